From an optimization exercise on the open Yosys and OpenROAD flow, aimed at small area and a short achievable clock period; shortcuts taken in it are not production practice.
The RTL was checked by simulation tests, not by an equivalence proof against the original design.
Order is by start time. A run may have started before the one above it ended, and the first run may already hold edits.
Not every run is shown, and edits may drop behaviour that the tests do not exercise.
No activity file was given, so power comes from the tool's default toggle rates.

### flow/run.sh
#!/bin/bash
# synth_recipe.tcl (not shown) runs the flow's synth.tcl, then flattens the netlist and writes it again
# the make line also repeats each setting of config.mk as NAME=value (left out here)
make -C /OpenROAD-flow-scripts/flow DESIGN_CONFIG=/design/flow/config.mk WORK_HOME=/design/flow/orfs CLKGATE_MAP_FILE= SYNTH_SCRIPT=/design/flow/synth_recipe.tcl finish
### flow/config.mk
export PLATFORM = sky130hd
export DESIGN_NAME = tomasulo_backend
export DESIGN_NICKNAME = tomasulo_backend
export VERILOG_FILES = /design/flow/design.v
export SDC_FILE = /design/flow/constraint.sdc
export NUM_CORES = 4
export LEC_CHECK = 0
export CAP_MARGIN = 20
export CORE_MARGIN = 2
export CORE_UTILIZATION = 35
export SLEW_MARGIN = 20
### flow/constraint.sdc
create_clock -name core_clock -period 28.0 [get_ports {Clk}]
set_input_delay 5.6000 -clock core_clock [delete_from_list [all_inputs] [get_ports {Clk}]]
set_output_delay 5.6000 -clock core_clock [all_outputs]
set_load 0.01 [all_outputs]
### flow/design.v
module Xor(Z,A,B);
  input  A, B;
  output Z;
  not  xor_not0 (A_neg,  A);
  not  xor_not1 (B_neg,  B);
  and  xor_and0 (S0, A,  B_neg);
  and  xor_and1 (S1, B,  A_neg);
  or   xor_or0  (Z , S0, S1);
endmodule
module Full_Adder(A, B, Cin, S, Cout);
  input  A, B, Cin;
  output S, Cout;
  Xor  fa_xor0 (X0, A,  B);
  Xor  fa_xor1 (S , X0, Cin);
  and  fa_and0 (S0, A,    B);
  and  fa_and1 (S1, Cin,  X0);
  or   fa_or0  (Cout, S0, S1);
endmodule
module Full_Adder32(A,B,Cin,Mod,S,Cout,Overflow);
  input  [31:0] A, B;
  input         Cin, Mod;
  output [31:0] S;
  output        Cout;
  output        Overflow;
  wire [30:0] Cp;
  generate
  genvar i;
    for(i=0; i<32; i=i+1) begin: Adder_gen
      if(i == 0)
        Full_Adder Full_Adder_inst ( .A(A[i]), .B(B[i]^Mod), .Cin(Cin),     .S(S[i]), .Cout(Cp[i])   );
      else if(i<31)
        Full_Adder Full_Adder_inst ( .A(A[i]), .B(B[i]^Mod), .Cin(Cp[i-1]), .S(S[i]), .Cout(Cp[i])   );
      else  
        Full_Adder Full_Adder_inst ( .A(A[i]), .B(B[i]^Mod), .Cin(Cp[i-1]), .S(S[i]), .Cout(Cout)   );
    end
  endgenerate
  assign Overflow = Cout ^ Cp[30];
endmodule
module ALU( 
   input       [31:0]   Operand1, 
   input       [31:0]   Operand2,
   input       [ 4:0]   Shfamt,
   input       [ 4:0]   Tag_In,
   input       [ 3:0]   ALU_Opcode,   
   output reg  [31:0]   Result,
   output      [ 4:0]   Tag_Out,
   output reg           ALU_Branch,
   output reg           ALU_Branch_Taken,
   output reg           Carry_Out,
   output reg           Overflow   
   );
   parameter OP_AND  = 4'b0000;   
   parameter OP_OR   = 4'b0001;   
   parameter OP_ADD  = 4'b0010;   
   parameter OP_ADDU = 4'b0011;   
   parameter OP_SUB  = 4'b0110;   
   parameter OP_SLT  = 4'b0111;   
   parameter OP_SLTU = 4'b1010;   
   parameter OP_NOR  = 4'b1100;   
   parameter OP_SLL  = 4'b1000;   
   parameter OP_SRL  = 4'b1001;   
   parameter OP_BEQ  = 4'b0100;   
   parameter OP_BNQ  = 4'b0101;   
   wire [31:0] FA_Result;
   wire        FA_Cout;
   wire        FA_Overflow;
   wire        FA_Mod;
   assign FA_Mod = (ALU_Opcode == OP_SUB);
   Full_Adder32 Full_Adder32_inst0(
      .A        (Operand1),
      .B        (Operand2),
      .Cin      (FA_Mod),
      .Mod      (FA_Mod),
      .S        (FA_Result),   
      .Cout     (FA_Cout),
      .Overflow (FA_Overflow)
    );
   always@(*) begin
      ALU_Branch       = 1'b0;
      ALU_Branch_Taken = 1'b0;
      Carry_Out        = 1'b0;
      Overflow         = 1'b0;
      Result           = 32'h00000000;
      case(ALU_Opcode)
         OP_AND:  Result =   Operand1 & Operand2;
         OP_OR:   Result =   Operand1 | Operand2;        
         OP_ADDU: {Carry_Out,Result} =  {FA_Cout,FA_Result};          
         OP_SLTU: Result =  (Operand1 < Operand2) ? 32'h00000001:32'b00000000;
         OP_NOR:  Result = ~(Operand1 | Operand2);
         OP_SLL:  Result =   Operand1 << Shfamt;
         OP_SRL:  Result =   Operand1 >> Shfamt;
         OP_BEQ:  {ALU_Branch, ALU_Branch_Taken} = {1'b1, (Operand1 == Operand2)} ;
         OP_BNQ:  {ALU_Branch, ALU_Branch_Taken} = {1'b1, (Operand1 != Operand2)} ;
         OP_ADD:  {Overflow, Carry_Out, Result} =  {FA_Overflow, FA_Cout, FA_Result};
         OP_SUB:  {Overflow, Carry_Out, Result} =  {FA_Overflow, FA_Cout, FA_Result};             
         OP_SLT: begin
            Result =  ($signed(Operand1) < $signed(Operand2)) ? 32'h00000001:32'b00000000;
         end
         default: Result = 32'h00000000;
       endcase
   end 
   assign Tag_Out = Tag_In;  
endmodule
module Mult(
   input                Clk,
   input                Rst,
   input       [15:0]   OpA,
   input       [15:0]   OpB,
   output      [31:0]   Result
   );
   reg [31:0] result_reg [0:2];
   always@(posedge Clk, posedge Rst) begin
      if(Rst) begin
         result_reg[0] <= 32'h00000000;
         result_reg[1] <= 32'h00000000;
         result_reg[2] <= 32'h00000000;
      end
      else begin
         result_reg[0] <= OpA*OpB;
         result_reg[1] <= result_reg[0];
         result_reg[2] <= result_reg[1];
      end    
   end
   assign Result = result_reg[2];
endmodule
module DCache( 
   input                Clk,
   input                Rst,
   input       [31:0]   IssueQue_Data_In,
   input       [31:0]   IssueQue_Address,
   input       [ 4:0]   IssueQue_Tag_In,
   input                IssueQue_Opcode,
   input                IssueQue_Ready_In,
   output               IssueQue_Issue_Out,                        
   input                IssueUnit_Issue_In,
   output      [31:0]   IssueUnit_Data_Out,
   output      [ 4:0]   IssueUnit_Tag_Out, 
   output               IssueUnit_Ready_Out
   );
   integer i;
   reg [7:0] bank0 [0:31];
   reg [7:0] bank1 [0:31];
   reg [7:0] bank2 [0:31];
   reg [7:0] bank3 [0:31];
   wire [1:0] off  = IssueQue_Address[1:0];
   wire [4:0] row  = IssueQue_Address[6:2];
   wire [4:0] rown = IssueQue_Address[6:2] + 5'd1;
   wire [4:0] row0 = (off > 2'd0) ? rown : row;
   wire [4:0] row1 = (off > 2'd1) ? rown : row;
   wire [4:0] row2 = (off > 2'd2) ? rown : row;
   wire [4:0] row3 = row;
   wire [7:0] b0 = bank0[row0];
   wire [7:0] b1 = bank1[row1];
   wire [7:0] b2 = bank2[row2];
   wire [7:0] b3 = bank3[row3];
   assign IssueUnit_Tag_Out    = IssueQue_Tag_In;  
   assign IssueUnit_Ready_Out  = IssueQue_Ready_In & IssueQue_Opcode;  
   assign IssueQue_Issue_Out   = ((~IssueQue_Opcode) & IssueQue_Ready_In) | IssueUnit_Issue_In;
   assign IssueUnit_Data_Out = (off == 2'd0) ? {b3, b2, b1, b0} :
                               (off == 2'd1) ? {b0, b3, b2, b1} :
                               (off == 2'd2) ? {b1, b0, b3, b2} :
                                               {b2, b1, b0, b3};
   wire [7:0] d0 = IssueQue_Data_In[ 7: 0];
   wire [7:0] d1 = IssueQue_Data_In[15: 8];
   wire [7:0] d2 = IssueQue_Data_In[23:16];
   wire [7:0] d3 = IssueQue_Data_In[31:24];
   wire [7:0] w0 = (off == 2'd0) ? d0 : (off == 2'd1) ? d3 : (off == 2'd2) ? d2 : d1;
   wire [7:0] w1 = (off == 2'd0) ? d1 : (off == 2'd1) ? d0 : (off == 2'd2) ? d3 : d2;
   wire [7:0] w2 = (off == 2'd0) ? d2 : (off == 2'd1) ? d1 : (off == 2'd2) ? d0 : d3;
   wire [7:0] w3 = (off == 2'd0) ? d3 : (off == 2'd1) ? d2 : (off == 2'd2) ? d1 : d0;
   wire store = IssueQue_Ready_In & (~IssueQue_Opcode);
   function [31:0] init_word(input integer r);
      case (r)
         0: init_word = 4;
         1: init_word = 5;
         2: init_word = 3;
         3: init_word = 9;
         4: init_word = 15;
         5: init_word = 1;
         6: init_word = 2;
         7: init_word = 2;
         8: init_word = 20;
         9: init_word = 7;
         default: init_word = 0;
      endcase
   endfunction
   always@(posedge Clk, posedge Rst) begin
      if(Rst) begin
         for(i = 0; i < 32; i = i+1) begin
            {bank3[i], bank2[i], bank1[i], bank0[i]} <= init_word(i);
         end
      end
      else if(store) begin
         bank0[row0] <= w0;
         bank1[row1] <= w1;
         bank2[row2] <= w2;
         bank3[row3] <= w3;
      end
   end
endmodule
module IssueQueueInt (
   input                Clk,
   input                Rst,
   input       [ 4:0]   Dispatch_Rd_Tag,
   input       [31:0]   Dispatch_Rs_Data,
   input       [ 4:0]   Dispatch_Rs_Tag,
   input                Dispatch_Rs_Data_Val,    
   input       [31:0]   Dispatch_Rt_Data,
   input       [ 4:0]   Dispatch_Rt_Tag,
   input                Dispatch_Rt_Data_Val,    
   input       [ 3:0]   Dispatch_Opcode,
   input       [ 4:0]   Dispatch_Shfamt,
   input                Dispatch_Enable,
   output reg           IssueQue_Full,
   input       [ 4:0]   CDB_Tag,
   input       [31:0]   CDB_Data,
   input                CDB_Valid,   
   output reg           IssueQue_Ready,
   output reg  [31:0]   IssueQue_Rs_Data,
   output reg  [31:0]   IssueQue_Rt_Data,
   output reg  [ 4:0]   IssueQue_Rd_Tag,
   output reg  [ 3:0]   IssueQue_Opcode,
   output reg  [ 4:0]   IssueQue_Shfamt,
   input                Issueblk_Issue,   
   input                RB_Flush_Valid    
);
   parameter N_QUEUE = 4;
   integer i;
   reg [ 3:0] opcode_reg  [0:N_QUEUE-1];
   reg [ 4:0] shfamt_reg  [0:N_QUEUE-1];
   reg [ 4:0] rd_tag_reg  [0:N_QUEUE-1];
   reg [ 4:0] rs_tag_reg  [0:N_QUEUE-1];
   reg [31:0] rs_data_reg [0:N_QUEUE-1];
   reg        rs_val_reg  [0:N_QUEUE-1];
   reg [ 4:0] rt_tag_reg  [0:N_QUEUE-1];
   reg [31:0] rt_data_reg [0:N_QUEUE-1];
   reg        rt_val_reg  [0:N_QUEUE-1];
   reg        valid_reg   [0:N_QUEUE-1];
   reg valid_logic     [0:N_QUEUE-1];
   reg queue_add;
   reg queue_shift     [1:N_QUEUE-1];
   reg queue_rs_match  [0:N_QUEUE-1];
   reg queue_rt_match  [0:N_QUEUE-1];
   reg queue_ready     [0:N_QUEUE-1];
   reg queue_issue     [0:N_QUEUE-1];
   reg [ 4:0] src_rs_tag  [0:N_QUEUE-1];
   reg [31:0] src_rs_data [0:N_QUEUE-1];
   reg        src_rs_val  [0:N_QUEUE-1];
   reg [ 4:0] src_rt_tag  [0:N_QUEUE-1];
   reg [31:0] src_rt_data [0:N_QUEUE-1];
   reg        src_rt_val  [0:N_QUEUE-1];
   always@(*) begin : Src_Match_Logic
      for(i = 0; i<N_QUEUE; i = i+1) begin
         if(i == (N_QUEUE-1)) begin
            src_rs_tag [i] = (queue_add) ? Dispatch_Rs_Tag      : rs_tag_reg [i];
            src_rs_data[i] = (queue_add) ? Dispatch_Rs_Data     : rs_data_reg[i];
            src_rs_val [i] = (queue_add) ? Dispatch_Rs_Data_Val : rs_val_reg [i];
            src_rt_tag [i] = (queue_add) ? Dispatch_Rt_Tag      : rt_tag_reg [i];
            src_rt_data[i] = (queue_add) ? Dispatch_Rt_Data     : rt_data_reg[i];
            src_rt_val [i] = (queue_add) ? Dispatch_Rt_Data_Val : rt_val_reg [i];
         end
         else begin
            src_rs_tag [i] = (queue_shift[i+1]) ? rs_tag_reg [i+1] : rs_tag_reg [i];
            src_rs_data[i] = (queue_shift[i+1]) ? rs_data_reg[i+1] : rs_data_reg[i];
            src_rs_val [i] = (queue_shift[i+1]) ? rs_val_reg [i+1] : rs_val_reg [i];
            src_rt_tag [i] = (queue_shift[i+1]) ? rt_tag_reg [i+1] : rt_tag_reg [i];
            src_rt_data[i] = (queue_shift[i+1]) ? rt_data_reg[i+1] : rt_data_reg[i];
            src_rt_val [i] = (queue_shift[i+1]) ? rt_val_reg [i+1] : rt_val_reg [i];
         end
         queue_rt_match[i] = CDB_Valid & (~src_rt_val[i]) & (CDB_Tag == src_rt_tag[i]);
         queue_rs_match[i] = CDB_Valid & (~src_rs_val[i]) & (CDB_Tag == src_rs_tag[i]);
      end
   end
   always@(*) begin : Match_Rdy_Logic
      for(i = 0; i<N_QUEUE; i = i+1) begin
         queue_ready[i] = rs_val_reg[i] & rt_val_reg[i] & valid_reg[i]; 
      end
   end
   always@(*) begin
      queue_add      = (Dispatch_Enable) & ( ~(valid_reg[0]&valid_reg[1]&valid_reg[2]&valid_reg[3]) | (Issueblk_Issue & (queue_issue[0]|queue_issue[1]|queue_issue[2]|queue_issue[3]))  );
      queue_shift[1] = (valid_reg[1]) & (~(Issueblk_Issue & queue_issue[1])) & ( ~(valid_reg[0]                          ) | (Issueblk_Issue &  queue_issue[0]                               ) );
      queue_shift[2] = (valid_reg[2]) & (~(Issueblk_Issue & queue_issue[2])) & ( ~(valid_reg[0]&valid_reg[1]             ) | (Issueblk_Issue & (queue_issue[0]|queue_issue[1]               )) );
      queue_shift[3] = (valid_reg[3]) & (~(Issueblk_Issue & queue_issue[3])) & ( ~(valid_reg[0]&valid_reg[1]&valid_reg[2]) | (Issueblk_Issue & (queue_issue[0]|queue_issue[1]|queue_issue[2])) );   
      valid_logic[0] = (RB_Flush_Valid) ? 1'b0 : ( queue_shift[1] | (valid_reg[0] & (~(Issueblk_Issue & queue_issue[0]))      ) );
      valid_logic[1] = (RB_Flush_Valid) ? 1'b0 : ( queue_shift[2] | (valid_reg[1] & (~(Issueblk_Issue & queue_issue[1])) & (~queue_shift[1])) );
      valid_logic[2] = (RB_Flush_Valid) ? 1'b0 : ( queue_shift[3] | (valid_reg[2] & (~(Issueblk_Issue & queue_issue[2])) & (~queue_shift[2])) );
      valid_logic[3] = (RB_Flush_Valid) ? 1'b0 : ( queue_add      | (valid_reg[3] & (~(Issueblk_Issue & queue_issue[3])) & (~queue_shift[3])) );
   end
   always@(*) begin
      for(i = 0; i<N_QUEUE; i = i+1) begin
         queue_issue[i] = 1'b0;
      end
      casex({queue_ready[3],queue_ready[2],queue_ready[1],queue_ready[0]})
         {1'bX, 1'bX, 1'bX, 1'b1}: begin
            queue_issue[0]   = 1'b1; 
            IssueQue_Ready   = 1'b1;
            IssueQue_Opcode  = opcode_reg [0];
            IssueQue_Shfamt  = shfamt_reg [0];
            IssueQue_Rs_Data = rs_data_reg[0];
            IssueQue_Rt_Data = rt_data_reg[0];
            IssueQue_Rd_Tag  = rd_tag_reg [0];   
         end
         {1'bX, 1'bX, 1'b1, 1'b0}: begin
            queue_issue[1]   = 1'b1; 
            IssueQue_Ready   = 1'b1;
            IssueQue_Opcode  = opcode_reg [1];
            IssueQue_Shfamt  = shfamt_reg [1];
            IssueQue_Rs_Data = rs_data_reg[1];
            IssueQue_Rt_Data = rt_data_reg[1];
            IssueQue_Rd_Tag  = rd_tag_reg [1]; 
         end
         {1'bX, 1'b1, 1'b0, 1'b0}: begin
            queue_issue[2]   = 1'b1;
            IssueQue_Ready   = 1'b1;
            IssueQue_Opcode  = opcode_reg [2];
            IssueQue_Shfamt  = shfamt_reg [2];
            IssueQue_Rs_Data = rs_data_reg[2];
            IssueQue_Rt_Data = rt_data_reg[2];
            IssueQue_Rd_Tag  = rd_tag_reg [2]; 
         end
         {1'b1, 1'b0, 1'b0, 1'b0}: begin
            queue_issue[3]   = 1'b1;
            IssueQue_Ready   = 1'b1;
            IssueQue_Opcode  = opcode_reg [3];
            IssueQue_Shfamt  = shfamt_reg [3];
            IssueQue_Rs_Data = rs_data_reg[3];
            IssueQue_Rt_Data = rt_data_reg[3];
            IssueQue_Rd_Tag  = rd_tag_reg [3];  
         end
         default: begin   
            IssueQue_Ready   = 1'b0;
            IssueQue_Opcode  = opcode_reg [0];
            IssueQue_Shfamt  = shfamt_reg [0];
            IssueQue_Rs_Data = rs_data_reg[0];
            IssueQue_Rt_Data = rt_data_reg[0];
            IssueQue_Rd_Tag  = rd_tag_reg [0];        
         end  
      endcase
      IssueQue_Full = valid_reg[3] & valid_reg[2] & valid_reg[1] & valid_reg[0] & (~Issueblk_Issue);  
   end
   always@(posedge Clk, posedge Rst) begin
      if(Rst) begin
         for(i = 0; i < N_QUEUE; i = i + 1) begin
            opcode_reg  [i] <= 4'b0;
            shfamt_reg  [i] <= 5'b0;
            rd_tag_reg  [i] <= 5'b0;
            rs_tag_reg  [i] <= 5'b0;
            rs_data_reg [i] <= 32'h0;
            rs_val_reg  [i] <= 1'b0;
            rt_tag_reg  [i] <= 5'b0;
            rt_data_reg [i] <= 32'h0;
            rt_val_reg  [i] <= 1'b0;
            valid_reg   [i] <= 1'b0;
         end
      end
      else begin
         for(i = 0; i < N_QUEUE; i = i + 1) begin
            if(i == (N_QUEUE-1)) begin
               opcode_reg[i] <= (queue_add) ? Dispatch_Opcode : opcode_reg[i];
               shfamt_reg[i] <= (queue_add) ? Dispatch_Shfamt : shfamt_reg[i];
               rd_tag_reg[i] <= (queue_add) ? Dispatch_Rd_Tag : rd_tag_reg[i];
               rs_tag_reg[i] <= (queue_add) ? Dispatch_Rs_Tag : rs_tag_reg[i];
               rt_tag_reg[i] <= (queue_add) ? Dispatch_Rt_Tag : rt_tag_reg[i];
               rs_data_reg[i] <= (queue_rs_match[i]) ? CDB_Data : src_rs_data[i];
               rs_val_reg [i] <= (queue_rs_match[i]) | src_rs_val[i];
               rt_data_reg[i] <= (queue_rt_match[i]) ? CDB_Data : src_rt_data[i];
               rt_val_reg [i] <= (queue_rt_match[i]) | src_rt_val[i];
               valid_reg [i] <=  valid_logic[i];
            end
            else begin
               opcode_reg[i] <= (queue_shift[i+1]) ? opcode_reg[i+1] : opcode_reg[i];
               shfamt_reg[i] <= (queue_shift[i+1]) ? shfamt_reg[i+1] : shfamt_reg[i];
               rd_tag_reg[i] <= (queue_shift[i+1]) ? rd_tag_reg[i+1] : rd_tag_reg[i];
               rs_tag_reg[i] <= (queue_shift[i+1]) ? rs_tag_reg[i+1] : rs_tag_reg[i];
               rt_tag_reg[i] <= (queue_shift[i+1]) ? rt_tag_reg[i+1] : rt_tag_reg[i];
               rs_data_reg[i] <= (queue_rs_match[i]) ? CDB_Data : src_rs_data[i];
               rs_val_reg [i] <= (queue_rs_match[i]) | src_rs_val[i];
               rt_data_reg[i] <= (queue_rt_match[i]) ? CDB_Data : src_rt_data[i];
               rt_val_reg [i] <= (queue_rt_match[i]) | src_rt_val[i];
               valid_reg [i] <=  valid_logic[i];
            end
         end
      end
  end
endmodule
module IssueQueueMult (
   input                Clk,
   input                Rst,
   input       [ 4:0]   Dispatch_Rd_Tag,
   input       [15:0]   Dispatch_Rs_Data,
   input       [ 4:0]   Dispatch_Rs_Tag,
   input                Dispatch_Rs_Data_Val,    
   input       [15:0]   Dispatch_Rt_Data,
   input       [ 4:0]   Dispatch_Rt_Tag,
   input                Dispatch_Rt_Data_Val,    
   input                Dispatch_Enable,
   output reg           IssueQue_Full,
   input       [ 4:0]   CDB_Tag,
   input       [15:0]   CDB_Data,
   input                CDB_Valid,   
   output reg           IssueQue_Ready,
   output reg  [15:0]   IssueQue_Rs_Data,
   output reg  [15:0]   IssueQue_Rt_Data,
   output reg  [ 4:0]   IssueQue_Rd_Tag,
   input                Issueblk_Issue,   
   input                RB_Flush_Valid    
);
   parameter N_QUEUE = 4;
   integer i;
   reg [ 4:0] rd_tag_reg  [0:N_QUEUE-1];
   reg [ 4:0] rs_tag_reg  [0:N_QUEUE-1];
   reg [15:0] rs_data_reg [0:N_QUEUE-1];
   reg        rs_val_reg  [0:N_QUEUE-1];
   reg [ 4:0] rt_tag_reg  [0:N_QUEUE-1];
   reg [15:0] rt_data_reg [0:N_QUEUE-1];
   reg        rt_val_reg  [0:N_QUEUE-1];
   reg        valid_reg   [0:N_QUEUE-1];
   reg valid_logic     [0:N_QUEUE-1];
   reg queue_add;
   reg queue_shift     [1:N_QUEUE-1];
   reg queue_rs_match  [0:N_QUEUE-1];
   reg queue_rt_match  [0:N_QUEUE-1];
   reg queue_ready     [0:N_QUEUE-1];
   reg queue_issue     [0:N_QUEUE-1];
   reg [ 4:0] src_rs_tag  [0:N_QUEUE-1];
   reg [15:0] src_rs_data [0:N_QUEUE-1];
   reg        src_rs_val  [0:N_QUEUE-1];
   reg [ 4:0] src_rt_tag  [0:N_QUEUE-1];
   reg [15:0] src_rt_data [0:N_QUEUE-1];
   reg        src_rt_val  [0:N_QUEUE-1];
   always@(*) begin : Src_Match_Logic
      for(i = 0; i<N_QUEUE; i = i+1) begin
         if(i == (N_QUEUE-1)) begin
            src_rs_tag [i] = (queue_add) ? Dispatch_Rs_Tag      : rs_tag_reg [i];
            src_rs_data[i] = (queue_add) ? Dispatch_Rs_Data     : rs_data_reg[i];
            src_rs_val [i] = (queue_add) ? Dispatch_Rs_Data_Val : rs_val_reg [i];
            src_rt_tag [i] = (queue_add) ? Dispatch_Rt_Tag      : rt_tag_reg [i];
            src_rt_data[i] = (queue_add) ? Dispatch_Rt_Data     : rt_data_reg[i];
            src_rt_val [i] = (queue_add) ? Dispatch_Rt_Data_Val : rt_val_reg [i];
         end
         else begin
            src_rs_tag [i] = (queue_shift[i+1]) ? rs_tag_reg [i+1] : rs_tag_reg [i];
            src_rs_data[i] = (queue_shift[i+1]) ? rs_data_reg[i+1] : rs_data_reg[i];
            src_rs_val [i] = (queue_shift[i+1]) ? rs_val_reg [i+1] : rs_val_reg [i];
            src_rt_tag [i] = (queue_shift[i+1]) ? rt_tag_reg [i+1] : rt_tag_reg [i];
            src_rt_data[i] = (queue_shift[i+1]) ? rt_data_reg[i+1] : rt_data_reg[i];
            src_rt_val [i] = (queue_shift[i+1]) ? rt_val_reg [i+1] : rt_val_reg [i];
         end
         queue_rt_match[i] = CDB_Valid & (~src_rt_val[i]) & (CDB_Tag == src_rt_tag[i]);
         queue_rs_match[i] = CDB_Valid & (~src_rs_val[i]) & (CDB_Tag == src_rs_tag[i]);
      end
   end
   always@(*) begin : Match_Rdy_Logic
      for(i = 0; i<N_QUEUE; i = i+1) begin
         queue_ready[i] = rs_val_reg[i] & rt_val_reg[i] & valid_reg[i]; 
      end
   end
   always@(*) begin
      queue_add      = (Dispatch_Enable) & ( ~(valid_reg[0]&valid_reg[1]&valid_reg[2]&valid_reg[3]) | (Issueblk_Issue & (queue_issue[0]|queue_issue[1]|queue_issue[2]|queue_issue[3]))  );
      queue_shift[1] = (valid_reg[1]) & (~(Issueblk_Issue & queue_issue[1])) & ( ~(valid_reg[0]                          ) | (Issueblk_Issue &  queue_issue[0]                               ) );
      queue_shift[2] = (valid_reg[2]) & (~(Issueblk_Issue & queue_issue[2])) & ( ~(valid_reg[0]&valid_reg[1]             ) | (Issueblk_Issue & (queue_issue[0]|queue_issue[1]               )) );
      queue_shift[3] = (valid_reg[3]) & (~(Issueblk_Issue & queue_issue[3])) & ( ~(valid_reg[0]&valid_reg[1]&valid_reg[2]) | (Issueblk_Issue & (queue_issue[0]|queue_issue[1]|queue_issue[2])) );   
      valid_logic[0] = (RB_Flush_Valid) ? 1'b0 : ( queue_shift[1] | (valid_reg[0] & (~(Issueblk_Issue & queue_issue[0]))      ) );
      valid_logic[1] = (RB_Flush_Valid) ? 1'b0 : ( queue_shift[2] | (valid_reg[1] & (~(Issueblk_Issue & queue_issue[1])) & (~queue_shift[1])) );
      valid_logic[2] = (RB_Flush_Valid) ? 1'b0 : ( queue_shift[3] | (valid_reg[2] & (~(Issueblk_Issue & queue_issue[2])) & (~queue_shift[2])) );
      valid_logic[3] = (RB_Flush_Valid) ? 1'b0 : ( queue_add      | (valid_reg[3] & (~(Issueblk_Issue & queue_issue[3])) & (~queue_shift[3])) );
   end
   always@(*) begin
      for(i = 0; i<N_QUEUE; i = i+1) begin
         queue_issue[i] = 1'b0;
      end
      casex({queue_ready[3],queue_ready[2],queue_ready[1],queue_ready[0]})
         {1'bX, 1'bX, 1'bX, 1'b1}: begin
            queue_issue[0]   = 1'b1; 
            IssueQue_Ready   = 1'b1;
            IssueQue_Rs_Data = rs_data_reg[0];
            IssueQue_Rt_Data = rt_data_reg[0];
            IssueQue_Rd_Tag  = rd_tag_reg [0];   
         end
         {1'bX, 1'bX, 1'b1, 1'b0}: begin
            queue_issue[1]   = 1'b1; 
            IssueQue_Ready   = 1'b1;
            IssueQue_Rs_Data = rs_data_reg[1];
            IssueQue_Rt_Data = rt_data_reg[1];
            IssueQue_Rd_Tag  = rd_tag_reg [1]; 
         end
         {1'bX, 1'b1, 1'b0, 1'b0}: begin
            queue_issue[2]   = 1'b1;
            IssueQue_Ready   = 1'b1;
            IssueQue_Rs_Data = rs_data_reg[2];
            IssueQue_Rt_Data = rt_data_reg[2];
            IssueQue_Rd_Tag  = rd_tag_reg [2]; 
         end
         {1'b1, 1'b0, 1'b0, 1'b0}: begin
            queue_issue[3]   = 1'b1;
            IssueQue_Ready   = 1'b1;
            IssueQue_Rs_Data = rs_data_reg[3];
            IssueQue_Rt_Data = rt_data_reg[3];
            IssueQue_Rd_Tag  = rd_tag_reg [3];  
         end
         default: begin   
            IssueQue_Ready   = 1'b0;
            IssueQue_Rs_Data = rs_data_reg[0];
            IssueQue_Rt_Data = rt_data_reg[0];
            IssueQue_Rd_Tag  = rd_tag_reg [0];        
         end  
      endcase
      IssueQue_Full = valid_reg[3] & valid_reg[2] & valid_reg[1] & valid_reg[0] & (~Issueblk_Issue);  
   end
   always@(posedge Clk, posedge Rst) begin
      if(Rst) begin
         for(i = 0; i < N_QUEUE; i = i + 1) begin
            rd_tag_reg  [i] <= 5'b0;
            rs_tag_reg  [i] <= 5'b0;
            rs_data_reg [i] <= 16'h0;
            rs_val_reg  [i] <= 1'b0;
            rt_tag_reg  [i] <= 5'b0;
            rt_data_reg [i] <= 16'h0;
            rt_val_reg  [i] <= 1'b0;
            valid_reg   [i] <= 1'b0;
         end
      end
      else begin
         for(i = 0; i < N_QUEUE; i = i + 1) begin
            if(i == (N_QUEUE-1)) begin
               rd_tag_reg[i] <= (queue_add) ? Dispatch_Rd_Tag : rd_tag_reg[i];
               rs_tag_reg[i] <= (queue_add) ? Dispatch_Rs_Tag : rs_tag_reg[i];
               rt_tag_reg[i] <= (queue_add) ? Dispatch_Rt_Tag : rt_tag_reg[i];
               rs_data_reg[i] <= (queue_rs_match[i]) ? CDB_Data : src_rs_data[i];
               rs_val_reg [i] <= (queue_rs_match[i]) | src_rs_val[i];
               rt_data_reg[i] <= (queue_rt_match[i]) ? CDB_Data : src_rt_data[i];
               rt_val_reg [i] <= (queue_rt_match[i]) | src_rt_val[i];
               valid_reg [i] <=  valid_logic[i];
            end
            else begin
               rd_tag_reg[i] <= (queue_shift[i+1]) ? rd_tag_reg[i+1] : rd_tag_reg[i];
               rs_tag_reg[i] <= (queue_shift[i+1]) ? rs_tag_reg[i+1] : rs_tag_reg[i];
               rt_tag_reg[i] <= (queue_shift[i+1]) ? rt_tag_reg[i+1] : rt_tag_reg[i];
               rs_data_reg[i] <= (queue_rs_match[i]) ? CDB_Data : src_rs_data[i];
               rs_val_reg [i] <= (queue_rs_match[i]) | src_rs_val[i];
               rt_data_reg[i] <= (queue_rt_match[i]) ? CDB_Data : src_rt_data[i];
               rt_val_reg [i] <= (queue_rt_match[i]) | src_rt_val[i];
               valid_reg [i] <=  valid_logic[i];
            end
         end
      end
  end
endmodule
module IssueQueueLS (
   input                Clk,
   input                Rst,
   input       [ 4:0]   Dispatch_Rd_Tag,
   input       [31:0]   Dispatch_Rs_Data,
   input       [ 4:0]   Dispatch_Rs_Tag,
   input                Dispatch_Rs_Data_Val,    
   input       [31:0]   Dispatch_Rt_Data,
   input       [ 4:0]   Dispatch_Rt_Tag,
   input                Dispatch_Rt_Data_Val,    
   input                Dispatch_Opcode,
   input       [15:0]   Dispatch_Imm,  
   input                Dispatch_Enable,
   output reg           IssueQue_Full,
   input       [ 4:0]   CDB_Tag,
   input       [31:0]   CDB_Data,
   input                CDB_Valid,   
   output reg           IssueQue_Ready,
   output reg  [31:0]   IssueQue_Data,
   output reg  [31:0]   IssueQue_Address,
   output reg  [ 4:0]   IssueQue_Rd_Tag,
   output reg           IssueQue_Opcode,
   input                Issueblk_Issue,   
   input                RB_Store_Ready,
   input                RB_Flush_Valid    
);
   parameter N_QUEUE = 4;
   integer i;
   reg        opcode_reg  [0:N_QUEUE-1];
   reg [15:0] imm_reg     [0:N_QUEUE-1];
   reg [31:0] address_reg [0:N_QUEUE-1];
   reg [ 4:0] rd_tag_reg  [0:N_QUEUE-1];
   reg [ 4:0] rs_tag_reg  [0:N_QUEUE-1];
   reg [31:0] rs_data_reg [0:N_QUEUE-1];
   reg        rs_val_reg  [0:N_QUEUE-1];
   reg [ 4:0] rt_tag_reg  [0:N_QUEUE-1];
   reg [31:0] rt_data_reg [0:N_QUEUE-1];
   reg        rt_val_reg  [0:N_QUEUE-1];
   reg        valid_reg   [0:N_QUEUE-1];
   reg valid_logic     [0:N_QUEUE-1];
   reg queue_add;
   reg queue_shift     [1:N_QUEUE-1];
   reg queue_rs_match  [0:N_QUEUE-1];
   reg queue_rt_match  [0:N_QUEUE-1];
   reg queue_ready     [0:N_QUEUE-1];
   reg queue_issue     [0:N_QUEUE-1];
   reg [ 4:0] src_rs_tag  [0:N_QUEUE-1];
   reg [31:0] src_rs_data [0:N_QUEUE-1];
   reg        src_rs_val  [0:N_QUEUE-1];
   reg [ 4:0] src_rt_tag  [0:N_QUEUE-1];
   reg [31:0] src_rt_data [0:N_QUEUE-1];
   reg        src_rt_val  [0:N_QUEUE-1];
   reg [15:0] src_imm     [0:N_QUEUE-1];
   always@(*) begin : Src_Match_Logic
      for(i = 0; i<N_QUEUE; i = i+1) begin
         if(i == (N_QUEUE-1)) begin
            src_rs_tag [i] = (queue_add) ? Dispatch_Rs_Tag      : rs_tag_reg [i];
            src_imm    [i] = (queue_add) ? Dispatch_Imm         : imm_reg    [i];
            src_rs_data[i] = (queue_add) ? Dispatch_Rs_Data     : rs_data_reg[i];
            src_rs_val [i] = (queue_add) ? Dispatch_Rs_Data_Val : rs_val_reg [i];
            src_rt_tag [i] = (queue_add) ? Dispatch_Rt_Tag      : rt_tag_reg [i];
            src_rt_data[i] = (queue_add) ? Dispatch_Rt_Data     : rt_data_reg[i];
            src_rt_val [i] = (queue_add) ? Dispatch_Rt_Data_Val : rt_val_reg [i];
         end
         else begin
            src_rs_tag [i] = (queue_shift[i+1]) ? rs_tag_reg [i+1] : rs_tag_reg [i];
            src_imm    [i] = (queue_shift[i+1]) ? imm_reg    [i+1] : imm_reg    [i];
            src_rs_data[i] = (queue_shift[i+1]) ? rs_data_reg[i+1] : rs_data_reg[i];
            src_rs_val [i] = (queue_shift[i+1]) ? rs_val_reg [i+1] : rs_val_reg [i];
            src_rt_tag [i] = (queue_shift[i+1]) ? rt_tag_reg [i+1] : rt_tag_reg [i];
            src_rt_data[i] = (queue_shift[i+1]) ? rt_data_reg[i+1] : rt_data_reg[i];
            src_rt_val [i] = (queue_shift[i+1]) ? rt_val_reg [i+1] : rt_val_reg [i];
         end
         queue_rt_match[i] = CDB_Valid & (~src_rt_val[i]) & (CDB_Tag == src_rt_tag[i]);
         queue_rs_match[i] = CDB_Valid & (~src_rs_val[i]) & (CDB_Tag == src_rs_tag[i]);
      end
   end
   always@(*) begin : Match_Rdy_Logic
      for(i = 0; i<N_QUEUE; i = i+1) begin
         queue_ready[i] =(RB_Store_Ready | opcode_reg[i]) & rs_val_reg[i] & (rt_val_reg[i] | opcode_reg[i]);  
      end
   end
   always@(*) begin
      queue_add      = (Dispatch_Enable) & ( ~(valid_reg[0]&valid_reg[1]&valid_reg[2]&valid_reg[3]) | (Issueblk_Issue & (queue_issue[0]|queue_issue[1]|queue_issue[2]|queue_issue[3]))  );
      queue_shift[1] = (valid_reg[1]) & (~(Issueblk_Issue & queue_issue[1])) & ( ~(valid_reg[0]                          ) | (Issueblk_Issue &  queue_issue[0]                               ) );
      queue_shift[2] = (valid_reg[2]) & (~(Issueblk_Issue & queue_issue[2])) & ( ~(valid_reg[0]&valid_reg[1]             ) | (Issueblk_Issue & (queue_issue[0]|queue_issue[1]               )) );
      queue_shift[3] = (valid_reg[3]) & (~(Issueblk_Issue & queue_issue[3])) & ( ~(valid_reg[0]&valid_reg[1]&valid_reg[2]) | (Issueblk_Issue & (queue_issue[0]|queue_issue[1]|queue_issue[2])) );   
      valid_logic[0] = (RB_Flush_Valid) ? 1'b0 : ( queue_shift[1] | (valid_reg[0] & (~(Issueblk_Issue & queue_issue[0]))      ) );
      valid_logic[1] = (RB_Flush_Valid) ? 1'b0 : ( queue_shift[2] | (valid_reg[1] & (~(Issueblk_Issue & queue_issue[1])) & (~queue_shift[1])) );
      valid_logic[2] = (RB_Flush_Valid) ? 1'b0 : ( queue_shift[3] | (valid_reg[2] & (~(Issueblk_Issue & queue_issue[2])) & (~queue_shift[2])) );
      valid_logic[3] = (RB_Flush_Valid) ? 1'b0 : ( queue_add      | (valid_reg[3] & (~(Issueblk_Issue & queue_issue[3])) & (~queue_shift[3])) );
   end
   always@(*) begin
      for(i = 0; i<N_QUEUE; i = i+1) begin
         queue_issue[i] = 1'b0;
      end
      casex({queue_ready[3], valid_reg[3], queue_ready[2], valid_reg[2], queue_ready[1], valid_reg[1], queue_ready[0], valid_reg[0]})
         {2'bXX, 2'bXX, 2'bXX, 2'b11}: begin
            queue_issue[0]   = 1'b1; 
            IssueQue_Ready   = 1'b1;
            IssueQue_Opcode  = opcode_reg [0];           
            IssueQue_Data    = rt_data_reg[0];
            IssueQue_Address = address_reg[0];
            IssueQue_Rd_Tag  = rd_tag_reg [0];   
         end
         {2'bXX, 2'bXX, 2'b11, 2'b00}: begin
            queue_issue[1]   = 1'b1; 
            IssueQue_Ready   = 1'b1;
            IssueQue_Opcode  = opcode_reg [1];         
            IssueQue_Data    = rt_data_reg[1];
            IssueQue_Address = address_reg[1];
            IssueQue_Rd_Tag  = rd_tag_reg [1]; 
         end
         {2'bXX, 2'b11, 2'b00, 2'b00}: begin
            queue_issue[2]   = 1'b1;
            IssueQue_Ready   = 1'b1;
            IssueQue_Opcode  = opcode_reg [2];           
            IssueQue_Data    = rt_data_reg[2];
            IssueQue_Address = address_reg[2];
            IssueQue_Rd_Tag  = rd_tag_reg [2]; 
         end
         {2'b11, 2'b00, 2'b00, 2'b00}: begin
            queue_issue[3]   = 1'b1;
            IssueQue_Ready   = 1'b1;
            IssueQue_Opcode  = opcode_reg [3];           
            IssueQue_Data    = rt_data_reg[3];
            IssueQue_Address = address_reg[3];
            IssueQue_Rd_Tag  = rd_tag_reg [3];  
         end
         default: begin   
            IssueQue_Ready   = 1'b0;
            IssueQue_Opcode  = opcode_reg [0];            
            IssueQue_Data    = rt_data_reg[0];
            IssueQue_Address = address_reg[0];
            IssueQue_Rd_Tag  = rd_tag_reg [0];        
         end  
      endcase
      IssueQue_Full = valid_reg[3] & valid_reg[2] & valid_reg[1] & valid_reg[0] & (~Issueblk_Issue);  
   end
   always@(posedge Clk, posedge Rst) begin
      if(Rst) begin
         for(i = 0; i < N_QUEUE; i = i + 1) begin
            opcode_reg  [i] <= 1'b0;
            imm_reg     [i] <= 16'b0;
            address_reg [i] <= 32'h0;
            rd_tag_reg  [i] <= 5'b0;
            rs_tag_reg  [i] <= 5'b0;
            rs_data_reg [i] <= 32'h0;
            rs_val_reg  [i] <= 1'b0;
            rt_tag_reg  [i] <= 5'b0;
            rt_data_reg [i] <= 32'h0;
            rt_val_reg  [i] <= 1'b0;
            valid_reg   [i] <= 1'b0;
         end
      end
      else begin
         for(i = 0; i < N_QUEUE; i = i + 1) begin
            if(i == (N_QUEUE-1)) begin
               opcode_reg[i] <= (queue_add) ? Dispatch_Opcode : opcode_reg[i];
               imm_reg[i]    <= (queue_add) ? Dispatch_Imm    :    imm_reg[i];
               rd_tag_reg[i] <= (queue_add) ? Dispatch_Rd_Tag : rd_tag_reg[i];
               rs_tag_reg[i] <= (queue_add) ? Dispatch_Rs_Tag : rs_tag_reg[i];
               rt_tag_reg[i] <= (queue_add) ? Dispatch_Rt_Tag : rt_tag_reg[i];
               address_reg[i] <= (queue_rs_match[i]) ? (CDB_Data + {{16{src_imm[i][15]}},src_imm[i]}) : 
                                 (queue_add)  ?  (Dispatch_Rs_Data + {{16{Dispatch_Imm[15]}},Dispatch_Imm}) : address_reg[i]; 
               rs_data_reg[i] <= (queue_rs_match[i]) ? CDB_Data : src_rs_data[i];
               rs_val_reg [i] <= (queue_rs_match[i]) | src_rs_val[i];
               rt_data_reg[i] <= (queue_rt_match[i]) ? CDB_Data : src_rt_data[i];
               rt_val_reg [i] <= (queue_rt_match[i]) | src_rt_val[i];
               valid_reg [i] <=  valid_logic[i];
            end
            else begin
               opcode_reg[i] <= (queue_shift[i+1]) ? opcode_reg[i+1] : opcode_reg[i];
               imm_reg[i]    <= (queue_shift[i+1]) ? imm_reg[i+1]    :    imm_reg[i];
               rd_tag_reg[i] <= (queue_shift[i+1]) ? rd_tag_reg[i+1] : rd_tag_reg[i];
               rs_tag_reg[i] <= (queue_shift[i+1]) ? rs_tag_reg[i+1] : rs_tag_reg[i];
               rt_tag_reg[i] <= (queue_shift[i+1]) ? rt_tag_reg[i+1] : rt_tag_reg[i];
               address_reg[i] <= (queue_rs_match[i]) ? (CDB_Data + {{16{src_imm[i][15]}},src_imm[i]}) : (queue_shift[i+1])  ? address_reg[i+1] : address_reg[i];
               rs_data_reg[i] <= (queue_rs_match[i]) ? CDB_Data : src_rs_data[i];
               rs_val_reg [i] <= (queue_rs_match[i]) | src_rs_val[i];
               rt_data_reg[i] <= (queue_rt_match[i]) ? CDB_Data : src_rt_data[i];
               rt_val_reg [i] <= (queue_rt_match[i]) | src_rt_val[i];
               valid_reg [i] <=  valid_logic[i];
            end
         end
      end
  end
endmodule
module IssueUnit(
   input                Clk,
   input                Rst,
   input                Ready_Int0,
   input                Ready_Int1,
   input                Ready_Mult,
   input                Ready_LS,
   output reg           Issue_Int0,
   output reg           Issue_Int1,
   output reg           Issue_Mult,
   output reg           Issue_LS,
   output      [ 4:0]   CDB_Tag,
   output      [31:0]   CDB_Data,
   output               CDB_Valid,
   output               CDB_Branch,
   output               CDB_Branch_Taken,
   input       [ 4:0]   IntIssue0_Tag,
   input       [31:0]   IntIssue0_Result,
   input                IntIssue0_ALU_Branch,
   input                IntIssue0_ALU_Branch_Taken,
   input       [ 4:0]   IntIssue1_Tag,
   input       [31:0]   IntIssue1_Result,
   input                IntIssue1_ALU_Branch,
   input                IntIssue1_ALU_Branch_Taken,
   input       [ 4:0]   LSIssue_Tag,
   input       [31:0]   LSIssue_Result,
   input       [ 4:0]   MultIssue_Tag,
   input       [31:0]   MultIssue_Result   
);
   reg  [ 4:0]   CDB_Tag_reg;
   reg  [31:0]   CDB_Data_reg;
   reg           CDB_Valid_reg;
   reg           CDB_Branch_reg;
   reg           CDB_Branch_Taken_reg;
   wire       mult_done;
   reg [ 1:0] LRU_logic;
   reg [ 1:0] LRU_reg;
   reg [ 3:0] CDB_Slot_reg;
   always@(posedge Clk, posedge Rst) begin
      if(Rst) begin
         CDB_Slot_reg <= 4'b0000;
      end
      else begin      
         CDB_Slot_reg[3] <= Ready_Mult;  
         CDB_Slot_reg[2] <= CDB_Slot_reg[3];
         CDB_Slot_reg[1] <= CDB_Slot_reg[2];
         CDB_Slot_reg[0] <= CDB_Slot_reg[1] | Ready_Int0 | Ready_Int1 | Ready_LS;  
      end
   end
   always@(posedge Clk, posedge Rst) begin
      if(Rst) begin
         LRU_reg <= 2'b10;
      end    
      else begin
         LRU_reg <= LRU_logic;        
      end         
   end
   assign mult_done = CDB_Slot_reg[1];
   always@(*) begin 
      Issue_Int0 = 1'b0;
      Issue_Int1 = 1'b0;
      Issue_LS   = 1'b0;      
      Issue_Mult = Ready_Mult;
      LRU_logic  = LRU_reg;
      casex ({mult_done,LRU_reg})
         {1'b0, 2'b00}: begin
            casex({Ready_LS, Ready_Int1, Ready_Int0})
               {1'b1,1'bX,1'bX}: begin
                  Issue_LS   = 1'b1;
                  LRU_logic  = 2'b10;   
               end
               {1'b0,1'b1,1'bX}: begin
                  Issue_Int1 = 1'b1;
                  LRU_logic  = 2'b01;   
               end 
               {1'b0,1'b0,1'b1}: begin
                  Issue_Int0 = 1'b1;
                  LRU_logic  = 2'b00;   
               end   
            endcase           
         end 
         {1'b0, 2'b01}: begin       
            casex({Ready_LS, Ready_Int0, Ready_Int1})
               {1'b1,1'bX,1'bX}: begin
                  Issue_LS   = 1'b1;
                  LRU_logic  = 2'b11;   
               end
               {1'b0,1'b1,1'bX}: begin
                  Issue_Int0 = 1'b1;
                  LRU_logic  = 2'b00;   
               end 
               {1'b0,1'b0,1'b1}: begin
                  Issue_Int1 = 1'b1;
                  LRU_logic  = 2'b01;   
               end   
            endcase       
         end
         {1'b0, 2'b10}: begin       
            casex({Ready_Int1, Ready_Int0, Ready_LS})
               {1'b1,1'bX,1'bX}: begin
                  Issue_Int1 = 1'b1;
                  LRU_logic  = 2'b01;   
               end
               {1'b0,1'b1,1'bX}: begin
                  Issue_Int0 = 1'b1;
                  LRU_logic  = 2'b00;   
               end 
               {1'b0,1'b0,1'b1}: begin
                  Issue_LS   = 1'b1;
                  LRU_logic  = 2'b10;   
               end   
            endcase
         end
         {1'b0, 2'b11}: begin       
            casex({Ready_Int0, Ready_Int1, Ready_LS})
               {1'b1,1'bX,1'bX}: begin
                  Issue_Int0   = 1'b1;
                  LRU_logic  = 2'b00;   
               end
               {1'b0,1'b1,1'bX}: begin
                  Issue_Int1 = 1'b1;
                  LRU_logic  = 2'b01;   
               end 
               {1'b0,1'b0,1'b1}: begin
                  Issue_LS   = 1'b1;
                  LRU_logic  = 2'b11;   
               end   
            endcase    
         end
         default begin       
            LRU_logic  = LRU_reg;        
         end
      endcase
   end
   assign CDB_Tag          = CDB_Tag_reg;
   assign CDB_Data         = CDB_Data_reg;
   assign CDB_Valid        = CDB_Valid_reg;
   assign CDB_Branch       = CDB_Branch_reg;
   assign CDB_Branch_Taken = CDB_Branch_Taken_reg;
   always@(posedge Clk, posedge Rst) begin
      if (Rst) begin
         CDB_Tag_reg          <= 5'b00000;
         CDB_Data_reg         <= 32'h00000000;
         CDB_Valid_reg        <= 1'b0;
         CDB_Branch_reg       <= 1'b0;
         CDB_Branch_Taken_reg <= 1'b0;   
      end
      else begin
        case({mult_done,Issue_LS,Issue_Int1,Issue_Int0})
         4'b0100: begin
            CDB_Tag_reg          <= LSIssue_Tag;
            CDB_Data_reg         <= LSIssue_Result;
            CDB_Valid_reg        <= 1'b1;
            CDB_Branch_reg       <= 1'b0;
            CDB_Branch_Taken_reg <= 1'b0;
         end
         4'b0001: begin
            CDB_Tag_reg          <= IntIssue0_Tag;
            CDB_Data_reg         <= IntIssue0_Result;
            CDB_Valid_reg        <= 1'b1;
            CDB_Branch_reg       <= IntIssue0_ALU_Branch;
            CDB_Branch_Taken_reg <= IntIssue0_ALU_Branch_Taken;     
         end
         4'b0010: begin
            CDB_Tag_reg          <= IntIssue1_Tag;
            CDB_Data_reg         <= IntIssue1_Result;
            CDB_Valid_reg        <= 1'b1;
            CDB_Branch_reg       <= IntIssue1_ALU_Branch;
            CDB_Branch_Taken_reg <= IntIssue1_ALU_Branch_Taken;
         end
         4'b1000: begin
            CDB_Tag_reg          <= MultIssue_Tag;
            CDB_Data_reg         <= MultIssue_Result;
            CDB_Valid_reg        <= 1'b1;
            CDB_Branch_reg       <= 1'b0;
            CDB_Branch_Taken_reg <= 1'b0;   
         end
         default: begin
            CDB_Tag_reg          <= 5'b00000;
            CDB_Data_reg         <= 32'h00000000;
            CDB_Valid_reg        <= 1'b0;
            CDB_Branch_reg       <= 1'b0;
            CDB_Branch_Taken_reg <= 1'b0;  
         end  
        endcase
      end
   end
endmodule
module BackEnd(
   input                Clk,
   input                Rst,  
   input       [ 4:0]   Dispatch_Rd_Tag,
   input       [31:0]   Dispatch_Rs_Data,
   input       [ 4:0]   Dispatch_Rs_Tag,
   input                Dispatch_Rs_Data_Val,
   input       [31:0]   Dispatch_Rt_Data,
   input       [ 4:0]   Dispatch_Rt_Tag,
   input                Dispatch_Rt_Data_Val,     
   input       [ 3:0]   Dispatch_Opcode_Int,
   input       [ 4:0]   Dispatch_Shfamt_Int,   
   input                Dispatch_Opcode_LS,
   input       [15:0]   Dispatch_Imm_LS,   
   input                Dispatch_Enable_Int0,
   input                Dispatch_Enable_Int1,
   input                Dispatch_Enable_Mult,
   input                Dispatch_Enable_LS,   
   output               IssueQueInt0_Full,
   output               IssueQueInt1_Full,
   output               IssueQueMult_Full,
   output               IssueQueLS_Full,
   input       [ 4:0]   CDB_Tag_In,
   input       [31:0]   CDB_Data_In,
   input                CDB_Valid_In,
   output      [ 4:0]   CDB_Tag_Out,
   output      [31:0]   CDB_Data_Out,
   output               CDB_Valid_Out,
   output               CDB_Branch_Out,
   output               CDB_Branch_Taken_Out,
   input                RB_Store_Ready,
   input                RB_Flush_Valid,
   output               ALU0_Overflow,
   output               ALU0_Carry_Out,
   output               ALU1_Overflow,
   output               ALU1_Carry_Out   
  );
   wire        IssueQueInt0_Ready;
   wire [31:0] IssueQueInt0_Rs_Data;
   wire [31:0] IssueQueInt0_Rt_Data;
   wire [ 4:0] IssueQueInt0_Rd_Tag;
   wire [ 3:0] IssueQueInt0_Opcode;
   wire [ 4:0] IssueQueInt0_Shfamt;
   wire        IssueblkInt0_Issue;
   wire [31:0] ALU0_Result;
   wire [ 4:0] ALU0_Tag_Out;
   wire        ALU0_Branch;
   wire        ALU0_Branch_Taken;  
   wire        IssueQueInt1_Ready;
   wire [31:0] IssueQueInt1_Rs_Data;
   wire [31:0] IssueQueInt1_Rt_Data;
   wire [ 4:0] IssueQueInt1_Rd_Tag;
   wire [ 3:0] IssueQueInt1_Opcode;
   wire [ 4:0] IssueQueInt1_Shfamt;
   wire        IssueblkInt1_Issue;
   wire [31:0] ALU1_Result;
   wire [ 4:0] ALU1_Tag_Out;
   wire        ALU1_Branch;
   wire        ALU1_Branch_Taken;
   wire        IssueQueMult_Ready;
   wire [15:0] IssueQueMult_Rs_Data;
   wire [15:0] IssueQueMult_Rt_Data;
   wire [ 4:0] IssueQueMult_Rd_Tag;
   wire        IssueblkMult_Issue;
   wire [31:0] Multiplier_Result; 
   wire        IssueQueLS_Ready;
   wire [31:0] IssueQueLS_Data;
   wire [31:0] IssueQueLS_Address;
   wire [ 4:0] IssueQueLS_Rd_Tag;
   wire        IssueQueLS_Opcode;
   wire        IssueblkLS_Issue;
   wire [31:0] DCache_Data;
   wire [ 4:0] DCache_Tag_Out;
   wire        DCache_Ready_Out;
   wire        DCache_Issue_In;
   IssueQueueInt IssueQueueInt_inst0(
   .Clk                   (Clk),
   .Rst                   (Rst),
   .Dispatch_Rd_Tag       (Dispatch_Rd_Tag),
   .Dispatch_Rs_Data      (Dispatch_Rs_Data),
   .Dispatch_Rs_Tag       (Dispatch_Rs_Tag),
   .Dispatch_Rs_Data_Val  (Dispatch_Rs_Data_Val), 
   .Dispatch_Rt_Data      (Dispatch_Rt_Data),
   .Dispatch_Rt_Tag       (Dispatch_Rt_Tag),
   .Dispatch_Rt_Data_Val  (Dispatch_Rt_Data_Val), 
   .Dispatch_Opcode       (Dispatch_Opcode_Int),
   .Dispatch_Shfamt       (Dispatch_Shfamt_Int),
   .Dispatch_Enable       (Dispatch_Enable_Int0),
   .IssueQue_Full         (IssueQueInt0_Full),
   .CDB_Tag               (CDB_Tag_In),
   .CDB_Data              (CDB_Data_In),
   .CDB_Valid             (CDB_Valid_In),
   .IssueQue_Ready        (IssueQueInt0_Ready),
   .IssueQue_Rs_Data      (IssueQueInt0_Rs_Data),
   .IssueQue_Rt_Data      (IssueQueInt0_Rt_Data),
   .IssueQue_Rd_Tag       (IssueQueInt0_Rd_Tag),
   .IssueQue_Opcode       (IssueQueInt0_Opcode),
   .IssueQue_Shfamt       (IssueQueInt0_Shfamt),
   .Issueblk_Issue        (IssueblkInt0_Issue),  
   .RB_Flush_Valid        (RB_Flush_Valid)
);
   ALU ALU_inst0( 
   .Operand1          (IssueQueInt0_Rs_Data), 
   .Operand2          (IssueQueInt0_Rt_Data),
   .Shfamt            (IssueQueInt0_Shfamt),
   .Tag_In            (IssueQueInt0_Rd_Tag),
   .ALU_Opcode        (IssueQueInt0_Opcode),
   .Result            (ALU0_Result),
   .Tag_Out           (ALU0_Tag_Out),
   .ALU_Branch        (ALU0_Branch),
   .ALU_Branch_Taken  (ALU0_Branch_Taken),
   .Carry_Out         (ALU0_Carry_Out),
   .Overflow          (ALU0_Overflow)
   );
   IssueQueueInt IssueQueueInt_inst1(
   .Clk                   (Clk),
   .Rst                   (Rst),
   .Dispatch_Rd_Tag       (Dispatch_Rd_Tag),
   .Dispatch_Rs_Data      (Dispatch_Rs_Data),
   .Dispatch_Rs_Tag       (Dispatch_Rs_Tag),
   .Dispatch_Rs_Data_Val  (Dispatch_Rs_Data_Val), 
   .Dispatch_Rt_Data      (Dispatch_Rt_Data),
   .Dispatch_Rt_Tag       (Dispatch_Rt_Tag),
   .Dispatch_Rt_Data_Val  (Dispatch_Rt_Data_Val), 
   .Dispatch_Opcode       (Dispatch_Opcode_Int),
   .Dispatch_Shfamt       (Dispatch_Shfamt_Int),
   .Dispatch_Enable       (Dispatch_Enable_Int1),
   .IssueQue_Full         (IssueQueInt1_Full),
   .CDB_Tag               (CDB_Tag_In),
   .CDB_Data              (CDB_Data_In),
   .CDB_Valid             (CDB_Valid_In),
   .IssueQue_Ready        (IssueQueInt1_Ready),
   .IssueQue_Rs_Data      (IssueQueInt1_Rs_Data),
   .IssueQue_Rt_Data      (IssueQueInt1_Rt_Data),
   .IssueQue_Rd_Tag       (IssueQueInt1_Rd_Tag),
   .IssueQue_Opcode       (IssueQueInt1_Opcode),
   .IssueQue_Shfamt       (IssueQueInt1_Shfamt),
   .Issueblk_Issue        (IssueblkInt1_Issue),  
   .RB_Flush_Valid        (RB_Flush_Valid)
);
   ALU ALU_inst1( 
   .Operand1          (IssueQueInt1_Rs_Data), 
   .Operand2          (IssueQueInt1_Rt_Data),
   .Shfamt            (IssueQueInt1_Shfamt),
   .Tag_In            (IssueQueInt1_Rd_Tag),
   .ALU_Opcode        (IssueQueInt1_Opcode),
   .Result            (ALU1_Result),
   .Tag_Out           (ALU1_Tag_Out),
   .ALU_Branch        (ALU1_Branch),
   .ALU_Branch_Taken  (ALU1_Branch_Taken),
   .Carry_Out         (ALU1_Carry_Out),
   .Overflow          (ALU1_Overflow)
   );
   IssueQueueMult IssueQueueMult_inst0 (
   .Clk                   (Clk),
   .Rst                   (Rst),
   .Dispatch_Rd_Tag       (Dispatch_Rd_Tag),
   .Dispatch_Rs_Data      (Dispatch_Rs_Data[15:0]),
   .Dispatch_Rs_Tag       (Dispatch_Rs_Tag),
   .Dispatch_Rs_Data_Val  (Dispatch_Rs_Data_Val), 
   .Dispatch_Rt_Data      (Dispatch_Rt_Data[15:0]),
   .Dispatch_Rt_Tag       (Dispatch_Rt_Tag),
   .Dispatch_Rt_Data_Val  (Dispatch_Rt_Data_Val), 
   .Dispatch_Enable       (Dispatch_Enable_Mult),
   .IssueQue_Full         (IssueQueMult_Full),
   .CDB_Tag               (CDB_Tag_In),
   .CDB_Data              (CDB_Data_In[15:0]),
   .CDB_Valid             (CDB_Valid_In),  
   .IssueQue_Ready        (IssueQueMult_Ready),
   .IssueQue_Rs_Data      (IssueQueMult_Rs_Data),
   .IssueQue_Rt_Data      (IssueQueMult_Rt_Data),
   .IssueQue_Rd_Tag       (IssueQueMult_Rd_Tag),
   .Issueblk_Issue        (IssueblkMult_Issue),  
   .RB_Flush_Valid        (RB_Flush_Valid)
); 
   reg [ 4:0] Mult_Tag_Pipe [0:2];
   wire [4:0] Mult_Tag_Out = Mult_Tag_Pipe[2];
   always@(posedge Clk, posedge Rst) begin
      if(Rst) begin
         Mult_Tag_Pipe[0] <= 5'b0;
         Mult_Tag_Pipe[1] <= 5'b0;
         Mult_Tag_Pipe[2] <= 5'b0;
      end
      else begin
         Mult_Tag_Pipe[0] <= IssueQueMult_Rd_Tag;
         Mult_Tag_Pipe[1] <= Mult_Tag_Pipe[0];
         Mult_Tag_Pipe[2] <= Mult_Tag_Pipe[1];
      end
   end
   Mult Mult_inst0(
   .Clk     (Clk),
   .Rst     (Rst),
   .OpA     (IssueQueMult_Rs_Data),
   .OpB     (IssueQueMult_Rt_Data),
   .Result  (Multiplier_Result)
   );
   IssueQueueLS IssueQueueLS_inst0 (
   .Clk                    (Clk),
   .Rst                    (Rst),
   .Dispatch_Rd_Tag        (Dispatch_Rd_Tag),
   .Dispatch_Rs_Data       (Dispatch_Rs_Data),
   .Dispatch_Rs_Tag        (Dispatch_Rs_Tag),
   .Dispatch_Rs_Data_Val   (Dispatch_Rs_Data_Val),
   .Dispatch_Rt_Data       (Dispatch_Rt_Data),
   .Dispatch_Rt_Tag        (Dispatch_Rt_Tag),
   .Dispatch_Rt_Data_Val   (Dispatch_Rt_Data_Val),
   .Dispatch_Opcode        (Dispatch_Opcode_LS),
   .Dispatch_Imm           (Dispatch_Imm_LS),
   .Dispatch_Enable        (Dispatch_Enable_LS),
   .IssueQue_Full          (IssueQueLS_Full),
   .CDB_Tag                (CDB_Tag_In),
   .CDB_Data               (CDB_Data_In),
   .CDB_Valid              (CDB_Valid_In), 
   .IssueQue_Ready         (IssueQueLS_Ready),
   .IssueQue_Data          (IssueQueLS_Data),
   .IssueQue_Address       (IssueQueLS_Address),
   .IssueQue_Rd_Tag        (IssueQueLS_Rd_Tag),
   .IssueQue_Opcode        (IssueQueLS_Opcode),
   .Issueblk_Issue         (IssueblkLS_Issue), 
   .RB_Store_Ready         (RB_Store_Ready),
   .RB_Flush_Valid         (RB_Flush_Valid)  
);
   DCache DCache_inst0 ( 
   .Clk                  (Clk),
   .Rst                  (Rst),
   .IssueQue_Data_In     (IssueQueLS_Data),
   .IssueQue_Address     (IssueQueLS_Address),
   .IssueQue_Tag_In      (IssueQueLS_Rd_Tag),
   .IssueQue_Opcode      (IssueQueLS_Opcode),
   .IssueQue_Ready_In    (IssueQueLS_Ready),
   .IssueQue_Issue_Out   (IssueblkLS_Issue),                        
   .IssueUnit_Issue_In   (DCache_Issue_In),
   .IssueUnit_Data_Out   (DCache_Data),
   .IssueUnit_Tag_Out    (DCache_Tag_Out), 
   .IssueUnit_Ready_Out  (DCache_Ready_Out)
   );
   IssueUnit IssueUnit_inst0(
   .Clk                         (Clk),
   .Rst                         (Rst),
   .Ready_Int0                  (IssueQueInt0_Ready),
   .Ready_Int1                  (IssueQueInt1_Ready),
   .Ready_Mult                  (IssueQueMult_Ready),
   .Ready_LS                    (DCache_Ready_Out),
   .Issue_Int0                  (IssueblkInt0_Issue),
   .Issue_Int1                  (IssueblkInt1_Issue),
   .Issue_Mult                  (IssueblkMult_Issue),
   .Issue_LS                    (DCache_Issue_In),
   .CDB_Tag                     (CDB_Tag_Out),
   .CDB_Data                    (CDB_Data_Out),
   .CDB_Valid                   (CDB_Valid_Out),
   .CDB_Branch                  (CDB_Branch_Out),
   .CDB_Branch_Taken            (CDB_Branch_Taken_Out),
   .IntIssue0_Tag               (ALU0_Tag_Out),
   .IntIssue0_Result            (ALU0_Result),
   .IntIssue0_ALU_Branch        (ALU0_Branch),
   .IntIssue0_ALU_Branch_Taken  (ALU0_Branch_Taken),
   .IntIssue1_Tag               (ALU1_Tag_Out),
   .IntIssue1_Result            (ALU1_Result),
   .IntIssue1_ALU_Branch        (ALU1_Branch),
   .IntIssue1_ALU_Branch_Taken  (ALU1_Branch_Taken),
   .LSIssue_Tag                 (DCache_Tag_Out),
   .LSIssue_Result              (DCache_Data),
   .MultIssue_Tag               (Mult_Tag_Out),
   .MultIssue_Result            (Multiplier_Result)
);
endmodule
module tomasulo_backend (
   input                Clk,
   input                Rst,
   input       [ 4:0]   Dispatch_Rd_Tag,
   input       [31:0]   Dispatch_Rs_Data,
   input       [ 4:0]   Dispatch_Rs_Tag,
   input                Dispatch_Rs_Data_Val,
   input       [31:0]   Dispatch_Rt_Data,
   input       [ 4:0]   Dispatch_Rt_Tag,
   input                Dispatch_Rt_Data_Val,
   input       [ 3:0]   Dispatch_Opcode_Int,
   input       [ 4:0]   Dispatch_Shfamt_Int,
   input                Dispatch_Opcode_LS,
   input       [15:0]   Dispatch_Imm_LS,
   input                Dispatch_Enable_Int0,
   input                Dispatch_Enable_Int1,
   input                Dispatch_Enable_Mult,
   input                Dispatch_Enable_LS,
   output               IssueQueInt0_Full,
   output               IssueQueInt1_Full,
   output               IssueQueMult_Full,
   output               IssueQueLS_Full,
   output      [ 4:0]   CDB_Tag,
   output      [31:0]   CDB_Data,
   output               CDB_Valid,
   output               CDB_Branch,
   output               CDB_Branch_Taken,
   input                RB_Store_Ready,
   input                RB_Flush_Valid,
   output               ALU0_Overflow,
   output               ALU0_Carry_Out,
   output               ALU1_Overflow,
   output               ALU1_Carry_Out
);
   BackEnd BackEnd_inst0 (
   .Clk                   (Clk),
   .Rst                   (Rst),
   .Dispatch_Rd_Tag       (Dispatch_Rd_Tag),
   .Dispatch_Rs_Data      (Dispatch_Rs_Data),
   .Dispatch_Rs_Tag       (Dispatch_Rs_Tag),
   .Dispatch_Rs_Data_Val  (Dispatch_Rs_Data_Val),
   .Dispatch_Rt_Data      (Dispatch_Rt_Data),
   .Dispatch_Rt_Tag       (Dispatch_Rt_Tag),
   .Dispatch_Rt_Data_Val  (Dispatch_Rt_Data_Val),
   .Dispatch_Opcode_Int   (Dispatch_Opcode_Int),
   .Dispatch_Shfamt_Int   (Dispatch_Shfamt_Int),
   .Dispatch_Opcode_LS    (Dispatch_Opcode_LS),
   .Dispatch_Imm_LS       (Dispatch_Imm_LS),
   .Dispatch_Enable_Int0  (Dispatch_Enable_Int0),
   .Dispatch_Enable_Int1  (Dispatch_Enable_Int1),
   .Dispatch_Enable_Mult  (Dispatch_Enable_Mult),
   .Dispatch_Enable_LS    (Dispatch_Enable_LS),
   .IssueQueInt0_Full     (IssueQueInt0_Full),
   .IssueQueInt1_Full     (IssueQueInt1_Full),
   .IssueQueMult_Full     (IssueQueMult_Full),
   .IssueQueLS_Full       (IssueQueLS_Full),
   .CDB_Tag_In            (CDB_Tag),
   .CDB_Data_In           (CDB_Data),
   .CDB_Valid_In          (CDB_Valid),
   .CDB_Tag_Out           (CDB_Tag),
   .CDB_Data_Out          (CDB_Data),
   .CDB_Valid_Out         (CDB_Valid),
   .CDB_Branch_Out        (CDB_Branch),
   .CDB_Branch_Taken_Out  (CDB_Branch_Taken),
   .RB_Store_Ready        (RB_Store_Ready),
   .RB_Flush_Valid        (RB_Flush_Valid),
   .ALU0_Overflow         (ALU0_Overflow),
   .ALU0_Carry_Out        (ALU0_Carry_Out),
   .ALU1_Overflow         (ALU1_Overflow),
   .ALU1_Carry_Out        (ALU1_Carry_Out)
   );
endmodule
==> results of run 1 <==
[synthesized netlist by cell type (all sizes together) (21+ instances only)]
| cell type | instances |
|---|---|
| nand2 | 2397 |
| or2 | 24 |
| mux2i | 696 |
| o21ai | 1419 |
| mux2 | 1066 |
| mux4 | 41 |
| o21a | 32 |
| and3 | 72 |
| nor2 | 685 |
| and2 | 67 |
| dfrtp | 2348 |
| clkbuf | 853 |
| xor2 | 57 |
| a22oi | 178 |
| inv | 511 |
| a222oi | 240 |
| o31ai | 26 |
| a2111oi | 35 |
| a31oi | 89 |
| a21o | 31 |
| a211oi | 87 |
| o21bai | 31 |
| buf | 180 |
| o2111ai | 41 |
| a221oi | 90 |
| a22o | 73 |
| fa | 261 |
| nand2b | 29 |
| nand3 | 207 |
| nor2b | 29 |
| o211ai | 87 |
| o221ai | 42 |
| a221o | 31 |
| ha | 332 |
| o22ai | 36 |
| nand4 | 86 |
| a21oi | 513 |
| a32oi | 45 |
| xnor2 | 215 |
| nor3 | 150 |
| nor4 | 50 |
| a32o | 21 |
| a21boi | 77 |
[area by class of cell]
class	count	share of cell area (%)
clock buffers	386	5.22
flip-flops and latches	2368	39.0
diodes	28	0.0460
multi-input cells	9891	46.4
repair buffers	562	3.15
well taps	5038	4.14
inverters	515	1.27
clock inverters	98	0.861
[metrics by stage]
step	util (%)	area (um^2)	setup slack [ns]	hold WS [ns]	instances
after floorplan	-	135000	-10.50	0.331	13807
after global placement	37.3	143000	3.31	0.331	18368
after detailed placement	37.3	143000	3.29	0.335	18370
after CTS	39.7	152000	2.29	0.328	18854
after global routing	39.8	152000	1.70	0.350	18871
final	39.8	152000	2.44	0.328	18886
[metal layers]
| layer | vias to the layer above | wire length [um] |
|---|---|---|
| li1 | 48632 | - |
| met1 | 55056 | 209000 |
| met2 | 4557 | 234000 |
| met3 | 1129 | 38300 |
| met4 | 8 | 27600 |
| met5 | - | 38 |
[logic make-up (layout without fill, tap and decap cells)]
| group | count (synthesis) | in the layout |
|---|---|---|
| flops | 2368 | 2368 |
| compound gates | 3353 | 3353 |
| simple gates | 3870 | 3870 |
| fa+ha+maj | 593 | 593 |
| other cells | 0 | 28 |
| xor+xnor | 272 | 272 |
| buf+inv | 1548 | 1561 |
| mux | 1803 | 1803 |
[worst max path at each step]
stage,startpoint,to,slack [ns],cells after the start
6_report,BackEnd_inst0.IssueQueueInt_inst1.valid_reg[0],ALU1_Overflow,2.44,47
5_1_grt,BackEnd_inst0.IssueQueueInt_inst1.valid_reg[0],ALU1_Overflow,1.70,47
4_1_cts,BackEnd_inst0.IssueQueueInt_inst1.valid_reg[0],ALU1_Overflow,2.29,47
3_5_place_dp,BackEnd_inst0.IssueQueueInt_inst1.valid_reg[0],ALU1_Overflow,3.29,47
3_3_place_gp,BackEnd_inst0.IssueQueueInt_inst1.valid_reg[0],ALU1_Overflow,3.31,47
2_1_floorplan,Rst,BackEnd_inst0.DCache_inst0.bank0[0][0],-10.50,1
[worst reg2reg max path: cells and delay by family (launching register included)]
family | cells | cell delay [ns]
and+or+nand+nor | 4 | 1.18
DFF | 1 | 0.53
xor gates and xnor gates | 1 | 0.30
buffers and inverters | 6 | 1.04
AOI/OAI and AO/OA | 8 | 2.52
adders and majority gates | 31 | 13.98
==> impl_results.md, run 1 <==
* Adder-cell share of the synthesized area at 6.96%
* Number of global-route vias before repair at around 110k
* Core Region at 383000 um^2
* Period utilization at between 90 and 100%
* Yosys top cell area share at 43.6%
* Crit path DAT at 19.96 ns
* Antenna violations before repair at 43
* CP Buf/Inv Count at 7
* Nets at between 10000 and 15000
* CTS buffer count at between 200 and 300
* Synth area leader: dfrtp_1
* Vias per inst at 5.79
* Buffers on Ports at approximately 150
* Tot GR Track Use at 25.5%
* M2 GR Usage at 40.9%
* RSZ-0062 raised after global routing: no
* Proportion of layout cells with a drive suffix above 1 at approximately 16%
* Die W at 624 um
* Filler cell count at 37564
* Register area share after synthesis at 44.0%
* Post-route ant nets at 0
* Met1 Use GR at ~34%
* Seq cells post-synth at 2368
* DRT iter0 DRCs at ~12000
* Mux contribution to synthesized area at 14.8%
* H-tree depth at 5
* Setup violation total in the final timing report at 0
* Top_reg_cell synth: dfrtp_1
* Synth Area in Compound Gates at 16.1%
* Avg Inst Size Synth at 9.75 um^2
* Sink Count at 2368
* Starting density of the core at a little over a third
* Pin count of the biggest net entering global routing at roughly 170
* Dominant cells by area after synthesis: dfrtp_1, mux2_2, nand2_1
* Post-Synthesis Cell Area at between 100000 and 150000 um^2
* Setup Fix Bufs, Post-CTS at 0
* Root Driver: clkbuf_16
* Warnings from Yosys at 87
* Layout Area Growth over Synthesis at 13.0%
* Cell row count at between 200 and 250
* Synthesized net count at 14515
* Setup_tns at 0 ns
* CTS resizes at 0
* Worst hold path class: flop to flop
* Total wire length at around 500000 um
* Die height at 624 um
* DR WL/cell at 26.9 um
* Reg2reg end: BackEnd_inst0.IssueUnit_inst0.CDB_Data_reg[31]
* CTS clk-pin slew, worst paths at 0.06 ns
* Slew @ Worst Pin at 1.28 ns
* Multi-input gate area at 70600 um^2
* Worst flop-to-flop path startpoint: BackEnd_inst0.IssueQueueInt_inst1.valid_reg[0]
* Most frequent cells in the layout: nand2_1, dfrtp_1, o21ai_0
* Largest family of logic cells by synthesized area: compound AO/OA/AOI/OAI gates
* Synth Area in Simple Gates at between 10% and 20%
* Final hold vios at 0
* First-pass GRT wire length at 746000 um
* Worst Setup End Kind: output pin
* Clock skew at 0.123 ns
* Detailed Routing Iterations Pass 1 at 8
* Met3 Track Usage GR at just over 4%
* Residual DRC at 0
* Gate Count Post-Synth at 13807
* Slowest-stage cell, CP: clkdlybuf4s50_1
* Critical path's most frequent cell: fa_1
* Register area at 59300 um^2
* Vias at 109382
* Cell family with most CP delay: adder cells
* Grt total ovfl at 0
* Maximum fanout along the worst path at 32
* Maxcap violations at 0
* GP Congestion at 1.03
* Die area at ~390000 um^2
* Status: finished clean
* Grt peak-use layer: met2
* Clk latency of the worst-skew pair at 0.97 ns
* Reg2Reg Depth at 50
* Worst setup SP type: flop
* Netlist cell types at between 100 and 150
* Fmax at between 0.03 and 0.04 GHz
* Hold wc startpoint: BackEnd_inst0.Mult_inst0.result_reg[1][7]
* Slew headroom at roughly 15%
* Xor/xnor cell area share of the yosys netlist at 1.77%
* Fraction of registers with async set/reset at 100%
* Slowest stage delay, CP at 0.69 ns
* CP required at between 20 and 25 ns
* Worst R2R Setup Slack at 8.38 ns
* Post-synth EDFFs at 0
* Period minus WS final at 25.56 ns
* Hold Path Cell Cnt at 0
* Type of the worst setup path: flop to output pin
* Hpwl dp at around 360000 um
* Slew Viols, Final at 0
* Post-CTS Hold Fix Bufs at 0
* Commonest non-fill, non-tap cell in the layout: nand2_1
* Ports at 163
* CTS tree: done
* Clock tree buffer depth at 4
* WHS Endpoint: BackEnd_inst0.Mult_inst0.result_reg[2][7]
Power of run 1 is not shown: the default activity estimate is doubtful for this run.
==> run 2, diff against run 1 <==
==> flow/design.v (replaced) <==
module Xor(Z,A,B);
  input  A, B;
  output Z;
  not  xor_not0 (A_neg,  A);
  not  xor_not1 (B_neg,  B);
  and  xor_and0 (S0, A,  B_neg);
  and  xor_and1 (S1, B,  A_neg);
  or   xor_or0  (Z , S0, S1);
endmodule
module Full_Adder(A, B, Cin, S, Cout);
  input  A, B, Cin;
  output S, Cout;
  Xor  fa_xor0 (X0, A,  B);
  Xor  fa_xor1 (S , X0, Cin);
  and  fa_and0 (S0, A,    B);
  and  fa_and1 (S1, Cin,  X0);
  or   fa_or0  (Cout, S0, S1);
endmodule
module Full_Adder32(A,B,Cin,Mod,S,Cout,Overflow);
  input  [31:0] A, B;
  input         Cin, Mod;
  output [31:0] S;
  output        Cout;
  output        Overflow;
  wire [30:0] Cp;
  generate
  genvar i;
    for(i=0; i<32; i=i+1) begin: Adder_gen
      if(i == 0)
        Full_Adder Full_Adder_inst ( .A(A[i]), .B(B[i]^Mod), .Cin(Cin),     .S(S[i]), .Cout(Cp[i])   );
      else if(i<31)
        Full_Adder Full_Adder_inst ( .A(A[i]), .B(B[i]^Mod), .Cin(Cp[i-1]), .S(S[i]), .Cout(Cp[i])   );
      else  
        Full_Adder Full_Adder_inst ( .A(A[i]), .B(B[i]^Mod), .Cin(Cp[i-1]), .S(S[i]), .Cout(Cout)   );
    end
  endgenerate
  assign Overflow = Cout ^ Cp[30];
endmodule
module ALU_Adder (
   input       [31:0]   Operand1,
   input       [31:0]   Operand2,
   input       [ 3:0]   ALU_Opcode,
   output      [31:0]   Sum,
   output               Cout,
   output               Ovf,
   output               Carry_Out,
   output               Overflow
);
   wire        sub = ALU_Opcode[3] | ALU_Opcode[2];
   wire [31:0] b   = Operand2 ^ {32{sub}};
   wire [33:0] t   = {1'b0, Operand1, 1'b1} + {1'b0, b, sub};
   assign Sum  = t[32:1];
   assign Cout = t[33];
   assign Ovf  = (Operand1[31] ~^ b[31]) & (Sum[31] ^ Operand1[31]);
   assign Carry_Out = Cout & ~ALU_Opcode[3] & ALU_Opcode[1] & ~(ALU_Opcode[2] & ALU_Opcode[0]);
   assign Overflow  = Ovf  & ~ALU_Opcode[3] & ALU_Opcode[1] & ~ALU_Opcode[0];
endmodule
module ALU (
   input       [31:0]   Operand1,
   input       [31:0]   Operand2,    
   input       [ 3:0]   ALU_Opcode,
   input       [31:0]   Sum,         
   input                Cout,
   input                Ovf,
   output reg  [31:0]   Result,
   output               ALU_Branch,
   output               ALU_Branch_Taken
);
   parameter OP_AND  = 4'b0000;
   parameter OP_OR   = 4'b0001;
   parameter OP_ADD  = 4'b0010;
   parameter OP_ADDU = 4'b0011;
   parameter OP_SUB  = 4'b0110;
   parameter OP_SLT  = 4'b0111;
   parameter OP_SLTU = 4'b1010;
   parameter OP_NOR  = 4'b1100;
   parameter OP_SLL  = 4'b1000;
   parameter OP_SRL  = 4'b1001;
   parameter OP_BEQ  = 4'b0100;
   parameter OP_BNQ  = 4'b0101;
   integer k;
   wire        right = ALU_Opcode[0];
   reg  [31:0] rev_in, rev_out;
   wire [31:0] sh_in  = right ? rev_in : Operand1;
   wire [31:0] sh_out = sh_in << Operand2[4:0];
   always @(*) begin
      for (k = 0; k < 32; k = k + 1) begin
         rev_in[k]  = Operand1[31-k];
         rev_out[k] = sh_out[31-k];
      end
   end
   wire [31:0] shifted = right ? rev_out : sh_out;
   wire eq = (Sum == 32'b0);
   always @(*) begin
      case (ALU_Opcode)
         OP_AND:  Result = Operand1 & Operand2;
         OP_OR:   Result = Operand1 | Operand2;
         OP_NOR:  Result = ~(Operand1 | Operand2);
         OP_ADD, OP_ADDU, OP_SUB:
                  Result = Sum;
         OP_SLT:  Result = {31'b0, Sum[31] ^ Ovf};
         OP_SLTU: Result = {31'b0, ~Cout};
         OP_SLL, OP_SRL:
                  Result = shifted;
         default: Result = 32'b0;
      endcase
   end
   assign ALU_Branch       = (ALU_Opcode[3:1] == 3'b010);
   assign ALU_Branch_Taken = ALU_Branch & (eq ^ ALU_Opcode[0]);
endmodule
module Mult (
   input                Clk,
   input       [15:0]   OpA,
   input       [15:0]   OpB,
   input       [ 4:0]   Tag_In,
   output      [31:0]   Result,
   output      [ 4:0]   Tag_Out
);
   reg [15:0] a_reg, b_reg;
   reg [31:0] p1_reg, p2_reg;
   reg [ 4:0] t0_reg, t1_reg, t2_reg;
   always @(posedge Clk) begin
      a_reg  <= OpA;
      b_reg  <= OpB;
      p1_reg <= a_reg * b_reg;
      p2_reg <= p1_reg;
      t0_reg <= Tag_In;
      t1_reg <= t0_reg;
      t2_reg <= t1_reg;
   end
   assign Result  = p2_reg;
   assign Tag_Out = t2_reg;
endmodule
module DCache (
   input                Clk,
   input                Rst,
   input       [31:0]   Store_Data,
   input       [ 6:0]   Address,
   input                Store,
   output      [31:0]   Load_Data
);
   integer i;
   reg [7:0] bank0 [0:31];
   reg [7:0] bank1 [0:31];
   reg [7:0] bank2 [0:31];
   reg [7:0] bank3 [0:31];
   wire [1:0] off  = Address[1:0];
   wire [4:0] row  = Address[6:2];
   wire [4:0] rown = Address[6:2] + 5'd1;
   wire [4:0] row0 = (off > 2'd0) ? rown : row;
   wire [4:0] row1 = (off > 2'd1) ? rown : row;
   wire [4:0] row2 = (off > 2'd2) ? rown : row;
   wire [4:0] row3 = row;
   wire [7:0] b0 = bank0[row0];
   wire [7:0] b1 = bank1[row1];
   wire [7:0] b2 = bank2[row2];
   wire [7:0] b3 = bank3[row3];
   assign Load_Data = (off == 2'd0) ? {b3, b2, b1, b0} :
                      (off == 2'd1) ? {b0, b3, b2, b1} :
                      (off == 2'd2) ? {b1, b0, b3, b2} :
                                      {b2, b1, b0, b3};
   wire [7:0] d0 = Store_Data[ 7: 0];
   wire [7:0] d1 = Store_Data[15: 8];
   wire [7:0] d2 = Store_Data[23:16];
   wire [7:0] d3 = Store_Data[31:24];
   wire [7:0] w0 = (off == 2'd0) ? d0 : (off == 2'd1) ? d3 : (off == 2'd2) ? d2 : d1;
   wire [7:0] w1 = (off == 2'd0) ? d1 : (off == 2'd1) ? d0 : (off == 2'd2) ? d3 : d2;
   wire [7:0] w2 = (off == 2'd0) ? d2 : (off == 2'd1) ? d1 : (off == 2'd2) ? d0 : d3;
   wire [7:0] w3 = (off == 2'd0) ? d3 : (off == 2'd1) ? d2 : (off == 2'd2) ? d1 : d0;
   function [31:0] init_word(input integer r);
      case (r)
         0: init_word = 4;
         1: init_word = 5;
         2: init_word = 3;
         3: init_word = 9;
         4: init_word = 15;
         5: init_word = 1;
         6: init_word = 2;
         7: init_word = 2;
         8: init_word = 20;
         9: init_word = 7;
         default: init_word = 0;
      endcase
   endfunction
   always @(posedge Clk, posedge Rst) begin
      if (Rst) begin
         for (i = 0; i < 32; i = i + 1) begin
            {bank3[i], bank2[i], bank1[i], bank0[i]} <= init_word(i);
         end
      end
      else if (Store) begin
         bank0[row0] <= w0;
         bank1[row1] <= w1;
         bank2[row2] <= w2;
         bank3[row3] <= w3;
      end
   end
endmodule
module IssueQueueInt (
   input                Clk,
   input                Rst,
   input       [ 4:0]   Dispatch_Rd_Tag,
   input       [31:0]   Dispatch_Rs_Data,
   input       [ 4:0]   Dispatch_Rs_Tag,
   input                Dispatch_Rs_Data_Val,
   input       [31:0]   Dispatch_Rt_Data,
   input       [ 4:0]   Dispatch_Rt_Tag,
   input                Dispatch_Rt_Data_Val,
   input       [ 3:0]   Dispatch_Opcode,
   input       [ 4:0]   Dispatch_Shfamt,
   input                Dispatch_Enable,
   output               IssueQue_AllValid,
   input       [ 4:0]   CDB_Tag,
   input       [31:0]   CDB_Data,
   input                CDB_Valid,
   output               IssueQue_Ready,
   output      [31:0]   IssueQue_Rs_Data,
   output      [31:0]   IssueQue_Rt_Data,    
   output      [ 4:0]   IssueQue_Rd_Tag,
   output      [ 3:0]   IssueQue_Opcode,
   input                Issueblk_Issue,
   input                RB_Flush_Valid
);
   integer i;
   reg [ 3:0] op   [0:3];
   reg [ 4:0] rd   [0:3];
   reg [ 4:0] rst  [0:3];
   reg [31:0] rsd  [0:3];
   reg        rsv  [0:3];
   reg [ 4:0] rtt  [0:3];
   reg [31:0] rtd  [0:3];
   reg        rtv  [0:3];
   reg        v    [0:3];
   wire r0 = rsv[0] & rtv[0] & v[0];
   wire r1 = rsv[1] & rtv[1] & v[1];
   wire r2 = rsv[2] & rtv[2] & v[2];
   wire r3 = rsv[3] & rtv[3] & v[3];
   wire s1 = ~r0 & r1;
   wire s2 = ~r0 & ~r1 & r2;
   wire s3 = ~r0 & ~r1 & ~r2 & r3;
   wire s0 = ~(s1 | s2 | s3);
   assign IssueQue_Ready = r0 | r1 | r2 | r3;
   assign IssueQue_Rs_Data = ({32{s0}} & rsd[0]) | ({32{s1}} & rsd[1]) | ({32{s2}} & rsd[2]) | ({32{s3}} & rsd[3]);
   assign IssueQue_Rt_Data = ({32{s0}} & rtd[0]) | ({32{s1}} & rtd[1]) | ({32{s2}} & rtd[2]) | ({32{s3}} & rtd[3]);
   assign IssueQue_Rd_Tag  = ({ 5{s0}} & rd [0]) | ({ 5{s1}} & rd [1]) | ({ 5{s2}} & rd [2]) | ({ 5{s3}} & rd [3]);
   assign IssueQue_Opcode  = ({ 4{s0}} & op [0]) | ({ 4{s1}} & op [1]) | ({ 4{s2}} & op [2]) | ({ 4{s3}} & op [3]);
   wire i0 = Issueblk_Issue & r0;
   wire i1 = Issueblk_Issue & s1;
   wire i2 = Issueblk_Issue & s2;
   wire i3 = Issueblk_Issue & s3;
   wire allv = v[0] & v[1] & v[2] & v[3];
   wire add  = Dispatch_Enable & (~allv | Issueblk_Issue);
   wire sh1  = v[1] & ~i1 & (~v[0] | i0);
   wire sh2  = v[2] & ~i2 & (~(v[0] & v[1]) | i0 | i1);
   wire sh3  = v[3] & ~i3 & (~(v[0] & v[1] & v[2]) | i0 | i1 | i2);
   wire vn0 = ~RB_Flush_Valid & (sh1 | (v[0] & ~i0));
   wire vn1 = ~RB_Flush_Valid & (sh2 | (v[1] & ~i1 & ~sh1));
   wire vn2 = ~RB_Flush_Valid & (sh3 | (v[2] & ~i2 & ~sh2));
   wire vn3 = ~RB_Flush_Valid & (add | (v[3] & ~i3 & ~sh3));
   assign IssueQue_AllValid = allv;
   wire d_shift = (Dispatch_Opcode[3:1] == 3'b100);
   wire [31:0] d_rtd = {Dispatch_Rt_Data[31:5], d_shift ? Dispatch_Shfamt : Dispatch_Rt_Data[4:0]};
   reg        mv  [0:3];
   reg [ 3:0] nop [0:3];
   reg [ 4:0] nrd [0:3];
   reg [ 4:0] nrst[0:3];
   reg [31:0] nrsd[0:3];
   reg        nrsv[0:3];
   reg [ 4:0] nrtt[0:3];
   reg [31:0] nrtd[0:3];
   reg        nrtv[0:3];
   reg        mrs [0:3];
   reg        mrt [0:3];
   always @(*) begin
      mv[0] = sh1; mv[1] = sh2; mv[2] = sh3; mv[3] = add;
      for (i = 0; i < 3; i = i + 1) begin
         nop [i] = mv[i] ? op [i+1] : op [i];
         nrd [i] = mv[i] ? rd [i+1] : rd [i];
         nrst[i] = mv[i] ? rst[i+1] : rst[i];
         nrsd[i] = mv[i] ? rsd[i+1] : rsd[i];
         nrsv[i] = mv[i] ? rsv[i+1] : rsv[i];
         nrtt[i] = mv[i] ? rtt[i+1] : rtt[i];
         nrtd[i] = mv[i] ? rtd[i+1] : rtd[i];
         nrtv[i] = mv[i] ? rtv[i+1] : rtv[i];
      end
      nop [3] = add ? Dispatch_Opcode      : op [3];
      nrd [3] = add ? Dispatch_Rd_Tag      : rd [3];
      nrst[3] = add ? Dispatch_Rs_Tag      : rst[3];
      nrsd[3] = add ? Dispatch_Rs_Data     : rsd[3];
      nrsv[3] = add ? Dispatch_Rs_Data_Val : rsv[3];
      nrtt[3] = add ? Dispatch_Rt_Tag      : rtt[3];
      nrtd[3] = add ? d_rtd                : rtd[3];
      nrtv[3] = add ? Dispatch_Rt_Data_Val : rtv[3];
      for (i = 0; i < 4; i = i + 1) begin
         mrs[i] = CDB_Valid & ~nrsv[i] & (CDB_Tag == nrst[i]);
         mrt[i] = CDB_Valid & ~nrtv[i] & (CDB_Tag == nrtt[i]);
      end
   end
   always @(posedge Clk, posedge Rst) begin
      if (Rst) begin
         for (i = 0; i < 4; i = i + 1) begin
            op[i] <= 4'b0;
            v [i] <= 1'b0;
         end
      end
      else begin
         v[0] <= vn0; v[1] <= vn1; v[2] <= vn2; v[3] <= vn3;
         for (i = 0; i < 4; i = i + 1)
            op[i] <= nop[i];
      end
   end
   always @(posedge Clk) begin
      for (i = 0; i < 4; i = i + 1) begin
         rd [i] <= nrd [i];
         rst[i] <= nrst[i];
         rtt[i] <= nrtt[i];
         rsd[i] <= mrs[i] ? CDB_Data : nrsd[i];
         rsv[i] <= mrs[i] | nrsv[i];
         rtd[i] <= (mrt[i] & (nop[i][3:1] != 3'b100)) ? CDB_Data : nrtd[i];
         rtv[i] <= mrt[i] | nrtv[i];
      end
   end
endmodule
module IssueQueueMult (
   input                Clk,
   input                Rst,
   input       [ 4:0]   Dispatch_Rd_Tag,
   input       [15:0]   Dispatch_Rs_Data,
   input       [ 4:0]   Dispatch_Rs_Tag,
   input                Dispatch_Rs_Data_Val,
   input       [15:0]   Dispatch_Rt_Data,
   input       [ 4:0]   Dispatch_Rt_Tag,
   input                Dispatch_Rt_Data_Val,
   input                Dispatch_Enable,
   output               IssueQue_Full,
   input       [ 4:0]   CDB_Tag,
   input       [15:0]   CDB_Data,
   input                CDB_Valid,
   output               IssueQue_Ready,
   output      [15:0]   IssueQue_Rs_Data,
   output      [15:0]   IssueQue_Rt_Data,
   output      [ 4:0]   IssueQue_Rd_Tag,
   input                Issueblk_Issue,
   input                RB_Flush_Valid
);
   integer i;
   reg [ 4:0] rd   [0:3];
   reg [15:0] rsd  [0:3];
   reg        rsv  [0:3];
   reg [15:0] rtd  [0:3];
   reg        rtv  [0:3];
   reg        v    [0:3];
   wire r0 = rsv[0] & rtv[0] & v[0];
   wire r1 = rsv[1] & rtv[1] & v[1];
   wire r2 = rsv[2] & rtv[2] & v[2];
   wire r3 = rsv[3] & rtv[3] & v[3];
   wire s1 = ~r0 & r1;
   wire s2 = ~r0 & ~r1 & r2;
   wire s3 = ~r0 & ~r1 & ~r2 & r3;
   wire s0 = ~(s1 | s2 | s3);
   assign IssueQue_Ready = r0 | r1 | r2 | r3;
   assign IssueQue_Rs_Data = ({16{s0}} & rsd[0]) | ({16{s1}} & rsd[1]) | ({16{s2}} & rsd[2]) | ({16{s3}} & rsd[3]);
   assign IssueQue_Rt_Data = ({16{s0}} & rtd[0]) | ({16{s1}} & rtd[1]) | ({16{s2}} & rtd[2]) | ({16{s3}} & rtd[3]);
   assign IssueQue_Rd_Tag  = ({ 5{s0}} & rd [0]) | ({ 5{s1}} & rd [1]) | ({ 5{s2}} & rd [2]) | ({ 5{s3}} & rd [3]);
   wire i0 = Issueblk_Issue & r0;
   wire i1 = Issueblk_Issue & s1;
   wire i2 = Issueblk_Issue & s2;
   wire i3 = Issueblk_Issue & s3;
   wire allv = v[0] & v[1] & v[2] & v[3];
   wire add  = Dispatch_Enable & (~allv | Issueblk_Issue);
   wire sh1  = v[1] & ~i1 & (~v[0] | i0);
   wire sh2  = v[2] & ~i2 & (~(v[0] & v[1]) | i0 | i1);
   wire sh3  = v[3] & ~i3 & (~(v[0] & v[1] & v[2]) | i0 | i1 | i2);
   wire vn0 = ~RB_Flush_Valid & (sh1 | (v[0] & ~i0));
   wire vn1 = ~RB_Flush_Valid & (sh2 | (v[1] & ~i1 & ~sh1));
   wire vn2 = ~RB_Flush_Valid & (sh3 | (v[2] & ~i2 & ~sh2));
   wire vn3 = ~RB_Flush_Valid & (add | (v[3] & ~i3 & ~sh3));
   assign IssueQue_Full = allv & ~Issueblk_Issue;
   wire [15:0] d_rsd = {Dispatch_Rs_Data[15:5], Dispatch_Rs_Data_Val ? Dispatch_Rs_Data[4:0] : Dispatch_Rs_Tag};
   wire [15:0] d_rtd = {Dispatch_Rt_Data[15:5], Dispatch_Rt_Data_Val ? Dispatch_Rt_Data[4:0] : Dispatch_Rt_Tag};
   reg        mv  [0:3];
   reg [ 4:0] nrd [0:3];
   reg [15:0] nrsd[0:3];
   reg        nrsv[0:3];
   reg [15:0] nrtd[0:3];
   reg        nrtv[0:3];
   reg        mrs [0:3];
   reg        mrt [0:3];
   always @(*) begin
      mv[0] = sh1; mv[1] = sh2; mv[2] = sh3; mv[3] = add;
      for (i = 0; i < 3; i = i + 1) begin
         nrd [i] = mv[i] ? rd [i+1] : rd [i];
         nrsd[i] = mv[i] ? rsd[i+1] : rsd[i];
         nrsv[i] = mv[i] ? rsv[i+1] : rsv[i];
         nrtd[i] = mv[i] ? rtd[i+1] : rtd[i];
         nrtv[i] = mv[i] ? rtv[i+1] : rtv[i];
      end
      nrd [3] = add ? Dispatch_Rd_Tag      : rd [3];
      nrsd[3] = add ? d_rsd                : rsd[3];
      nrsv[3] = add ? Dispatch_Rs_Data_Val : rsv[3];
      nrtd[3] = add ? d_rtd                : rtd[3];
      nrtv[3] = add ? Dispatch_Rt_Data_Val : rtv[3];
      for (i = 0; i < 4; i = i + 1) begin
         mrs[i] = CDB_Valid & ~nrsv[i] & (CDB_Tag == nrsd[i][4:0]);
         mrt[i] = CDB_Valid & ~nrtv[i] & (CDB_Tag == nrtd[i][4:0]);
      end
   end
   always @(posedge Clk, posedge Rst) begin
      if (Rst) begin
         for (i = 0; i < 4; i = i + 1)
            v[i] <= 1'b0;
      end
      else begin
         v[0] <= vn0; v[1] <= vn1; v[2] <= vn2; v[3] <= vn3;
      end
   end
   always @(posedge Clk) begin
      for (i = 0; i < 4; i = i + 1) begin
         rd [i] <= nrd[i];
         rsd[i] <= mrs[i] ? CDB_Data : nrsd[i];
         rsv[i] <= mrs[i] | nrsv[i];
         rtd[i] <= mrt[i] ? CDB_Data : nrtd[i];
         rtv[i] <= mrt[i] | nrtv[i];
      end
   end
endmodule
module IssueQueueLS (
   input                Clk,
   input                Rst,
   input       [ 4:0]   Dispatch_Rd_Tag,
   input       [31:0]   Dispatch_Rs_Data,
   input       [ 4:0]   Dispatch_Rs_Tag,
   input                Dispatch_Rs_Data_Val,
   input       [31:0]   Dispatch_Rt_Data,
   input       [ 4:0]   Dispatch_Rt_Tag,
   input                Dispatch_Rt_Data_Val,
   input                Dispatch_Opcode,
   input       [15:0]   Dispatch_Imm,
   input                Dispatch_Enable,
   output               IssueQue_AllValid,
   input       [ 4:0]   CDB_Tag,
   input       [31:0]   CDB_Data,
   input                CDB_Valid,
   output               Ready_1,            
   output               Load_1,             
   output               Store_1,            
   output               Load_0,             
   output      [31:0]   IssueQue_Data,
   output      [ 6:0]   IssueQue_Address,
   output      [ 4:0]   IssueQue_Rd_Tag,
   input                IssueUnit_Issue,    
   output               IssueQue_Store,     
   input                RB_Store_Ready,
   input                RB_Flush_Valid
);
   integer i;
   reg        op   [0:3];
   reg [ 6:0] af   [0:3];
   reg [ 4:0] rd   [0:3];
   reg [ 4:0] rst  [0:3];
   reg        rsv  [0:3];
   reg [ 4:0] rtl  [0:3];    
   reg [31:5] rth  [0:3];    
   reg        rtv  [0:3];
   reg        v    [0:3];
   wire a0 = rsv[0] & (rtv[0] | op[0]);
   wire a1 = rsv[1] & (rtv[1] | op[1]);
   wire a2 = rsv[2] & (rtv[2] | op[2]);
   wire a3 = rsv[3] & (rtv[3] | op[3]);
   wire nb0_1 = ~a0 & ~v[0];
   wire nb1_1 = ~a1 & ~v[1];
   wire nb2_1 = ~a2 & ~v[2];
   wire nb0_0 = ~(a0 & op[0]) & ~v[0];
   wire nb1_0 = ~(a1 & op[1]) & ~v[1];
   wire nb2_0 = ~(a2 & op[2]) & ~v[2];
   wire c0_1 = a0 & v[0];
   wire s1_1 = nb0_1 & a1 & v[1];
   wire s2_1 = nb0_1 & nb1_1 & a2 & v[2];
   wire s3_1 = nb0_1 & nb1_1 & nb2_1 & a3 & v[3];
   wire c0_0 = a0 & op[0] & v[0];
   wire s1_0 = nb0_0 & a1 & op[1] & v[1];
   wire s2_0 = nb0_0 & nb1_0 & a2 & op[2] & v[2];
   wire s3_0 = nb0_0 & nb1_0 & nb2_0 & a3 & op[3] & v[3];
   assign Ready_1  = c0_1 | s1_1 | s2_1 | s3_1;
   assign Load_1   = (c0_1 & op[0]) | (s1_1 & op[1]) | (s2_1 & op[2]) | (s3_1 & op[3]);
   assign Store_1  = Ready_1 & ~Load_1;
   assign Load_0   = c0_0 | s1_0 | s2_0 | s3_0;
   wire c0 = RB_Store_Ready ? c0_1 : c0_0;
   wire s1 = RB_Store_Ready ? s1_1 : s1_0;
   wire s2 = RB_Store_Ready ? s2_1 : s2_0;
   wire s3 = RB_Store_Ready ? s3_1 : s3_0;
   wire s0 = ~(s1 | s2 | s3);
   assign IssueQue_Address = ({ 7{s0}} & af[0]) | ({ 7{s1}} & af[1]) | ({ 7{s2}} & af[2]) | ({ 7{s3}} & af[3]);
   assign IssueQue_Rd_Tag  = ({ 5{s0}} & rd[0]) | ({ 5{s1}} & rd[1]) | ({ 5{s2}} & rd[2]) | ({ 5{s3}} & rd[3]);
   assign IssueQue_Data    = ({32{s0}} & {rth[0], rtl[0]}) | ({32{s1}} & {rth[1], rtl[1]}) |
                             ({32{s2}} & {rth[2], rtl[2]}) | ({32{s3}} & {rth[3], rtl[3]});
   wire store = RB_Store_Ready & Store_1;
   assign IssueQue_Store = store;
   wire issue = store | IssueUnit_Issue;
   wire i0 = issue & c0;
   wire i1 = issue & s1;
   wire i2 = issue & s2;
   wire i3 = issue & s3;
   wire allv = v[0] & v[1] & v[2] & v[3];
   wire add  = Dispatch_Enable & (~allv | issue);
   wire sh1  = v[1] & ~i1 & (~v[0] | i0);
   wire sh2  = v[2] & ~i2 & (~(v[0] & v[1]) | i0 | i1);
   wire sh3  = v[3] & ~i3 & (~(v[0] & v[1] & v[2]) | i0 | i1 | i2);
   wire vn0 = ~RB_Flush_Valid & (sh1 | (v[0] & ~i0));
   wire vn1 = ~RB_Flush_Valid & (sh2 | (v[1] & ~i1 & ~sh1));
   wire vn2 = ~RB_Flush_Valid & (sh3 | (v[2] & ~i2 & ~sh2));
   wire vn3 = ~RB_Flush_Valid & (add | (v[3] & ~i3 & ~sh3));
   assign IssueQue_AllValid = allv;
   wire [6:0] d_af  = Dispatch_Rs_Data_Val ? (Dispatch_Rs_Data[6:0] + Dispatch_Imm[6:0]) : Dispatch_Imm[6:0];
   wire [4:0] d_rtl = Dispatch_Rt_Data_Val ? Dispatch_Rt_Data[4:0] : Dispatch_Rt_Tag;
   reg        mv  [0:3];
   reg        nop [0:3];
   reg [ 6:0] naf [0:3];
   reg [ 4:0] nrd [0:3];
   reg [ 4:0] nrst[0:3];
   reg        nrsv[0:3];
   reg [ 4:0] nrtl[0:3];
   reg [31:5] nrth[0:3];
   reg        nrtv[0:3];
   reg        mrs [0:3];
   reg        mrt [0:3];
   always @(*) begin
      mv[0] = sh1; mv[1] = sh2; mv[2] = sh3; mv[3] = add;
      for (i = 0; i < 3; i = i + 1) begin
         nop [i] = mv[i] ? op [i+1] : op [i];
         naf [i] = mv[i] ? af [i+1] : af [i];
         nrd [i] = mv[i] ? rd [i+1] : rd [i];
         nrst[i] = mv[i] ? rst[i+1] : rst[i];
         nrsv[i] = mv[i] ? rsv[i+1] : rsv[i];
         nrtl[i] = mv[i] ? rtl[i+1] : rtl[i];
         nrth[i] = mv[i] ? rth[i+1] : rth[i];
         nrtv[i] = mv[i] ? rtv[i+1] : rtv[i];
      end
      nop [3] = add ? Dispatch_Opcode        : op [3];
      naf [3] = add ? d_af                   : af [3];
      nrd [3] = add ? Dispatch_Rd_Tag        : rd [3];
      nrst[3] = add ? Dispatch_Rs_Tag        : rst[3];
      nrsv[3] = add ? Dispatch_Rs_Data_Val   : rsv[3];
      nrtl[3] = add ? d_rtl                  : rtl[3];
      nrth[3] = add ? Dispatch_Rt_Data[31:5] : rth[3];
      nrtv[3] = add ? Dispatch_Rt_Data_Val   : rtv[3];
      for (i = 0; i < 4; i = i + 1) begin
         mrs[i] = CDB_Valid & ~nrsv[i] & (CDB_Tag == nrst[i]);
         mrt[i] = CDB_Valid & ~nrtv[i] & (CDB_Tag == nrtl[i]);
      end
   end
   always @(posedge Clk, posedge Rst) begin
      if (Rst) begin
         for (i = 0; i < 4; i = i + 1) begin
            op [i] <= 1'b0;
            rst[i] <= 5'b0;
            rsv[i] <= 1'b0;
            rtl[i] <= 5'b0;
            rtv[i] <= 1'b0;
            v  [i] <= 1'b0;
         end
      end
      else begin
         v[0] <= vn0; v[1] <= vn1; v[2] <= vn2; v[3] <= vn3;
         for (i = 0; i < 4; i = i + 1) begin
            op [i] <= nop[i];
            rst[i] <= nrst[i];
            rsv[i] <= mrs[i] | nrsv[i];
            rtl[i] <= mrt[i] ? CDB_Data[4:0] : nrtl[i];
            rtv[i] <= mrt[i] | nrtv[i];
         end
      end
   end
   always @(posedge Clk) begin
      for (i = 0; i < 4; i = i + 1) begin
         af [i] <= mrs[i] ? (CDB_Data[6:0] + naf[i]) : naf[i];
         rd [i] <= nrd[i];
         rth[i] <= mrt[i] ? CDB_Data[31:5] : nrth[i];
      end
   end
endmodule
module IssueUnit (
   input                Clk,
   input                Rst,
   input                RB_Store_Ready,
   input                Ready_Int0,
   input                Ready_Int1,
   input                Ready_Mult,
   input                Load_1,         
   input                Load_0,         
   input                Store_1,        
   input                AllValid_Int0,
   input                AllValid_Int1,
   input                AllValid_LS,
   output               Issue_Int0,
   output               Issue_Int1,
   output               Issue_LS,
   output               Int_Sel1,       
   output               IssueQueInt0_Full,
   output               IssueQueInt1_Full,
   output               IssueQueLS_Full,
   input       [ 4:0]   Int_Tag,
   input       [31:0]   Int_Result,
   input                Int_Branch,
   input                Int_Branch_Taken,
   input       [ 4:0]   LS_Tag,
   input       [31:0]   LS_Result,
   input       [ 4:0]   Mult_Tag,
   input       [31:0]   Mult_Result,
   output reg  [ 4:0]   CDB_Tag,
   output reg  [31:0]   CDB_Data,
   output reg           CDB_Valid,
   output reg           CDB_Branch,
   output reg           CDB_Branch_Taken
);
   reg [2:0] slot;       
   reg [1:0] LRU_reg;
   wire mult_done = slot[2];
   wire int_first = LRU_reg[1];
   wire i0_first  = LRU_reg[0];
   wire pick1 = ~mult_done & (i0_first ? (~Ready_Int0 & Ready_Int1) : Ready_Int1);
   wire pick0 = ~mult_done & (i0_first ? Ready_Int0 : (~Ready_Int1 & Ready_Int0));
   wire ls_ok = ~mult_done & ~(int_first & (Ready_Int0 | Ready_Int1));
   wire Issue_LS_1   = ls_ok & Load_1;
   wire Issue_LS_0   = ls_ok & Load_0;
   wire Issue_Int1_1 = pick1 & ~(~int_first & Load_1);
   wire Issue_Int1_0 = pick1 & ~(~int_first & Load_0);
   wire Issue_Int0_1 = pick0 & ~(~int_first & Load_1);
   wire Issue_Int0_0 = pick0 & ~(~int_first & Load_0);
   assign Issue_LS   = RB_Store_Ready ? Issue_LS_1   : Issue_LS_0;
   assign Issue_Int1 = RB_Store_Ready ? Issue_Int1_1 : Issue_Int1_0;
   assign Issue_Int0 = RB_Store_Ready ? Issue_Int0_1 : Issue_Int0_0;
   FullFlags FullFlags_inst0 (
      .RB_Store_Ready (RB_Store_Ready),
      .Int0_Full_1    (AllValid_Int0 & ~Issue_Int0_1),
      .Int0_Full_0    (AllValid_Int0 & ~Issue_Int0_0),
      .Int1_Full_1    (AllValid_Int1 & ~Issue_Int1_1),
      .Int1_Full_0    (AllValid_Int1 & ~Issue_Int1_0),
      .LS_Full_1      (AllValid_LS & ~(Store_1 | Issue_LS_1)),
      .LS_Full_0      (AllValid_LS & ~Issue_LS_0),
      .Int0_Full      (IssueQueInt0_Full),
      .Int1_Full      (IssueQueInt1_Full),
      .LS_Full        (IssueQueLS_Full)
   );
   assign Int_Sel1 = i0_first ? ~Ready_Int0 : Ready_Int1;
   wire [1:0] LRU_next = Issue_LS   ? {1'b1, LRU_reg[0]} :
                         Issue_Int1 ? 2'b01 :
                         Issue_Int0 ? 2'b00 : LRU_reg;
   wire int_issue = Issue_Int0 | Issue_Int1;
   always @(posedge Clk, posedge Rst) begin
      if (Rst) begin
         slot             <= 3'b000;
         LRU_reg          <= 2'b10;
         CDB_Tag          <= 5'b0;
         CDB_Data         <= 32'b0;
         CDB_Valid        <= 1'b0;
         CDB_Branch       <= 1'b0;
         CDB_Branch_Taken <= 1'b0;
      end
      else begin
         slot    <= {slot[1:0], Ready_Mult};
         LRU_reg <= LRU_next;
         CDB_Valid        <= mult_done | Issue_LS | int_issue;
         CDB_Tag          <= mult_done ? Mult_Tag    : Issue_LS ? LS_Tag    : int_issue ? Int_Tag    : 5'b0;
         CDB_Data         <= mult_done ? Mult_Result : Issue_LS ? LS_Result : int_issue ? Int_Result : 32'b0;
         CDB_Branch       <= int_issue & Int_Branch;
         CDB_Branch_Taken <= int_issue & Int_Branch_Taken;
      end
   end
endmodule
module FullFlags (
   input                RB_Store_Ready,
   input                Int0_Full_1,
   input                Int0_Full_0,
   input                Int1_Full_1,
   input                Int1_Full_0,
   input                LS_Full_1,
   input                LS_Full_0,
   output               Int0_Full,
   output               Int1_Full,
   output               LS_Full
);
   assign Int0_Full = RB_Store_Ready ? Int0_Full_1 : Int0_Full_0;
   assign Int1_Full = RB_Store_Ready ? Int1_Full_1 : Int1_Full_0;
   assign LS_Full   = RB_Store_Ready ? LS_Full_1   : LS_Full_0;
endmodule
module BackEnd (
   input                Clk,
   input                Rst,
   input       [ 4:0]   Dispatch_Rd_Tag,
   input       [31:0]   Dispatch_Rs_Data,
   input       [ 4:0]   Dispatch_Rs_Tag,
   input                Dispatch_Rs_Data_Val,
   input       [31:0]   Dispatch_Rt_Data,
   input       [ 4:0]   Dispatch_Rt_Tag,
   input                Dispatch_Rt_Data_Val,
   input       [ 3:0]   Dispatch_Opcode_Int,
   input       [ 4:0]   Dispatch_Shfamt_Int,
   input                Dispatch_Opcode_LS,
   input       [15:0]   Dispatch_Imm_LS,
   input                Dispatch_Enable_Int0,
   input                Dispatch_Enable_Int1,
   input                Dispatch_Enable_Mult,
   input                Dispatch_Enable_LS,
   output               IssueQueInt0_Full,
   output               IssueQueInt1_Full,
   output               IssueQueMult_Full,
   output               IssueQueLS_Full,
   input       [ 4:0]   CDB_Tag_In,
   input       [31:0]   CDB_Data_In,
   input                CDB_Valid_In,
   output      [ 4:0]   CDB_Tag_Out,
   output      [31:0]   CDB_Data_Out,
   output               CDB_Valid_Out,
   output               CDB_Branch_Out,
   output               CDB_Branch_Taken_Out,
   input                RB_Store_Ready,
   input                RB_Flush_Valid,
   output               ALU0_Overflow,
   output               ALU0_Carry_Out,
   output               ALU1_Overflow,
   output               ALU1_Carry_Out
);
   wire        Int0_Ready, Int1_Ready;
   wire [31:0] Int0_Rs, Int0_Rt, Int1_Rs, Int1_Rt;
   wire [ 4:0] Int0_Tag, Int1_Tag;
   wire [ 3:0] Int0_Op, Int1_Op;
   wire        Issue_Int0, Issue_Int1, Issue_LS, Int_Sel1;
   wire        Mult_Ready;
   wire [15:0] Mult_Rs, Mult_Rt;
   wire [ 4:0] Mult_Tag;
   wire [31:0] Mult_Result;
   wire [ 4:0] Mult_Tag_Out;
   wire        LS_Load_1, LS_Load_0, LS_Store_1, LS_Ready_1, LS_Store;
   wire        Int0_AllValid, Int1_AllValid, LS_AllValid;
   wire [31:0] LS_Data, Load_Data;
   wire [ 6:0] LS_Address;
   wire [ 4:0] LS_Tag;
   IssueQueueInt IssueQueueInt_inst0 (
      .Clk(Clk), .Rst(Rst),
      .Dispatch_Rd_Tag(Dispatch_Rd_Tag),
      .Dispatch_Rs_Data(Dispatch_Rs_Data), .Dispatch_Rs_Tag(Dispatch_Rs_Tag), .Dispatch_Rs_Data_Val(Dispatch_Rs_Data_Val),
      .Dispatch_Rt_Data(Dispatch_Rt_Data), .Dispatch_Rt_Tag(Dispatch_Rt_Tag), .Dispatch_Rt_Data_Val(Dispatch_Rt_Data_Val),
      .Dispatch_Opcode(Dispatch_Opcode_Int), .Dispatch_Shfamt(Dispatch_Shfamt_Int),
      .Dispatch_Enable(Dispatch_Enable_Int0), .IssueQue_AllValid(Int0_AllValid),
      .CDB_Tag(CDB_Tag_In), .CDB_Data(CDB_Data_In), .CDB_Valid(CDB_Valid_In),
      .IssueQue_Ready(Int0_Ready), .IssueQue_Rs_Data(Int0_Rs), .IssueQue_Rt_Data(Int0_Rt),
      .IssueQue_Rd_Tag(Int0_Tag), .IssueQue_Opcode(Int0_Op),
      .Issueblk_Issue(Issue_Int0), .RB_Flush_Valid(RB_Flush_Valid)
   );
   IssueQueueInt IssueQueueInt_inst1 (
      .Clk(Clk), .Rst(Rst),
      .Dispatch_Rd_Tag(Dispatch_Rd_Tag),
      .Dispatch_Rs_Data(Dispatch_Rs_Data), .Dispatch_Rs_Tag(Dispatch_Rs_Tag), .Dispatch_Rs_Data_Val(Dispatch_Rs_Data_Val),
      .Dispatch_Rt_Data(Dispatch_Rt_Data), .Dispatch_Rt_Tag(Dispatch_Rt_Tag), .Dispatch_Rt_Data_Val(Dispatch_Rt_Data_Val),
      .Dispatch_Opcode(Dispatch_Opcode_Int), .Dispatch_Shfamt(Dispatch_Shfamt_Int),
      .Dispatch_Enable(Dispatch_Enable_Int1), .IssueQue_AllValid(Int1_AllValid),
      .CDB_Tag(CDB_Tag_In), .CDB_Data(CDB_Data_In), .CDB_Valid(CDB_Valid_In),
      .IssueQue_Ready(Int1_Ready), .IssueQue_Rs_Data(Int1_Rs), .IssueQue_Rt_Data(Int1_Rt),
      .IssueQue_Rd_Tag(Int1_Tag), .IssueQue_Opcode(Int1_Op),
      .Issueblk_Issue(Issue_Int1), .RB_Flush_Valid(RB_Flush_Valid)
   );
   wire [31:0] Sum0, Sum1;
   wire        Cout0, Cout1, Ovf0, Ovf1;
   ALU_Adder ALU_Adder_inst0 (
      .Operand1(Int0_Rs), .Operand2(Int0_Rt), .ALU_Opcode(Int0_Op),
      .Sum(Sum0), .Cout(Cout0), .Ovf(Ovf0),
      .Carry_Out(ALU0_Carry_Out), .Overflow(ALU0_Overflow)
   );
   ALU_Adder ALU_Adder_inst1 (
      .Operand1(Int1_Rs), .Operand2(Int1_Rt), .ALU_Opcode(Int1_Op),
      .Sum(Sum1), .Cout(Cout1), .Ovf(Ovf1),
      .Carry_Out(ALU1_Carry_Out), .Overflow(ALU1_Overflow)
   );
   wire [31:0] Alu_Rs  = Int_Sel1 ? Int1_Rs  : Int0_Rs;
   wire [31:0] Alu_Rt  = Int_Sel1 ? Int1_Rt  : Int0_Rt;
   wire [ 3:0] Alu_Op  = Int_Sel1 ? Int1_Op  : Int0_Op;
   wire [ 4:0] Alu_Tag = Int_Sel1 ? Int1_Tag : Int0_Tag;
   wire [31:0] Alu_Sum = Int_Sel1 ? Sum1     : Sum0;
   wire        Alu_Cout = Int_Sel1 ? Cout1   : Cout0;
   wire        Alu_Ovf  = Int_Sel1 ? Ovf1    : Ovf0;
   wire [31:0] Alu_Result;
   wire        Alu_Branch, Alu_Branch_Taken;
   ALU ALU_inst0 (
      .Operand1(Alu_Rs), .Operand2(Alu_Rt), .ALU_Opcode(Alu_Op),
      .Sum(Alu_Sum), .Cout(Alu_Cout), .Ovf(Alu_Ovf),
      .Result(Alu_Result), .ALU_Branch(Alu_Branch), .ALU_Branch_Taken(Alu_Branch_Taken)
   );
   IssueQueueMult IssueQueueMult_inst0 (
      .Clk(Clk), .Rst(Rst),
      .Dispatch_Rd_Tag(Dispatch_Rd_Tag),
      .Dispatch_Rs_Data(Dispatch_Rs_Data[15:0]), .Dispatch_Rs_Tag(Dispatch_Rs_Tag), .Dispatch_Rs_Data_Val(Dispatch_Rs_Data_Val),
      .Dispatch_Rt_Data(Dispatch_Rt_Data[15:0]), .Dispatch_Rt_Tag(Dispatch_Rt_Tag), .Dispatch_Rt_Data_Val(Dispatch_Rt_Data_Val),
      .Dispatch_Enable(Dispatch_Enable_Mult), .IssueQue_Full(IssueQueMult_Full),
      .CDB_Tag(CDB_Tag_In), .CDB_Data(CDB_Data_In[15:0]), .CDB_Valid(CDB_Valid_In),
      .IssueQue_Ready(Mult_Ready), .IssueQue_Rs_Data(Mult_Rs), .IssueQue_Rt_Data(Mult_Rt),
      .IssueQue_Rd_Tag(Mult_Tag),
      .Issueblk_Issue(Mult_Ready), .RB_Flush_Valid(RB_Flush_Valid)
   );
   Mult Mult_inst0 (
      .Clk(Clk), .OpA(Mult_Rs), .OpB(Mult_Rt), .Tag_In(Mult_Tag),
      .Result(Mult_Result), .Tag_Out(Mult_Tag_Out)
   );
   IssueQueueLS IssueQueueLS_inst0 (
      .Clk(Clk), .Rst(Rst),
      .Dispatch_Rd_Tag(Dispatch_Rd_Tag),
      .Dispatch_Rs_Data(Dispatch_Rs_Data), .Dispatch_Rs_Tag(Dispatch_Rs_Tag), .Dispatch_Rs_Data_Val(Dispatch_Rs_Data_Val),
      .Dispatch_Rt_Data(Dispatch_Rt_Data), .Dispatch_Rt_Tag(Dispatch_Rt_Tag), .Dispatch_Rt_Data_Val(Dispatch_Rt_Data_Val),
      .Dispatch_Opcode(Dispatch_Opcode_LS), .Dispatch_Imm(Dispatch_Imm_LS),
      .Dispatch_Enable(Dispatch_Enable_LS), .IssueQue_AllValid(LS_AllValid),
      .CDB_Tag(CDB_Tag_In), .CDB_Data(CDB_Data_In), .CDB_Valid(CDB_Valid_In),
      .Ready_1(LS_Ready_1), .Load_1(LS_Load_1), .Store_1(LS_Store_1), .Load_0(LS_Load_0),
      .IssueQue_Data(LS_Data), .IssueQue_Address(LS_Address), .IssueQue_Rd_Tag(LS_Tag),
      .IssueUnit_Issue(Issue_LS), .IssueQue_Store(LS_Store),
      .RB_Store_Ready(RB_Store_Ready), .RB_Flush_Valid(RB_Flush_Valid)
   );
   DCache DCache_inst0 (
      .Clk(Clk), .Rst(Rst),
      .Store_Data(LS_Data), .Address(LS_Address), .Store(LS_Store),
      .Load_Data(Load_Data)
   );
   IssueUnit IssueUnit_inst0 (
      .Clk(Clk), .Rst(Rst),
      .RB_Store_Ready(RB_Store_Ready),
      .Ready_Int0(Int0_Ready), .Ready_Int1(Int1_Ready), .Ready_Mult(Mult_Ready),
      .Load_1(LS_Load_1), .Load_0(LS_Load_0), .Store_1(LS_Store_1),
      .AllValid_Int0(Int0_AllValid), .AllValid_Int1(Int1_AllValid), .AllValid_LS(LS_AllValid),
      .Issue_Int0(Issue_Int0), .Issue_Int1(Issue_Int1), .Issue_LS(Issue_LS), .Int_Sel1(Int_Sel1),
      .IssueQueInt0_Full(IssueQueInt0_Full), .IssueQueInt1_Full(IssueQueInt1_Full), .IssueQueLS_Full(IssueQueLS_Full),
      .Int_Tag(Alu_Tag), .Int_Result(Alu_Result),
      .Int_Branch(Alu_Branch), .Int_Branch_Taken(Alu_Branch_Taken),
      .LS_Tag(LS_Tag), .LS_Result(Load_Data),
      .Mult_Tag(Mult_Tag_Out), .Mult_Result(Mult_Result),
      .CDB_Tag(CDB_Tag_Out), .CDB_Data(CDB_Data_Out), .CDB_Valid(CDB_Valid_Out),
      .CDB_Branch(CDB_Branch_Out), .CDB_Branch_Taken(CDB_Branch_Taken_Out)
   );
endmodule
module tomasulo_backend (
   input                Clk,
   input                Rst,
   input       [ 4:0]   Dispatch_Rd_Tag,
   input       [31:0]   Dispatch_Rs_Data,
   input       [ 4:0]   Dispatch_Rs_Tag,
   input                Dispatch_Rs_Data_Val,
   input       [31:0]   Dispatch_Rt_Data,
   input       [ 4:0]   Dispatch_Rt_Tag,
   input                Dispatch_Rt_Data_Val,
   input       [ 3:0]   Dispatch_Opcode_Int,
   input       [ 4:0]   Dispatch_Shfamt_Int,
   input                Dispatch_Opcode_LS,
   input       [15:0]   Dispatch_Imm_LS,
   input                Dispatch_Enable_Int0,
   input                Dispatch_Enable_Int1,
   input                Dispatch_Enable_Mult,
   input                Dispatch_Enable_LS,
   output               IssueQueInt0_Full,
   output               IssueQueInt1_Full,
   output               IssueQueMult_Full,
   output               IssueQueLS_Full,
   output      [ 4:0]   CDB_Tag,
   output      [31:0]   CDB_Data,
   output               CDB_Valid,
   output               CDB_Branch,
   output               CDB_Branch_Taken,
   input                RB_Store_Ready,
   input                RB_Flush_Valid,
   output               ALU0_Overflow,
   output               ALU0_Carry_Out,
   output               ALU1_Overflow,
   output               ALU1_Carry_Out
);
   BackEnd BackEnd_inst0 (
   .Clk                   (Clk),
   .Rst                   (Rst),
   .Dispatch_Rd_Tag       (Dispatch_Rd_Tag),
   .Dispatch_Rs_Data      (Dispatch_Rs_Data),
   .Dispatch_Rs_Tag       (Dispatch_Rs_Tag),
   .Dispatch_Rs_Data_Val  (Dispatch_Rs_Data_Val),
   .Dispatch_Rt_Data      (Dispatch_Rt_Data),
   .Dispatch_Rt_Tag       (Dispatch_Rt_Tag),
   .Dispatch_Rt_Data_Val  (Dispatch_Rt_Data_Val),
   .Dispatch_Opcode_Int   (Dispatch_Opcode_Int),
   .Dispatch_Shfamt_Int   (Dispatch_Shfamt_Int),
   .Dispatch_Opcode_LS    (Dispatch_Opcode_LS),
   .Dispatch_Imm_LS       (Dispatch_Imm_LS),
   .Dispatch_Enable_Int0  (Dispatch_Enable_Int0),
   .Dispatch_Enable_Int1  (Dispatch_Enable_Int1),
   .Dispatch_Enable_Mult  (Dispatch_Enable_Mult),
   .Dispatch_Enable_LS    (Dispatch_Enable_LS),
   .IssueQueInt0_Full     (IssueQueInt0_Full),
   .IssueQueInt1_Full     (IssueQueInt1_Full),
   .IssueQueMult_Full     (IssueQueMult_Full),
   .IssueQueLS_Full       (IssueQueLS_Full),
   .CDB_Tag_In            (CDB_Tag),
   .CDB_Data_In           (CDB_Data),
   .CDB_Valid_In          (CDB_Valid),
   .CDB_Tag_Out           (CDB_Tag),
   .CDB_Data_Out          (CDB_Data),
   .CDB_Valid_Out         (CDB_Valid),
   .CDB_Branch_Out        (CDB_Branch),
   .CDB_Branch_Taken_Out  (CDB_Branch_Taken),
   .RB_Store_Ready        (RB_Store_Ready),
   .RB_Flush_Valid        (RB_Flush_Valid),
   .ALU0_Overflow         (ALU0_Overflow),
   .ALU0_Carry_Out        (ALU0_Carry_Out),
   .ALU1_Overflow         (ALU1_Overflow),
   .ALU1_Carry_Out        (ALU1_Carry_Out)
   );
endmodule
==> run 2 against run 1 <==
- still clean
- hold slack got worse by 0.021 ns
- design area shrank 13%
- critical path depth is 40 lower
- largest cell class is now sequential cells
- highest routed layer unchanged
==> impl_results.md, run 2 <==
* Total wire length at 426000 um (was 509000 um)
* Worst setup SP type: primary input (was flop)
* Pin count of the biggest net entering global routing at 150 (was 168)
* Nets at 12080 (was 14316)
* Setup Fix Bufs, Post-CTS at 0 (unchanged)
* Hold WS at 0.307 ns (was 0.328 ns)
* Crit path DAT at 8.79 ns (was 19.96 ns)
* Die height at 583 um (was 624 um)
* Synthesized net count at 12218 (was 14515)
* Synth area leader: dfrtp_1 (unchanged)
* Filler cell count at 32489 (was 37564)
* Top_reg_cell synth: dfrtp_1 (unchanged)
* Clock skew at 0.0719 ns (was 0.123 ns)
* Seq cells post-synth at 2240 (was 2368)
* CTS buffer count at 243 (was 270)
* Worst flop-to-flop path startpoint: BackEnd_inst0.IssueQueueLS_inst0.v[0] (was BackEnd_inst0.IssueQueueInt_inst1.valid_reg[0])
* Buffers on Ports at 153 (unchanged)
* Reg2Reg Depth at 23 (was 50)
* Detailed Routing Iterations Pass 1 at 11 (was 8)
* Commonest cells in the netlist: nand2_1, dfrtp_1, nor2_1 (was nand2_1, dfrtp_1, o21ai_0)
* Fraction of registers with async set/reset at 52.2% (was 100%)
* Worst hold path class: flop to flop (unchanged)
* Die area at 339000 um^2 (was 390000 um^2)
* Post-Synthesis Cell Area at 117000 um^2 (was 135000 um^2)
* Vias per inst at 5.78 (was 5.79)
* Cell row count at 212 (was 227)
* Antenna violations before repair at 26 (was 43)
* Register area share after synthesis at 50.0% (was 44.0%)
* Status: finished clean (unchanged)
* Count leader, synth: nand2_1 (unchanged)
* CP required at 22.40 ns (about the same)
* Proportion of layout cells with a drive suffix above 1 at 13.2% (was 15.8%)
* Period minus WS final at 14.39 ns (was 25.56 ns)
* Layout Area Growth over Synthesis at 12.9% (was 13.0%)
* GP Congestion at 0.982 (was 1.03)
* Residual DRC at 0 (unchanged)
* Slew headroom at 12.7% (was 14.5%)
* Core Region at 333000 um^2 (was 383000 um^2)
* Clk latency of the worst-skew pair at 0.95 ns (was 0.97 ns)
* Crit path launch: RB_Store_Ready (was BackEnd_inst0.IssueQueueInt_inst1.valid_reg[0])
* Setup_tns at 0 ns (unchanged)
* Commonest non-fill, non-tap cell in the layout: nand2_1 (unchanged)
* Final hold vios at 0 (unchanged)
* Netlist cell types at 123 (was 106)
* CTS clk-pin slew, worst paths at 0.06 ns (about the same)
* Die W at 583 um (was 624 um)
* RSZ-0062 raised after global routing: no (unchanged)
* CTS resizes at 0 (unchanged)
* Period utilization at 51.4% (was 91.3%)
* Starting density of the core at 35.1% (was 35.2%)
* Gate Count Post-Synth at 11700 (was 13807)
* Maxcap violations at 0 (unchanged)
* Clock tree buffer depth at 4 (unchanged)
* Number of global-route vias before repair at 89016 (was 106783)
* Yosys top cell area share at 24.5% (was 43.6%)
* Setup violation total in the final timing report at 0 (unchanged)
* Maximum fanout along the worst path at 14 (was 32)
* Ports at 163 (unchanged)
* Tot GR Track Use at 24.4% (was 25.5%)
* DR WL/cell at 26.4 um (was 26.9 um)
* First-pass GRT wire length at 622000 um (was 746000 um)
* Avg Inst Size Synth at 10.0 um^2 (was 9.75 um^2)
* DRT iter0 DRCs at 12221 (was 11685)
* Slew @ Worst Pin at 1.27 ns (was 1.28 ns)
* Vias at 93460 (was 109382)
* Hold Path Cell Cnt at 0 (unchanged)
* Grt total ovfl at 0 (unchanged)
* Hold wc startpoint: BackEnd_inst0.Mult_inst0.p1_reg[18] (was BackEnd_inst0.Mult_inst0.result_reg[1][7])
* Post-synth EDFFs at 788 (was 0)
* Warnings from Yosys at 65 (was 87)
* Hpwl dp at 291000 um (was 360000 um)
* Slew Viols, Final at 0 (unchanged)
* Most frequent cells in the layout: nand2_1, dfrtp_1, nor2_1 (was nand2_1, dfrtp_1, o21ai_0)
* Post-CTS Hold Fix Bufs at 0 (unchanged)
* Post-route ant nets at 0 (unchanged)
* Worst Setup End Kind: output pin (unchanged)
* Sink Count at 2240 (was 2368)
* Root Driver: clkbuf_16 (unchanged)
* Dominant cells by area after synthesis: dfrtp_1, edfxtp_1, mux2_2 (was dfrtp_1, mux2_2, nand2_1)
* Type of the worst setup path: primary input to output pin (was flop to output pin)
* Fmax at 0.0695 GHz (was 0.0391 GHz)
* CTS tree: done (unchanged)
* H-tree depth at 4 (was 5)
-- run 2: changes by cell type after synthesis, sizes merged, moves of 339 or more --
cell,delta
nand2,-781
a21oi,+381
mux2i,-492
dfrtp,-1199
edfxtp,+788
nor2,+415
mux2,-467
o21ai,-339
-- run 2: area by class of cell --
cell class              instances  area (um^2)  area share [%]
clock buffers                 327         6800            5.14
well taps                    4387         5490            4.15
repair buffers                482         4040            3.05
multi-input cells            8273        54400            41.2
inverters                     322         1210           0.918
diodes                          8         20.0          0.0151
flip-flops and latches       2240        58600            44.3
clock inverters               123         1640            1.24
-- run 2: final timing paths --
check / end / slack [ns]
setup / recovery: IssueQueLS_Full / 13.61
setup reg to reg: BackEnd_inst0.IssueUnit_inst0.CDB_Data[10] / 19.23
max in group asynchronous: BackEnd_inst0.DCache_inst0.bank1[27][7] / 18.32
hold / removal: BackEnd_inst0.Mult_inst0.p2_reg[18] / 0.31
hold reg to reg: BackEnd_inst0.Mult_inst0.p2_reg[18] / 0.31
min in group asynchronous: BackEnd_inst0.DCache_inst0.bank2[7][2] / 5.17
-- run 2: logic make-up (layout without fill, tap and decap cells) --
| family | count (synthesis) | in the layout | synth area share (%) |
|---|---|---|---|
| buffers and inverters | 1187 | 1254 | 4.07 |
| flip-flops | 2240 | 2240 | 50.0 |
| multiplexers | 803 | 803 | 7.50 |
| XOR/XNOR | 338 | 338 | 2.53 |
| adder cells (fa/ha/maj) | 410 | 410 | 5.64 |
| AND/OR/NAND/NOR | 3562 | 3562 | 13.0 |
| AO/OA/AOI/OAI | 3160 | 3160 | 17.2 |
| other | 0 | 8 | 0 |
-- run 2: stage by stage --
stage          area (um^2)  instances  utilization [%]  setup WS, ns
4_1_cts             132000      16154             39.6         13.69
3_3_place_gp        124000      15703             37.1         13.70
6_report            132000      16162             39.7         13.61
2_1_floorplan       117000      11700                -          6.27
3_5_place_dp        124000      15704             37.1         13.71
5_1_grt             132000      16157             39.7         13.57
-- run 2: metal layers --
layer / vias up / track usage, % / wire, um
met2: 4438 / 37.2 / 188000
li1: 41807 / - / -
met1: 46373 / 33.9 / 179000
met4: 20 / 11.5 / 22500
met5: - / 0 / 128
met3: 822 / 3.86 / 37100
-- run 2: worst max-delay path, stage by stage --
cell and delay (ns):
clkdlybuf4s50_1 0.64, o2111ai_1 0.28, o31a_1 0.28, and3b_1 0.21, buf_4 0.21, nor3_1 0.85, clkdlybuf4s50_1 0.70
Power of run 2 is not shown: the default activity estimate is doubtful for this run.
==> run 3, diff against run 2 <==
==> flow/flow/run.sh (new file) <==
#!/bin/bash
set -euo pipefail
bash standard.sh \
  SETUP_SLACK_MARGIN=16 \
  "BUFFER_PORTS_ARGS=-buffer_cell sky130_fd_sc_hd__buf_4" \
  finish > make_finish.log 2>&1
==> flow/standard.sh (new file) <==
#!/bin/bash
# synth_recipe.tcl (not shown) runs the flow's synth.tcl, then flattens the netlist and writes it again
# the make line also repeats each setting of config.mk as NAME=value (left out here)
make -C /OpenROAD-flow-scripts/flow DESIGN_CONFIG=/design/flow/config.mk WORK_HOME=/design/flow/orfs CLKGATE_MAP_FILE= SYNTH_SCRIPT=/design/flow/synth_recipe.tcl "${@:-finish}"
--- a/flow/config.mk
+++ b/flow/config.mk
@@ -8,4 +8,4 @@
 export CAP_MARGIN = 20
 export CORE_MARGIN = 2
-export CORE_UTILIZATION = 35
+export CORE_UTILIZATION = 50
 export SLEW_MARGIN = 20
removed: flow/run.sh
==> run 3 against run 2 <==
- critical path depth grew 1
- core utilization grew 17 points
- clock-buffer cell count increased by 9
- synthesized area did not move
- cell count decreased by 7.1%
- routed wire length grew 6.0%
- non-clock buffer count increased by 90
- still clean on timing, DRC and antenna
==> impl_results.md, run 3 <==
* Status: finished clean (unchanged)
* Buffers on Ports at 153 (unchanged)
* RSZ-0062 raised after global routing: yes (was no)
* Non-Filler Instances at 15009 (was 16162)
* Post-CTS Hold Fix Bufs at 0 (unchanged)
* Post-route ant nets at 0 (unchanged)
* Tot GR Track Use at 37.2% (was 24.4%)
* Clock tree buffer depth at 3 (was 4)
* Slew Viols, Final at 0 (unchanged)
* CP Buf/Inv Count at 4 (was 3)
* Slowest-stage cell, CP: o31a_1 (was nor3_1)
* Maxcap violations at 0 (unchanged)
* Seq cells post-synth at 2240 (unchanged)
* Worst setup SP type: primary input (unchanged)
* Slew @ Worst Pin at 1.21 ns (was 1.27 ns)
* Worst hold path class: flop to flop (unchanged)
* Ports at 163 (unchanged)
* Setup violation total in the final timing report at 0 (unchanged)
* Most frequent cells in the layout: nand2_1, dfrtp_1, nor2_1 (unchanged)
* Critical path's most frequent cell: buf_6 (was clkdlybuf4s50_1)
* Synth area leader: dfrtp_1 (unchanged)
* Vias at 96279 (was 93460)
* Sink Count at 2240 (unchanged)
* Antenna violations before repair at 55 (was 26)
* Period minus WS final at 12.58 ns (was 14.39 ns)
* Die height at 488 um (was 583 um)
* Hpwl dp at 313000 um (was 291000 um)
* Clk latency of the worst-skew pair at 0.95 ns (about the same)
* Core Region at 233000 um^2 (was 333000 um^2)
* Die area at 238000 um^2 (was 339000 um^2)
* Gate Count Post-Synth at 11700 (unchanged)
* Commonest cells in the netlist: nand2_1, dfrtp_1, nor2_1 (unchanged)
* Top_reg_cell synth: dfrtp_1 (unchanged)
* Slowest stage delay, CP at 0.25 ns (was 0.85 ns)
* Grt total ovfl at 0 (unchanged)
* DRT iter0 DRCs at 13661 (was 12221)
* Crit path DAT at 6.98 ns (was 8.79 ns)
* Worst Slack Setup Final at 15.42 ns (was 13.61 ns)
* Die W at 488 um (was 583 um)
* Slew headroom at 17.1% (was 12.7%)
* Total wire length at 452000 um (was 426000 um)
* Setup_tns at 0 ns (unchanged)
* Yosys top cell area share at 24.5% (unchanged)
* Proportion of layout cells with a drive suffix above 1 at 15.7% (was 13.2%)
* Starting density of the core at 50.3% (was 35.1%)
* Residual DRC at 0 (unchanged)
* Vias per inst at 6.41 (was 5.78)
* Netlist cell types at 123 (unchanged)
* Number of global-route vias before repair at 91668 (was 89016)
* Root Driver: clkbuf_16 (unchanged)
* Placed insts at 14448 (was 15704)
* Register area share after synthesis at 50.0% (unchanged)
* Dominant cells by area after synthesis: dfrtp_1, edfxtp_1, mux2_2 (unchanged)
* Fmax at 0.0795 GHz (was 0.0695 GHz)
* Fraction of registers with async set/reset at 52.2% (unchanged)
* Layout Area Growth over Synthesis at 12.8% (was 12.9%)
* Detailed Routing Iterations Pass 1 at 12 (was 11)
* CP required at 22.40 ns (about the same)
* Crit path cell chain: buf_12 > nand2b_4 > o31a_1 > buf_6 > a21oi_4 > buf_6 > a31oi_4 > buf_6 (was clkdlybuf4s50_1 > o2111ai_1 > o31a_1 > and3b_1 > buf_4 > nor3_1 > clkdlybuf4s50_1)
* First-pass GRT wire length at 647000 um (was 622000 um)
* Maximum fanout along the worst path at 5 (was 14)
* Post-Synthesis Cell Area at 117000 um^2 (unchanged)
* CTS clk-pin slew, worst paths at 0.06 ns (about the same)
* Type of the worst setup path: primary input to output pin (unchanged)
* Worst Setup End Kind: output pin (unchanged)
* H-tree depth at 4 (unchanged)
* Clock skew at 0.161 ns (was 0.0719 ns)
* Warnings from Yosys at 65 (unchanged)
* Nets at 12164 (was 12080)
* Synthesized net count at 12218 (unchanged)
* Cell row count at 177 (was 212)
* Final core occ at 56.8% (was 39.7%)
* Period utilization at 44.9% (was 51.4%)
* Count leader, synth: nand2_1 (unchanged)
* CTS tree: done (unchanged)
* DR WL/cell at 30.1 um (was 26.4 um)
* Cell family with most CP delay: compound AO/OA/AOI/OAI gates (was buffers and inverters)
* Avg Inst Size Synth at 10.0 um^2 (unchanged)
* Final hold vios at 0 (unchanged)
* GP Congestion at 0.980 (was 0.982)
* Post-synth EDFFs at 788 (unchanged)
* CTS buffer count at 235 (was 243)
* Pin count of the biggest net entering global routing at 187 (was 150)
* Place WS at 14.69 ns (was 13.71 ns)
* Commonest non-fill, non-tap cell in the layout: nand2_1 (unchanged)
-- run 3: cell counts after synthesis --
Identical to the previous run, type by type.
-- run 3: final cells by class --
| class | count | area (um^2) |
|---|---|---|
| Fill cell | 20150 | 101000 |
| Inverter | 322 | 1220 |
| Tap cell | 3132 | 3920 |
| Antenna cell | 27 | 67.6 |
| Sequential cell | 2240 | 58600 |
| Clock buffer | 336 | 6870 |
| Clock inverter | 105 | 1500 |
| Timing Repair Buffer | 572 | 4880 |
| Multi-Input combinational cell | 8275 | 55100 |
-- run 3: through the flow --
stage	cell area (um^2)	hold WS, ns
5_1_grt	132000	0.324
3_5_place_dp	122000	0.313
3_3_place_gp	122000	0.311
4_1_cts	131000	0.320
6_report	132000	0.315
2_1_floorplan	117000	0.310
-- run 3: worst paths after layout --
| path | start | endpoint | slack, ns | depth (start not counted) |
|---|---|---|---|---|
| min in group asynchronous | Rst | BackEnd_inst0.DCache_inst0.bank2[16][0] | 4.87 | 2 |
| max reg2reg | BackEnd_inst0.Mult_inst0.a_reg[12] | BackEnd_inst0.Mult_inst0.p1_reg[29] | 19.98 | 26 |
| max | RB_Store_Ready | IssueQueInt1_Full | 15.42 | 8 |
| min | BackEnd_inst0.Mult_inst0.p1_reg[23] | BackEnd_inst0.Mult_inst0.p2_reg[23] | 0.31 | 0 |
| max in group asynchronous | Rst | BackEnd_inst0.IssueUnit_inst0.CDB_Tag[4] | 18.57 | 8 |
| min reg2reg | BackEnd_inst0.Mult_inst0.p1_reg[23] | BackEnd_inst0.Mult_inst0.p2_reg[23] | 0.31 | 0 |
-- run 3: kinds of logic after synthesis --
family	Yosys count	synth area share, %
simple gates	3562	13.0
compound gates	3160	17.2
flops	2240	50.0
buf+inv	1187	4.07
mux	803	7.50
fa+ha+maj	410	5.64
xor+xnor	338	2.53
-- run 3: what timing repair did --
action	in CTS	in global routing
gates resized for setup	108	83
endpoints found under the setup margin	27	28
pin swaps	23	31
buffers inserted	26	52
cloned	6	6
-- run 3: worst reg2reg max path: stages (launching register included) --
cell and delay (ns):
dfxtp_1 0.87, nand2_1 0.19, fa_1 0.56, inv_1 0.06, fa_1 0.54, inv_1 0.05, fa_1 0.49, inv_1 0.05
fa_1 0.52, inv_1 0.06, fa_1 0.49, inv_1 0.05, fa_1 0.44, ha_1 0.36, nand3_1 0.11, nand2_1 0.05
a41oi_1 0.30, a221oi_1 0.17, a41o_1 0.30, o41ai_1 0.55, o21ai_0 0.30, or4_1 0.46, a31oi_1 0.28, nor2b_1 0.08
o21ai_0 0.24, nor2b_1 0.19, xnor2_1 0.13
-- run 3: layer usage --
layer	global-route usage (%)	vias to the layer above	share of wire [%]
met4	18.7	49	5.9
met2	54.2	5467	43
met3	11.0	1103	12
met5	0.388	-	0.10
li1	-	41962	-
met1	50.4	47698	39
Power of run 3 is not shown: the default activity estimate is doubtful for this run.
==> run 4, diff against run 3 <==
--- a/flow/design.v
+++ b/flow/design.v
@@ -120,8 +120,439 @@
    reg [31:0] p1_reg, p2_reg;
    reg [ 4:0] t0_reg, t1_reg, t2_reg;
+   reg [420:1] n;
+   reg [255:0] pp;
+   reg [31:0] ra, rb;
+   integer gi, gj;
+   always @(*) begin
+      for (gi = 0; gi < 16; gi = gi + 1)
+         for (gj = 0; gj < 16; gj = gj + 1)
+            pp[gi*16+gj] = a_reg[gi] & b_reg[gj];
+      n[1] = pp[13] ^ pp[28];
+      n[2] = pp[13] & pp[28];
+      n[3] = pp[14] ^ pp[29] ^ pp[44];
+      n[4] = (pp[14] & pp[29]) | (pp[14] & pp[44]) | (pp[29] & pp[44]);
+      n[5] = pp[59] ^ pp[74];
+      n[6] = pp[59] & pp[74];
+      n[7] = pp[15] ^ pp[30] ^ pp[45];
+      n[8] = (pp[15] & pp[30]) | (pp[15] & pp[45]) | (pp[30] & pp[45]);
+      n[9] = pp[60] ^ pp[75] ^ pp[90];
+      n[10] = (pp[60] & pp[75]) | (pp[60] & pp[90]) | (pp[75] & pp[90]);
+      n[11] = pp[105] ^ pp[120];
+      n[12] = pp[105] & pp[120];
+      n[13] = pp[31] ^ pp[46] ^ pp[61];
+      n[14] = (pp[31] & pp[46]) | (pp[31] & pp[61]) | (pp[46] & pp[61]);
+      n[15] = pp[76] ^ pp[91] ^ pp[106];
+      n[16] = (pp[76] & pp[91]) | (pp[76] & pp[106]) | (pp[91] & pp[106]);
+      n[17] = pp[121] ^ pp[136];
+      n[18] = pp[121] & pp[136];
+      n[19] = pp[47] ^ pp[62] ^ pp[77];
+      n[20] = (pp[47] & pp[62]) | (pp[47] & pp[77]) | (pp[62] & pp[77]);
+      n[21] = pp[92] ^ pp[107] ^ pp[122];
+      n[22] = (pp[92] & pp[107]) | (pp[92] & pp[122]) | (pp[107] & pp[122]);
+      n[23] = pp[63] ^ pp[78] ^ pp[93];
+      n[24] = (pp[63] & pp[78]) | (pp[63] & pp[93]) | (pp[78] & pp[93]);
+      n[25] = pp[9] ^ pp[24];
+      n[26] = pp[9] & pp[24];
+      n[27] = pp[10] ^ pp[25] ^ pp[40];
+      n[28] = (pp[10] & pp[25]) | (pp[10] & pp[40]) | (pp[25] & pp[40]);
+      n[29] = pp[55] ^ pp[70];
+      n[30] = pp[55] & pp[70];
+      n[31] = pp[11] ^ pp[26] ^ pp[41];
+      n[32] = (pp[11] & pp[26]) | (pp[11] & pp[41]) | (pp[26] & pp[41]);
+      n[33] = pp[56] ^ pp[71] ^ pp[86];
+      n[34] = (pp[56] & pp[71]) | (pp[56] & pp[86]) | (pp[71] & pp[86]);
+      n[35] = pp[101] ^ pp[116];
+      n[36] = pp[101] & pp[116];
+      n[37] = pp[12] ^ pp[27] ^ pp[42];
+      n[38] = (pp[12] & pp[27]) | (pp[12] & pp[42]) | (pp[27] & pp[42]);
+      n[39] = pp[57] ^ pp[72] ^ pp[87];
+      n[40] = (pp[57] & pp[72]) | (pp[57] & pp[87]) | (pp[72] & pp[87]);
+      n[41] = pp[102] ^ pp[117] ^ pp[132];
+      n[42] = (pp[102] & pp[117]) | (pp[102] & pp[132]) | (pp[117] & pp[132]);
+      n[43] = pp[147] ^ pp[162];
+      n[44] = pp[147] & pp[162];
+      n[45] = n[1] ^ pp[43] ^ pp[58];
+      n[46] = (n[1] & pp[43]) | (n[1] & pp[58]) | (pp[43] & pp[58]);
+      n[47] = pp[73] ^ pp[88] ^ pp[103];
+      n[48] = (pp[73] & pp[88]) | (pp[73] & pp[103]) | (pp[88] & pp[103]);
+      n[49] = pp[118] ^ pp[133] ^ pp[148];
+      n[50] = (pp[118] & pp[133]) | (pp[118] & pp[148]) | (pp[133] & pp[148]);
+      n[51] = pp[163] ^ pp[178] ^ pp[193];
+      n[52] = (pp[163] & pp[178]) | (pp[163] & pp[193]) | (pp[178] & pp[193]);
+      n[53] = n[2] ^ n[3] ^ n[5];
+      n[54] = (n[2] & n[3]) | (n[2] & n[5]) | (n[3] & n[5]);
+      n[55] = pp[89] ^ pp[104] ^ pp[119];
+      n[56] = (pp[89] & pp[104]) | (pp[89] & pp[119]) | (pp[104] & pp[119]);
+      n[57] = pp[134] ^ pp[149] ^ pp[164];
+      n[58] = (pp[134] & pp[149]) | (pp[134] & pp[164]) | (pp[149] & pp[164]);
+      n[59] = pp[179] ^ pp[194] ^ pp[209];
+      n[60] = (pp[179] & pp[194]) | (pp[179] & pp[209]) | (pp[194] & pp[209]);
+      n[61] = n[4] ^ n[6] ^ n[7];
+      n[62] = (n[4] & n[6]) | (n[4] & n[7]) | (n[6] & n[7]);
+      n[63] = n[9] ^ n[11] ^ pp[135];
+      n[64] = (n[9] & n[11]) | (n[9] & pp[135]) | (n[11] & pp[135]);
+      n[65] = pp[150] ^ pp[165] ^ pp[180];
+      n[66] = (pp[150] & pp[165]) | (pp[150] & pp[180]) | (pp[165] & pp[180]);
+      n[67] = pp[195] ^ pp[210] ^ pp[225];
+      n[68] = (pp[195] & pp[210]) | (pp[195] & pp[225]) | (pp[210] & pp[225]);
+      n[69] = n[8] ^ n[10] ^ n[12];
+      n[70] = (n[8] & n[10]) | (n[8] & n[12]) | (n[10] & n[12]);
+      n[71] = n[13] ^ n[15] ^ n[17];
+      n[72] = (n[13] & n[15]) | (n[13] & n[17]) | (n[15] & n[17]);
+      n[73] = pp[151] ^ pp[166] ^ pp[181];
+      n[74] = (pp[151] & pp[166]) | (pp[151] & pp[181]) | (pp[166] & pp[181]);
+      n[75] = pp[196] ^ pp[211] ^ pp[226];
+      n[76] = (pp[196] & pp[211]) | (pp[196] & pp[226]) | (pp[211] & pp[226]);
+      n[77] = n[14] ^ n[16] ^ n[18];
+      n[78] = (n[14] & n[16]) | (n[14] & n[18]) | (n[16] & n[18]);
+      n[79] = n[19] ^ n[21] ^ pp[137];
+      n[80] = (n[19] & n[21]) | (n[19] & pp[137]) | (n[21] & pp[137]);
+      n[81] = pp[152] ^ pp[167] ^ pp[182];
+      n[82] = (pp[152] & pp[167]) | (pp[152] & pp[182]) | (pp[167] & pp[182]);
+      n[83] = pp[197] ^ pp[212] ^ pp[227];
+      n[84] = (pp[197] & pp[212]) | (pp[197] & pp[227]) | (pp[212] & pp[227]);
+      n[85] = n[20] ^ n[22] ^ n[23];
+      n[86] = (n[20] & n[22]) | (n[20] & n[23]) | (n[22] & n[23]);
+      n[87] = pp[108] ^ pp[123] ^ pp[138];
+      n[88] = (pp[108] & pp[123]) | (pp[108] & pp[138]) | (pp[123] & pp[138]);
+      n[89] = pp[153] ^ pp[168] ^ pp[183];
+      n[90] = (pp[153] & pp[168]) | (pp[153] & pp[183]) | (pp[168] & pp[183]);
+      n[91] = pp[198] ^ pp[213] ^ pp[228];
+      n[92] = (pp[198] & pp[213]) | (pp[198] & pp[228]) | (pp[213] & pp[228]);
+      n[93] = n[24] ^ pp[79] ^ pp[94];
+      n[94] = (n[24] & pp[79]) | (n[24] & pp[94]) | (pp[79] & pp[94]);
+      n[95] = pp[109] ^ pp[124] ^ pp[139];
+      n[96] = (pp[109] & pp[124]) | (pp[109] & pp[139]) | (pp[124] & pp[139]);
+      n[97] = pp[154] ^ pp[169] ^ pp[184];
+      n[98] = (pp[154] & pp[169]) | (pp[154] & pp[184]) | (pp[169] & pp[184]);
+      n[99] = pp[199] ^ pp[214] ^ pp[229];
+      n[100] = (pp[199] & pp[214]) | (pp[199] & pp[229]) | (pp[214] & pp[229]);
+      n[101] = pp[95] ^ pp[110] ^ pp[125];
+      n[102] = (pp[95] & pp[110]) | (pp[95] & pp[125]) | (pp[110] & pp[125]);
+      n[103] = pp[140] ^ pp[155] ^ pp[170];
+      n[104] = (pp[140] & pp[155]) | (pp[140] & pp[170]) | (pp[155] & pp[170]);
+      n[105] = pp[185] ^ pp[200] ^ pp[215];
+      n[106] = (pp[185] & pp[200]) | (pp[185] & pp[215]) | (pp[200] & pp[215]);
+      n[107] = pp[111] ^ pp[126] ^ pp[141];
+      n[108] = (pp[111] & pp[126]) | (pp[111] & pp[141]) | (pp[126] & pp[141]);
+      n[109] = pp[156] ^ pp[171] ^ pp[186];
+      n[110] = (pp[156] & pp[171]) | (pp[156] & pp[186]) | (pp[171] & pp[186]);
+      n[111] = pp[127] ^ pp[142] ^ pp[157];
+      n[112] = (pp[127] & pp[142]) | (pp[127] & pp[157]) | (pp[142] & pp[157]);
+      n[113] = pp[6] ^ pp[21];
+      n[114] = pp[6] & pp[21];
+      n[115] = pp[7] ^ pp[22] ^ pp[37];
+      n[116] = (pp[7] & pp[22]) | (pp[7] & pp[37]) | (pp[22] & pp[37]);
+      n[117] = pp[52] ^ pp[67];
+      n[118] = pp[52] & pp[67];
+      n[119] = pp[8] ^ pp[23] ^ pp[38];
+      n[120] = (pp[8] & pp[23]) | (pp[8] & pp[38]) | (pp[23] & pp[38]);
+      n[121] = pp[53] ^ pp[68] ^ pp[83];
+      n[122] = (pp[53] & pp[68]) | (pp[53] & pp[83]) | (pp[68] & pp[83]);
+      n[123] = pp[98] ^ pp[113];
+      n[124] = pp[98] & pp[113];
+      n[125] = n[25] ^ pp[39] ^ pp[54];
+      n[126] = (n[25] & pp[39]) | (n[25] & pp[54]) | (pp[39] & pp[54]);
+      n[127] = pp[69] ^ pp[84] ^ pp[99];
+      n[128] = (pp[69] & pp[84]) | (pp[69] & pp[99]) | (pp[84] & pp[99]);
+      n[129] = pp[114] ^ pp[129] ^ pp[144];
+      n[130] = (pp[114] & pp[129]) | (pp[114] & pp[144]) | (pp[129] & pp[144]);
+      n[131] = n[26] ^ n[27] ^ n[29];
+      n[132] = (n[26] & n[27]) | (n[26] & n[29]) | (n[27] & n[29]);
+      n[133] = pp[85] ^ pp[100] ^ pp[115];
+      n[134] = (pp[85] & pp[100]) | (pp[85] & pp[115]) | (pp[100] & pp[115]);
+      n[135] = pp[130] ^ pp[145] ^ pp[160];
+      n[136] = (pp[130] & pp[145]) | (pp[130] & pp[160]) | (pp[145] & pp[160]);
+      n[137] = n[28] ^ n[30] ^ n[31];
+      n[138] = (n[28] & n[30]) | (n[28] & n[31]) | (n[30] & n[31]);
+      n[139] = n[33] ^ n[35] ^ pp[131];
+      n[140] = (n[33] & n[35]) | (n[33] & pp[131]) | (n[35] & pp[131]);
+      n[141] = pp[146] ^ pp[161] ^ pp[176];
+      n[142] = (pp[146] & pp[161]) | (pp[146] & pp[176]) | (pp[161] & pp[176]);
+      n[143] = n[32] ^ n[34] ^ n[36];
+      n[144] = (n[32] & n[34]) | (n[32] & n[36]) | (n[34] & n[36]);
+      n[145] = n[37] ^ n[39] ^ n[41];
+      n[146] = (n[37] & n[39]) | (n[37] & n[41]) | (n[39] & n[41]);
+      n[147] = n[43] ^ pp[177] ^ pp[192];
+      n[148] = (n[43] & pp[177]) | (n[43] & pp[192]) | (pp[177] & pp[192]);
+      n[149] = n[38] ^ n[40] ^ n[42];
+      n[150] = (n[38] & n[40]) | (n[38] & n[42]) | (n[40] & n[42]);
+      n[151] = n[44] ^ n[45] ^ n[47];
+      n[152] = (n[44] & n[45]) | (n[44] & n[47]) | (n[45] & n[47]);
+      n[153] = n[49] ^ n[51] ^ pp[208];
+      n[154] = (n[49] & n[51]) | (n[49] & pp[208]) | (n[51] & pp[208]);
+      n[155] = n[46] ^ n[48] ^ n[50];
+      n[156] = (n[46] & n[48]) | (n[46] & n[50]) | (n[48] & n[50]);
+      n[157] = n[52] ^ n[53] ^ n[55];
+      n[158] = (n[52] & n[53]) | (n[52] & n[55]) | (n[53] & n[55]);
+      n[159] = n[57] ^ n[59] ^ pp[224];
+      n[160] = (n[57] & n[59]) | (n[57] & pp[224]) | (n[59] & pp[224]);
+      n[161] = n[54] ^ n[56] ^ n[58];
+      n[162] = (n[54] & n[56]) | (n[54] & n[58]) | (n[56] & n[58]);
+      n[163] = n[60] ^ n[61] ^ n[63];
+      n[164] = (n[60] & n[61]) | (n[60] & n[63]) | (n[61] & n[63]);
+      n[165] = n[65] ^ n[67] ^ pp[240];
+      n[166] = (n[65] & n[67]) | (n[65] & pp[240]) | (n[67] & pp[240]);
+      n[167] = n[62] ^ n[64] ^ n[66];
+      n[168] = (n[62] & n[64]) | (n[62] & n[66]) | (n[64] & n[66]);
+      n[169] = n[68] ^ n[69] ^ n[71];
+      n[170] = (n[68] & n[69]) | (n[68] & n[71]) | (n[69] & n[71]);
+      n[171] = n[73] ^ n[75] ^ pp[241];
+      n[172] = (n[73] & n[75]) | (n[73] & pp[241]) | (n[75] & pp[241]);
+      n[173] = n[70] ^ n[72] ^ n[74];
+      n[174] = (n[70] & n[72]) | (n[70] & n[74]) | (n[72] & n[74]);
+      n[175] = n[76] ^ n[77] ^ n[79];
+      n[176] = (n[76] & n[77]) | (n[76] & n[79]) | (n[77] & n[79]);
+      n[177] = n[81] ^ n[83] ^ pp[242];
+      n[178] = (n[81] & n[83]) | (n[81] & pp[242]) | (n[83] & pp[242]);
+      n[179] = n[78] ^ n[80] ^ n[82];
+      n[180] = (n[78] & n[80]) | (n[78] & n[82]) | (n[80] & n[82]);
+      n[181] = n[84] ^ n[85] ^ n[87];
+      n[182] = (n[84] & n[85]) | (n[84] & n[87]) | (n[85] & n[87]);
+      n[183] = n[89] ^ n[91] ^ pp[243];
+      n[184] = (n[89] & n[91]) | (n[89] & pp[243]) | (n[91] & pp[243]);
+      n[185] = n[86] ^ n[88] ^ n[90];
+      n[186] = (n[86] & n[88]) | (n[86] & n[90]) | (n[88] & n[90]);
+      n[187] = n[92] ^ n[93] ^ n[95];
+      n[188] = (n[92] & n[93]) | (n[92] & n[95]) | (n[93] & n[95]);
+      n[189] = n[97] ^ n[99] ^ pp[244];
+      n[190] = (n[97] & n[99]) | (n[97] & pp[244]) | (n[99] & pp[244]);
+      n[191] = n[94] ^ n[96] ^ n[98];
+      n[192] = (n[94] & n[96]) | (n[94] & n[98]) | (n[96] & n[98]);
+      n[193] = n[100] ^ n[101] ^ n[103];
+      n[194] = (n[100] & n[101]) | (n[100] & n[103]) | (n[101] & n[103]);
+      n[195] = n[105] ^ pp[230] ^ pp[245];
+      n[196] = (n[105] & pp[230]) | (n[105] & pp[245]) | (pp[230] & pp[245]);
+      n[197] = n[102] ^ n[104] ^ n[106];
+      n[198] = (n[102] & n[104]) | (n[102] & n[106]) | (n[104] & n[106]);
+      n[199] = n[107] ^ n[109] ^ pp[201];
+      n[200] = (n[107] & n[109]) | (n[107] & pp[201]) | (n[109] & pp[201]);
+      n[201] = pp[216] ^ pp[231] ^ pp[246];
+      n[202] = (pp[216] & pp[231]) | (pp[216] & pp[246]) | (pp[231] & pp[246]);
+      n[203] = n[108] ^ n[110] ^ n[111];
+      n[204] = (n[108] & n[110]) | (n[108] & n[111]) | (n[110] & n[111]);
+      n[205] = pp[172] ^ pp[187] ^ pp[202];
+      n[206] = (pp[172] & pp[187]) | (pp[172] & pp[202]) | (pp[187] & pp[202]);
+      n[207] = pp[217] ^ pp[232] ^ pp[247];
+      n[208] = (pp[217] & pp[232]) | (pp[217] & pp[247]) | (pp[232] & pp[247]);
+      n[209] = n[112] ^ pp[143] ^ pp[158];
+      n[210] = (n[112] & pp[143]) | (n[112] & pp[158]) | (pp[143] & pp[158]);
+      n[211] = pp[173] ^ pp[188] ^ pp[203];
+      n[212] = (pp[173] & pp[188]) | (pp[173] & pp[203]) | (pp[188] & pp[203]);
+      n[213] = pp[218] ^ pp[233] ^ pp[248];
+      n[214] = (pp[218] & pp[233]) | (pp[218] & pp[248]) | (pp[233] & pp[248]);
+      n[215] = pp[159] ^ pp[174] ^ pp[189];
+      n[216] = (pp[159] & pp[174]) | (pp[159] & pp[189]) | (pp[174] & pp[189]);
+      n[217] = pp[204] ^ pp[219] ^ pp[234];
+      n[218] = (pp[204] & pp[219]) | (pp[204] & pp[234]) | (pp[219] & pp[234]);
+      n[219] = pp[175] ^ pp[190] ^ pp[205];
+      n[220] = (pp[175] & pp[190]) | (pp[175] & pp[205]) | (pp[190] & pp[205]);
+      n[221] = pp[4] ^ pp[19];
+      n[222] = pp[4] & pp[19];
+      n[223] = pp[5] ^ pp[20] ^ pp[35];
+      n[224] = (pp[5] & pp[20]) | (pp[5] & pp[35]) | (pp[20] & pp[35]);
+      n[225] = pp[50] ^ pp[65];
+      n[226] = pp[50] & pp[65];
+      n[227] = n[113] ^ pp[36] ^ pp[51];
+      n[228] = (n[113] & pp[36]) | (n[113] & pp[51]) | (pp[36] & pp[51]);
+      n[229] = pp[66] ^ pp[81] ^ pp[96];
+      n[230] = (pp[66] & pp[81]) | (pp[66] & pp[96]) | (pp[81] & pp[96]);
+      n[231] = n[114] ^ n[115] ^ n[117];
+      n[232] = (n[114] & n[115]) | (n[114] & n[117]) | (n[115] & n[117]);
+      n[233] = pp[82] ^ pp[97] ^ pp[112];
+      n[234] = (pp[82] & pp[97]) | (pp[82] & pp[112]) | (pp[97] & pp[112]);
+      n[235] = n[116] ^ n[118] ^ n[119];
+      n[236] = (n[116] & n[118]) | (n[116] & n[119]) | (n[118] & n[119]);
+      n[237] = n[121] ^ n[123] ^ pp[128];
+      n[238] = (n[121] & n[123]) | (n[121] & pp[128]) | (n[123] & pp[128]);
+      n[239] = n[120] ^ n[122] ^ n[124];
+      n[240] = (n[120] & n[122]) | (n[120] & n[124]) | (n[122] & n[124]);
+      n[241] = n[125] ^ n[127] ^ n[129];
+      n[242] = (n[125] & n[127]) | (n[125] & n[129]) | (n[127] & n[129]);
+      n[243] = n[126] ^ n[128] ^ n[130];
+      n[244] = (n[126] & n[128]) | (n[126] & n[130]) | (n[128] & n[130]);
+      n[245] = n[131] ^ n[133] ^ n[135];
+      n[246] = (n[131] & n[133]) | (n[131] & n[135]) | (n[133] & n[135]);
+      n[247] = n[132] ^ n[134] ^ n[136];
+      n[248] = (n[132] & n[134]) | (n[132] & n[136]) | (n[134] & n[136]);
+      n[249] = n[137] ^ n[139] ^ n[141];
+      n[250] = (n[137] & n[139]) | (n[137] & n[141]) | (n[139] & n[141]);
+      n[251] = n[138] ^ n[140] ^ n[142];
+      n[252] = (n[138] & n[140]) | (n[138] & n[142]) | (n[140] & n[142]);
+      n[253] = n[143] ^ n[145] ^ n[147];
+      n[254] = (n[143] & n[145]) | (n[143] & n[147]) | (n[145] & n[147]);
+      n[255] = n[144] ^ n[146] ^ n[148];
+      n[256] = (n[144] & n[146]) | (n[144] & n[148]) | (n[146] & n[148]);
+      n[257] = n[149] ^ n[151] ^ n[153];
+      n[258] = (n[149] & n[151]) | (n[149] & n[153]) | (n[151] & n[153]);
+      n[259] = n[150] ^ n[152] ^ n[154];
+      n[260] = (n[150] & n[152]) | (n[150] & n[154]) | (n[152] & n[154]);
+      n[261] = n[155] ^ n[157] ^ n[159];
+      n[262] = (n[155] & n[157]) | (n[155] & n[159]) | (n[157] & n[159]);
+      n[263] = n[156] ^ n[158] ^ n[160];
+      n[264] = (n[156] & n[158]) | (n[156] & n[160]) | (n[158] & n[160]);
+      n[265] = n[161] ^ n[163] ^ n[165];
+      n[266] = (n[161] & n[163]) | (n[161] & n[165]) | (n[163] & n[165]);
+      n[267] = n[162] ^ n[164] ^ n[166];
+      n[268] = (n[162] & n[164]) | (n[162] & n[166]) | (n[164] & n[166]);
+      n[269] = n[167] ^ n[169] ^ n[171];
+      n[270] = (n[167] & n[169]) | (n[167] & n[171]) | (n[169] & n[171]);
+      n[271] = n[168] ^ n[170] ^ n[172];
+      n[272] = (n[168] & n[170]) | (n[168] & n[172]) | (n[170] & n[172]);
+      n[273] = n[173] ^ n[175] ^ n[177];
+      n[274] = (n[173] & n[175]) | (n[173] & n[177]) | (n[175] & n[177]);
+      n[275] = n[174] ^ n[176] ^ n[178];
+      n[276] = (n[174] & n[176]) | (n[174] & n[178]) | (n[176] & n[178]);
+      n[277] = n[179] ^ n[181] ^ n[183];
+      n[278] = (n[179] & n[181]) | (n[179] & n[183]) | (n[181] & n[183]);
+      n[279] = n[180] ^ n[182] ^ n[184];
+      n[280] = (n[180] & n[182]) | (n[180] & n[184]) | (n[182] & n[184]);
+      n[281] = n[185] ^ n[187] ^ n[189];
+      n[282] = (n[185] & n[187]) | (n[185] & n[189]) | (n[187] & n[189]);
+      n[283] = n[186] ^ n[188] ^ n[190];
+      n[284] = (n[186] & n[188]) | (n[186] & n[190]) | (n[188] & n[190]);
+      n[285] = n[191] ^ n[193] ^ n[195];
+      n[286] = (n[191] & n[193]) | (n[191] & n[195]) | (n[193] & n[195]);
+      n[287] = n[192] ^ n[194] ^ n[196];
+      n[288] = (n[192] & n[194]) | (n[192] & n[196]) | (n[194] & n[196]);
+      n[289] = n[197] ^ n[199] ^ n[201];
+      n[290] = (n[197] & n[199]) | (n[197] & n[201]) | (n[199] & n[201]);
+      n[291] = n[198] ^ n[200] ^ n[202];
+      n[292] = (n[198] & n[200]) | (n[198] & n[202]) | (n[200] & n[202]);
+      n[293] = n[203] ^ n[205] ^ n[207];
+      n[294] = (n[203] & n[205]) | (n[203] & n[207]) | (n[205] & n[207]);
+      n[295] = n[204] ^ n[206] ^ n[208];
+      n[296] = (n[204] & n[206]) | (n[204] & n[208]) | (n[206] & n[208]);
+      n[297] = n[209] ^ n[211] ^ n[213];
+      n[298] = (n[209] & n[211]) | (n[209] & n[213]) | (n[211] & n[213]);
+      n[299] = n[210] ^ n[212] ^ n[214];
+      n[300] = (n[210] & n[212]) | (n[210] & n[214]) | (n[212] & n[214]);
+      n[301] = n[215] ^ n[217] ^ pp[249];
+      n[302] = (n[215] & n[217]) | (n[215] & pp[249]) | (n[217] & pp[249]);
+      n[303] = n[216] ^ n[218] ^ n[219];
+      n[304] = (n[216] & n[218]) | (n[216] & n[219]) | (n[218] & n[219]);
+      n[305] = pp[220] ^ pp[235] ^ pp[250];
+      n[306] = (pp[220] & pp[235]) | (pp[220] & pp[250]) | (pp[235] & pp[250]);
+      n[307] = n[220] ^ pp[191] ^ pp[206];
+      n[308] = (n[220] & pp[191]) | (n[220] & pp[206]) | (pp[191] & pp[206]);
+      n[309] = pp[221] ^ pp[236] ^ pp[251];
+      n[310] = (pp[221] & pp[236]) | (pp[221] & pp[251]) | (pp[236] & pp[251]);
+      n[311] = pp[207] ^ pp[222] ^ pp[237];
+      n[312] = (pp[207] & pp[222]) | (pp[207] & pp[237]) | (pp[222] & pp[237]);
+      n[313] = pp[3] ^ pp[18];
+      n[314] = pp[3] & pp[18];
+      n[315] = n[221] ^ pp[34] ^ pp[49];
+      n[316] = (n[221] & pp[34]) | (n[221] & pp[49]) | (pp[34] & pp[49]);
+      n[317] = n[222] ^ n[223] ^ n[225];
+      n[318] = (n[222] & n[223]) | (n[222] & n[225]) | (n[223] & n[225]);
+      n[319] = n[224] ^ n[226] ^ n[227];
+      n[320] = (n[224] & n[226]) | (n[224] & n[227]) | (n[226] & n[227]);
+      n[321] = n[228] ^ n[230] ^ n[231];
+      n[322] = (n[228] & n[230]) | (n[228] & n[231]) | (n[230] & n[231]);
+      n[323] = n[232] ^ n[234] ^ n[235];
+      n[324] = (n[232] & n[234]) | (n[232] & n[235]) | (n[234] & n[235]);
+      n[325] = n[236] ^ n[238] ^ n[239];
+      n[326] = (n[236] & n[238]) | (n[236] & n[239]) | (n[238] & n[239]);
+      n[327] = n[240] ^ n[242] ^ n[243];
+      n[328] = (n[240] & n[242]) | (n[240] & n[243]) | (n[242] & n[243]);
+      n[329] = n[244] ^ n[246] ^ n[247];
+      n[330] = (n[244] & n[246]) | (n[244] & n[247]) | (n[246] & n[247]);
+      n[331] = n[248] ^ n[250] ^ n[251];
+      n[332] = (n[248] & n[250]) | (n[248] & n[251]) | (n[250] & n[251]);
+      n[333] = n[252] ^ n[254] ^ n[255];
+      n[334] = (n[252] & n[254]) | (n[252] & n[255]) | (n[254] & n[255]);
+      n[335] = n[256] ^ n[258] ^ n[259];
+      n[336] = (n[256] & n[258]) | (n[256] & n[259]) | (n[258] & n[259]);
+      n[337] = n[260] ^ n[262] ^ n[263];
+      n[338] = (n[260] & n[262]) | (n[260] & n[263]) | (n[262] & n[263]);
+      n[339] = n[264] ^ n[266] ^ n[267];
+      n[340] = (n[264] & n[266]) | (n[264] & n[267]) | (n[266] & n[267]);
+      n[341] = n[268] ^ n[270] ^ n[271];
+      n[342] = (n[268] & n[270]) | (n[268] & n[271]) | (n[270] & n[271]);
+      n[343] = n[272] ^ n[274] ^ n[275];
+      n[344] = (n[272] & n[274]) | (n[272] & n[275]) | (n[274] & n[275]);
+      n[345] = n[276] ^ n[278] ^ n[279];
+      n[346] = (n[276] & n[278]) | (n[276] & n[279]) | (n[278] & n[279]);
+      n[347] = n[280] ^ n[282] ^ n[283];
+      n[348] = (n[280] & n[282]) | (n[280] & n[283]) | (n[282] & n[283]);
+      n[349] = n[284] ^ n[286] ^ n[287];
+      n[350] = (n[284] & n[286]) | (n[284] & n[287]) | (n[286] & n[287]);
+      n[351] = n[288] ^ n[290] ^ n[291];
+      n[352] = (n[288] & n[290]) | (n[288] & n[291]) | (n[290] & n[291]);
+      n[353] = n[292] ^ n[294] ^ n[295];
+      n[354] = (n[292] & n[294]) | (n[292] & n[295]) | (n[294] & n[295]);
+      n[355] = n[296] ^ n[298] ^ n[299];
+      n[356] = (n[296] & n[298]) | (n[296] & n[299]) | (n[298] & n[299]);
+      n[357] = n[300] ^ n[302] ^ n[303];
+      n[358] = (n[300] & n[302]) | (n[300] & n[303]) | (n[302] & n[303]);
+      n[359] = n[304] ^ n[306] ^ n[307];
+      n[360] = (n[304] & n[306]) | (n[304] & n[307]) | (n[306] & n[307]);
+      n[361] = n[308] ^ n[310] ^ n[311];
+      n[362] = (n[308] & n[310]) | (n[308] & n[311]) | (n[310] & n[311]);
+      n[363] = n[312] ^ pp[223] ^ pp[238];
+      n[364] = (n[312] & pp[223]) | (n[312] & pp[238]) | (pp[223] & pp[238]);
+      n[365] = pp[2] ^ pp[17];
+      n[366] = pp[2] & pp[17];
+      n[367] = n[313] ^ pp[33] ^ pp[48];
+      n[368] = (n[313] & pp[33]) | (n[313] & pp[48]) | (pp[33] & pp[48]);
+      n[369] = n[314] ^ n[315] ^ pp[64];
+      n[370] = (n[314] & n[315]) | (n[314] & pp[64]) | (n[315] & pp[64]);
+      n[371] = n[316] ^ n[317] ^ pp[80];
+      n[372] = (n[316] & n[317]) | (n[316] & pp[80]) | (n[317] & pp[80]);
+      n[373] = n[318] ^ n[319] ^ n[229];
+      n[374] = (n[318] & n[319]) | (n[318] & n[229]) | (n[319] & n[229]);
+      n[375] = n[320] ^ n[321] ^ n[233];
+      n[376] = (n[320] & n[321]) | (n[320] & n[233]) | (n[321] & n[233]);
+      n[377] = n[322] ^ n[323] ^ n[237];
+      n[378] = (n[322] & n[323]) | (n[322] & n[237]) | (n[323] & n[237]);
+      n[379] = n[324] ^ n[325] ^ n[241];
+      n[380] = (n[324] & n[325]) | (n[324] & n[241]) | (n[325] & n[241]);
+      n[381] = n[326] ^ n[327] ^ n[245];
+      n[382] = (n[326] & n[327]) | (n[326] & n[245]) | (n[327] & n[245]);
+      n[383] = n[328] ^ n[329] ^ n[249];
+      n[384] = (n[328] & n[329]) | (n[328] & n[249]) | (n[329] & n[249]);
+      n[385] = n[330] ^ n[331] ^ n[253];
+      n[386] = (n[330] & n[331]) | (n[330] & n[253]) | (n[331] & n[253]);
+      n[387] = n[332] ^ n[333] ^ n[257];
+      n[388] = (n[332] & n[333]) | (n[332] & n[257]) | (n[333] & n[257]);
+      n[389] = n[334] ^ n[335] ^ n[261];
+      n[390] = (n[334] & n[335]) | (n[334] & n[261]) | (n[335] & n[261]);
+      n[391] = n[336] ^ n[337] ^ n[265];
+      n[392] = (n[336] & n[337]) | (n[336] & n[265]) | (n[337] & n[265]);
+      n[393] = n[338] ^ n[339] ^ n[269];
+      n[394] = (n[338] & n[339]) | (n[338] & n[269]) | (n[339] & n[269]);
+      n[395] = n[340] ^ n[341] ^ n[273];
+      n[396] = (n[340] & n[341]) | (n[340] & n[273]) | (n[341] & n[273]);
+      n[397] = n[342] ^ n[343] ^ n[277];
+      n[398] = (n[342] & n[343]) | (n[342] & n[277]) | (n[343] & n[277]);
+      n[399] = n[344] ^ n[345] ^ n[281];
+      n[400] = (n[344] & n[345]) | (n[344] & n[281]) | (n[345] & n[281]);
+      n[401] = n[346] ^ n[347] ^ n[285];
+      n[402] = (n[346] & n[347]) | (n[346] & n[285]) | (n[347] & n[285]);
+      n[403] = n[348] ^ n[349] ^ n[289];
+      n[404] = (n[348] & n[349]) | (n[348] & n[289]) | (n[349] & n[289]);
+      n[405] = n[350] ^ n[351] ^ n[293];
+      n[406] = (n[350] & n[351]) | (n[350] & n[293]) | (n[351] & n[293]);
+      n[407] = n[352] ^ n[353] ^ n[297];
+      n[408] = (n[352] & n[353]) | (n[352] & n[297]) | (n[353] & n[297]);
+      n[409] = n[354] ^ n[355] ^ n[301];
+      n[410] = (n[354] & n[355]) | (n[354] & n[301]) | (n[355] & n[301]);
+      n[411] = n[356] ^ n[357] ^ n[305];
+      n[412] = (n[356] & n[357]) | (n[356] & n[305]) | (n[357] & n[305]);
+      n[413] = n[358] ^ n[359] ^ n[309];
+      n[414] = (n[358] & n[359]) | (n[358] & n[309]) | (n[359] & n[309]);
+      n[415] = n[360] ^ n[361] ^ pp[252];
+      n[416] = (n[360] & n[361]) | (n[360] & pp[252]) | (n[361] & pp[252]);
+      n[417] = n[362] ^ n[363] ^ pp[253];
+      n[418] = (n[362] & n[363]) | (n[362] & pp[253]) | (n[363] & pp[253]);
+      n[419] = n[364] ^ pp[239] ^ pp[254];
+      n[420] = (n[364] & pp[239]) | (n[364] & pp[254]) | (pp[239] & pp[254]);
+      ra = {1'b0, n[420], n[418], n[416], n[414], n[412], n[410], n[408], n[406], n[404], n[402], n[400], n[398], n[396], n[394], n[392], n[390], n[388], n[386], n[384], n[382], n[380], n[378], n[376], n[374], n[372], n[370], n[368], n[366], n[365], pp[1], pp[0]};
+      rb = {1'b0, pp[255], n[419], n[417], n[415], n[413], n[411], n[409], n[407], n[405], n[403], n[401], n[399], n[397], n[395], n[393], n[391], n[389], n[387], n[385], n[383], n[381], n[379], n[377], n[375], n[373], n[371], n[369], n[367], pp[32], pp[16], 1'b0};
+   end
    always @(posedge Clk) begin
       a_reg  <= OpA;
       b_reg  <= OpB;
-      p1_reg <= a_reg * b_reg;
+      p1_reg <= ra + rb;
       p2_reg <= p1_reg;
       t0_reg <= Tag_In;
@@ -136,6 +567,7 @@
    input                Rst,
    input       [31:0]   Store_Data,
-   input       [ 6:0]   Address,
+   input       [11:0]   Store_Address,    
    input                Store,
+   input       [11:0]   Load_Address,
    output      [31:0]   Load_Data
 );
@@ -145,19 +577,26 @@
    reg [7:0] bank2 [0:31];
    reg [7:0] bank3 [0:31];
-   wire [1:0] off  = Address[1:0];
-   wire [4:0] row  = Address[6:2];
-   wire [4:0] rown = Address[6:2] + 5'd1;
+   wire [1:0] roff  = Load_Address[1:0];
+   wire [4:0] rrow  = Load_Address[6:2];
+   wire [4:0] rrown = Load_Address[11:7];
+   wire [4:0] rrow0 = (roff > 2'd0) ? rrown : rrow;
+   wire [4:0] rrow1 = (roff > 2'd1) ? rrown : rrow;
+   wire [4:0] rrow2 = (roff > 2'd2) ? rrown : rrow;
+   wire [4:0] rrow3 = rrow;
+   wire [7:0] b0 = bank0[rrow0];
+   wire [7:0] b1 = bank1[rrow1];
+   wire [7:0] b2 = bank2[rrow2];
+   wire [7:0] b3 = bank3[rrow3];
+   assign Load_Data = (roff == 2'd0) ? {b3, b2, b1, b0} :
+                      (roff == 2'd1) ? {b0, b3, b2, b1} :
+                      (roff == 2'd2) ? {b1, b0, b3, b2} :
+                                       {b2, b1, b0, b3};
+   wire [1:0] off  = Store_Address[1:0];
+   wire [4:0] row  = Store_Address[6:2];
+   wire [4:0] rown = Store_Address[11:7];
    wire [4:0] row0 = (off > 2'd0) ? rown : row;
    wire [4:0] row1 = (off > 2'd1) ? rown : row;
    wire [4:0] row2 = (off > 2'd2) ? rown : row;
    wire [4:0] row3 = row;
-   wire [7:0] b0 = bank0[row0];
-   wire [7:0] b1 = bank1[row1];
-   wire [7:0] b2 = bank2[row2];
-   wire [7:0] b3 = bank3[row3];
-   assign Load_Data = (off == 2'd0) ? {b3, b2, b1, b0} :
-                      (off == 2'd1) ? {b0, b3, b2, b1} :
-                      (off == 2'd2) ? {b1, b0, b3, b2} :
-                                      {b2, b1, b0, b3};
    wire [7:0] d0 = Store_Data[ 7: 0];
    wire [7:0] d1 = Store_Data[15: 8];
@@ -232,12 +671,13 @@
    reg        rtv  [0:3];
    reg        v    [0:3];
+   reg  [3:0] sel;
    wire r0 = rsv[0] & rtv[0] & v[0];
    wire r1 = rsv[1] & rtv[1] & v[1];
    wire r2 = rsv[2] & rtv[2] & v[2];
    wire r3 = rsv[3] & rtv[3] & v[3];
-   wire s1 = ~r0 & r1;
-   wire s2 = ~r0 & ~r1 & r2;
-   wire s3 = ~r0 & ~r1 & ~r2 & r3;
-   wire s0 = ~(s1 | s2 | s3);
+   wire s0 = sel[0];
+   wire s1 = sel[1];
+   wire s2 = sel[2];
+   wire s3 = sel[3];
    assign IssueQue_Ready = r0 | r1 | r2 | r3;
    assign IssueQue_Rs_Data = ({32{s0}} & rsd[0]) | ({32{s1}} & rsd[1]) | ({32{s2}} & rsd[2]) | ({32{s3}} & rsd[3]);
@@ -245,5 +685,5 @@
    assign IssueQue_Rd_Tag  = ({ 5{s0}} & rd [0]) | ({ 5{s1}} & rd [1]) | ({ 5{s2}} & rd [2]) | ({ 5{s3}} & rd [3]);
    assign IssueQue_Opcode  = ({ 4{s0}} & op [0]) | ({ 4{s1}} & op [1]) | ({ 4{s2}} & op [2]) | ({ 4{s3}} & op [3]);
-   wire i0 = Issueblk_Issue & r0;
+   wire i0 = Issueblk_Issue & s0;
    wire i1 = Issueblk_Issue & s1;
    wire i2 = Issueblk_Issue & s2;
@@ -297,6 +737,15 @@
       end
    end
+   wire rn0 = (mrs[0] | nrsv[0]) & (mrt[0] | nrtv[0]) & vn0;
+   wire rn1 = (mrs[1] | nrsv[1]) & (mrt[1] | nrtv[1]) & vn1;
+   wire rn2 = (mrs[2] | nrsv[2]) & (mrt[2] | nrtv[2]) & vn2;
+   wire rn3 = (mrs[3] | nrsv[3]) & (mrt[3] | nrtv[3]) & vn3;
+   wire sn1 = ~rn0 & rn1;
+   wire sn2 = ~rn0 & ~rn1 & rn2;
+   wire sn3 = ~rn0 & ~rn1 & ~rn2 & rn3;
+   wire [3:0] sel_next = {sn3, sn2, sn1, ~(sn1 | sn2 | sn3)};
    always @(posedge Clk, posedge Rst) begin
       if (Rst) begin
+         sel <= 4'b0001;
          for (i = 0; i < 4; i = i + 1) begin
             op[i] <= 4'b0;
@@ -305,4 +754,5 @@
       end
       else begin
+         sel <= sel_next;
          v[0] <= vn0; v[1] <= vn1; v[2] <= vn2; v[3] <= vn3;
          for (i = 0; i < 4; i = i + 1)
@@ -446,6 +896,7 @@
    output               Store_1,            
    output               Load_0,             
-   output      [31:0]   IssueQue_Data,
-   output      [ 6:0]   IssueQue_Address,
+   output      [31:0]   IssueQue_Data,      
+   output      [11:0]   Load_Address,       
+   output      [11:0]   Store_Address,
    output      [ 4:0]   IssueQue_Rd_Tag,
    input                IssueUnit_Issue,    
@@ -486,13 +937,23 @@
    assign Store_1  = Ready_1 & ~Load_1;
    assign Load_0   = c0_0 | s1_0 | s2_0 | s3_0;
+   wire s0_1 = ~(s1_1 | s2_1 | s3_1);
+   wire s0_0 = ~(s1_0 | s2_0 | s3_0);
    wire c0 = RB_Store_Ready ? c0_1 : c0_0;
    wire s1 = RB_Store_Ready ? s1_1 : s1_0;
    wire s2 = RB_Store_Ready ? s2_1 : s2_0;
    wire s3 = RB_Store_Ready ? s3_1 : s3_0;
-   wire s0 = ~(s1 | s2 | s3);
-   assign IssueQue_Address = ({ 7{s0}} & af[0]) | ({ 7{s1}} & af[1]) | ({ 7{s2}} & af[2]) | ({ 7{s3}} & af[3]);
-   assign IssueQue_Rd_Tag  = ({ 5{s0}} & rd[0]) | ({ 5{s1}} & rd[1]) | ({ 5{s2}} & rd[2]) | ({ 5{s3}} & rd[3]);
-   assign IssueQue_Data    = ({32{s0}} & {rth[0], rtl[0]}) | ({32{s1}} & {rth[1], rtl[1]}) |
-                             ({32{s2}} & {rth[2], rtl[2]}) | ({32{s3}} & {rth[3], rtl[3]});
+   wire [11:0] ax0 = {af[0][6:2] + 5'd1, af[0]};
+   wire [11:0] ax1 = {af[1][6:2] + 5'd1, af[1]};
+   wire [11:0] ax2 = {af[2][6:2] + 5'd1, af[2]};
+   wire [11:0] ax3 = {af[3][6:2] + 5'd1, af[3]};
+   wire [11:0] ax_1 = ({12{s0_1}} & ax0) | ({12{s1_1}} & ax1) | ({12{s2_1}} & ax2) | ({12{s3_1}} & ax3);
+   wire [11:0] ax_0 = ({12{s0_0}} & ax0) | ({12{s1_0}} & ax1) | ({12{s2_0}} & ax2) | ({12{s3_0}} & ax3);
+   wire [ 4:0] rd_1 = ({ 5{s0_1}} & rd[0]) | ({ 5{s1_1}} & rd[1]) | ({ 5{s2_1}} & rd[2]) | ({ 5{s3_1}} & rd[3]);
+   wire [ 4:0] rd_0 = ({ 5{s0_0}} & rd[0]) | ({ 5{s1_0}} & rd[1]) | ({ 5{s2_0}} & rd[2]) | ({ 5{s3_0}} & rd[3]);
+   assign Load_Address  = RB_Store_Ready ? ax_1 : ax_0;
+   assign IssueQue_Rd_Tag = RB_Store_Ready ? rd_1 : rd_0;
+   assign Store_Address = ax_1;
+   assign IssueQue_Data = ({32{s0_1}} & {rth[0], rtl[0]}) | ({32{s1_1}} & {rth[1], rtl[1]}) |
+                          ({32{s2_1}} & {rth[2], rtl[2]}) | ({32{s3_1}} & {rth[3], rtl[3]});
    wire store = RB_Store_Ready & Store_1;
    assign IssueQue_Store = store;
@@ -597,7 +1058,10 @@
    output               Issue_LS,
    output               Int_Sel1,       
-   output               IssueQueInt0_Full,
-   output               IssueQueInt1_Full,
-   output               IssueQueLS_Full,
+   output               Int0_Full_1,
+   output               Int0_Full_0,
+   output               Int1_Full_1,
+   output               Int1_Full_0,
+   output               LS_Full_1,
+   output               LS_Full_0,
    input       [ 4:0]   Int_Tag,
    input       [31:0]   Int_Result,
@@ -631,16 +1095,10 @@
    assign Issue_Int1 = RB_Store_Ready ? Issue_Int1_1 : Issue_Int1_0;
    assign Issue_Int0 = RB_Store_Ready ? Issue_Int0_1 : Issue_Int0_0;
-   FullFlags FullFlags_inst0 (
-      .RB_Store_Ready (RB_Store_Ready),
-      .Int0_Full_1    (AllValid_Int0 & ~Issue_Int0_1),
-      .Int0_Full_0    (AllValid_Int0 & ~Issue_Int0_0),
-      .Int1_Full_1    (AllValid_Int1 & ~Issue_Int1_1),
-      .Int1_Full_0    (AllValid_Int1 & ~Issue_Int1_0),
-      .LS_Full_1      (AllValid_LS & ~(Store_1 | Issue_LS_1)),
-      .LS_Full_0      (AllValid_LS & ~Issue_LS_0),
-      .Int0_Full      (IssueQueInt0_Full),
-      .Int1_Full      (IssueQueInt1_Full),
-      .LS_Full        (IssueQueLS_Full)
-   );
+   assign Int0_Full_1 = AllValid_Int0 & ~Issue_Int0_1;
+   assign Int0_Full_0 = AllValid_Int0 & ~Issue_Int0_0;
+   assign Int1_Full_1 = AllValid_Int1 & ~Issue_Int1_1;
+   assign Int1_Full_0 = AllValid_Int1 & ~Issue_Int1_0;
+   assign LS_Full_1   = AllValid_LS & ~(Store_1 | Issue_LS_1);
+   assign LS_Full_0   = AllValid_LS & ~Issue_LS_0;
    assign Int_Sel1 = i0_first ? ~Ready_Int0 : Ready_Int1;
    wire [1:0] LRU_next = Issue_LS   ? {1'b1, LRU_reg[0]} :
@@ -703,8 +1161,11 @@
    input                Dispatch_Enable_Mult,
    input                Dispatch_Enable_LS,
-   output               IssueQueInt0_Full,
-   output               IssueQueInt1_Full,
+   output               Int0_Full_1,    
+   output               Int0_Full_0,
+   output               Int1_Full_1,
+   output               Int1_Full_0,
    output               IssueQueMult_Full,
-   output               IssueQueLS_Full,
+   output               LS_Full_1,
+   output               LS_Full_0,
    input       [ 4:0]   CDB_Tag_In,
    input       [31:0]   CDB_Data_In,
@@ -735,5 +1196,5 @@
    wire        Int0_AllValid, Int1_AllValid, LS_AllValid;
    wire [31:0] LS_Data, Load_Data;
-   wire [ 6:0] LS_Address;
+   wire [11:0] LS_Load_Address, LS_Store_Address;
    wire [ 4:0] LS_Tag;
    IssueQueueInt IssueQueueInt_inst0 (
@@ -811,5 +1272,6 @@
       .CDB_Tag(CDB_Tag_In), .CDB_Data(CDB_Data_In), .CDB_Valid(CDB_Valid_In),
       .Ready_1(LS_Ready_1), .Load_1(LS_Load_1), .Store_1(LS_Store_1), .Load_0(LS_Load_0),
-      .IssueQue_Data(LS_Data), .IssueQue_Address(LS_Address), .IssueQue_Rd_Tag(LS_Tag),
+      .IssueQue_Data(LS_Data), .Load_Address(LS_Load_Address), .Store_Address(LS_Store_Address),
+      .IssueQue_Rd_Tag(LS_Tag),
       .IssueUnit_Issue(Issue_LS), .IssueQue_Store(LS_Store),
       .RB_Store_Ready(RB_Store_Ready), .RB_Flush_Valid(RB_Flush_Valid)
@@ -817,5 +1279,6 @@
    DCache DCache_inst0 (
       .Clk(Clk), .Rst(Rst),
-      .Store_Data(LS_Data), .Address(LS_Address), .Store(LS_Store),
+      .Store_Data(LS_Data), .Store_Address(LS_Store_Address), .Store(LS_Store),
+      .Load_Address(LS_Load_Address),
       .Load_Data(Load_Data)
    );
@@ -827,5 +1290,6 @@
       .AllValid_Int0(Int0_AllValid), .AllValid_Int1(Int1_AllValid), .AllValid_LS(LS_AllValid),
       .Issue_Int0(Issue_Int0), .Issue_Int1(Issue_Int1), .Issue_LS(Issue_LS), .Int_Sel1(Int_Sel1),
-      .IssueQueInt0_Full(IssueQueInt0_Full), .IssueQueInt1_Full(IssueQueInt1_Full), .IssueQueLS_Full(IssueQueLS_Full),
+      .Int0_Full_1(Int0_Full_1), .Int0_Full_0(Int0_Full_0), .Int1_Full_1(Int1_Full_1), .Int1_Full_0(Int1_Full_0),
+      .LS_Full_1(LS_Full_1), .LS_Full_0(LS_Full_0),
       .Int_Tag(Alu_Tag), .Int_Result(Alu_Result),
       .Int_Branch(Alu_Branch), .Int_Branch_Taken(Alu_Branch_Taken),
@@ -870,4 +1334,17 @@
    output               ALU1_Carry_Out
 );
+   wire Int0_Full_1, Int0_Full_0, Int1_Full_1, Int1_Full_0, LS_Full_1, LS_Full_0;
+   FullFlags FullFlags_inst0 (
+   .RB_Store_Ready        (RB_Store_Ready),
+   .Int0_Full_1           (Int0_Full_1),
+   .Int0_Full_0           (Int0_Full_0),
+   .Int1_Full_1           (Int1_Full_1),
+   .Int1_Full_0           (Int1_Full_0),
+   .LS_Full_1             (LS_Full_1),
+   .LS_Full_0             (LS_Full_0),
+   .Int0_Full             (IssueQueInt0_Full),
+   .Int1_Full             (IssueQueInt1_Full),
+   .LS_Full               (IssueQueLS_Full)
+   );
    BackEnd BackEnd_inst0 (
    .Clk                   (Clk),
@@ -888,8 +1365,11 @@
    .Dispatch_Enable_Mult  (Dispatch_Enable_Mult),
    .Dispatch_Enable_LS    (Dispatch_Enable_LS),
-   .IssueQueInt0_Full     (IssueQueInt0_Full),
-   .IssueQueInt1_Full     (IssueQueInt1_Full),
+   .Int0_Full_1           (Int0_Full_1),
+   .Int0_Full_0           (Int0_Full_0),
+   .Int1_Full_1           (Int1_Full_1),
+   .Int1_Full_0           (Int1_Full_0),
    .IssueQueMult_Full     (IssueQueMult_Full),
-   .IssueQueLS_Full       (IssueQueLS_Full),
+   .LS_Full_1             (LS_Full_1),
+   .LS_Full_0             (LS_Full_0),
    .CDB_Tag_In            (CDB_Tag),
    .CDB_Data_In           (CDB_Data),
==> flow/flow/run.sh (replaced) <==
#!/bin/bash
# The standard layout (standard.sh, with its synthesis unchanged), with:
#  - timing repair aimed at a setup target tighter than the clock period,
#  - buf_4 cells as the port buffers,
set -euo pipefail
bash standard.sh \
  SETUP_SLACK_MARGIN=16.5 \
  "BUFFER_PORTS_ARGS=-buffer_cell sky130_fd_sc_hd__buf_4" \
  "CTS_ARGS=-sink_clustering_enable -repair_clock_nets -dont_use_dummy_load -sink_clustering_size 20 -buf_list {sky130_fd_sc_hd__clkbuf_4 sky130_fd_sc_hd__clkbuf_8}" \
  finish > make_finish.log 2>&1
--- a/flow/config.mk
+++ b/flow/config.mk
@@ -8,4 +8,6 @@
 export CAP_MARGIN = 20
 export CORE_MARGIN = 2
-export CORE_UTILIZATION = 50
+export CORE_UTILIZATION = 60
 export SLEW_MARGIN = 20
+export SYNTH_HIERARCHICAL = 1
+export SYNTH_MINIMUM_KEEP_SIZE = 20000
==> run 4 against run 3 <==
- synthesized cell count rose by 3.0%
- global-route usage grew 6.9 points
- clock skew fell by 0.027 ns
- critical path depth unchanged
- register-to-register slack got worse by 0.08 ns
- maximum frequency barely moved
- die area shrank 15%
- largest cell class unchanged
==> impl_results.md, run 4 <==
* Status: finished clean (unchanged)
* Cell family with most CP delay: simple AND/OR/NAND/NOR gates (was compound AO/OA/AOI/OAI gates)
* Met3 Track Usage GR at 13.9% (was 11.0%)
* Worst path depth at 8 (unchanged)
* Dominant cells by area after synthesis: dfrtp_1, edfxtp_1, mux2_2 (unchanged)
* Met1 Use GR at 60.4% (was 50.4%)
* Post-route ant nets at 0 (unchanged)
* Root Driver: clkbuf_8 (was clkbuf_16)
* Netlist cell types at 109 (was 123)
* Starting density of the core at 60.4% (was 50.3%)
* Most frequent cells in the layout: nand2_1, dfrtp_1, nor2_1 (unchanged)
* M2 GR Usage at 62.9% (was 54.2%)
* Total wire length at 456000 um (was 452000 um)
* Reg2Reg Depth at 15 (was 26)
* Maximum fanout along the worst path at 12 (was 5)
* Top_reg_cell synth: dfrtp_1 (unchanged)
* Hold wc startpoint: BackEnd_inst0.Mult_inst0.p1_reg[22] (was BackEnd_inst0.Mult_inst0.p1_reg[23])
* Vias at 101928 (was 96279)
* Cell row count at 163 (was 177)
* Die area at 203000 um^2 (was 238000 um^2)
* Non-Filler Instances at 14798 (was 15009)
* Commonest non-fill, non-tap cell in the layout: nand2_1 (unchanged)
* Commonest cells in the netlist: nand2_1, dfrtp_1, nor2_1 (unchanged)
* CP required at 22.40 ns (about the same)
* Slowest-stage cell, CP: nand3_2 (was o31a_1)
* Die W at 450 um (was 488 um)
* Slew Viols, Final at 0 (unchanged)
* Synth area leader: dfrtp_1 (unchanged)
* Pin count of the biggest net entering global routing at 179 (was 187)
* Setup violation total in the final timing report at 0 (unchanged)
* Slew headroom at 12.3% (was 17.1%)
* Setup_tns at 0 ns (unchanged)
* Post-Synthesis Cell Area at 119000 um^2 (was 117000 um^2)
* Period utilization at 45.0% (was 44.9%)
* Number of global-route vias before repair at 96943 (was 91668)
* Seq cells post-synth at 2248 (was 2240)
* CP Buf/Inv Count at 4 (unchanged)
* Slowest stage delay, CP at 0.46 ns (was 0.25 ns)
* Worst hold path class: flop to flop (unchanged)
* Worst setup SP type: primary input (unchanged)
* Nets at 12600 (was 12164)
* RSZ-0062 raised after global routing: yes (unchanged)
* Slew @ Worst Pin at 1.28 ns (was 1.21 ns)
* Period minus WS final at 12.59 ns (was 12.58 ns)
* Final hold vios at 0 (unchanged)
* Vias per inst at 6.89 (was 6.41)
* Sink Count at 2248 (was 2240)
* Count leader, synth: nand2_1 (unchanged)
* Maxcap violations at 0 (unchanged)
* Grt total ovfl at 0 (unchanged)
* Fmax at 0.0794 GHz (was 0.0795 GHz)
* Crit path cell chain: buf_16 > inv_16 > a31oi_4 > buf_4 > nand3_2 > nand2_8 > nor2_4 > buf_6 (was buf_12 > nand2b_4 > o31a_1 > buf_6 > a21oi_4 > buf_6 > a31oi_4 > buf_6)
* Avg Inst Size Synth at 9.91 um^2 (was 10.0 um^2)
* Residual DRC at 0 (unchanged)
* Hold Path Cell Cnt at 0 (unchanged)
* Die height at 450 um (was 488 um)
* Detailed Routing Iterations Pass 1 at 14 (was 12)
* Gate Count Post-Synth at 12050 (was 11700)
* GP Congestion at 1.01 (was 0.980)
* Layout Area Growth over Synthesis at 9.33% (was 12.8%)
* Grt peak-use layer: met2 (unchanged)
* DRT iter0 DRCs at 15170 (was 13661)
* Synthesized net count at 12509 (was 12218)
* Post-CTS Hold Fix Bufs at 0 (unchanged)
* Tot GR Track Use at 44.1% (was 37.2%)
* Register area share after synthesis at 49.3% (was 50.0%)
* CTS clk-pin slew, worst paths at 0.06 ns (about the same)
* CTS tree: done (unchanged)
* Antenna violations before repair at 32 (was 55)
* Post-synth EDFFs at 788 (unchanged)
* First-pass GRT wire length at 658000 um (was 647000 um)
* Worst flop-to-flop path startpoint: BackEnd_inst0.IssueQueueLS_inst0.rsv[0] (was BackEnd_inst0.Mult_inst0.a_reg[12])
* CTS buffer count at 384 (was 235)
* Buffers on Ports at 153 (unchanged)
* Clk latency of the worst-skew pair at 1.14 ns (was 0.95 ns)
* Clock tree buffer depth at 4 (was 3)
* H-tree depth at 5 (was 4)
* Warnings from Yosys at 71 (was 65)
* Worst Setup End Kind: output pin (unchanged)
* DR WL/cell at 30.8 um (was 30.1 um)
* Worst R2R Setup Slack at 19.90 ns (was 19.98 ns)
* Core Region at 198000 um^2 (was 233000 um^2)
* Yosys top cell area share at 24.2% (was 24.5%)
* Placed insts at 14291 (was 14448)
* Ports at 163 (unchanged)
* Type of the worst setup path: primary input to output pin (unchanged)
* Crit path DAT at 6.99 ns (was 6.98 ns)
* Clock skew at 0.134 ns (was 0.161 ns)
* Fraction of registers with async set/reset at 52.4% (was 52.2%)
* Hpwl dp at 311000 um (was 313000 um)
* Crit path launch: RB_Store_Ready (unchanged)
* Proportion of layout cells with a drive suffix above 1 at 14.8% (was 15.7%)
[run 4: path summary, 6_finish.rpt]
| kind | endpoint |
|---|---|
| max | IssueQueLS_Full |
| min | BackEnd_inst0.Mult_inst0.p2_reg[22] |
| max reg2reg | BackEnd_inst0.IssueUnit_inst0.CDB_Data[3] |
| min reg2reg | BackEnd_inst0.Mult_inst0.p2_reg[22] |
| max in group asynchronous | BackEnd_inst0.IssueQueueInt_inst0.sel[3] |
| min in group asynchronous | BackEnd_inst0.DCache_inst0.bank1[25][5] |
[run 4: cells by family after synthesis]
logic type               Yosys count  synth area share (%)
multiplexers                     875                  7.97
AND/OR/NAND/NOR                 3634                  13.2
AO/OA/AOI/OAI                   3355                  18.0
buffers and inverters           1229                  4.05
XOR/XNOR                         356                  2.61
flip-flops                      2248                  49.3
adder cells (fa/ha/maj)          353                  4.95
[run 4: area by class of cell]
| type | instances | area (um^2) |
|---|---|---|
| Sequential cell | 2248 | 58800 |
| Timing Repair Buffer | 576 | 4790 |
| Fill cell | 15672 | 67100 |
| Clock buffer | 384 | 5290 |
| Timing Repair inverter | 1 | 8.76 |
| Tap cell | 2640 | 3300 |
| Inverter | 357 | 1360 |
| Antenna cell | 19 | 47.5 |
| Multi-Input combinational cell | 8573 | 56900 |
[run 4: what timing repair did]
item	in CTS	in global routing
pin swaps	32	54
endpoints found under the hold margin	0	0
resized for setup	103	63
setup endpoints to repair	7	7
buffers inserted	51	43
cloned	7	1
[run 4: metal layers]
| metal | up-vias | routed length (um) | share of wire (%) |
|---|---|---|---|
| met5 | - | 333 | 0.073 |
| met4 | 24 | 27300 | 6.0 |
| met3 | 1450 | 62600 | 14 |
| met2 | 7094 | 192000 | 42 |
| met1 | 49949 | 174000 | 38 |
| li1 | 43411 | - | - |
[run 4: metrics by stage]
| step | cell area (um^2) | worst slack [ns] | util, % | hold slack [ns] |
|---|---|---|---|---|
| after floorplan | 119000 | 6.16 | - | 0.310 |
| after global placement | 123000 | 14.45 | 62.4 | 0.310 |
| after detailed placement | 123000 | 14.41 | 62.4 | 0.312 |
| after CTS | 130000 | 15.41 | 65.6 | 0.304 |
| after global routing | 130000 | 15.45 | 66.0 | 0.315 |
| final | 131000 | 15.41 | 66.0 | 0.298 |
[run 4: worst reg2reg max path, stage by stage, from the launching register on]
cell       delay (ns)
dfrtp_1          0.49
a21oi_1          0.31
and3_1           0.92
o21ai_4          0.45
a221oi_2         0.80
o22a_1           0.54
nand2_2          0.51
o21ai_4          0.32
buf_4            0.49
and2_0           0.82
a221oi_1         0.23
nand3_1          0.27
nand4bb_1        0.36
o21ai_0          0.25
a2111oi_0        1.10
a221o_1          0.22
Power of run 4 is not shown: the default activity estimate is doubtful for this run.
==> run 5, diff against run 4 <==
--- a/flow/design.v
+++ b/flow/design.v
@@ -41,7 +41,4 @@
    input       [31:0]   Operand2,
    input       [ 3:0]   ALU_Opcode,
-   output      [31:0]   Sum,
-   output               Cout,
-   output               Ovf,
    output               Carry_Out,
    output               Overflow
@@ -49,10 +46,9 @@
    wire        sub = ALU_Opcode[3] | ALU_Opcode[2];
    wire [31:0] b   = Operand2 ^ {32{sub}};
-   wire [33:0] t   = {1'b0, Operand1, 1'b1} + {1'b0, b, sub};
-   assign Sum  = t[32:1];
-   assign Cout = t[33];
-   assign Ovf  = (Operand1[31] ~^ b[31]) & (Sum[31] ^ Operand1[31]);
-   assign Carry_Out = Cout & ~ALU_Opcode[3] & ALU_Opcode[1] & ~(ALU_Opcode[2] & ALU_Opcode[0]);
-   assign Overflow  = Ovf  & ~ALU_Opcode[3] & ALU_Opcode[1] & ~ALU_Opcode[0];
+   wire [32:0] t   = {1'b0, Operand1[30:0], 1'b1} + {1'b0, b[30:0], sub};
+   wire        c31 = t[32];
+   wire        c32 = (Operand1[31] & b[31]) | ((Operand1[31] ^ b[31]) & c31);
+   assign Carry_Out = c32 & ~ALU_Opcode[3] & ALU_Opcode[1] & ~(ALU_Opcode[2] & ALU_Opcode[0]);
+   assign Overflow  = (c32 ^ c31) & ~ALU_Opcode[3] & ALU_Opcode[1] & ~ALU_Opcode[0];
 endmodule
 module ALU (
@@ -60,7 +56,4 @@
    input       [31:0]   Operand2,    
    input       [ 3:0]   ALU_Opcode,
-   input       [31:0]   Sum,         
-   input                Cout,
-   input                Ovf,
    output reg  [31:0]   Result,
    output               ALU_Branch,
@@ -91,4 +84,10 @@
    end
    wire [31:0] shifted = right ? rev_out : sh_out;
+   wire        sub = ALU_Opcode[3] | ALU_Opcode[2];
+   wire [31:0] b   = Operand2 ^ {32{sub}};
+   wire [33:0] t   = {1'b0, Operand1, 1'b1} + {1'b0, b, sub};
+   wire [31:0] Sum  = t[32:1];
+   wire        Cout = t[33];
+   wire        Ovf  = (Operand1[31] ~^ b[31]) & (Sum[31] ^ Operand1[31]);
    wire eq = (Sum == 32'b0);
    always @(*) begin
@@ -1222,14 +1221,10 @@
       .Issueblk_Issue(Issue_Int1), .RB_Flush_Valid(RB_Flush_Valid)
    );
-   wire [31:0] Sum0, Sum1;
-   wire        Cout0, Cout1, Ovf0, Ovf1;
    ALU_Adder ALU_Adder_inst0 (
       .Operand1(Int0_Rs), .Operand2(Int0_Rt), .ALU_Opcode(Int0_Op),
-      .Sum(Sum0), .Cout(Cout0), .Ovf(Ovf0),
       .Carry_Out(ALU0_Carry_Out), .Overflow(ALU0_Overflow)
    );
    ALU_Adder ALU_Adder_inst1 (
       .Operand1(Int1_Rs), .Operand2(Int1_Rt), .ALU_Opcode(Int1_Op),
-      .Sum(Sum1), .Cout(Cout1), .Ovf(Ovf1),
       .Carry_Out(ALU1_Carry_Out), .Overflow(ALU1_Overflow)
    );
@@ -1238,12 +1233,8 @@
    wire [ 3:0] Alu_Op  = Int_Sel1 ? Int1_Op  : Int0_Op;
    wire [ 4:0] Alu_Tag = Int_Sel1 ? Int1_Tag : Int0_Tag;
-   wire [31:0] Alu_Sum = Int_Sel1 ? Sum1     : Sum0;
-   wire        Alu_Cout = Int_Sel1 ? Cout1   : Cout0;
-   wire        Alu_Ovf  = Int_Sel1 ? Ovf1    : Ovf0;
    wire [31:0] Alu_Result;
    wire        Alu_Branch, Alu_Branch_Taken;
    ALU ALU_inst0 (
       .Operand1(Alu_Rs), .Operand2(Alu_Rt), .ALU_Opcode(Alu_Op),
-      .Sum(Alu_Sum), .Cout(Alu_Cout), .Ovf(Alu_Ovf),
       .Result(Alu_Result), .ALU_Branch(Alu_Branch), .ALU_Branch_Taken(Alu_Branch_Taken)
    );
--- a/flow/flow/run.sh
+++ b/flow/flow/run.sh
@@ -5,5 +5,5 @@
 set -euo pipefail
 bash standard.sh \
-  SETUP_SLACK_MARGIN=16.5 \
+  SETUP_SLACK_MARGIN=17 \
   "BUFFER_PORTS_ARGS=-buffer_cell sky130_fd_sc_hd__buf_4" \
   "CTS_ARGS=-sink_clustering_enable -repair_clock_nets -dont_use_dummy_load -sink_clustering_size 20 -buf_list {sky130_fd_sc_hd__clkbuf_4 sky130_fd_sc_hd__clkbuf_8}" \
--- a/flow/config.mk
+++ b/flow/config.mk
@@ -8,6 +8,6 @@
 export CAP_MARGIN = 20
 export CORE_MARGIN = 2
-export CORE_UTILIZATION = 60
+export CORE_UTILIZATION = 65
 export SLEW_MARGIN = 20
 export SYNTH_HIERARCHICAL = 1
-export SYNTH_MINIMUM_KEEP_SIZE = 20000
+export SYNTH_MINIMUM_KEEP_SIZE = 9000
==> run 5 against run 4 <==
- clock-buffer cell count decreased by 9
- sequential cell count did not move
- setup slack better by 0.81 ns
- via count is 1.6% lower
- clock skew increased by 0.0011 ns
- cell count down 3.4%
- sequential share of layout area grew 0.59 points
- largest cell class unchanged
==> impl_results.md, run 5 <==
* Synthesized net count at 12269 (was 12509)
* Crit path launch: RB_Store_Ready (unchanged)
* Buffers on Ports at 153 (unchanged)
* Post-route ant nets at 0 (unchanged)
* Antenna violations before repair at 30 (was 32)
* Ports at 163 (unchanged)
* Slew Viols, Final at 0 (unchanged)
* Netlist cell types at 115 (was 109)
* Slowest-stage cell, CP: mux2_4 (was nand3_2)
* Layout Area Growth over Synthesis at 8.91% (was 9.33%)
* Final core occ at 71.3% (was 66.0%)
* Commonest cells in the netlist: nor2_1, nand2_1, dfrtp_1 (was nand2_1, dfrtp_1, nor2_1)
* Yosys top cell area share at 24.4% (was 24.2%)
* Worst flop-to-flop path startpoint: BackEnd_inst0.IssueQueueInt_inst1.rtv[3] (was BackEnd_inst0.IssueQueueLS_inst0.rsv[0])
* DR WL/cell at 30.5 um (was 30.8 um)
* Worst Slack Setup Final at 16.22 ns (was 15.41 ns)
* Place WS at 15.71 ns (was 14.41 ns)
* Cell row count at 156 (was 163)
* Type of the worst setup path: primary input to output pin (unchanged)
* Worst setup SP type: primary input (unchanged)
* Clk latency of the worst-skew pair at 1.13 ns (was 1.14 ns)
* Fraction of registers with async set/reset at 52.4% (unchanged)
* Nets at 12389 (was 12600)
* Post-synth EDFFs at 788 (unchanged)
* Non-Filler Instances at 14292 (was 14798)
* Count leader, synth: nor2_1 (was nand2_1)
* RSZ-0062 raised after global routing: yes (unchanged)
* Maximum fanout along the worst path at 5 (was 12)
* Gate Count Post-Synth at 11777 (was 12050)
* Pwr dens at 127 nW/um^2
* Slew headroom at 10.1% (was 12.3%)
* Setup_tns at 0 ns (unchanged)
* Sink Count at 2248 (unchanged)
* Residual DRC at 0 (unchanged)
* Placed insts at 13835 (was 14291)
* CP required at 22.40 ns (about the same)
* Period minus WS final at 11.78 ns (was 12.59 ns)
* Crit path DAT at 6.18 ns (was 6.99 ns)
* Vias at 100317 (was 101928)
* Seq cells post-synth at 2248 (unchanged)
* Die W at 431 um (was 450 um)
* DRT iter0 DRCs at 14702 (was 15170)
* CTS buffer count at 375 (was 384)
* Cell family with most CP delay: multiplexers (was simple AND/OR/NAND/NOR gates)
* Final hold vios at 0 (unchanged)
* Top_reg_cell synth: dfrtp_1 (unchanged)
* Commonest non-fill, non-tap cell in the layout: nor2_1 (was nand2_1)
* Core Region at 181000 um^2 (was 198000 um^2)
* Post-CTS Hold Fix Bufs at 0 (unchanged)
* Clock skew at 0.135 ns (was 0.134 ns)
* First-pass GRT wire length at 634000 um (was 658000 um)
* Number of global-route vias before repair at 96300 (was 96943)
* CP Buf/Inv Count at 2 (was 4)
* Slowest stage delay, CP at 0.32 ns (was 0.46 ns)
* Starting density of the core at 65.5% (was 60.4%)
* Hpwl dp at 300000 um (was 311000 um)
* Lkg Pwr at 0.0548 uW
* Peak supply drop at about 230 uV
* CTS clk-pin slew, worst paths at 0.06 ns (about the same)
* Root Driver: clkbuf_8 (unchanged)
* Dominant cells by area after synthesis: dfrtp_1, edfxtp_1, mux2_2 (unchanged)
* Maxcap violations at 0 (unchanged)
* Grt total ovfl at 0 (unchanged)
* Avg Inst Size Synth at 10.0 um^2 (was 9.91 um^2)
* Setup violation total in the final timing report at 0 (unchanged)
* Proportion of layout cells with a drive suffix above 1 at 15.2% (was 14.8%)
* Synth area leader: dfrtp_1 (unchanged)
* Die area at 185000 um^2 (was 203000 um^2)
* Pin count of the biggest net entering global routing at 160 (was 179)
* Vias per inst at 7.02 (was 6.89)
* Die height at 431 um (was 450 um)
* GP Congestion at 1.04 (was 1.01)
* Crit path cell chain: buf_16 > mux2_4 > buf_6 (was buf_16 > inv_16 > a31oi_4 > buf_4 > nand3_2 > nand2_8 > nor2_4 > buf_6)
* Fmax at 0.0849 GHz (was 0.0794 GHz)
* Total wire length at 436000 um (was 456000 um)
* Worst hold path class: flop to flop (unchanged)
* Post-Synthesis Cell Area at 118000 um^2 (was 119000 um^2)
* Detailed Routing Iterations Pass 1 at 12 (was 14)
* Period utilization at 42.1% (was 45.0%)
* H-tree depth at 5 (unchanged)
* Most frequent cells in the layout: nor2_1, nand2_1, dfrtp_1 (was nand2_1, dfrtp_1, nor2_1)
* Clock tree buffer depth at 4 (unchanged)
* Register area share after synthesis at 49.7% (was 49.3%)
* Tot GR Track Use at 46.3% (was 44.1%)
* Filler cell count at 13473 (was 15672)
* Warnings from Yosys at 71 (unchanged)
* Worst Setup End Kind: output pin (unchanged)
* Status: finished clean (unchanged)
* Hold wc startpoint: BackEnd_inst0.Mult_inst0.p1_reg[28] (was BackEnd_inst0.Mult_inst0.p1_reg[22])
* CTS tree: done (unchanged)
* Slew @ Worst Pin at 1.31 ns (was 1.28 ns)
* Worst R2R Setup Slack at 17.37 ns (was 19.90 ns)
-- run 5: layer usage --
metal / GRT usage (%) / wire, um
met5: 0 / 106
met1: 58.7 / 152000
met4: 33.5 / 38400
met2: 69.3 / 189000
met3: 11.8 / 56200
-- run 5: stage by stage --
stage,total power [uW],hold slack [ns],instance area (um^2)
floorplan,10700,0.310,118000
global placement,13300,0.310,122000
detailed placement,13500,0.312,122000
CTS,16000,0.271,129000
global route,17200,0.286,129000
finish,16300,0.253,129000
-- run 5: modules after synthesis (local to each module, per instance) --
| module | flip-flops and latches | times used |
|---|---|---|
| tomasulo_backend | 0 | 1 |
| BackEnd | 2248 | 1 |
-- run 5: where the power goes --
| part | internal, uW | total [uW] | switching, uW |
|---|---|---|---|
| Combinational | 3240 | 9150 | 5900 |
| Sequential | 4220 | 4780 | 561 |
| Clock | 1180 | 2410 | 1230 |
-- run 5: repair_timing --
action,CTS,global route
pin swaps,29,8
setup buffers,30,9
cloned,12,0
setup endpoints to repair,9,80
resized for setup,77,18
-- run 5: worst paths after layout --
| kind | endpoint | cells after the start |
|---|---|---|
| worst max-delay path | IssueQueLS_Full | 3 |
| worst min-delay path | BackEnd_inst0.Mult_inst0.p2_reg[28] | 0 |
| worst max register to register | BackEnd_inst0.IssueUnit_inst0.CDB_Branch_Taken | 30 |
| worst min register to register | BackEnd_inst0.Mult_inst0.p2_reg[28] | 0 |
| max in group asynchronous | BackEnd_inst0.IssueQueueInt_inst0.sel[1] | 8 |
| min in group asynchronous | BackEnd_inst0.DCache_inst0.bank2[29][7] | 2 |
-- run 5: cell type report --
type	count	area, um^2	area share, %
diodes	27	67.6	0.0524
clock buffers	375	5160	4.01
inverters	373	1400	1.09
multi-input cells	8344	55700	43.2
flip-flops and latches	2248	58800	45.7
well taps	2370	2970	2.30
repair buffers	555	4760	3.70
-- run 5: cell families (layout without fill, tap and decap cells) --
group,Yosys count,after routing,synth area share (%)
compound gates,3199,3199,17.4
xor+xnor,343,343,2.54
fa+ha+maj,377,377,5.27
buf+inv,1185,1303,3.88
flops,2248,2248,49.7
mux,901,901,8.30
other cells,0,27,0
simple gates,3524,3524,12.9
==> run 6, diff against run 5 <==
--- a/flow/design.v
+++ b/flow/design.v
@@ -566,7 +566,6 @@
    input                Rst,
    input       [31:0]   Store_Data,
-   input       [11:0]   Store_Address,    
+   input       [11:0]   Address,    
    input                Store,
-   input       [11:0]   Load_Address,
    output      [31:0]   Load_Data
 );
@@ -576,26 +575,19 @@
    reg [7:0] bank2 [0:31];
    reg [7:0] bank3 [0:31];
-   wire [1:0] roff  = Load_Address[1:0];
-   wire [4:0] rrow  = Load_Address[6:2];
-   wire [4:0] rrown = Load_Address[11:7];
-   wire [4:0] rrow0 = (roff > 2'd0) ? rrown : rrow;
-   wire [4:0] rrow1 = (roff > 2'd1) ? rrown : rrow;
-   wire [4:0] rrow2 = (roff > 2'd2) ? rrown : rrow;
-   wire [4:0] rrow3 = rrow;
-   wire [7:0] b0 = bank0[rrow0];
-   wire [7:0] b1 = bank1[rrow1];
-   wire [7:0] b2 = bank2[rrow2];
-   wire [7:0] b3 = bank3[rrow3];
-   assign Load_Data = (roff == 2'd0) ? {b3, b2, b1, b0} :
-                      (roff == 2'd1) ? {b0, b3, b2, b1} :
-                      (roff == 2'd2) ? {b1, b0, b3, b2} :
-                                       {b2, b1, b0, b3};
-   wire [1:0] off  = Store_Address[1:0];
-   wire [4:0] row  = Store_Address[6:2];
-   wire [4:0] rown = Store_Address[11:7];
+   wire [1:0] off  = Address[1:0];
+   wire [4:0] row  = Address[6:2];
+   wire [4:0] rown = Address[11:7];
    wire [4:0] row0 = (off > 2'd0) ? rown : row;
    wire [4:0] row1 = (off > 2'd1) ? rown : row;
    wire [4:0] row2 = (off > 2'd2) ? rown : row;
    wire [4:0] row3 = row;
+   wire [7:0] b0 = bank0[row0];
+   wire [7:0] b1 = bank1[row1];
+   wire [7:0] b2 = bank2[row2];
+   wire [7:0] b3 = bank3[row3];
+   assign Load_Data = (off == 2'd0) ? {b3, b2, b1, b0} :
+                      (off == 2'd1) ? {b0, b3, b2, b1} :
+                      (off == 2'd2) ? {b1, b0, b3, b2} :
+                                      {b2, b1, b0, b3};
    wire [7:0] d0 = Store_Data[ 7: 0];
    wire [7:0] d1 = Store_Data[15: 8];
@@ -653,4 +645,5 @@
    input                CDB_Valid,
    output               IssueQue_Ready,
+   output               IssueQue_Ready_Next,  
    output      [31:0]   IssueQue_Rs_Data,
    output      [31:0]   IssueQue_Rt_Data,    
@@ -744,4 +737,5 @@
    wire sn3 = ~rn0 & ~rn1 & ~rn2 & rn3;
    wire [3:0] sel_next = {sn3, sn2, sn1, ~(sn1 | sn2 | sn3)};
+   assign IssueQue_Ready_Next = rn0 | rn1 | rn2 | rn3;
    always @(posedge Clk, posedge Rst) begin
       if (Rst) begin
@@ -896,6 +890,5 @@
    output               Load_0,             
    output      [31:0]   IssueQue_Data,      
-   output      [11:0]   Load_Address,       
-   output      [11:0]   Store_Address,
+   output      [11:0]   Address,            
    output      [ 4:0]   IssueQue_Rd_Tag,
    input                IssueUnit_Issue,    
@@ -950,7 +943,6 @@
    wire [ 4:0] rd_1 = ({ 5{s0_1}} & rd[0]) | ({ 5{s1_1}} & rd[1]) | ({ 5{s2_1}} & rd[2]) | ({ 5{s3_1}} & rd[3]);
    wire [ 4:0] rd_0 = ({ 5{s0_0}} & rd[0]) | ({ 5{s1_0}} & rd[1]) | ({ 5{s2_0}} & rd[2]) | ({ 5{s3_0}} & rd[3]);
-   assign Load_Address  = RB_Store_Ready ? ax_1 : ax_0;
+   assign Address         = RB_Store_Ready ? ax_1 : ax_0;
    assign IssueQue_Rd_Tag = RB_Store_Ready ? rd_1 : rd_0;
-   assign Store_Address = ax_1;
    assign IssueQue_Data = ({32{s0_1}} & {rth[0], rtl[0]}) | ({32{s1_1}} & {rth[1], rtl[1]}) |
                           ({32{s2_1}} & {rth[2], rtl[2]}) | ({32{s3_1}} & {rth[3], rtl[3]});
@@ -1046,4 +1038,6 @@
    input                Ready_Int0,
    input                Ready_Int1,
+   input                Ready_Int0_Next,
+   input                Ready_Int1_Next,
    input                Ready_Mult,
    input                Load_1,         
@@ -1094,11 +1088,12 @@
    assign Issue_Int1 = RB_Store_Ready ? Issue_Int1_1 : Issue_Int1_0;
    assign Issue_Int0 = RB_Store_Ready ? Issue_Int0_1 : Issue_Int0_0;
-   assign Int0_Full_1 = AllValid_Int0 & ~Issue_Int0_1;
-   assign Int0_Full_0 = AllValid_Int0 & ~Issue_Int0_0;
-   assign Int1_Full_1 = AllValid_Int1 & ~Issue_Int1_1;
-   assign Int1_Full_0 = AllValid_Int1 & ~Issue_Int1_0;
-   assign LS_Full_1   = AllValid_LS & ~(Store_1 | Issue_LS_1);
-   assign LS_Full_0   = AllValid_LS & ~Issue_LS_0;
-   assign Int_Sel1 = i0_first ? ~Ready_Int0 : Ready_Int1;
+   assign Int0_Full_1 = ~(AllValid_Int0 & ~Issue_Int0_1);
+   assign Int0_Full_0 = ~(AllValid_Int0 & ~Issue_Int0_0);
+   assign Int1_Full_1 = ~(AllValid_Int1 & ~Issue_Int1_1);
+   assign Int1_Full_0 = ~(AllValid_Int1 & ~Issue_Int1_0);
+   assign LS_Full_1   = ~(AllValid_LS & ~(Store_1 | Issue_LS_1));
+   assign LS_Full_0   = ~(AllValid_LS & ~Issue_LS_0);
+   reg  sel1_reg;
+   assign Int_Sel1 = sel1_reg;
    wire [1:0] LRU_next = Issue_LS   ? {1'b1, LRU_reg[0]} :
                          Issue_Int1 ? 2'b01 :
@@ -1108,4 +1103,5 @@
       if (Rst) begin
          slot             <= 3'b000;
+         sel1_reg         <= 1'b0;
          LRU_reg          <= 2'b10;
          CDB_Tag          <= 5'b0;
@@ -1118,4 +1114,5 @@
          slot    <= {slot[1:0], Ready_Mult};
          LRU_reg <= LRU_next;
+         sel1_reg <= LRU_next[0] ? ~Ready_Int0_Next : Ready_Int1_Next;
          CDB_Valid        <= mult_done | Issue_LS | int_issue;
          CDB_Tag          <= mult_done ? Mult_Tag    : Issue_LS ? LS_Tag    : int_issue ? Int_Tag    : 5'b0;
@@ -1138,7 +1135,7 @@
    output               LS_Full
 );
-   assign Int0_Full = RB_Store_Ready ? Int0_Full_1 : Int0_Full_0;
-   assign Int1_Full = RB_Store_Ready ? Int1_Full_1 : Int1_Full_0;
-   assign LS_Full   = RB_Store_Ready ? LS_Full_1   : LS_Full_0;
+   assign Int0_Full = ~(RB_Store_Ready ? Int0_Full_1 : Int0_Full_0);
+   assign Int1_Full = ~(RB_Store_Ready ? Int1_Full_1 : Int1_Full_0);
+   assign LS_Full   = ~(RB_Store_Ready ? LS_Full_1   : LS_Full_0);
 endmodule
 module BackEnd (
@@ -1182,5 +1179,5 @@
    output               ALU1_Carry_Out
 );
-   wire        Int0_Ready, Int1_Ready;
+   wire        Int0_Ready, Int1_Ready, Int0_Ready_Next, Int1_Ready_Next;
    wire [31:0] Int0_Rs, Int0_Rt, Int1_Rs, Int1_Rt;
    wire [ 4:0] Int0_Tag, Int1_Tag;
@@ -1195,5 +1192,5 @@
    wire        Int0_AllValid, Int1_AllValid, LS_AllValid;
    wire [31:0] LS_Data, Load_Data;
-   wire [11:0] LS_Load_Address, LS_Store_Address;
+   wire [11:0] LS_Address;
    wire [ 4:0] LS_Tag;
    IssueQueueInt IssueQueueInt_inst0 (
@@ -1205,5 +1202,5 @@
       .Dispatch_Enable(Dispatch_Enable_Int0), .IssueQue_AllValid(Int0_AllValid),
       .CDB_Tag(CDB_Tag_In), .CDB_Data(CDB_Data_In), .CDB_Valid(CDB_Valid_In),
-      .IssueQue_Ready(Int0_Ready), .IssueQue_Rs_Data(Int0_Rs), .IssueQue_Rt_Data(Int0_Rt),
+      .IssueQue_Ready(Int0_Ready), .IssueQue_Ready_Next(Int0_Ready_Next), .IssueQue_Rs_Data(Int0_Rs), .IssueQue_Rt_Data(Int0_Rt),
       .IssueQue_Rd_Tag(Int0_Tag), .IssueQue_Opcode(Int0_Op),
       .Issueblk_Issue(Issue_Int0), .RB_Flush_Valid(RB_Flush_Valid)
@@ -1217,5 +1214,5 @@
       .Dispatch_Enable(Dispatch_Enable_Int1), .IssueQue_AllValid(Int1_AllValid),
       .CDB_Tag(CDB_Tag_In), .CDB_Data(CDB_Data_In), .CDB_Valid(CDB_Valid_In),
-      .IssueQue_Ready(Int1_Ready), .IssueQue_Rs_Data(Int1_Rs), .IssueQue_Rt_Data(Int1_Rt),
+      .IssueQue_Ready(Int1_Ready), .IssueQue_Ready_Next(Int1_Ready_Next), .IssueQue_Rs_Data(Int1_Rs), .IssueQue_Rt_Data(Int1_Rt),
       .IssueQue_Rd_Tag(Int1_Tag), .IssueQue_Opcode(Int1_Op),
       .Issueblk_Issue(Issue_Int1), .RB_Flush_Valid(RB_Flush_Valid)
@@ -1263,5 +1260,5 @@
       .CDB_Tag(CDB_Tag_In), .CDB_Data(CDB_Data_In), .CDB_Valid(CDB_Valid_In),
       .Ready_1(LS_Ready_1), .Load_1(LS_Load_1), .Store_1(LS_Store_1), .Load_0(LS_Load_0),
-      .IssueQue_Data(LS_Data), .Load_Address(LS_Load_Address), .Store_Address(LS_Store_Address),
+      .IssueQue_Data(LS_Data), .Address(LS_Address),
       .IssueQue_Rd_Tag(LS_Tag),
       .IssueUnit_Issue(Issue_LS), .IssueQue_Store(LS_Store),
@@ -1270,6 +1267,5 @@
    DCache DCache_inst0 (
       .Clk(Clk), .Rst(Rst),
-      .Store_Data(LS_Data), .Store_Address(LS_Store_Address), .Store(LS_Store),
-      .Load_Address(LS_Load_Address),
+      .Store_Data(LS_Data), .Address(LS_Address), .Store(LS_Store),
       .Load_Data(Load_Data)
    );
@@ -1278,4 +1274,5 @@
       .RB_Store_Ready(RB_Store_Ready),
       .Ready_Int0(Int0_Ready), .Ready_Int1(Int1_Ready), .Ready_Mult(Mult_Ready),
+      .Ready_Int0_Next(Int0_Ready_Next), .Ready_Int1_Next(Int1_Ready_Next),
       .Load_1(LS_Load_1), .Load_0(LS_Load_0), .Store_1(LS_Store_1),
       .AllValid_Int0(Int0_AllValid), .AllValid_Int1(Int1_AllValid), .AllValid_LS(LS_AllValid),
==> run 6 against run 5 <==
- still clean on timing, DRC and antenna
- cell count increased by 0.59%
- first-iteration DRC count fell by 11%
- synthesized cell count up 1.0%
- sequential cell count up 1
- setup slack gained 0.051 ns
- global-route usage down 0.80 points
- critical path type unchanged
- highest routed layer unchanged
==> impl_results.md, run 6 <==
* Status: finished clean (unchanged)
* Crit path launch: RB_Store_Ready (unchanged)
* Pin count of the biggest net entering global routing at 178 (was 160)
* Worst flop-to-flop path startpoint: BackEnd_inst0.IssueUnit_inst0.sel1_reg (was BackEnd_inst0.IssueQueueInt_inst1.rtv[3])
* CTS buffer count at 378 (was 375)
* Die height at 433 um (was 431 um)
* H-tree depth at 5 (unchanged)
* Ports at 163 (unchanged)
* Fmax at 0.0853 GHz (was 0.0849 GHz)
* Netlist cell types at 126 (was 115)
* Proportion of layout cells with a drive suffix above 1 at 14.6% (was 15.2%)
* Starting density of the core at 65.4% (was 65.5%)
* Place WS at 15.44 ns (was 15.71 ns)
* Maxcap violations at 0 (unchanged)
* Worst hold path class: flop to flop (unchanged)
* Register area at 58900 um^2 (was 58800 um^2)
* RSZ-0062 raised after global routing: yes (unchanged)
* Worst Slack Setup Final at 16.27 ns (was 16.22 ns)
* Non-Filler Instances at 14376 (was 14292)
* Vias per inst at 6.96 (was 7.02)
* Synth area leader: dfrtp_1 (unchanged)
* Root Driver: clkbuf_8 (unchanged)
* Tot GR Track Use at 45.5% (was 46.3%)
* Warnings from Yosys at 71 (unchanged)
* Post-Synthesis Cell Area at 120000 um^2 (was 118000 um^2)
* Cell row count at 157 (was 156)
* Fraction of registers with async set/reset at 52.4% (about the same)
* Lkg Pwr at 0.0545 uW (was 0.0548 uW)
* Slew headroom at 10.5% (was 10.1%)
* Most frequent cells in the layout: nand2_1, dfrtp_1, o21ai_0 (was nor2_1, nand2_1, dfrtp_1)
* Commonest cells in the netlist: nand2_1, dfrtp_1, o21ai_0 (was nor2_1, nand2_1, dfrtp_1)
* Pwr dens at 127 nW/um^2 (about the same)
* Setup violation total in the final timing report at 0 (unchanged)
* Filler cell count at 13634 (was 13473)
* Grt total ovfl at 0 (unchanged)
* Peak supply drop at 383 uV (was 229 uV)
* Final hold vios at 0 (unchanged)
* Clk latency of the worst-skew pair at 1.15 ns (was 1.13 ns)
* Crit path DAT at 6.13 ns (was 6.18 ns)
* Cell family with most CP delay: multiplexers (unchanged)
* Post-synth EDFFs at 788 (unchanged)
* Setup_tns at 0 ns (unchanged)
* CTS tree: done (unchanged)
* Period minus WS final at 11.73 ns (was 11.78 ns)
* Total wire length at 431000 um (was 436000 um)
* Slew Viols, Final at 0 (unchanged)
* Slowest stage delay, CP at 0.28 ns (was 0.32 ns)
* Nets at 12377 (was 12389)
* CTS clk-pin slew, worst paths at 0.05 ns (was 0.06 ns)
* Detailed Routing Iterations Pass 1 at 13 (was 12)
* DRT iter0 DRCs at 13037 (was 14702)
* Clock tree buffer depth at 4 (unchanged)
* Crit path cell chain: buf_16 > mux2i_4 > buf_6 (was buf_16 > mux2_4 > buf_6)
* Avg Inst Size Synth at 10.1 um^2 (was 10.0 um^2)
* Slowest-stage cell, CP: mux2i_4 (was mux2_4)
* Number of global-route vias before repair at 96534 (was 96300)
* Hold wc startpoint: BackEnd_inst0.Mult_inst0.p1_reg[9] (was BackEnd_inst0.Mult_inst0.p1_reg[28])
* Maximum fanout along the worst path at 4 (was 5)
* Post-route ant nets at 0 (unchanged)
* CP Buf/Inv Count at 2 (unchanged)
* CP required at 22.40 ns (about the same)
* Synthesized net count at 12391 (was 12269)
* Hpwl dp at 289000 um (was 300000 um)
* Gate Count Post-Synth at 11899 (was 11777)
* Worst Setup End Kind: output pin (unchanged)
* Count leader, synth: nand2_1 (was nor2_1)
* DR WL/cell at 30.0 um (was 30.5 um)
* Residual DRC at 0 (unchanged)
* Vias at 99999 (was 100317)
* Multi-input gate area at 56800 um^2 (was 55700 um^2)
* Top_reg_cell synth: dfrtp_1 (unchanged)
* Die W at 433 um (was 431 um)
* Worst setup SP type: primary input (unchanged)
* Clock skew at 0.115 ns (was 0.135 ns)
* Antenna violations before repair at 42 (was 30)
* Dominant cells by area after synthesis: dfrtp_1, edfxtp_1, mux2_2 (unchanged)
* Sink Count at 2249 (was 2248)
* GP Congestion at 1.01 (was 1.04)
* Yosys top cell area share at 24.2% (was 24.4%)
* Period utilization at 41.9% (was 42.1%)
* Type of the worst setup path: primary input to output pin (unchanged)
* Slew @ Worst Pin at 1.34 ns (was 1.31 ns)
* Register area share after synthesis at 49.2% (was 49.7%)
* Layout Area Growth over Synthesis at 8.70% (was 8.91%)
* Die area at 188000 um^2 (was 185000 um^2)
* Commonest non-fill, non-tap cell in the layout: nand2_1 (was nor2_1)
* First-pass GRT wire length at 629000 um (was 634000 um)
* Core Region at 183000 um^2 (was 181000 um^2)
* Seq cells post-synth at 2249 (was 2248)
* Buffers on Ports at 153 (unchanged)
* Placed insts at 13881 (was 13835)
## run 6: layout make-up
class	instances	area share, %
antenna	29	0.0558
timing repair buffer	506	3.52
sequential	2249	45.2
multi-input combinational	8358	43.7
tap	2464	2.37
clock buffer	378	4.00
inverter	392	1.13
## run 6: what timing repair did
item,in CTS,in global routing
setup endpoints to repair,39,27
pin swaps,31,15
cloned,8,2
resized for setup,88,19
hold buffers,0,0
setup buffers,39,24
hold endpoints to repair,0,0
## run 6: routing by layer
layer	vias up	part of all wire (%)	track usage (%)
li1	42674	-	-
met1	48448	34	55.6
met2	7151	44	68.7
met3	1698	13	13.3
met4	28	8.8	33.6
met5	-	0.047	0.416
## run 6: worst register-to-register path: cells and delay by family, from the launching register on
| kind | cells | cell delay, ns |
|---|---|---|
| AOI/OAI and AO/OA | 9 | 2.72 |
| and+or+nand+nor | 15 | 3.35 |
| xor gates and xnor gates | 1 | 0.17 |
| buffers and inverters | 2 | 1.57 |
| adders and majority gates | 2 | 0.92 |
| DFF | 1 | 0.75 |
| muxes | 1 | 0.21 |
## run 6: where the power goes
group / switching (uW) / internal [uW]
Sequential: 530 / 4180
Clock: 1230 / 1190
Combinational: 6120 / 3280
## run 6: kinds of logic (layout without fill, tap and decap cells)
kind of cell / after synthesis / count (layout) / synth area share (%)
AO/OA/AOI/OAI: 3063 / 3063 / 16.4
XOR/XNOR: 344 / 344 / 2.52
adder cells (fa/ha/maj): 377 / 377 / 5.21
buffers and inverters: 1292 / 1276 / 4.33
flip-flops: 2249 / 2249 / 49.2
multiplexers: 933 / 933 / 8.46
other: 0 / 29 / 0
AND/OR/NAND/NOR: 3641 / 3641 / 13.9
## run 6: modules after synthesis, one instance, submodules excluded
module            area, um^2  times used  cells
BackEnd               120000           1  11896
tomasulo_backend        30.0           1      3
## run 6: worst paths after layout
path,endpoint,slack [ns],cells after the start
worst max-delay path,IssueQueInt1_Full,16.27,3
worst min-delay path,BackEnd_inst0.Mult_inst0.p2_reg[9],0.25,0
worst max register to register,BackEnd_inst0.IssueUnit_inst0.CDB_Branch_Taken,18.11,30
worst min register to register,BackEnd_inst0.Mult_inst0.p2_reg[9],0.25,0
max in group asynchronous,BackEnd_inst0.IssueUnit_inst0.CDB_Branch_Taken,18.47,8
min in group asynchronous,BackEnd_inst0.DCache_inst0.bank1[25][6],4.79,3
## run 6: stage by stage
step | area, um^2 | utilization (%) | hold WS, ns | total power, uW
after floorplan | 120000 | - | 0.310 | 10600
after global placement | 123000 | 67.2 | 0.312 | 13500
after detailed placement | 123000 | 67.3 | 0.312 | 13600
after CTS | 129000 | 70.6 | 0.273 | 16100
after global routing | 130000 | 71.0 | 0.284 | 17400
final | 130000 | 71.1 | 0.255 | 16500
==> run 7, diff against run 6 <==
==> flow/flow/run.sh (replaced) <==
#!/bin/bash
# The standard layout (standard.sh, with its synthesis unchanged), with:
#  - timing repair aimed at a setup target tighter than the clock period,
#  - buf_4 cells as the port buffers,
set -euo pipefail
bash standard.sh \
  SETUP_SLACK_MARGIN=17 \
  "BUFFER_PORTS_ARGS=-buffer_cell sky130_fd_sc_hd__buf_4" \
  "CTS_ARGS=-sink_clustering_enable -repair_clock_nets -dont_use_dummy_load -sink_clustering_size 30 -sink_clustering_max_diameter 40 -buf_list {sky130_fd_sc_hd__clkbuf_8}" \
  finish > make_finish.log 2>&1
--- a/flow/config.mk
+++ b/flow/config.mk
@@ -8,5 +8,5 @@
 export CAP_MARGIN = 20
 export CORE_MARGIN = 2
-export CORE_UTILIZATION = 65
+export CORE_UTILIZATION = 68
 export SLEW_MARGIN = 20
 export SYNTH_HIERARCHICAL = 1
==> run 7 against run 6 <==
- non-clock buffer count fell by 49
- maximum frequency rose by 0.15%
- hold slack improved by 0.051 ns
- global-route usage rose by 1.3 points
- critical path type unchanged
- still clean on timing, DRC and antenna
==> impl_results.md, run 7 <==
* Proportion of layout cells with a drive suffix above 1 at 13.6% (was 14.6%)
* Period utilization at 41.8% (was 41.9%)
* Uppermost layer routed: met5 (unchanged)
* Core Region at 174000 um^2 (was 183000 um^2)
* Avg Inst Size Synth at 10.1 um^2 (unchanged)
* Met1 Wirelength at 146000 um (was 148000 um)
* Status: finished clean (unchanged)
* Most frequent cells in the layout: nand2_1, dfrtp_1, o21ai_0 (unchanged)
* Fraction of registers with async set/reset at 52.4% (unchanged)
* Slew headroom at 9.89% (was 10.5%)
* Seq cells post-synth at 2249 (unchanged)
* Register area share after synthesis at 49.2% (unchanged)
* Synth area leader: dfrtp_1 (unchanged)
* Vias per inst at 7.11 (was 6.96)
* Die area at 179000 um^2 (was 188000 um^2)
* Gate Count Post-Synth at 11899 (unchanged)
* Maxcap violations at 0 (unchanged)
* Hpwl dp at 286000 um (was 289000 um)
* Filler cell count at 12325 (was 13634)
* Detailed Routing Iterations Pass 1 at 10 (was 13)
* CTS buffer count at 309 (was 378)
* Netlist cell types at 126 (unchanged)
* Period minus WS final at 11.71 ns (was 11.73 ns)
* GP Congestion at 1.03 (was 1.01)
* Die W at 424 um (was 433 um)
* Largest family of logic cells by synthesized area: compound AO/OA/AOI/OAI gates (unchanged)
* Number of global-route vias before repair at 97669 (was 96534)
* Dominant cells by area after synthesis: dfrtp_1, edfxtp_1, mux2_2 (unchanged)
* Buffers on Ports at 153 (unchanged)
* H-tree depth at 5 (unchanged)
* Sink Count at 2249 (unchanged)
* Yosys top cell area share at 24.2% (unchanged)
* Setup_tns at 0 ns (unchanged)
* Cell row count at 153 (was 157)
* Type of the worst setup path: primary input to output pin (unchanged)
* Tot GR Track Use at 46.8% (was 45.5%)
* Antenna violations before repair at 34 (was 42)
* Post-route ant nets at 0 (unchanged)
* Count leader, synth: nand2_1 (unchanged)
* Clk latency of the worst-skew pair at 1.12 ns (was 1.15 ns)
* Synth Area in Compound Gates at 16.4% (unchanged)
* Worst hold path class: flop to flop (unchanged)
* CP required at 22.40 ns (about the same)
* Nets at 12259 (was 12377)
* Vias at 100411 (was 99999)
* CTS tree: done (unchanged)
* Met3 wire len at 55900 um (about the same)
* Maximum fanout along the worst path at 4 (unchanged)
* DR WL/cell at 30.2 um (was 30.0 um)
* Pin count of the biggest net entering global routing at 181 (was 178)
* Fmax at 0.0854 GHz (was 0.0853 GHz)
* Top_reg_cell synth: dfrtp_1 (unchanged)
* Mux contribution to synthesized area at 8.46% (unchanged)
* Post-synth EDFFs at 788 (unchanged)
* Slew Viols, Final at 0 (unchanged)
* Total wire length at 426000 um (was 431000 um)
* Clock skew at 0.136 ns (was 0.115 ns)
* Layout Area Growth over Synthesis at 7.39% (was 8.70%)
* DRT iter0 DRCs at 14801 (was 13037)
* Hold WS at 0.306 ns (was 0.255 ns)
* CTS clk-pin slew, worst paths at 0.09 ns (was 0.05 ns)
* Final hold vios at 0 (unchanged)
* RSZ-0062 raised after global routing: yes (unchanged)
* Post-Synthesis Cell Area at 120000 um^2 (unchanged)
* Grt total ovfl at 0 (unchanged)
* Warnings from Yosys at 71 (unchanged)
* Clock tree buffer depth at 4 (unchanged)
* Root Driver: clkbuf_8 (unchanged)
* Die height at 424 um (was 433 um)
* Ports at 163 (unchanged)
* First-pass GRT wire length at 624000 um (was 629000 um)
* Setup violation total in the final timing report at 0 (unchanged)
* Adder-cell share of the synthesized area at 5.21% (unchanged)
* Met2 wire length at 185000 um (was 189000 um)
* Commonest cells in the netlist: nand2_1, dfrtp_1, o21ai_0 (unchanged)
* Worst setup SP type: primary input (unchanged)
* Slew @ Worst Pin at 1.34 ns (about the same)
* Starting density of the core at 68.6% (was 65.4%)
* Worst Setup End Kind: output pin (unchanged)
* Crit path DAT at 6.11 ns (was 6.13 ns)
* Synthesized net count at 12391 (unchanged)
* Residual DRC at 0 (unchanged)
* Hold Path Cell Cnt at 0 (unchanged)
* Xor/xnor cell area share of the yosys netlist at 2.52% (unchanged)
* Commonest non-fill, non-tap cell in the layout: nand2_1 (unchanged)
* Reg2Reg Depth at 30 (unchanged)
* Synth Area in Simple Gates at 13.9% (unchanged)
## run 7: changes by cell type in the layout (fill, tap and decap cells not counted), moves of 4 or more
cell       change
o21ai_0        +6
buf_12         -7
diode_2        +7
buf_4         -43
o21ai_1        -4
clkbuf_8      -69
buf_16         -4
bufbuf_16      +4
## run 7: kinds of logic (layout without fill, tap and decap cells)
| logic type | after synthesis | after routing |
|---|---|---|
| multiplexers | 933 | 933 |
| adder cells (fa/ha/maj) | 377 | 377 |
| AO/OA/AOI/OAI | 3063 | 3063 |
| other | 0 | 36 |
| AND/OR/NAND/NOR | 3641 | 3641 |
| flip-flops | 2249 | 2249 |
| XOR/XNOR | 344 | 344 |
| buffers and inverters | 1292 | 1158 |
## run 7: area by class of cell
type / count / area [um^2] / area share (%)
sequential: 2249 / 58900 / 45.8
tap: 2325 / 2910 / 2.26
inverter: 392 / 1480 / 1.15
antenna: 36 / 90.1 / 0.0701
timing repair buffer: 457 / 4180 / 3.26
clock buffer: 309 / 4250 / 3.31
multi-input combinational: 8358 / 56800 / 44.2
## run 7: routing by layer
layer	up-vias	global-route usage, %
met1	48347	57.5
li1	42441	-
met4	18	36.1
met3	2064	13.7
met5	-	0
met2	7541	69.7
## run 7: final timing paths
path,start,endpoint,slack (ns)
worst max-delay path,RB_Store_Ready,IssueQueInt0_Full,16.29
min in group asynchronous,Rst,BackEnd_inst0.DCache_inst0.bank1[7][1],4.68
worst min-delay path,BackEnd_inst0.Mult_inst0.p1_reg[1],BackEnd_inst0.Mult_inst0.p2_reg[1],0.31
worst max register to register,BackEnd_inst0.IssueUnit_inst0.sel1_reg,BackEnd_inst0.IssueUnit_inst0.CDB_Branch_Taken,18.53
worst min register to register,BackEnd_inst0.Mult_inst0.p1_reg[1],BackEnd_inst0.Mult_inst0.p2_reg[1],0.31
max in group asynchronous,Rst,BackEnd_inst0.DCache_inst0.bank0[3][6],18.67
## run 7: timing repair
item	4_1_cts	5_1_grt
setup buffers	27	4
pin swaps	27	7
endpoints found under the setup margin	32	39
gates resized for setup	81	13
hold buffers	0	0
cloned	12	0
## run 7: modules after synthesis, one instance, submodules excluded
module            flops+latches  cells inside
tomasulo_backend              0             3
BackEnd                    2249         11896
## run 7: through the flow
step           setup WS [ns]  instance area [um^2]  cells  util, %
6_report               16.29                129000  14126     73.7
5_1_grt                16.28                128000  14095     73.7
4_1_cts                16.29                128000  14074     73.4
3_5_place_dp           15.89                123000  13726     70.5
3_3_place_gp           15.92                123000  13721     70.4
2_1_floorplan           6.15                120000  11899        -
## run 7: worst max-delay path: stages
cell     delay (ns)
buf_16         0.11
mux2i_4        0.27
buf_6          0.13
Power of run 7 is not shown: the default activity estimate is doubtful for this run.
==> run 8, diff against run 7 <==
==> flow/flow/run.sh (replaced) <==
#!/bin/bash
# The standard layout (standard.sh, with its synthesis unchanged), with:
#  - timing repair aimed at a setup target tighter than the clock period,
#  - buf_4 cells as the port buffers,
set -euo pipefail
bash standard.sh \
  SETUP_SLACK_MARGIN=17 \
  "BUFFER_PORTS_ARGS=-buffer_cell sky130_fd_sc_hd__buf_4" \
  "CTS_ARGS=-sink_clustering_enable -repair_clock_nets -dont_use_dummy_load -sink_clustering_size 20 -buf_list {sky130_fd_sc_hd__clkbuf_4 sky130_fd_sc_hd__clkbuf_8}" \
  finish > make_finish.log 2>&1
--- a/flow/config.mk
+++ b/flow/config.mk
@@ -6,8 +6,9 @@
 export NUM_CORES = 4
 export LEC_CHECK = 0
-export CAP_MARGIN = 20
+export CAP_MARGIN = 10
 export CORE_MARGIN = 2
-export CORE_UTILIZATION = 68
-export SLEW_MARGIN = 20
+export CORE_UTILIZATION = 65
+export GPL_TIMING_DRIVEN = 0
+export SLEW_MARGIN = 10
 export SYNTH_HIERARCHICAL = 1
 export SYNTH_MINIMUM_KEEP_SIZE = 9000
==> run 8 against run 7 <==
- the layout now fails its checks (max-capacitance violations, max-slew violations)
- critical path depth unchanged
- via count up 11%
- critical path type unchanged
- first-iteration DRC count up 35%
- sequential share of layout area down 1.3 points
- die area up 4.6%
- setup slack better by 0.0023 ns
- largest cell class unchanged
- maximum frequency about the same
==> impl_results.md, run 8 <==
* Reg2Reg Depth at 33 (was 30)
* Crit path DAT at 6.11 ns (about the same)
* Root Driver: clkbuf_8 (unchanged)
* Crit path cell chain: buf_12 > mux2i_4 > buf_6 (was buf_16 > mux2i_4 > buf_6)
* CTS clk-pin slew, worst paths at 0.05 ns (was 0.09 ns)
* Register area at 58800 um^2 (was 58900 um^2)
* Hold WS at 0.288 ns (was 0.306 ns)
* DR WL/cell at 35.0 um (was 30.2 um)
* Setup_tns at 0 ns (unchanged)
* Setup violation total in the final timing report at 0 (unchanged)
* Worst flop-to-flop path startpoint: BackEnd_inst0.IssueUnit_inst0.sel1_reg (unchanged)
* Worst Setup End Kind: output pin (unchanged)
* WHS Endpoint: BackEnd_inst0.Mult_inst0.p2_reg[2] (was BackEnd_inst0.Mult_inst0.p2_reg[1])
* Worst R2R Setup Slack at 16.93 ns (was 18.53 ns)
* Layout Area Growth over Synthesis at 10.5% (was 7.39%)
* Post-Synthesis Cell Area at 120000 um^2 (unchanged)
* Clk latency of the worst-skew pair at 1.17 ns (was 1.12 ns)
* Register area share after synthesis at 49.2% (unchanged)
* Failed Checks: max-capacitance violations, max-slew violations
* First-pass GRT wire length at 750000 um (was 624000 um)
* Post-synth EDFFs at 788 (unchanged)
* Worst setup SP type: primary input (unchanged)
* Buffers on Ports at 151 (was 153)
* CTS tree: done (unchanged)
* Slew Viols, Final at 40 (was 0)
* Die height at 433 um (was 424 um)
* Antenna violations before repair at 54 (was 34)
* Final hold vios at 0 (unchanged)
* Worst hold path class: flop to flop (unchanged)
* Vias at 111615 (was 100411)
* Top_reg_cell synth: dfrtp_1 (unchanged)
* Slowest-stage cell, CP: mux2i_4 (unchanged)
* Nets at 13059 (was 12259)
* Die W at 433 um (was 424 um)
* Residual DRC at 0 (unchanged)
* Period minus WS final at 11.71 ns (about the same)
* Status: complete, but fails checks (was finished clean)
* Vias per inst at 7.39 (was 7.11)
* GP Congestion at 1.10 (was 1.03)
* Grt total ovfl at 0 (unchanged)
* Commonest non-fill, non-tap cell in the layout: nand2_1 (unchanged)
* Hold Path Cell Cnt at 0 (unchanged)
* Fraction of registers with async set/reset at 52.4% (unchanged)
* Commonest cells in the netlist: nand2_1, dfrtp_1, o21ai_0 (unchanged)
* Hold wc startpoint: BackEnd_inst0.Mult_inst0.p1_reg[2] (was BackEnd_inst0.Mult_inst0.p1_reg[1])
* CP Buf/Inv Count at 2 (unchanged)
* CTS buffer count at 378 (was 309)
* Clock tree buffer depth at 4 (unchanged)
* Avg Inst Size Synth at 10.1 um^2 (unchanged)
* CP required at 22.40 ns (about the same)
* Ports at 163 (unchanged)
* Number of global-route vias before repair at 107348 (was 97669)
* Hpwl dp at 390000 um (was 286000 um)
* Synthesized net count at 12391 (unchanged)
* Slowest stage delay, CP at 0.26 ns (was 0.27 ns)
* Warnings from Yosys at 71 (unchanged)
* Synth area leader: dfrtp_1 (unchanged)
* Post-route ant nets at 0 (unchanged)
* Proportion of layout cells with a drive suffix above 1 at 13.3% (was 13.6%)
* Starting density of the core at 65.4% (was 68.6%)
* RSZ-0062 raised after global routing: yes (unchanged)
* Die area at 188000 um^2 (was 179000 um^2)
* Detailed Routing Iterations Pass 1 at 12 (was 10)
* Filler cell count at 13164 (was 12325)
* Reg2reg end: BackEnd_inst0.IssueUnit_inst0.CDB_Branch_Taken (unchanged)
* Pin count of the biggest net entering global routing at 42 (was 181)
* Cell family with most CP delay: multiplexers (unchanged)
* Maxcap violations at 7 (was 0)
* Yosys top cell area share at 24.2% (unchanged)
* Post-CTS Hold Fix Bufs at 0 (unchanged)
* Maximum fanout along the worst path at 4 (unchanged)
* Final core occ at 72.2% (was 73.7%)
* Dominant cells by area after synthesis: dfrtp_1, edfxtp_1, mux2_2 (unchanged)
* H-tree depth at 5 (unchanged)
* Most frequent cells in the layout: nand2_1, dfrtp_1, o21ai_0 (unchanged)
* Count leader, synth: nand2_1 (unchanged)
* Netlist cell types at 126 (unchanged)
* Placement-stage cell area at 125000 um^2 (was 123000 um^2)
* Slew @ Worst Pin at 1.64 ns (was 1.34 ns)
* Gate Count Post-Synth at 11899 (unchanged)
* Core Region at 183000 um^2 (was 174000 um^2)
* Period utilization at 41.8% (about the same)
* Sink Count at 2249 (unchanged)
* DRT iter0 DRCs at 20048 (was 14801)
* Final Instance Area at 132000 um^2 (was 129000 um^2)
* Fmax at 0.0854 GHz (about the same)
* Slew headroom at -9.65% (was 9.89%)
* Cell row count at 157 (was 153)
* Clock skew at 0.141 ns (was 0.136 ns)
* Tot GR Track Use at 55.8% (was 46.8%)
* Type of the worst setup path: primary input to output pin (unchanged)
* Seq cells post-synth at 2249 (unchanged)
* Total wire length at 529000 um (was 426000 um)
* Multi-input gate area at 56300 um^2 (was 56800 um^2)
## run 8: changes by cell type in the layout (fill, tap and decap cells not counted), sizes merged
cell	change
buf	+61
diode	+42
inv	+3
clkinvlp	+1
clkdlybuf4s18	+1
clkdlybuf4s15	+1
clkbuf	+749
bufbuf	-12
clkinv	-4
## run 8: Yosys stat by module, one instance, submodules excluded
module	times used	cell area [um^2]	cells	flops+latches
tomasulo_backend	1	30.0	3	0
BackEnd	1	120000	11896	2249
## run 8: repair_timing
action | in CTS | in global routing
cloned | 0 | 0
setup endpoints to repair | 31 | 133
buffers inserted | 33 | 21
pin swaps | 30 | 18
resized for setup | 212 | 60
## run 8: stage by stage
step           setup slack [ns]  std cells
3_3_place_gp              0.168      14514
5_1_grt                   16.30      15040
4_1_cts                   16.30      15003
3_5_place_dp              14.99      14592
2_1_floorplan              6.15      11899
6_report                  16.29      15107
## run 8: cell type report
cell class,count,area share (%)
Clock buffer,378,3.93
Inverter,392,1.12
Antenna cell,78,0.148
Buffer,900,3.21
Tap cell,2464,2.33
Sequential cell,2249,44.5
Multi-Input combinational cell,8358,42.6
Timing Repair Buffer,288,2.17
## run 8: kinds of logic (layout without fill, tap and decap cells)
kind of cell | count (synthesis) | after routing | share of synthesized area (%)
and+or+nand+nor | 3641 | 3641 | 13.9
xor gates and xnor gates | 344 | 344 | 2.52
AOI/OAI and AO/OA | 3063 | 3063 | 16.4
other | 0 | 78 | 0
DFF | 2249 | 2249 | 49.2
muxes | 933 | 933 | 8.46
buffers and inverters | 1292 | 1958 | 4.33
adders and majority gates | 377 | 377 | 5.21
## run 8: how the worst max path moves through the flow
stage	depth (start not counted)	from	slack [ns]	end
floorplan	1	Rst	6.15	BackEnd_inst0.DCache_inst0.bank0[0][0]
global placement	2	Rst	0.17	BackEnd_inst0.DCache_inst0.bank0[28][0]
detailed placement	23	BackEnd_inst0.IssueQueueInt_inst1.sel[3]	14.99	ALU1_Overflow
CTS	3	RB_Store_Ready	16.30	IssueQueLS_Full
global route	3	RB_Store_Ready	16.30	IssueQueLS_Full
finish	3	RB_Store_Ready	16.29	IssueQueLS_Full
## run 8: layer usage
metal | part of all wire (%) | track usage [%] | vias up
li1 | - | - | 44128
met1 | 31 | 64.5 | 52683
met2 | 40 | 78.1 | 11270
met3 | 16 | 24.6 | 3492
met4 | 12 | 49.3 | 42
met5 | 0.14 | 1.59 | -
Power of run 8 is not shown: the default activity estimate is doubtful for this run.

==> afterwards: timing with drivers on the ports <==
How much do the figures lean on ideal ports? The routed layouts below were timed once more, with nothing changed but the port constraints.
Step 1: set_driving_cell puts a clkbuf_16 on Clk and a buf_2 on each other input, an assumption about the parent block.
Step 2 also shifts input and output timing later by t, the mid clock arrival at the registers, as if the neighbouring blocks saw the same clock.
a / b / c = ideal / step 1 / step 2; a / b = the first two.
run	t (ns)	setup slack, ns	worst setup path at the end
run 1	1.030	2.437 / 2.321 / 3.350	register to output
run 2	1.029	13.611 / 13.491 / 13.483	input to register
run 3	0.972	15.420 / 15.338 / 15.002	input to register
run 4	1.178	15.413 / 15.195 / 15.195	input to output
run 5	1.167	16.220 / 15.988 / 15.567	input to register
run 6	1.185	16.271 / 16.101 / 15.714	input to register
run 7	1.147	16.288 / 16.108 / 15.766	input to register
run 8	1.205	16.291 / 16.227 / 15.701	input to register
The setup slack of run 5, which loses most, moves by -0.232 ns with the drivers and by -0.653 ns with both steps.
